What follows belongs to an exercise in optimizing a design on an open flow for small area; a production flow would make more cautious choices.
Function was checked by simulation only, so behaviour that the tests miss may differ from the original.
The runs stand in the order in which they began. Some may have run side by side, so a run need not build on the results above it, and the first need not be the original design.
The series may have gaps, and a smaller design here may also do less where the tests do not look.
Power is estimated from default activity; no workload was simulated.

==> flow/design.v <==
module axi_s_to_fifos #(
    parameter integer FIFO_DEPTH = 32,
    parameter integer C_DATA_WIDTH = 32
)(
    input  logic                     clk,
    input  logic                     nrst,
    input  logic [31:0]  awaddr,
    input  logic [3:0]               awprot,
    input  logic                     awvalid,
    output logic                     awready,
    input  logic [C_DATA_WIDTH-1:0]  wdata,
    input  logic [C_DATA_WIDTH/8-1:0] wstrb,
    input  logic                     wvalid,
    output logic                     wready,
    output logic [1:0]               bresp,
    output logic                     bvalid,
    input  logic                     bready,
    input  logic [31:0]  araddr,
    input  logic [3:0]               arprot,
    input  logic                     arvalid,
    output logic                     arready,
    output logic [C_DATA_WIDTH-1:0]  rdata,
    output logic [1:0]               rresp,
    output logic                     rvalid,
    input  logic                     rready,
    input logic [C_DATA_WIDTH-1:0]  fifo_wdata,
    output logic                    fifo_full,
    output logic                    fifo_almost_full,
    input logic                     fifo_wena,
    output logic [C_DATA_WIDTH-1:0] fifo_rdata,
    output logic                    fifo_empty,
    output logic                    fifo_almost_empty,
    input logic                     fifo_rena
);
    localparam ADDR_STATUS  = 0;
    localparam ADDR_WRITE   = 1;
    localparam ADDR_READ    = 2;
    localparam BYTES        = C_DATA_WIDTH/8;
    localparam ADDR_LSB     = $clog2(BYTES); 
    logic [C_DATA_WIDTH-1:0]    reg_write   [0:FIFO_DEPTH-1];
    logic [C_DATA_WIDTH-1:0]    reg_read    [0:FIFO_DEPTH-1];
    logic [31:0]                araddr_reg;
    logic [31:0]                awaddr_reg;
    logic [C_DATA_WIDTH-1:0]    wdata_reg;
    logic full2;
    logic almost_full2;
    logic empty2;
    logic almost_empty2;
    logic full1;
    logic almost_full1;
    logic empty1;
    logic almost_empty1;
    logic wrote_axi;
    logic rd_pop;
    logic push_fifo1;
    logic pop_fifo1;
    logic push_fifo2;
    logic pop_fifo2;
    localparam int INDEX_W = $clog2(FIFO_DEPTH);
    logic [INDEX_W-1:0] write_index_axi, read_index_axi;
    logic [INDEX_W-1:0] write_index_fifo, read_index_fifo;
    logic [INDEX_W:0]   size_fifo1, size_fifo2;
    typedef enum logic {
        IDLE_READ,
        READ_DATA
    } state_read;
    state_read state_r;
    always_ff @(posedge clk or negedge nrst) begin
        if (!nrst) begin
            arready             <= 0;
            araddr_reg          <= 0;
            rdata               <= 0;
            rresp               <= 0;
            rvalid              <= 0;
            state_r             <= IDLE_READ;
            read_index_axi      <= 0;
            rd_pop              <= 0;
        end else begin
            case (state_r)
                IDLE_READ: begin
                    arready     <= 1;
                    if (arvalid && arready) begin
                        araddr_reg  <= araddr;
                        state_r     <= READ_DATA;
                        arready <= 0;
                    end
                end
                READ_DATA: begin
                    if (!rvalid) begin
                        rvalid  <= 1;
                        rresp   <= 0;
                        rd_pop  <= (araddr_reg[31:ADDR_LSB] == ADDR_READ) && !empty1;
                        if (araddr_reg[31:ADDR_LSB] == ADDR_STATUS) begin
                            rdata   <= {28'b0,
                                        full2,
                                        almost_full2,
                                        empty1,
                                        almost_empty1};
                        end else if (araddr_reg[31:ADDR_LSB] == ADDR_READ && !empty1) begin
                            rdata   <= reg_read[read_index_axi];
                        end else begin
                            rdata   <= 0;
                        end
                    end else if (rready) begin
                        if (rd_pop) begin
                            read_index_axi <= read_index_axi + 1;
                            if (read_index_axi == FIFO_DEPTH - 1) begin
                                read_index_axi <= 0;
                            end
                        end
                        rvalid  <= 0;
                        state_r <= IDLE_READ;
                    end
                end
                default: begin
                    state_r <= IDLE_READ;
                end
            endcase
        end
    end
    always_ff @(posedge clk or negedge nrst) begin
        if (!nrst) begin
            for (int i = 0; i < FIFO_DEPTH; i++) begin
                reg_read[i]     <= '0;
            end
            write_index_fifo    <= 0;
        end else begin
            if (fifo_wena && !full1) begin
                reg_read[write_index_fifo] <= fifo_wdata;
                write_index_fifo <= write_index_fifo + 1;
                if (write_index_fifo == FIFO_DEPTH - 1) begin
                    write_index_fifo <= 0;
                end
            end
        end
    end
    always_comb begin
        push_fifo1 = (fifo_wena && !full1);
        pop_fifo1 = rd_pop && (state_r == READ_DATA) && (rready && rvalid);
    end
    always_ff @(posedge clk or negedge nrst) begin
        if (!nrst) begin
            size_fifo1 <= FIFO_DEPTH;
        end else begin
            size_fifo1 <= size_fifo1 + pop_fifo1 - push_fifo1;
        end
    end
    typedef enum logic [1:0] {
        IDLE_WRITE,
        HAVE_AW,
        HAVE_W,
        RESP
    } state_write;
    state_write state_w;
    always_ff @(posedge clk or negedge nrst) begin
        if (!nrst) begin
            awready         <= 0;
            wready          <= 0;
            bvalid          <= 0;
            bresp           <= 0;
            awaddr_reg      <= 0;
            wdata_reg       <= 0;
            wrote_axi       <= 0;
            write_index_axi <= 0;
            state_w         <= IDLE_WRITE;
            for (int i = 0; i < FIFO_DEPTH; i++) begin
                reg_write[i] <= '0;
            end
        end else begin
            case (state_w)
                IDLE_WRITE: begin
                    awready <= 1;
                    wready  <= 1;
                    wrote_axi   <= 0;
                    if ((wvalid && wready) && (awvalid && awready)) begin
                        wdata_reg   <= wdata;
                        awaddr_reg  <= awaddr;
                        wready      <= 0;
                        awready     <= 0;
                        state_w     <= RESP;
                    end else if (awvalid && awready) begin
                        awaddr_reg  <= awaddr;
                        awready     <= 0;
                        state_w     <= HAVE_AW;
                    end else if (wvalid && wready) begin
                        wdata_reg   <= wdata;
                        wready      <= 0;
                        state_w     <= HAVE_W;
                    end
                end
                HAVE_AW: begin
                    wready  <= 1;
                    if (wvalid && wready) begin
                        wdata_reg   <= wdata;
                        wready      <= 0;
                        state_w     <= RESP;
                    end
                end
                HAVE_W: begin
                    awready <= 1;
                    if (awvalid && awready) begin
                        awaddr_reg  <= awaddr;
                        awready     <= 0;
                        state_w     <= RESP;
                    end
                end
                RESP: begin
                    if (awaddr_reg[31:ADDR_LSB] == ADDR_WRITE && !wrote_axi && !full2) begin
                        reg_write[write_index_axi] <= wdata_reg;
                        write_index_axi <= write_index_axi + 1;
                        if (write_index_axi == FIFO_DEPTH - 1) begin
                            write_index_axi <= 0;
                        end
                        wrote_axi <= 1;
                    end
                    bvalid  <= 1;
                    bresp   <= 0;
                    if (bready && bvalid) begin
                        bvalid  <= 0;
                        state_w <= IDLE_WRITE;
                    end
                end
                default: begin
                    state_w <= IDLE_WRITE;
                end
            endcase
        end
    end
    always_ff @(posedge clk or negedge nrst) begin
        if (!nrst) begin
            read_index_fifo <= 0;
        end else begin
            if (fifo_rena && !empty2) begin
                read_index_fifo <= read_index_fifo + 1;
                if (read_index_fifo == FIFO_DEPTH - 1) begin
                    read_index_fifo <= 0;
                end
            end
        end
    end
    always_comb begin
        pop_fifo2 = (fifo_rena && !empty2);
        push_fifo2 = (awaddr_reg[31:ADDR_LSB] == ADDR_WRITE && !wrote_axi && !full2) && (state_w == RESP);
    end
    always_ff @(posedge clk or negedge nrst) begin
        if (!nrst) begin
            size_fifo2 <= FIFO_DEPTH;
        end else begin
            size_fifo2 <= size_fifo2 + pop_fifo2 - push_fifo2;
        end
    end
    always_comb fifo_rdata = reg_write[read_index_fifo];
    always_comb begin
        empty2        = size_fifo2 == FIFO_DEPTH;
        almost_empty2 = size_fifo2 == (FIFO_DEPTH - 1);
        full2         = size_fifo2 == 0;
        almost_full2  = size_fifo2 == 1;
        empty1         = size_fifo1 == FIFO_DEPTH;
        almost_empty1  = size_fifo1 == (FIFO_DEPTH - 1);
        full1          = size_fifo1 == 0;
        almost_full1   = size_fifo1 == 1;
        fifo_full           = full1;
        fifo_almost_full    = almost_full1;
        fifo_empty          = empty2;
        fifo_almost_empty   = almost_empty2;
    end
endmodule
==> flow/run.sh <==
#!/bin/bash
# synth_recipe.tcl (not shown) runs the flow's synth.tcl, then flattens the netlist and writes it again
# the make line also repeats each setting of config.mk as NAME=value (left out here)
make -C /OpenROAD-flow-scripts/flow DESIGN_CONFIG=/design/flow/config.mk WORK_HOME=/design/flow/orfs CLKGATE_MAP_FILE= SYNTH_SCRIPT=/design/flow/synth_recipe.tcl finish
==> flow/config.mk <==
export PLATFORM = sky130hd
export DESIGN_NAME = axi_s_to_fifos
export DESIGN_NICKNAME = axi_s_to_fifos
export VERILOG_FILES = /design/flow/design.v
export SDC_FILE = /design/flow/constraint.sdc
export NUM_CORES = 4
export LEC_CHECK = 0
export CAP_MARGIN = 20
export CORE_MARGIN = 2
export CORE_UTILIZATION = 40
export SLEW_MARGIN = 20
==> flow/constraint.sdc <==
create_clock -name core_clock -period 8.0 [get_ports {clk}]
set_input_delay 1.6000 -clock core_clock [delete_from_list [all_inputs] [get_ports {clk}]]
set_output_delay 1.6000 -clock core_clock [all_outputs]
set_load 0.01 [all_outputs]
==> impl_metrics.tcl, run 1 <==
set metrics [dict create \
    required_ns 6.40 \
    fin_total_pwr_w 0.03350 \
    post-cts-setup-buffer-count 0 \
    syn2layout_area_growth_pct 14.56 \
    maxSlewHeadroom_pct 17.74 \
    yosys_warnings 3 \
    finClkSkew_ns 0.09632 \
    synth_flop_cell "dfrtp_1" \
    grt_use_met3_pct 5.491 \
    yosysSeqAreaShare_pct 56.35 \
    fin_nets 7468 \
    clockBufferDepth 3 \
    cts_hold_buf 0 \
    r2r_cells 8 \
    grt_usage_pct 29.11 \
    critical_path_arrival_ns 5.63 \
    place_congestion 0.8429 \
    die_w_um 499.8 \
    worst_slew_pin_slew_ns 1.228 \
    synth_top_cell_by_area "dfrtp_1" \
    gr-total-overflow 0 \
    cts_resized 0 \
    clkTransAtPathRegs_ns 0.06 \
    start_util_pct 40.09 \
    power.leakage_nw 52.41 \
    outcome "finished clean" \
    io_buffers 205 \
    period_share_pct 90.43 \
    antenna_left 0 \
    drt-initial-drc-count 7848 \
    cts_sinks 2214 \
    fin_tns_setup_ns 0 \
    met2_usage_pct 45.97 \
    chipHeight_um 499.8 \
    ys_top_cells_by_count "2212 x dfrtp_1, 2191 x mux2_2, 441 x clkbuf_1, 360 x a22oi_1, 215 x nand2_1" \
    min_from "rdata[28]" \
    grt_pass1_vias 68390 \
    dr.pass1.iters 6 \
    synthesis.area_um2 98320 \
    clk_latency_ns 0.94 \
    drive_above_1_share_pct 40.38 \
    std_cell_rows 182 \
    crit_type "reg2out" \
    max_stage_delay_ns 0.68 \
    r2r_end "reg_write[25][6]" \
    rsz0062_at_grt "no" \
    finalWorstSetupSlack_ns 0.7657 \
    min_path_type "reg2reg" \
    cp-end-kind "output pin" \
    async_flop_share_pct 100.0 \
    wl_um 371100 \
    ir_drop_mv 0.2315 \
    vias 67900 \
    finalCriticalPeriod_ns 7.234 \
    io_pins 226 \
    max-cap-violations 0 \
    grt_pass1_wl_um 521200 \
    synthCells 7259 \
    critPathLaunchType "flip-flop" \
    dp_hpwl_um 214700 \
    place_ws_ns 1.879 \
    htreeDepth 4 \
    wl_per_cell_um 34.71 \
    utilization_pct 45.93 \
    cts_tree "built" \
    core_um2 245300 \
    crit_slowest_cell "clkdlybuf4s50_1" \
    use_met1_pct 38.32 \
    antenna_found_initial 23 \
    synthTopCellsByArea "dfrtp_1 56%, mux2_2 25%, a22oi_1 2.7%" \
    hold_depth 2 \
    die-area_um2 249800 \
    numCtsBuffers 234 \
    synth_area_per_cell_um2 13.54 \
    cts-root-buf "clkbuf_16" \
    crit_fanout 34 \
    slew_violations 0 \
    drcViolationCount 0 \
    synth-edff-count 0 \
    r2r_slack_ns 3.24 \
    fmax_mhz 138.2 \
    critical_path.most_common_cell "buf_4" \
    globalRoute.busiestLayer "met2" \
    synth_top_cell_area_share_pct 56.30 \
    vias_per_cell 6.352 \
    final_hold_viol_count 0 \
    setup_violations 0 \
    ys_ff_latch 2214 \
    path_cells "inv_1 > ha_2 > buf_4 > nand2b_1 > nor2_2 > or2_2 > buf_4 > nor2_1 > a41oi_1 > clkdlybuf4s50_1" \
    yosys.cell_count.top_type "dfrtp_1" \
    grt_start_max_net_pins 169 \
    ys_types 74 \
    power_density_nw_per_um2 297.4 \
    hold_path_end "rdata[28]" \
]
## layout by cell type, fill, tap and decap left out, types with 18 or more instances in the layout
cell type,count
nor2_1,117
a222oi_1,65
nor3_1,56
nand2_4,21
a22o_1,86
clkinv_2,39
nor4_1,35
a221o_1,21
a31oi_1,21
a221oi_1,69
a21oi_1,91
dfrtp_1,2192
clkbuf_8,70
mux2i_1,212
clkbuf_16,234
o22ai_1,68
inv_1,43
buf_2,21
a2111oi_0,20
a32oi_1,34
a22oi_1,360
nand2_1,180
mux2_2,2191
buf_4,215
a32o_1,18
clkdlybuf4s50_1,183
o2111ai_1,27
o211ai_1,20
nand4_1,58
clkbuf_1,47
nand2b_1,22
o21ai_0,110
ha_1,43
nand3_1,39
## metal layers
layer | wire (um) | share of wire (%) | vias to the layer above
li1 | - | - | 27020
met1 | 149500 | 40 | 36590
met4 | 21090 | 5.7 | 8
met3 | 29790 | 8.0 | 920
met5 | 47 | 0.013 | -
met2 | 170600 | 46 | 3365
## how the worst max path moves through the flow
stage	from	to	slack (ns)	cells after the start
after global routing	read_index_fifo[0]	fifo_rdata[2]	0.61	10
after detailed placement	read_index_fifo[0]	fifo_rdata[2]	1.88	10
after CTS	read_index_fifo[0]	fifo_rdata[2]	0.91	10
after global placement	read_index_fifo[0]	fifo_rdata[2]	1.86	10
after floorplan	read_index_fifo[3]	fifo_rdata[31]	3.28	14
final	read_index_fifo[0]	fifo_rdata[2]	0.77	10
## power breakdown
part,total [W],internal (W),switching [W]
clock,0.0114,0.00657,0.00482
combinational,0.00645,0.00296,0.00348
sequential,0.0157,0.0135,0.00215
## cells by family (layout without fill, tap and decap cells)
logic type | count (synthesis) | after routing | share of synthesized area, %
compound gates | 1121 | 1121 | 8.624
xor+xnor | 10 | 10 | 0.08907
fa+ha+maj | 52 | 52 | 0.6770
buf+inv | 715 | 914 | 2.909
flops | 2214 | 2214 | 56.35
mux | 2417 | 2417 | 27.57
other cells | 1 | 13 | 0.003814
simple gates | 729 | 729 | 3.774
## final cells by class
type                       instances  area [um2]
antenna                            9       22.52
clock buffer                     351        6995
clock inverter                    79        1156
fill                           21650      132600
inverter                          46       172.7
multi-input combinational       4333       40890
sequential                      2214       55450
tap                             3220        4029
timing repair buffer             438        3929
## through the flow
step | cells | hold slack [ns] | cell area, um2
global placement | 10250 | 0.4558 | 104500
detailed placement | 10250 | 0.4699 | 104500
floorplan | 7262 | 0.4502 | 98330
finish | 10690 | 0.4834 | 112600
CTS | 10680 | 0.4835 | 112700
global route | 10690 | 0.5078 | 112600
## critical path, delay by kind of cell (launching register included)
family | cells | cell delay, ns
AOI/OAI and AO/OA | 1 | 0.67
adders and majority gates | 1 | 0.49
buffers and inverters | 4 | 1.90
DFF | 1 | 0.43
and+or+nand+nor | 4 | 1.19
==> run 2: changes to the inputs <==
==> flow/design.v (replaced) <==
module axi_s_to_fifos #(
    parameter integer FIFO_DEPTH = 32,
    parameter integer C_DATA_WIDTH = 32
)(
    input  logic                     clk,
    input  logic                     nrst,
    input  logic [31:0]  awaddr,
    input  logic [3:0]               awprot,
    input  logic                     awvalid,
    output logic                     awready,
    input  logic [C_DATA_WIDTH-1:0]  wdata,
    input  logic [C_DATA_WIDTH/8-1:0] wstrb,
    input  logic                     wvalid,
    output logic                     wready,
    output logic [1:0]               bresp,
    output logic                     bvalid,
    input  logic                     bready,
    input  logic [31:0]  araddr,
    input  logic [3:0]               arprot,
    input  logic                     arvalid,
    output logic                     arready,
    output logic [C_DATA_WIDTH-1:0]  rdata,
    output logic [1:0]               rresp,
    output logic                     rvalid,
    input  logic                     rready,
    input logic [C_DATA_WIDTH-1:0]  fifo_wdata,
    output logic                    fifo_full,
    output logic                    fifo_almost_full,
    input logic                     fifo_wena,
    output logic [C_DATA_WIDTH-1:0] fifo_rdata,
    output logic                    fifo_empty,
    output logic                    fifo_almost_empty,
    input logic                     fifo_rena
);
    localparam int IW = $clog2(FIFO_DEPTH);
    localparam int DW = C_DATA_WIDTH;
    logic [DW-1:0] mem_r [0:FIFO_DEPTH-1];
    logic [DW-1:0] mem_w [0:FIFO_DEPTH-1];
    logic [DW-1:0] wdata_reg;
    logic [IW-1:0] wp_r, rp_r;
    logic [IW:0]   cnt_r;
    logic [IW-1:0] wp_w, rp_w;
    logic [IW:0]   cnt_w;
    logic full_r, afull_r, empty_r, aempty_r;
    logic full_w, afull_w, empty_w, aempty_w;
    assign full_r   = cnt_r == FIFO_DEPTH;
    assign afull_r  = cnt_r == FIFO_DEPTH - 1;
    assign empty_r  = cnt_r == 0;
    assign aempty_r = cnt_r == 1;
    assign full_w   = cnt_w == FIFO_DEPTH;
    assign afull_w  = cnt_w == FIFO_DEPTH - 1;
    assign empty_w  = cnt_w == 0;
    assign aempty_w = cnt_w == 1;
    assign fifo_full         = full_r;
    assign fifo_almost_full  = afull_r;
    assign fifo_empty        = empty_w;
    assign fifo_almost_empty = aempty_w;
    assign bresp = 2'b00;
    assign rresp = 2'b00;
    logic rd_wait;           
    logic sel_st, sel_rd;    
    logic rd_pop;            
    logic [3:0] st;          
    wire ar_hs = arvalid && arready;
    wire r_hs  = rvalid && rready;
    wire pop_r = rd_pop && r_hs;
    wire push_r = fifo_wena && !full_r;
    always_ff @(posedge clk or negedge nrst) begin
        if (!nrst) begin
            arready <= 1'b0;
            rvalid  <= 1'b0;
            rd_wait <= 1'b0;
            rd_pop  <= 1'b0;
        end else begin
            if (rd_wait) begin
                rd_wait <= 1'b0;
                rvalid  <= 1'b1;
                rd_pop  <= sel_rd && !empty_r;
            end else if (rvalid) begin
                if (rready) rvalid <= 1'b0;
            end else if (ar_hs) begin
                arready <= 1'b0;
                rd_wait <= 1'b1;
            end else begin
                arready <= 1'b1;
            end
        end
    end
    always_ff @(posedge clk) begin
        if (ar_hs) begin
            sel_st <= araddr[31:2] == 30'd0;
            sel_rd <= araddr[31:2] == 30'd2;
        end
        if (rd_wait)
            st <= sel_st ? {full_w, afull_w, empty_r, aempty_r} : 4'b0;
    end
    logic in_resp;           
    logic pend;              
    wire aw_hs = awvalid && awready;
    wire w_hs  = wvalid && wready;
    wire aw_is_wr = awaddr[31:2] == 30'd1;
    wire push_w = in_resp && pend && !full_w;
    wire pop_w  = fifo_rena && !empty_w;
    always_ff @(posedge clk or negedge nrst) begin
        if (!nrst) begin
            awready <= 1'b0;
            wready  <= 1'b0;
            bvalid  <= 1'b0;
            in_resp <= 1'b0;
            pend    <= 1'b0;
        end else begin
            if (in_resp) begin
                if (push_w) pend <= 1'b0;
                bvalid <= 1'b1;
                if (bready && bvalid) begin
                    bvalid  <= 1'b0;
                    in_resp <= 1'b0;
                    pend    <= 1'b0;
                end
            end else if (!awready && !wready) begin
                awready <= 1'b1;
                wready  <= 1'b1;
            end else begin
                if (aw_hs) begin
                    awready <= 1'b0;
                    pend    <= aw_is_wr;
                end
                if (w_hs)
                    wready <= 1'b0;
                if ((aw_hs || !awready) && (w_hs || !wready))
                    in_resp <= 1'b1;
            end
        end
    end
    always_ff @(posedge clk) begin
        if (w_hs) wdata_reg <= wdata;
    end
    always_ff @(posedge clk or negedge nrst) begin
        if (!nrst) begin
            wp_r  <= '0;
            rp_r  <= '0;
            cnt_r <= '0;
            wp_w  <= '0;
            rp_w  <= '0;
            cnt_w <= '0;
        end else begin
            wp_r  <= wp_r + push_r;
            rp_r  <= rp_r + pop_r;
            cnt_r <= cnt_r + {{IW{pop_r & ~push_r}}, pop_r ^ push_r};
            wp_w  <= wp_w + push_w;
            rp_w  <= rp_w + pop_w;
            cnt_w <= cnt_w + {{IW{pop_w & ~push_w}}, pop_w ^ push_w};
        end
    end
    logic [DW-1:0] rd_r, rd_w;
    logic [FIFO_DEPTH-1:0] sel_r, sel_w;
    logic [FIFO_DEPTH*DW-1:0] flat_r, flat_w;
    always_comb begin
        for (int k = 0; k < FIFO_DEPTH; k++) begin
            sel_r[k] = rd_pop && (rp_r == k[IW-1:0]);
            sel_w[k] = (rp_w == k[IW-1:0]);
            flat_r[k*DW +: DW] = mem_r[k];
            flat_w[k*DW +: DW] = mem_w[k];
        end
    end
    axi_s_to_fifos_ohmux #(.N(FIFO_DEPTH), .W(DW)) u_mux_r (.sel(sel_r), .d(flat_r), .y(rd_r));
    axi_s_to_fifos_ohmux #(.N(FIFO_DEPTH), .W(DW)) u_mux_w (.sel(sel_w), .d(flat_w), .y(rd_w));
    genvar g;
    generate
        for (g = 0; g < FIFO_DEPTH; g++) begin : g_row
            always_ff @(posedge clk) begin
                if (push_r && wp_r == g) mem_r[g] <= fifo_wdata;
                if (push_w && wp_w == g) mem_w[g] <= wdata_reg;
            end
        end
    endgenerate
    assign rdata      = rd_r | {{(DW-4){1'b0}}, st};
    assign fifo_rdata = rd_w;
endmodule
module axi_s_to_fifos_ohmux #(
    parameter integer N = 32,
    parameter integer W = 32
)(
    input  logic [N-1:0]   sel,
    input  logic [N*W-1:0] d,
    output logic [W-1:0]   y
);
    genvar b, k;
    generate
        for (b = 0; b < W; b++) begin : g_bit
            logic [N-1:0] col;
            for (k = 0; k < N; k++) begin : g_col
                assign col[k] = d[k*W + b];
            end
            axi_s_to_fifos_ohmux32 u_bit (.sel(sel), .d(col), .y(y[b]));
        end
    endgenerate
endmodule
module axi_s_to_fifos_ohmux32 (
    input  logic [31:0] sel,
    input  logic [31:0] d,
    output logic        y
);
    logic [10:0] g;
    genvar k;
    generate
        for (k = 0; k < 10; k++) begin : g_aoi
            axi_s_to_fifos_aoi222 u_aoi (
                .a0(sel[3*k]),   .b0(d[3*k]),
                .a1(sel[3*k+1]), .b1(d[3*k+1]),
                .a2(sel[3*k+2]), .b2(d[3*k+2]),
                .y(g[k]));
        end
    endgenerate
    axi_s_to_fifos_aoi22 u_aoi_last (
        .a0(sel[30]), .b0(d[30]),
        .a1(sel[31]), .b1(d[31]),
        .y(g[10]));
    assign y = ~&g;
endmodule
module axi_s_to_fifos_aoi222 (
    input  logic a0, b0, a1, b1, a2, b2,
    output logic y
);
    assign y = ~((a0 & b0) | (a1 & b1) | (a2 & b2));
endmodule
module axi_s_to_fifos_aoi22 (
    input  logic a0, b0, a1, b1,
    output logic y
);
    assign y = ~((a0 & b0) | (a1 & b1));
endmodule
==> flow/flow/run.sh (new file) <==
#!/bin/bash
# Standard ORFS layout (standard.sh, synthesis unchanged) with:
#  - single-stage buf_1 port buffers instead of the default delay buffers
#  - clkbuf_8 leaf clusters of at most 18 sinks, and no dummy loads in CTS
set -euo pipefail
export BUFFER_PORTS_ARGS="-buffer_cell sky130_fd_sc_hd__buf_1"
export CTS_ARGS="-sink_clustering_enable -repair_clock_nets -dont_use_dummy_load -buf_list sky130_fd_sc_hd__clkbuf_8 -sink_clustering_size 18 -sink_clustering_max_diameter 40"
bash standard.sh > standard_run.log 2>&1
==> flow/standard.sh (new file) <==
#!/bin/bash
# synth_recipe.tcl (not shown) runs the flow's synth.tcl, then flattens the netlist and writes it again
# the make line also repeats each setting of config.mk as NAME=value (left out here)
make -C /OpenROAD-flow-scripts/flow DESIGN_CONFIG=/design/flow/config.mk WORK_HOME=/design/flow/orfs CLKGATE_MAP_FILE= SYNTH_SCRIPT=/design/flow/synth_recipe.tcl "${@:-finish}"
--- a/flow/config.mk
+++ b/flow/config.mk
@@ -8,4 +8,6 @@
 export CAP_MARGIN = 20
 export CORE_MARGIN = 2
-export CORE_UTILIZATION = 40
+export CORE_UTILIZATION = 80
 export SLEW_MARGIN = 20
+export SYNTH_HIERARCHICAL = 1
+export SYNTH_MINIMUM_KEEP_SIZE = 0
removed: flow/run.sh
==> run 2 against run 1 <==
Effect of this change: via count shrank 36%; register-to-register slack gained 0.87 ns; maximum frequency grew 25%; utilization is 42 points higher.
==> impl_metrics.tcl, run 2 <==
set metrics [dict create \
    clk_latency_ns 0.87 \
    worst_slew_pin_slew_ns 1.183 \
    finalCriticalPeriod_ns 5.804 \
    chipHeight_um 309.3 \
    drive_above_1_share_pct 14.06 \
    drt-initial-drc-count 10320 \
    period_share_pct 72.55 \
    post-cts-setup-buffer-count 0 \
    hold_depth 1 \
    maxSlewHeadroom_pct 21.16 \
    setup_violations 0 \
    io_buffers 205 \
    min_path_type "reg2reg" \
    cts_resized 0 \
    rsz0062_at_grt "no" \
    wl_per_cell_um 38.63 \
    gr-total-overflow 0 \
    die_w_um 309.3 \
    antenna_found_initial 14 \
    die-area_um2 95660 \
    max-cap-violations 0 \
    grt_pass1_vias 43200 \
    synth_flop_cell "edfxtp_1" \
    grt_usage_pct 42.74 \
    antenna_left 0 \
    place_congestion 0.9320 \
    clockBufferDepth 3 \
    fin_tns_setup_ns 0 \
    cts_tree "built" \
    r2r_cells 9 \
    power_density_nw_per_um2 275.0 \
    async_flop_share_pct 1.928 \
    grt_pass1_wl_um 282400 \
    mostFrequentLayoutCell "edfxtp_1" \
    r2r_end "cnt_r[5]" \
    std_cell_rows 111 \
    final_cell_mix "2086 x edfxtp_1, 640 x a222oi_1, 176 x buf_1" \
    synth-edff-count 2086 \
    outcome "finished clean" \
    yosys.cell_count.top_type "edfxtp_1" \
    grt_start_max_net_pins 42 \
    hold_path_end "pend" \
    fin_total_pwr_w 0.02232 \
    power.leakage_nw 24.84 \
    fin_nets 4152 \
    crit_fanout 32 \
    required_ns 6.40 \
    cts_sinks 2127 \
    final_hold_viol_count 0 \
    synth_top_cell_area_share_pct 84.01 \
    ys_top_cells_by_count "2086 x edfxtp_1, 640 x a222oi_1, 137 x nand4_1, 135 x nor2_1, 81 x nand3_1" \
    synthCells 3479 \
    io_pins 226 \
    critPathLaunchType "flip-flop" \
    min_from "pend" \
    crit_type "reg2out" \
    ir_drop_mv 0.2782 \
    slew_violations 0 \
    core_um2 92080 \
    cp-end-kind "output pin" \
    vias_per_cell 8.324 \
    r2r-start "cnt_r[1]" \
    drcViolationCount 0 \
    vias 43540 \
    cts_hold_buf 0 \
    clkTransAtPathRegs_ns 0.09 \
    synthTopCellsByArea "edfxtp_1 84%, a222oi_1 8.6%, dfrtp_1 1.4%" \
    yosys_warnings 9 \
    dp_hpwl_um 108800 \
    dr.pass1.iters 19 \
    cts-root-buf "clkbuf_8" \
    start_util_pct 80.98 \
    critical_path_arrival_ns 4.20 \
    synthesis.area_um2 74560 \
    r2r_slack_ns 4.11 \
    syn2layout_area_growth_pct 8.872 \
    ys_ff_latch 2127 \
    fmax_mhz 172.3 \
    htreeDepth 4 \
    finClkSkew_ns 0.07779 \
    ys_types 49 \
    synth_top_cell_by_area "edfxtp_1" \
    yosysSeqAreaShare_pct 85.39 \
    wl_um 202100 \
    numCtsBuffers 172 \
    synth_area_per_cell_um2 21.43 \
]
-- run 2: final cells by class --
class	count	area, um2
Antenna cell	4	10.01
Fill cell	3419	10900
Clock buffer	172	2367
Timing Repair Buffer	359	2128
Inverter	13	48.80
Tap cell	1243	1555
Sequential cell	2127	63670
Multi-Input combinational cell	1313	11400
-- run 2: worst max-delay path, stage by stage, from the launching register on --
cell and delay (ns):
dfrtp_1 0.63, nand2b_1 0.37, or3_1 0.30, nor2_2 0.04, buf_4 0.31, a222oi_1 0.66
nand4_1 0.40, or3_1 0.50, buf_1 0.16
-- run 2: logic make-up (layout without fill, tap and decap cells) --
kind of cell,Yosys count,in the layout,synth area share [%]
compound gates,735,735,9.953
flops,2127,2127,85.39
buf+inv,42,544,0.2316
simple gates,531,531,3.829
mux,2,2,0.02853
xor+xnor,24,24,0.2819
other cells,1,8,0.005029
fa+ha+maj,17,17,0.2853
-- run 2: worst max path at each step --
stage / from / endpoint / slack (ns) / depth (start not counted)
final: rp_r[0] / rdata[30] / 2.20 / 8
after global routing: rp_r[0] / rdata[0] / 2.05 / 9
after CTS: rp_r[1] / rdata[4] / 2.25 / 8
after detailed placement: rp_r[1] / rdata[4] / 3.16 / 8
after global placement: rp_r[2] / rdata[4] / 3.20 / 7
after floorplan: rp_r[0] / rdata[0] / 3.01 / 8
-- run 2: modules after synthesis, one instance, submodules excluded, a selection --
module                  copies in the design  cells  area (um2)
axi_s_to_fifos_aoi222                    640      1       10.01
axi_s_to_fifos_aoi22                      64      1       12.51
axi_s_to_fifos_ohmux32                    64      4       23.77
axi_s_to_fifos                             1   2519       65830
-- run 2: per-stage QoR --
step | setup slack [ns] | area (um2) | hold slack, ns | utilization, % | std cells
after floorplan | 3.012 | 74570 | 0.4641 | - | 3482
after global placement | 3.197 | 78440 | 0.4744 | 85.18 | 5034
after detailed placement | 3.159 | 78470 | 0.4950 | 85.22 | 5036
after CTS | 2.248 | 80840 | 0.5064 | 87.79 | 5208
after global routing | 2.054 | 81170 | 0.5370 | 88.16 | 5229
final | 2.196 | 81180 | 0.5003 | 88.16 | 5231
-- run 2: per-layer routing --
layer  wire length [um]  vias to the layer above  part of all wire, %  GRT usage [%]
met5                 86                        -                0.043              0
met4               7937                       14                  3.9          18.15
met3              42220                      689                   21          19.02
met2              89620                     4972                   44          61.12
met1              62230                    21070                   31          58.63
li1                   -                    16800                    -              -
-- run 2: power by group --
group | total (W) | switching [W] | internal [W]
clock network | 0.00500 | 0.00309 | 0.00192
registers | 0.0133 | 0.000397 | 0.0129
logic | 0.00403 | 0.00295 | 0.00108
total | 0.0223 | 0.00643 | 0.0159
==> run 3: changes to the inputs <==
--- a/flow/flow/run.sh
+++ b/flow/flow/run.sh
@@ -3,6 +3,8 @@
 #  - single-stage buf_1 port buffers instead of the default delay buffers
 #  - clkbuf_8 leaf clusters of at most 18 sinks, and no dummy loads in CTS
+#  - power recovery (downsizing) after global route
 set -euo pipefail
 export BUFFER_PORTS_ARGS="-buffer_cell sky130_fd_sc_hd__buf_1"
 export CTS_ARGS="-sink_clustering_enable -repair_clock_nets -dont_use_dummy_load -buf_list sky130_fd_sc_hd__clkbuf_8 -sink_clustering_size 18 -sink_clustering_max_diameter 40"
+export RECOVER_POWER=100
 bash standard.sh > standard_run.log 2>&1
==> run 3 against run 2 <==
Effect of this change: sequential power hardly changed; hold slack worse by 0.00062 ns; largest cell class unchanged; total power is 0.34% lower; highest routed layer unchanged; the layout now fails its checks (capacitance limit, slew limit); first-iteration DRC count is 3.2% lower; final cell count hardly changed; non-clock buffer count stayed put; synthesized area stayed put; worst setup slack worse by 1.3 ns; utilization is 0.88 points lower; sequential cell count stayed put.
==> impl_metrics.tcl, run 3 <==
set metrics [dict create \
    fillers 3598 \
    synth_flop_cell "edfxtp_1" \
    crit_type "reg2out" \
    grt_pass1_wl_um 282400 \
    place_area_um2 78470 \
    worst_slew_pin_slew_ns 3.297 \
    power_density_nw_per_um2 276.8 \
    drive_above_1_share_pct 9.990 \
    wl_met1_um 61880 \
    critical_path_arrival_ns 5.51 \
    crit_fanout 17 \
    core_um2 92080 \
    grt_pass1_vias 43200 \
    yosys.cell_count.top_type "edfxtp_1" \
    synth_top_cell_by_area "edfxtp_1" \
    place_congestion 0.9320 \
    clockBufferDepth 3 \
    vias 43650 \
    synthesis.area_um2 74560 \
    finClkSkew_ns 0.08423 \
    wl_um 202600 \
    dr_wl_met2_um 89470 \
    cp-end-kind "output pin" \
    cts-root-buf "clkbuf_8" \
    fmax_mhz 140.7 \
    antenna_left 0 \
    outcome "finished with violations" \
    rsz0062_at_grt "no" \
    setup_violations 0 \
    io_buffers 205 \
    cts_hold_buf 0 \
    synth_area_per_cell_um2 21.43 \
    wl_met3_um 42970 \
    post-cts-setup-buffer-count 0 \
    cts_sinks 2127 \
    std_cell_rows 111 \
    antenna_found_initial 14 \
    finalCriticalPeriod_ns 7.109 \
    final_hold_viol_count 0 \
    power.leakage_nw 24.28 \
    clkTransAtPathRegs_ns 0.07 \
    fin_tns_setup_ns 0 \
    start_util_pct 80.98 \
    die_w_um 309.3 \
    ir_drop_mv 0.2778 \
    wl_per_cell_um 38.73 \
    syn2layout_area_growth_pct 7.789 \
    yosys_warnings 9 \
    mostFrequentLayoutCell "edfxtp_1" \
    dp_hpwl_um 108800 \
    async_flop_share_pct 1.928 \
    min_path_type "reg2reg" \
    synthTopCellsByArea "edfxtp_1 84%, a222oi_1 8.6%, dfrtp_1 1.4%" \
    chipHeight_um 309.3 \
    grt_start_max_net_pins 42 \
    violations "capacitance limit, slew limit" \
    synthCells 3479 \
    synth-edff-count 2086 \
    grt_usage_pct 42.74 \
    highest_layer "met5" \
    ys_ff_latch 2127 \
    synth_top_cell_area_share_pct 84.01 \
    vias_per_cell 8.343 \
    drt-initial-drc-count 9987 \
    maxSlewHeadroom_pct -119.8 \
    final_cell_mix "2086 x edfxtp_1, 640 x a222oi_1, 172 x clkbuf_8" \
    ys_types 49 \
    clk_latency_ns 0.88 \
    htreeDepth 4 \
    dr.pass1.iters 10 \
    gr-total-overflow 0 \
    critPathLaunchType "flip-flop" \
    cts_tree "built" \
    slew_violations 2233 \
    io_pins 226 \
    fin_area_um2 80370 \
    fin_nets 4152 \
    drcViolationCount 0 \
    period_share_pct 88.86 \
    die-area_um2 95660 \
    cts_resized 0 \
    ys_top_cells_by_count "2086 x edfxtp_1, 640 x a222oi_1, 137 x nand4_1, 135 x nor2_1, 81 x nand3_1" \
    yosysSeqAreaShare_pct 85.39 \
    numCtsBuffers 172 \
    max-cap-violations 84 \
    required_ns 6.40 \
]
-- run 3: changes by cell type in the layout (fill, tap and decap cells not counted), moves of 4 or more --
| cell | before | now |
|---|---|---|
| a22oi_1 | 1 | 5 |
| a22oi_2 | 64 | 60 |
| buf_1 | 176 | 169 |
| buf_4 | 133 | 61 |
| buf_8 | 19 | 0 |
| clkbuf_1 | 0 | 128 |
| clkbuf_2 | 29 | 1 |
| nor2_1 | 23 | 49 |
| nor2_4 | 60 | 36 |
| nor3_1 | 7 | 13 |
| nor3_2 | 15 | 9 |
-- run 3: worst paths after layout --
kind	start	to	slack (ns)	depth (start not counted)
worst max-delay path	rd_pop	rdata[20]	0.89	9
worst min register to register	pend	pend	0.50	1
max in group asynchronous	nrst	rp_r[4]	4.92	2
worst min-delay path	pend	pend	0.50	1
min in group asynchronous	nrst	cnt_r[0]	1.62	2
worst max register to register	cnt_r[1]	mem_r[17][21]	3.01	7
-- run 3: routing by layer --
layer,track usage (%),vias up
met4,18.15,14
met1,58.63,21000
met2,61.12,5089
met5,0,-
met3,19.02,736
li1,-,16820
-- run 3: cell type report --
type	count	area (um2)	share of cell area (%)
clock buffers	172	2367	2.945
well taps	1243	1555	1.935
multi-input cells	1313	11140	13.86
repair buffers	359	1578	1.963
inverters	13	48.80	0.06071
diodes	5	12.51	0.01557
flip-flops and latches	2127	63670	79.22
-- run 3: per-module statistics from Yosys (local to each module, per instance), a selection --
module,area [um2],copies in the design,flops+latches,cells inside
axi_s_to_fifos,65830,1,2127,2519
axi_s_to_fifos_ohmux32,23.77,64,0,4
axi_s_to_fifos_aoi22,12.51,64,0,1
axi_s_to_fifos_aoi222,10.01,640,0,1
-- run 3: logic make-up after synthesis --
kind of cell	Yosys count	share of synthesized area (%)
flip-flops	2127	85.39
AO/OA/AOI/OAI	735	9.953
AND/OR/NAND/NOR	531	3.829
buffers and inverters	42	0.2316
XOR/XNOR	24	0.2819
adder cells (fa/ha/maj)	17	0.2853
multiplexers	2	0.02853
other	1	0.005029
-- run 3: report_power, final --
part / internal, W / switching [W]
combinational: 0.00101 / 0.00291
sequential: 0.0129 / 0.000389
clock: 0.00192 / 0.00309
total: 0.0159 / 0.00639
-- run 3: through the flow --
step	util, %	power (W)	hold WS (ns)	std cells	setup slack, ns
floorplan	-	0.01518	0.4641	3482	3.012
global placement	85.18	0.01707	0.4744	5034	3.197
detailed placement	85.22	0.01725	0.4950	5036	3.159
CTS	87.79	0.02200	0.5064	5208	2.248
global route	87.28	0.02267	0.5370	5229	1.028
finish	87.28	0.02225	0.4997	5232	0.8911
-- run 3: worst max-delay path: stages (launching register included) --
cell and delay (ns):
dfrtp_1 0.49, inv_1 0.17, nor2_1 0.22, nand3_1 0.23
nor2_1 1.51, clkbuf_1 1.12, a222oi_1 0.27, nand4_1 0.21
or3_1 0.25, buf_1 0.19
==> run 4: changes to the inputs <==
--- a/flow/design.v
+++ b/flow/design.v
@@ -154,14 +154,35 @@
     end
     logic [DW-1:0] rd_r, rd_w;
-    logic [FIFO_DEPTH-1:0] sel_r, sel_w;
+    logic [FIFO_DEPTH-1:0] sel_r, sel_w, we_r, we_w;
     logic [FIFO_DEPTH*DW-1:0] flat_r, flat_w;
+    logic [7:0] sel_r_lo, sel_w_lo, we_r_lo, we_w_lo;
+    logic [3:0] sel_r_hi, sel_w_hi, we_r_hi, we_w_hi;
     always_comb begin
+        for (int j = 0; j < 8; j++) begin
+            sel_r_lo[j] = rd_pop && (rp_r[2:0] == j[2:0]);
+            sel_w_lo[j] = (rp_w[2:0] == j[2:0]);
+            we_r_lo[j]  = push_r && (wp_r[2:0] == j[2:0]);
+            we_w_lo[j]  = push_w && (wp_w[2:0] == j[2:0]);
+        end
+        for (int i = 0; i < 4; i++) begin
+            sel_r_hi[i] = (rp_r[4:3] == i[1:0]);
+            sel_w_hi[i] = (rp_w[4:3] == i[1:0]);
+            we_r_hi[i]  = (wp_r[4:3] == i[1:0]);
+            we_w_hi[i]  = (wp_w[4:3] == i[1:0]);
+        end
         for (int k = 0; k < FIFO_DEPTH; k++) begin
-            sel_r[k] = rd_pop && (rp_r == k[IW-1:0]);
-            sel_w[k] = (rp_w == k[IW-1:0]);
             flat_r[k*DW +: DW] = mem_r[k];
             flat_w[k*DW +: DW] = mem_w[k];
         end
     end
+    genvar gd;
+    generate
+        for (gd = 0; gd < FIFO_DEPTH; gd++) begin : g_dec
+            axi_s_to_fifos_and2 u_sel_r (.a(sel_r_lo[gd % 8]), .b(sel_r_hi[gd / 8]), .y(sel_r[gd]));
+            axi_s_to_fifos_and2 u_sel_w (.a(sel_w_lo[gd % 8]), .b(sel_w_hi[gd / 8]), .y(sel_w[gd]));
+            axi_s_to_fifos_and2 u_we_r  (.a(we_r_lo[gd % 8]),  .b(we_r_hi[gd / 8]),  .y(we_r[gd]));
+            axi_s_to_fifos_and2 u_we_w  (.a(we_w_lo[gd % 8]),  .b(we_w_hi[gd / 8]),  .y(we_w[gd]));
+        end
+    endgenerate
     axi_s_to_fifos_ohmux #(.N(FIFO_DEPTH), .W(DW)) u_mux_r (.sel(sel_r), .d(flat_r), .y(rd_r));
     axi_s_to_fifos_ohmux #(.N(FIFO_DEPTH), .W(DW)) u_mux_w (.sel(sel_w), .d(flat_w), .y(rd_w));
@@ -170,6 +191,6 @@
         for (g = 0; g < FIFO_DEPTH; g++) begin : g_row
             always_ff @(posedge clk) begin
-                if (push_r && wp_r == g) mem_r[g] <= fifo_wdata;
-                if (push_w && wp_w == g) mem_w[g] <= wdata_reg;
+                if (we_r[g]) mem_r[g] <= fifo_wdata;
+                if (we_w[g]) mem_w[g] <= wdata_reg;
             end
         end
@@ -202,5 +223,5 @@
     output logic        y
 );
-    logic [10:0] g;
+    logic [9:0] g;
     genvar k;
     generate
@@ -213,9 +234,8 @@
         end
     endgenerate
-    axi_s_to_fifos_aoi22 u_aoi_last (
-        .a0(sel[30]), .b0(d[30]),
-        .a1(sel[31]), .b1(d[31]),
-        .y(g[10]));
-    assign y = ~&g;
+    logic [1:0] h;
+    axi_s_to_fifos_nand2 u_n30 (.a(sel[30]), .b(d[30]), .y(h[0]));
+    axi_s_to_fifos_nand2 u_n31 (.a(sel[31]), .b(d[31]), .y(h[1]));
+    assign y = ~&{g[9:0], h};
 endmodule
 module axi_s_to_fifos_aoi222 (
@@ -225,8 +245,14 @@
     assign y = ~((a0 & b0) | (a1 & b1) | (a2 & b2));
 endmodule
-module axi_s_to_fifos_aoi22 (
-    input  logic a0, b0, a1, b1,
+module axi_s_to_fifos_nand2 (
+    input  logic a, b,
     output logic y
 );
-    assign y = ~((a0 & b0) | (a1 & b1));
-endmodule
+    assign y = ~(a & b);
+endmodule
+module axi_s_to_fifos_and2 (
+    input  logic a, b,
+    output logic y
+);
+    assign y = a & b;
+endmodule
==> flow/flow/run.sh (replaced) <==
#!/bin/bash
# Standard ORFS layout (standard.sh, synthesis unchanged) with:
#  - single-stage buf_1 port buffers instead of the default delay buffers
#  - clkbuf_8 leaf clusters of at most 18 sinks, and no dummy loads in CTS
set -euo pipefail
export BUFFER_PORTS_ARGS="-buffer_cell sky130_fd_sc_hd__buf_1"
export CTS_ARGS="-sink_clustering_enable -repair_clock_nets -dont_use_dummy_load -buf_list sky130_fd_sc_hd__clkbuf_8 -sink_clustering_size 18 -sink_clustering_max_diameter 40"
bash standard.sh > standard_run.log 2>&1
--- a/flow/config.mk
+++ b/flow/config.mk
@@ -8,5 +8,5 @@
 export CAP_MARGIN = 20
 export CORE_MARGIN = 2
-export CORE_UTILIZATION = 80
+export CORE_UTILIZATION = 86
 export SLEW_MARGIN = 20
 export SYNTH_HIERARCHICAL = 1
==> run 4 against run 3 <==
Effect of this change: the run now fails in global routing (5_1_grt); synthesized area hardly changed; synthesized cell count is 1.4% higher.
==> impl_metrics.tcl, run 4 <==
set metrics [dict create \
    yosys.cell_count.top_type "edfxtp_1" \
    grt_start_max_net_pins 42 \
    dp.cells 4939 \
    cts_sinks 2127 \
    io_pins 226 \
    cts-root-buf "clkbuf_8" \
    die_w_um 298.4 \
    chipHeight_um 298.4 \
    async_flop_share_pct 1.928 \
    synthTopCellsByArea "edfxtp_1 84%, a222oi_1 8.6%, nand4_1 1.7%" \
    cts_hold_buf 0 \
    htreeDepth 4 \
    synthesis.area_um2 74560 \
    synth_top_cell_by_area "edfxtp_1" \
    outcome "stopped before the end" \
    numCtsBuffers 165 \
    synthCells 3527 \
    place_congestion 0.8869 \
    ys_types 51 \
    clockBufferDepth 3 \
    ys_top_cells_by_count "2086 x edfxtp_1, 640 x a222oi_1, 197 x nand4_1, 140 x nand2_1, 135 x and2_1" \
    error "[ERROR DPL-0033] detailed placement checks failed during check placement." \
    antenna_found_initial 11 \
    synth_flop_cell "edfxtp_1" \
    yosys_warnings 9 \
    std_cell_rows 107 \
    yosysSeqAreaShare_pct 85.39 \
    synth-edff-count 2086 \
    io_buffers 205 \
    post-cts-setup-buffer-count 0 \
    cts_resized 0 \
    synth_top_cell_area_share_pct 84.02 \
    synth_area_per_cell_um2 21.14 \
    start_util_pct 87.15 \
    ys_ff_latch 2127 \
    haltStage "global routing (5_1_grt)" \
    dp_hpwl_um 108200 \
]
-- run 4: cell count changes after synthesis, moves of 7 or more --
| cell | previous run | this run |
|---|---|---|
| nand4_1 | 137 | 197 |
| nand2_1 | 19 | 140 |
| inv_1 | 12 | 19 |
| nor2_1 | 135 | 23 |
| a22oi_2 | 64 | 0 |
| and2_1 | 3 | 135 |
| nand3_1 | 81 | 10 |
-- run 4: power groups by stage --
stage               registers [W]  logic (W)  clock network (W)
floorplan                  0.0134    0.00174                  0
global placement           0.0135    0.00300                  0
detailed placement         0.0136    0.00315                  0
CTS                        0.0134    0.00326            0.00502
-- run 4: logic make-up after synthesis --
family	after synthesis	synth area share (%)
simple gates	646	4.872
flops	2127	85.39
buf+inv	38	0.2215
other cells	1	0.005030
xor+xnor	26	0.3054
fa+ha+maj	16	0.2685
mux	2	0.02853
compound gates	671	8.906
-- run 4: worst min-delay path by stage --
stage / slack [ns] / end / depth (start not counted) / startpoint
CTS: 0.52 / cnt_w[5] / 1 / cnt_w[5]
detailed placement: 0.51 / cnt_w[5] / 1 / cnt_w[5]
floorplan: 0.47 / cnt_w[5] / 1 / cnt_w[5]
global placement: 0.49 / cnt_w[5] / 1 / cnt_w[5]
-- run 4: modules after synthesis, one instance, submodules excluded, excerpt --
module                  cell area, um2  cells  flops+latches
axi_s_to_fifos                   65270   2375           2127
axi_s_to_fifos_ohmux32           25.02      4              0
axi_s_to_fifos_and2              6.256      1              0
axi_s_to_fifos_aoi222            10.01      1              0
axi_s_to_fifos_nand2             3.754      1              0
-- run 4: stage by stage --
| step | setup WS (ns) | hold slack (ns) | cell area [um2] |
|---|---|---|---|
| after floorplan | 4.107 | 0.4686 | 74570 |
| after global placement | 3.660 | 0.4880 | 77340 |
| after detailed placement | 3.447 | 0.5106 | 77340 |
| after CTS | 2.355 | 0.5230 | 79610 |
==> run 5: changes to the inputs <==
--- a/flow/config.mk
+++ b/flow/config.mk
@@ -6,8 +6,8 @@
 export NUM_CORES = 4
 export LEC_CHECK = 0
-export CAP_MARGIN = 20
+export CAP_MARGIN = 5
 export CORE_MARGIN = 2
-export CORE_UTILIZATION = 86
-export SLEW_MARGIN = 20
+export CORE_UTILIZATION = 82
+export SLEW_MARGIN = 5
 export SYNTH_HIERARCHICAL = 1
 export SYNTH_MINIMUM_KEEP_SIZE = 0
==> run 5 against run 4 <==
Effect of this change: now clean on timing, DRC and antenna; synthesized area stayed put; synthesized cell count unchanged.
==> impl_metrics.tcl, run 5 <==
set metrics [dict create \
    outcome "finished clean" \
    synthesis.area_um2 74560 \
    grt_usage_pct 40.61 \
    synthTopCellsByArea "edfxtp_1 84%, a222oi_1 8.6%, nand4_1 1.7%" \
    critical_path_arrival_ns 3.89 \
    std_cell_rows 110 \
    dr.pass1.iters 10 \
    core_um2 90010 \
    critPathLaunchType "flip-flop" \
    vias 42680 \
    crit_fanout 32 \
    async_flop_share_pct 1.928 \
    dp_hpwl_um 101000 \
    r2r_cells 8 \
    post-cts-setup-buffer-count 0 \
    finClkSkew_ns 0.07069 \
    ir_drop_mv 0.2296 \
    fmax_mhz 182.0 \
    cts_resized 0 \
    cts-root-buf "clkbuf_8" \
    power_density_nw_per_um2 271.8 \
    grt_pass1_wl_um 269900 \
    die-area_um2 93350 \
    synthCells 3527 \
    io_pins 226 \
    yosys.cell_count.top_type "edfxtp_1" \
    yosys_warnings 9 \
    clk_latency_ns 0.89 \
    synth_area_per_cell_um2 21.14 \
    crit_type "reg2out" \
    power.leakage_nw 24.51 \
    fillers 3260 \
    ys_ff_latch 2127 \
    die_w_um 305.5 \
    wl_per_cell_um 36.61 \
    io_buffers 205 \
    clkTransAtPathRegs_ns 0.10 \
    finalCriticalPeriod_ns 5.494 \
    antenna_left 0 \
    place_congestion 0.8387 \
    wl_um 188400 \
    max-cap-violations 0 \
    hold_depth 1 \
    numCtsBuffers 177 \
    grt_pass1_vias 43290 \
    synth_flop_cell "edfxtp_1" \
    ys_types 51 \
    vias_per_cell 8.294 \
    drcViolationCount 0 \
    drive_above_1_share_pct 8.470 \
    gr-total-overflow 0 \
    fin_hold_ws_ns 0.4856 \
    fin_nets 4134 \
    start_util_pct 82.83 \
    mostFrequentLayoutCell "edfxtp_1" \
    cp-end-kind "output pin" \
    synth-edff-count 2086 \
    grt_start_max_net_pins 42 \
    yosysSeqAreaShare_pct 85.39 \
    chipHeight_um 305.5 \
    final_cell_mix "2086 x edfxtp_1, 640 x a222oi_1, 197 x nand4_1" \
    cts_tree "built" \
    synth_top_cell_by_area "edfxtp_1" \
    final_hold_viol_count 0 \
    slew_violations 0 \
    period_share_pct 68.68 \
    clockBufferDepth 3 \
    cts_hold_buf 0 \
    fin_tns_setup_ns 0 \
    synth_top_cell_area_share_pct 84.02 \
    maxSlewHeadroom_pct 13.67 \
    ys_top_cells_by_count "2086 x edfxtp_1, 640 x a222oi_1, 197 x nand4_1, 140 x nand2_1, 135 x and2_1" \
    worst_slew_pin_slew_ns 1.295 \
    htreeDepth 4 \
    syn2layout_area_growth_pct 7.059 \
    rsz0062_at_grt "no" \
    drt-initial-drc-count 10380 \
    min_path_type "reg2reg" \
    required_ns 6.40 \
    cts_sinks 2127 \
    antenna_found_initial 6 \
    setup_violations 0 \
]
## run 5: report_power, final
| part | switching (W) | internal, W | total (W) |
|---|---|---|---|
| registers | 0.000458 | 0.0129 | 0.0133 |
| logic | 0.00227 | 0.00101 | 0.00328 |
| clock network | 0.00310 | 0.00197 | 0.00507 |
## run 5: path summary, 6_finish.rpt
kind	endpoint	slack, ns	start
hold reg to reg	awready	0.49	wready
setup / recovery	rdata[2]	2.51	rp_r[2]
min in group asynchronous	cnt_r[2]	0.93	nrst
setup reg to reg	cnt_w[4]	4.71	cnt_w[2]
max in group asynchronous	wready	6.35	nrst
hold / removal	awready	0.49	wready
## run 5: logic make-up (layout without fill, tap and decap cells)
family | Yosys count | after routing | share of synthesized area, %
other | 1 | 7 | 0.005030
AND/OR/NAND/NOR | 646 | 646 | 4.872
multiplexers | 2 | 2 | 0.02853
AO/OA/AOI/OAI | 671 | 671 | 8.906
flip-flops | 2127 | 2127 | 85.39
adder cells (fa/ha/maj) | 16 | 16 | 0.2685
XOR/XNOR | 26 | 26 | 0.3054
buffers and inverters | 38 | 475 | 0.2215
## run 5: routing by layer
| layer | routed length [um] | track usage, % | part of all wire (%) | vias to the layer above |
|---|---|---|---|---|
| met2 | 86890 | 61.23 | 46 | 4822 |
| li1 | - | - | - | 16740 |
| met4 | 8521 | 17.87 | 4.5 | 6 |
| met3 | 34220 | 11.77 | 18 | 653 |
| met5 | 36 | 0 | 0.019 | - |
| met1 | 58710 | 57.23 | 31 | 20460 |
## run 5: final cells by class
class	instances	area, um2	share of cell area, %
sequential	2127	63670	79.76
multi-input combinational	1365	10820	13.55
clock buffer	177	2436	3.052
tap	1176	1471	1.843
timing repair buffer	279	1350	1.691
inverter	19	71.32	0.08935
antenna	3	7.507	0.009405
## run 5: through the flow
step	power (W)	cells	setup WS [ns]	utilization [%]	instance area, um2
2_1_floorplan	0.01510	3530	4.107	-	74570
3_3_place_gp	0.01653	4965	3.556	85.93	77340
3_5_place_dp	0.01671	4965	3.526	85.93	77340
4_1_cts	0.02156	5142	2.574	88.63	79780
5_1_grt	0.02217	5144	2.434	88.67	79810
6_report	0.02169	5146	2.506	88.68	79820
## run 5: critical path, stage by stage, from the launching register on
cell	delay [ns]
dfrtp_1	0.49
nand2b_1	0.18
nor2_1	0.07
and2_1	0.17
buf_4	0.30
a222oi_1	0.60
nand4_1	0.34
or3_1	0.46
or2_2	0.28
buf_1	0.13
## run 5: Yosys stat by module, one instance, submodules excluded, excerpt
module / times used / cell area [um2] / flops+latches / cells inside
axi_s_to_fifos_ohmux32: 64 / 25.02 / 0 / 4
axi_s_to_fifos_nand2: 128 / 3.754 / 0 / 1
axi_s_to_fifos_and2: 128 / 6.256 / 0 / 1
axi_s_to_fifos_aoi222: 640 / 10.01 / 0 / 1
axi_s_to_fifos: 1 / 65270 / 2127 / 2375
==> run 6: changes to the inputs <==
--- a/flow/config.mk
+++ b/flow/config.mk
@@ -6,8 +6,8 @@
 export NUM_CORES = 4
 export LEC_CHECK = 0
-export CAP_MARGIN = 5
+export CAP_MARGIN = 20
 export CORE_MARGIN = 2
-export CORE_UTILIZATION = 82
-export SLEW_MARGIN = 5
+export CORE_UTILIZATION = 80
+export SLEW_MARGIN = 20
 export SYNTH_HIERARCHICAL = 1
 export SYNTH_MINIMUM_KEEP_SIZE = 0
==> run 6 against run 5 <==
Effect of this change: still clean on timing, DRC and antenna; via count shrank 0.36%; clock skew is 0.0096 ns lower; maximum frequency shrank 1.3%; synthesized cell count unchanged; clock power decreased by 3%.
==> impl_metrics.tcl, run 6 <==
set metrics [dict create \
    outcome "finished clean" \
    required_ns 6.40 \
    async_flop_share_pct 1.928 \
    start_util_pct 80.97 \
    synthesis.area_um2 74560 \
    synth_area_per_cell_um2 21.14 \
    ys_types 51 \
    synth_flop_cell "edfxtp_1" \
    wl_um 189700 \
    io_buffers 205 \
    grt_pass1_vias 42620 \
    cp-end-kind "output pin" \
    place_ws_ns 3.470 \
    antenna_found_initial 5 \
    final_cell_mix "2086 x edfxtp_1, 640 x a222oi_1, 197 x nand4_1" \
    period_share_pct 69.57 \
    yosysSeqAreaShare_pct 85.39 \
    setup_violations 0 \
    finalWorstSetupSlack_ns 2.434 \
    power.leakage_nw 24.54 \
    numCtsBuffers 169 \
    std_cell_rows 111 \
    die_w_um 309.3 \
    die-area_um2 95650 \
    cts_hold_buf 0 \
    drcViolationCount 0 \
    clk_latency_ns 0.88 \
    critical_path_arrival_ns 3.97 \
    dp_hpwl_um 102200 \
    min_path_type "reg2reg" \
    fin_area_um2 79890 \
    yosys.cell_count.top_type "edfxtp_1" \
    slew_violations 0 \
    synth_top_cell_area_share_pct 84.02 \
    wl_per_cell_um 36.43 \
    core_um2 92080 \
    ys_top_cells_by_count "2086 x edfxtp_1, 640 x a222oi_1, 197 x nand4_1, 140 x nand2_1, 135 x and2_1" \
    vias_per_cell 8.166 \
    clkTransAtPathRegs_ns 0.07 \
    syn2layout_area_growth_pct 7.147 \
    cts_resized 0 \
    dr.pass1.iters 10 \
    critPathLaunchType "flip-flop" \
    synthTopCellsByArea "edfxtp_1 84%, a222oi_1 8.6%, nand4_1 1.7%" \
    finClkSkew_ns 0.06108 \
    drt-initial-drc-count 10640 \
    cts-root-buf "clkbuf_8" \
    fin_tns_setup_ns 0 \
    chipHeight_um 309.3 \
    post-cts-setup-buffer-count 0 \
    synthCells 3527 \
    ys_ff_latch 2127 \
    cts_tree "built" \
    crit_fanout 18 \
    grt_pass1_wl_um 269000 \
    io_pins 226 \
    max-cap-violations 0 \
    fmax_mhz 179.7 \
    clockBufferDepth 3 \
    antenna_left 0 \
    utilization_pct 86.76 \
    place_area_um2 77440 \
    worst_slew_pin_slew_ns 1.249 \
    power_density_nw_per_um2 270.1 \
    maxSlewHeadroom_pct 16.70 \
    rsz0062_at_grt "no" \
    htreeDepth 4 \
    drive_above_1_share_pct 8.783 \
    yosys_warnings 9 \
    ir_drop_mv 0.2582 \
    crit_type "reg2out" \
    cts_sinks 2127 \
    fillers 3681 \
    synth_top_cell_by_area "edfxtp_1" \
    place_congestion 0.8412 \
    grt_usage_pct 40.05 \
    synth-edff-count 2086 \
    grt_start_max_net_pins 42 \
    fin_nets 4129 \
    finalCriticalPeriod_ns 5.566 \
    mostFrequentLayoutCell "edfxtp_1" \
    vias 42530 \
    gr-total-overflow 0 \
    final_hold_viol_count 0 \
]
==> run 6: logic make-up (layout without fill, tap and decap cells) <==
kind of cell | after synthesis | count (layout) | synth area share, %
other | 1 | 7 | 0.005030
XOR/XNOR | 26 | 26 | 0.3054
AO/OA/AOI/OAI | 671 | 671 | 8.906
buffers and inverters | 38 | 470 | 0.2215
flip-flops | 2127 | 2127 | 85.39
AND/OR/NAND/NOR | 646 | 646 | 4.872
adder cells (fa/ha/maj) | 16 | 16 | 0.2685
multiplexers | 2 | 2 | 0.02853
==> run 6: per-module statistics from Yosys (local to each module, per instance), excerpt <==
module | cell area [um2] | flip-flops and latches | cells inside | copies in the design
axi_s_to_fifos_nand2 | 3.754 | 0 | 1 | 128
axi_s_to_fifos | 65270 | 2127 | 2375 | 1
axi_s_to_fifos_aoi222 | 10.01 | 0 | 1 | 640
axi_s_to_fifos_ohmux32 | 25.02 | 0 | 4 | 64
axi_s_to_fifos_and2 | 6.256 | 0 | 1 | 128
==> run 6: worst max-delay path, stage by stage, from the launching register on <==
cell	delay, ns
dfrtp_1	0.42
nor2b_1	0.43
and2_1	0.90
buf_4	0.52
a222oi_1	0.15
nand4_1	0.29
or3_1	0.19
buf_1	0.19
==> run 6: final cells by class <==
| type | instances | area [um2] | share of cell area, % |
|---|---|---|---|
| Sequential cell | 2127 | 63670 | 79.70 |
| Clock buffer | 169 | 2326 | 2.912 |
| Inverter | 19 | 71.32 | 0.08928 |
| Multi-Input combinational cell | 1365 | 10840 | 13.57 |
| Antenna cell | 3 | 7.507 | 0.009397 |
| Tap cell | 1243 | 1555 | 1.947 |
| Timing Repair Buffer | 282 | 1416 | 1.773 |
==> run 6: through the flow <==
step	hold slack [ns]	total power, W	cells
2_1_floorplan	0.4686	0.01510	3530
3_3_place_gp	0.4866	0.01656	5032
3_5_place_dp	0.5028	0.01675	5033
4_1_cts	0.5164	0.02144	5202
5_1_grt	0.5324	0.02207	5207
6_report	0.5174	0.02158	5208
==> run 6: final timing paths <==
check / startpoint / end / slack (ns) / cells past startpoint
setup reg to reg: cnt_w[2] / cnt_w[4] / 4.58 / 8
hold / removal: cnt_w[5] / cnt_w[5] / 0.52 / 1
min in group asynchronous: nrst / rp_r[3] / 0.91 / 1
hold reg to reg: cnt_w[5] / cnt_w[5] / 0.52 / 1
max in group asynchronous: nrst / wp_r[3] / 6.42 / 1
setup / recovery: rp_w[4] / fifo_rdata[4] / 2.43 / 7
==> run 6: routing by layer <==
metal  up-vias  wire [um]  track usage [%]
li1      16730          -                -
met2      4525      87360            59.59
met5         -         30           0.2022
met3       508      33990            11.99
met4         4       7540            17.50
met1     20760      60820            56.93
==> run 6: where the power goes <==
part | switching (W) | leakage [nW] | internal (W)
logic | 0.00231 | 4.04 | 0.00101
clock network | 0.00305 | 1.22 | 0.00188
registers | 0.000438 | 19.3 | 0.0129
==> run 7: changes to the inputs <==
==> flow/flow/run.sh (replaced) <==
#!/bin/bash
# Standard ORFS layout (standard.sh, synthesis unchanged) with:
#  - single-stage buf_1 port buffers instead of the default delay buffers
#  - clkbuf_8 leaf clusters of at most 20 sinks within 50 um, and no dummy loads in CTS
set -euo pipefail
export BUFFER_PORTS_ARGS="-buffer_cell sky130_fd_sc_hd__buf_1"
export CTS_ARGS="-sink_clustering_enable -repair_clock_nets -dont_use_dummy_load -buf_list sky130_fd_sc_hd__clkbuf_8 -sink_clustering_size 20 -sink_clustering_max_diameter 50"
bash standard.sh > standard_run.log 2>&1
==> run 7 against run 6 <==
Effect of this change: first-iteration DRC count down 2.7%; final area shrank 0.39%; clock power down 6.9%; total power fell by 1.6%; clock-buffer cell count is 27 lower; final cell count shrank 0.50%; register-to-register slack lost 0.04 ns; global-route usage is 0.19 points lower; critical endpoint unchanged; sequential cell count stayed put; die area did not move.
==> impl_metrics.tcl, run 7 <==
set metrics [dict create \
    fillers 3683 \
    worst_slew_pin_slew_ns 1.239 \
    required_ns 6.40 \
    synthTopCellsByArea "edfxtp_1 84%, a222oi_1 8.6%, nand4_1 1.7%" \
    crit_path_end "fifo_rdata[4]" \
    vias_per_cell 8.195 \
    crit_fanout 18 \
    r2r-start "cnt_w[2]" \
    crit_slowest_cell "dfrtp_1" \
    seqCellArea_um2 63670 \
    finalCriticalPeriod_ns 5.556 \
    wl_um 189400 \
    multiInputGateArea_um2 10840 \
    cts_hold_buf 0 \
    ys_types 51 \
    fin_nets 4105 \
    path_cells "and3b_1 > and2_1 > buf_4 > a222oi_1 > nand4_1 > or3_1 > buf_1" \
    drive_above_1_share_pct 8.228 \
    synthCells 3527 \
    clk_latency_ns 0.87 \
    grt_pass1_wl_um 268200 \
    std_cell_rows 111 \
    drt-initial-drc-count 10350 \
    period_share_pct 69.45 \
    synth_top_cell_by_area "edfxtp_1" \
    async_flop_share_pct 1.928 \
    syn2layout_area_growth_pct 6.730 \
    dr.pass1.iters 11 \
    clockBufferDepth 3 \
    fmax_mhz 180.0 \
    vias 42470 \
    yosys.cell_count.top_type "edfxtp_1" \
    cts-root-buf "clkbuf_8" \
    r2r_slack_ns 4.54 \
    synth-edff-count 2086 \
    fin_tns_setup_ns 0 \
    r2r_end "cnt_w[4]" \
    start_util_pct 80.97 \
    wl_per_cell_um 36.55 \
    drcViolationCount 0 \
    yosys_warnings 9 \
    cts_sinks 2127 \
    grt_start_max_net_pins 42 \
    die-area_um2 95650 \
    ys_top_cells_by_count "2086 x edfxtp_1, 640 x a222oi_1, 197 x nand4_1, 140 x nand2_1, 135 x and2_1" \
    htreeDepth 4 \
    gr-total-overflow 0 \
    rsz0062_at_grt "no" \
    final_cell_mix "2086 x edfxtp_1, 640 x a222oi_1, 197 x nand4_1" \
    r2r_cells 8 \
    maxSlewHeadroom_pct 17.43 \
    synth_area_per_cell_um2 21.14 \
    critPathLaunchType "flip-flop" \
    critical_path_arrival_ns 3.96 \
    dp_hpwl_um 102200 \
    io_pins 226 \
    place_congestion 0.8412 \
    chipHeight_um 309.3 \
    power.leakage_nw 24.37 \
    grt_usage_pct 39.86 \
    utilization_pct 86.42 \
    synth_top_cell_area_share_pct 84.02 \
    antenna_found_initial 6 \
    cp-startpoint "rp_w[2]" \
    slew_violations 0 \
    ys_ff_latch 2127 \
    antenna_left 0 \
    core_um2 92080 \
    mostFrequentLayoutCell "edfxtp_1" \
    yosysSeqAreaShare_pct 85.39 \
    die_w_um 309.3 \
    cts_resized 0 \
    synth_flop_cell "edfxtp_1" \
    clkTransAtPathRegs_ns 0.11 \
    final_hold_viol_count 0 \
    power_density_nw_per_um2 266.8 \
    min_path_type "reg2reg" \
    outcome "finished clean" \
    synthesis.area_um2 74560 \
    max-cap-violations 0 \
    ir_drop_mv 0.2797 \
    setup_violations 0 \
    max_stage_delay_ns 0.53 \
    cp-end-kind "output pin" \
    crit_type "reg2out" \
    cts_tree "built" \
    numCtsBuffers 142 \
    finClkSkew_ns 0.06179 \
    io_buffers 205 \
    post-cts-setup-buffer-count 0 \
    grt_pass1_vias 42330 \
]
run 7: layout make-up:
type	instances	share of cell area, %
clock buffer	142	2.456
inverter	19	0.08963
multi-input combinational	1365	13.62
tap	1243	1.954
antenna	1	0.003145
timing repair buffer	285	1.865
sequential	2127	80.01
run 7: metrics by stage:
stage / worst slack [ns] / area, um2 / power [W] / hold slack (ns) / cells
after floorplan: 4.107 / 74570 / 0.01510 / 0.4686 / 3530
after global placement: 3.554 / 77430 / 0.01656 / 0.4866 / 5032
after detailed placement: 3.470 / 77440 / 0.01675 / 0.5028 / 5033
after CTS: 2.530 / 79390 / 0.02109 / 0.5221 / 5175
after global routing: 2.352 / 79570 / 0.02170 / 0.5398 / 5182
final: 2.444 / 79570 / 0.02123 / 0.5217 / 5182
run 7: worst min path at each step:
| stage | from | endpoint | cells after the start |
|---|---|---|---|
| floorplan | cnt_w[5] | cnt_w[5] | 1 |
| global placement | cnt_w[5] | cnt_w[5] | 1 |
| detailed placement | cnt_w[5] | cnt_w[5] | 1 |
| CTS | cnt_w[5] | cnt_w[5] | 1 |
| global route | cnt_w[5] | cnt_w[5] | 1 |
| finish | cnt_w[5] | cnt_w[5] | 1 |
run 7: modules after synthesis, one instance, submodules excluded, a selection:
module | copies in the design | area [um2] | flip-flops and latches | cells
axi_s_to_fifos | 1 | 65270 | 2127 | 2375
axi_s_to_fifos_and2 | 128 | 6.256 | 0 | 1
axi_s_to_fifos_aoi222 | 640 | 10.01 | 0 | 1
axi_s_to_fifos_nand2 | 128 | 3.754 | 0 | 1
axi_s_to_fifos_ohmux32 | 64 | 25.02 | 0 | 4
run 7: cells by family after synthesis:
group	share of synthesized area, %
AOI/OAI and AO/OA	8.906
xor gates and xnor gates	0.3054
adders and majority gates	0.2685
buffers and inverters	0.2215
DFF	85.39
muxes	0.02853
other	0.005030
and+or+nand+nor	4.872
run 7: routing by layer:
| metal | GRT usage (%) | vias to the layer above | wire, um |
|---|---|---|---|
| li1 | - | 16680 | - |
| met1 | 56.75 | 20760 | 61260 |
| met2 | 59.44 | 4439 | 87000 |
| met3 | 11.60 | 579 | 33030 |
| met4 | 17.49 | 8 | 8052 |
| met5 | 0 | - | 45 |
run 7: power by group:
| part | leakage (nW) | internal (W) | switching [W] |
|---|---|---|---|
| combinational | 4.07 | 0.00102 | 0.00231 |
| clock | 1.02 | 0.00160 | 0.00299 |
| sequential | 19.3 | 0.0129 | 0.000439 |
| total | 24.4 | 0.0155 | 0.00574 |
run 7: critical path: cells and delay by family (launching register included):
| family | cells | cell delay [ns] |
|---|---|---|
| flip-flops | 1 | 0.53 |
| buffers and inverters | 2 | 0.57 |
| AO/OA/AOI/OAI | 1 | 0.41 |
| AND/OR/NAND/NOR | 4 | 1.53 |
==> run 8: changes to the inputs <==
--- a/flow/design.v
+++ b/flow/design.v
@@ -35,10 +35,8 @@
     localparam int IW = $clog2(FIFO_DEPTH);
     localparam int DW = C_DATA_WIDTH;
-    logic [DW-1:0] mem_r [0:FIFO_DEPTH-1];
-    logic [DW-1:0] mem_w [0:FIFO_DEPTH-1];
+    logic [FIFO_DEPTH-1:0][DW-1:0] mem_r;
+    logic [FIFO_DEPTH-1:0][DW-1:0] mem_w;
     logic [DW-1:0] wdata_reg;
-    logic [IW-1:0] wp_r, rp_r;
     logic [IW:0]   cnt_r;
-    logic [IW-1:0] wp_w, rp_w;
     logic [IW:0]   cnt_w;
     logic full_r, afull_r, empty_r, aempty_r;
@@ -138,40 +136,23 @@
     always_ff @(posedge clk or negedge nrst) begin
         if (!nrst) begin
-            wp_r  <= '0;
-            rp_r  <= '0;
             cnt_r <= '0;
-            wp_w  <= '0;
-            rp_w  <= '0;
             cnt_w <= '0;
         end else begin
-            wp_r  <= wp_r + push_r;
-            rp_r  <= rp_r + pop_r;
             cnt_r <= cnt_r + {{IW{pop_r & ~push_r}}, pop_r ^ push_r};
-            wp_w  <= wp_w + push_w;
-            rp_w  <= rp_w + pop_w;
             cnt_w <= cnt_w + {{IW{pop_w & ~push_w}}, pop_w ^ push_w};
         end
     end
     logic [DW-1:0] rd_r, rd_w;
-    logic [FIFO_DEPTH-1:0] sel_r, sel_w, we_r, we_w;
-    logic [FIFO_DEPTH*DW-1:0] flat_r, flat_w;
-    logic [7:0] sel_r_lo, sel_w_lo, we_r_lo, we_w_lo;
-    logic [3:0] sel_r_hi, sel_w_hi, we_r_hi, we_w_hi;
+    logic [FIFO_DEPTH-1:0] sel_r, sel_w;
+    logic [7:0] sel_r_lo, sel_w_lo;
+    logic [4:0] sel_r_hi, sel_w_hi;
     always_comb begin
         for (int j = 0; j < 8; j++) begin
-            sel_r_lo[j] = rd_pop && (rp_r[2:0] == j[2:0]);
-            sel_w_lo[j] = (rp_w[2:0] == j[2:0]);
-            we_r_lo[j]  = push_r && (wp_r[2:0] == j[2:0]);
-            we_w_lo[j]  = push_w && (wp_w[2:0] == j[2:0]);
-        end
-        for (int i = 0; i < 4; i++) begin
-            sel_r_hi[i] = (rp_r[4:3] == i[1:0]);
-            sel_w_hi[i] = (rp_w[4:3] == i[1:0]);
-            we_r_hi[i]  = (wp_r[4:3] == i[1:0]);
-            we_w_hi[i]  = (wp_w[4:3] == i[1:0]);
-        end
-        for (int k = 0; k < FIFO_DEPTH; k++) begin
-            flat_r[k*DW +: DW] = mem_r[k];
-            flat_w[k*DW +: DW] = mem_w[k];
+            sel_r_lo[j] = rd_pop && (cnt_r[2:0] == j[2:0]);
+            sel_w_lo[j] = (cnt_w[2:0] == j[2:0]);
+        end
+        for (int i = 0; i < 5; i++) begin
+            sel_r_hi[i] = (cnt_r[IW:3] == i[2:0]);
+            sel_w_hi[i] = (cnt_w[IW:3] == i[2:0]);
         end
     end
@@ -179,21 +160,14 @@
     generate
         for (gd = 0; gd < FIFO_DEPTH; gd++) begin : g_dec
-            axi_s_to_fifos_and2 u_sel_r (.a(sel_r_lo[gd % 8]), .b(sel_r_hi[gd / 8]), .y(sel_r[gd]));
-            axi_s_to_fifos_and2 u_sel_w (.a(sel_w_lo[gd % 8]), .b(sel_w_hi[gd / 8]), .y(sel_w[gd]));
-            axi_s_to_fifos_and2 u_we_r  (.a(we_r_lo[gd % 8]),  .b(we_r_hi[gd / 8]),  .y(we_r[gd]));
-            axi_s_to_fifos_and2 u_we_w  (.a(we_w_lo[gd % 8]),  .b(we_w_hi[gd / 8]),  .y(we_w[gd]));
+            axi_s_to_fifos_and2 u_sel_r (.a(sel_r_lo[(gd + 1) % 8]), .b(sel_r_hi[(gd + 1) / 8]), .y(sel_r[gd]));
+            axi_s_to_fifos_and2 u_sel_w (.a(sel_w_lo[(gd + 1) % 8]), .b(sel_w_hi[(gd + 1) / 8]), .y(sel_w[gd]));
         end
     endgenerate
-    axi_s_to_fifos_ohmux #(.N(FIFO_DEPTH), .W(DW)) u_mux_r (.sel(sel_r), .d(flat_r), .y(rd_r));
-    axi_s_to_fifos_ohmux #(.N(FIFO_DEPTH), .W(DW)) u_mux_w (.sel(sel_w), .d(flat_w), .y(rd_w));
-    genvar g;
-    generate
-        for (g = 0; g < FIFO_DEPTH; g++) begin : g_row
-            always_ff @(posedge clk) begin
-                if (we_r[g]) mem_r[g] <= fifo_wdata;
-                if (we_w[g]) mem_w[g] <= wdata_reg;
-            end
-        end
-    endgenerate
+    axi_s_to_fifos_ohmux #(.N(FIFO_DEPTH), .W(DW)) u_mux_r (.sel(sel_r), .d(mem_r), .y(rd_r));
+    axi_s_to_fifos_ohmux #(.N(FIFO_DEPTH), .W(DW)) u_mux_w (.sel(sel_w), .d(mem_w), .y(rd_w));
+    always_ff @(posedge clk) begin
+        if (push_r) mem_r <= {mem_r[FIFO_DEPTH-2:0], fifo_wdata};
+        if (push_w) mem_w <= {mem_w[FIFO_DEPTH-2:0], wdata_reg};
+    end
     assign rdata      = rd_r | {{(DW-4){1'b0}}, st};
     assign fifo_rdata = rd_w;
==> flow/flow/run.sh (replaced) <==
#!/bin/bash
# Standard ORFS layout (standard.sh, synthesis unchanged) with:
#  - single-stage buf_1 port buffers instead of the default delay buffers
#  - clkbuf_8 leaf clusters of at most 18 sinks, and no dummy loads in CTS
set -euo pipefail
export BUFFER_PORTS_ARGS="-buffer_cell sky130_fd_sc_hd__buf_1"
export CTS_ARGS="-sink_clustering_enable -repair_clock_nets -dont_use_dummy_load -buf_list sky130_fd_sc_hd__clkbuf_8 -sink_clustering_size 18 -sink_clustering_max_diameter 40"
bash standard.sh > standard_run.log 2>&1
==> run 8 against run 7 <==
Effect of this change: critical path depth is 1 higher; utilization increased by 0.79 points; total power is 1.8% lower; highest routed layer is now met4; global-route usage fell by 2.2 points.
==> impl_metrics.tcl, run 8 <==
set metrics [dict create \
    synthAdderAreaFrac_pct 0.2601 \
    crit_slowest_cell "and2_1" \
    maxSlewHeadroom_pct 19.87 \
    fin_area_um2 78740 \
    grt_pass1_vias 40490 \
    critical_path_arrival_ns 4.43 \
    cts_hold_buf 0 \
    worst_slew_pin_slew_ns 1.202 \
    synth_area_per_cell_um2 21.79 \
    clockBufferDepth 3 \
    cts-root-buf "clkbuf_8" \
    yosys.area_share.simple_pct 4.140 \
    antenna_left 0 \
    fmax_mhz 165.9 \
    drive_above_1_share_pct 7.702 \
    finClkSkew_ns 0.07071 \
    ys_ff_latch 2107 \
    synth_top_cell_area_share_pct 85.67 \
    std_cell_rows 110 \
    fin_nets 3995 \
    ys_top_cells_by_count "2086 x edfxtp_1, 640 x a222oi_1, 196 x nand4_1, 141 x nand2_1, 70 x and2_1" \
    utilization_pct 87.21 \
    seqCellArea_um2 63170 \
    grt_start_max_net_pins 238 \
    finalWorstSetupSlack_ns 1.971 \
    rsz0062_at_grt "no" \
    die_w_um 306.3 \
    wl_per_cell_um 35.36 \
    synthesis.area_um2 73110 \
    numCtsBuffers 178 \
    start_util_pct 80.98 \
    wl_um 177100 \
    yosys.cell_count.top_type "edfxtp_1" \
    critPathLaunchType "flip-flop" \
    cp-end-kind "output pin" \
    io_pins 226 \
    grt_usage_pct 37.61 \
    htreeDepth 4 \
    path_cells "nor3b_1 > and2_1 > buf_4 > a222oi_1 > nand4_1 > or3_1 > or2_2 > buf_1" \
    ir_drop_mv 0.2078 \
    dp_hpwl_um 93940 \
    drt-initial-drc-count 9883 \
    crit_fanout 17 \
    final_cell_mix "2086 x edfxtp_1, 640 x a222oi_1, 204 x buf_1" \
    cts_resized 0 \
    max_stage_delay_ns 1.03 \
    synthCells 3356 \
    synth_top_family_by_area "compound AO/OA/AOI/OAI gates" \
    yosysSeqAreaShare_pct 86.39 \
    async_flop_share_pct 0.9967 \
    post-cts-setup-buffer-count 0 \
    crit_type "reg2out" \
    synth_flop_cell "edfxtp_1" \
    antenna_found_initial 1 \
    power.leakage_nw 24.87 \
    required_ns 6.40 \
    r2r-start "cnt_w[1]" \
    finalCriticalPeriod_ns 6.029 \
    slew_violations 0 \
    synthTopCellsByArea "edfxtp_1 86%, a222oi_1 8.8%, nand4_1 1.7%" \
    clk_latency_ns 0.91 \
    fin_tns_setup_ns 0 \
    mostFrequentLayoutCell "edfxtp_1" \
    period_share_pct 75.37 \
    r2r_slack_ns 4.25 \
    cp-startpoint "cnt_r[5]" \
    cts_tree "built" \
    outcome "finished clean" \
    core_um2 90290 \
    setup_violations 0 \
    synth.mux.area_fraction_pct 0.01540 \
    min_from "wdata_reg[31]" \
    gr-total-overflow 0 \
    fillers 3484 \
    die-area_um2 93830 \
    io_buffers 205 \
    clkTransAtPathRegs_ns 0.10 \
    max-cap-violations 0 \
    place_area_um2 76160 \
    dr.pass1.iters 12 \
    fin_hold_ws_ns 0.3856 \
    synth_xor_area_share_pct 0.1198 \
    synth-compound-area-share_pct 8.959 \
    ys_types 41 \
    grt_pass1_wl_um 254100 \
    final_hold_viol_count 0 \
    power_density_nw_per_um2 264.8 \
    place_congestion 0.8625 \
    synth-edff-count 2086 \
    yosys_warnings 7 \
    vias 40810 \
    multiInputGateArea_um2 9922 \
    chipHeight_um 306.3 \
    place_ws_ns 3.086 \
    syn2layout_area_growth_pct 7.692 \
    drcViolationCount 0 \
    min_path_type "reg2reg" \
    synth_top_cell_by_area "edfxtp_1" \
    vias_per_cell 8.147 \
    cts_sinks 2107 \
]
==> run 8: changes by cell type after synthesis, sizes merged, moves of 8 or more <==
cell and change:
nand3 -10, xnor2 -8, clkbuf -13, and2 -65, nor3 -8, nor2b -8
xor2 -8, dfrtp -20
==> run 8: worst paths after layout <==
kind                                   end  depth (start not counted)
worst max-delay path              rdata[0]                          8
worst min-delay path             mem_w[31]                          0
worst max register to register  mem_w[163]                          5
worst min register to register   mem_w[31]                          0
max in group asynchronous         cnt_r[4]                          1
min in group asynchronous         cnt_w[5]                          1
==> run 8: per-stage QoR <==
step / power, W / std cells
6_report: 0.02085 / 5009
5_1_grt: 0.02137 / 5007
4_1_cts: 0.02079 / 5002
3_5_place_dp: 0.01585 / 4824
3_3_place_gp: 0.01569 / 4822
2_1_floorplan: 0.01477 / 3359
==> run 8: logic make-up after synthesis <==
group,after synthesis
fa+ha+maj,14
buf+inv,17
other cells,1
compound gates,661
mux,1
flops,2107
xor+xnor,10
simple gates,545
==> run 8: worst max-delay path: cells and delay by family (launching register included) <==
kind,cells,cell delay [ns]
AO/OA/AOI/OAI,1,0.18
buffers and inverters,2,0.69
AND/OR/NAND/NOR,5,2.18
flip-flops,1,0.48
==> run 8: layout make-up <==
type                            instances  area share [%]
Antenna cell                            3        0.009534
Clock buffer                          178           3.111
Inverter                               12         0.05721
Tap cell                             1176           1.869
Sequential cell                      2107           80.22
Multi-Input combinational cell       1235           12.60
Timing Repair Buffer                  298           2.129
==> run 8: power by group <==
| group | internal (W) | total (W) | switching (W) |
|---|---|---|---|
| registers | 0.0129 | 0.0133 | 0.000429 |
| clock network | 0.00198 | 0.00513 | 0.00314 |
| logic | 0.000774 | 0.00243 | 0.00165 |
| total | 0.0156 | 0.0209 | 0.00523 |
==> run 8: modules after synthesis (local to each module, per instance), a selection <==
module / flip-flops and latches / cells inside
axi_s_to_fifos: 2107 / 2268
axi_s_to_fifos_ohmux32: 0 / 4
axi_s_to_fifos_aoi222: 0 / 1
axi_s_to_fifos_and2: 0 / 1
axi_s_to_fifos_nand2: 0 / 1
==> run 8: metal layers <==
| layer | routed length, um | track usage [%] | vias up |
|---|---|---|---|
| met3 | 31790 | 12.85 | 657 |
| met2 | 80210 | 56.06 | 4089 |
| li1 | - | - | 16270 |
| met4 | 8190 | 15.23 | 0 |
| met5 | 0 | 0 | - |
| met1 | 56950 | 52.68 | 19790 |
==> run 9: changes to the inputs <==
--- a/flow/config.mk
+++ b/flow/config.mk
@@ -9,4 +9,5 @@
 export CORE_MARGIN = 2
 export CORE_UTILIZATION = 80
+export GPL_TIMING_DRIVEN = 0
 export SLEW_MARGIN = 20
 export SYNTH_HIERARCHICAL = 1
==> run 9 against run 8 <==
Effect of this change: global-route usage grew 1.7 points; non-clock buffer count up 8; via count increased by 2.5%; synthesized area stayed put; clock skew is 0.0013 ns lower; final cell count is essentially flat; critical path depth stayed put; maximum frequency is 7.2% higher; total power up 0.49%; hold slack improved by 0.011 ns; clock-buffer cell count shrank 6; final area rose by 2.0%; highest routed layer unchanged.
==> impl_metrics.tcl, run 9 <==
set metrics [dict create \
    cts_tree "built" \
    wl_per_cell_um 36.80 \
    die_w_um 306.3 \
    cts_sinks 2107 \
    final_hold_viol_count 0 \
    mostFrequentLayoutCell "edfxtp_1" \
    drive_above_1_share_pct 9.186 \
    critPathLaunchType "flip-flop" \
    vias_per_cell 8.350 \
    synth-edff-count 2086 \
    outcome "finished clean" \
    async_flop_share_pct 0.9967 \
    std_cell_rows 110 \
    start_util_pct 80.98 \
    worst_slew_pin_slew_ns 0.9243 \
    drt-initial-drc-count 10790 \
    period_share_pct 70.34 \
    final_cells 5011 \
    numCtsBuffers 172 \
    io_buffers 205 \
    die-area_um2 93830 \
    synthTopCellsByArea "edfxtp_1 86%, a222oi_1 8.8%, nand4_1 1.7%" \
    maxSlewHeadroom_pct 38.25 \
    cts_resized 0 \
    dp.cells 4836 \
    yosys.cell_count.top_type "edfxtp_1" \
    finClkSkew_ns 0.06946 \
    antenna_found_initial 2 \
    htreeDepth 4 \
    io_pins 226 \
    ys_types 41 \
    grt_usage_pct 39.33 \
    synthCells 3356 \
    r2r_slack_ns 4.13 \
    core_um2 90290 \
    critical_path_arrival_ns 4.03 \
    grt_pass1_vias 41950 \
    fin_hold_ws_ns 0.3969 \
    min_path_type "reg2reg" \
    multiInputGateArea_um2 10030 \
    post-cts-setup-buffer-count 0 \
    synth_area_per_cell_um2 21.79 \
    power_density_nw_per_um2 260.9 \
    crit_type "reg2out" \
    chipHeight_um 306.3 \
    place_congestion 0.8442 \
    grt_pass1_wl_um 265800 \
    final_cell_mix "2086 x edfxtp_1, 640 x a222oi_1, 204 x buf_1" \
    grt_start_max_net_pins 70 \
    max-cap-violations 0 \
    slew_violations 0 \
    cp-end-kind "output pin" \
    synth_top_cell_by_area "edfxtp_1" \
    clkTransAtPathRegs_ns 0.10 \
    dp_hpwl_um 101800 \
    synth_top_cell_area_share_pct 85.67 \
    synth_flop_cell "edfxtp_1" \
    clk_latency_ns 0.91 \
    setup_violations 0 \
    rsz0062_at_grt "no" \
    required_ns 6.40 \
    drcViolationCount 0 \
    power.leakage_nw 25.37 \
    cts-root-buf "clkbuf_8" \
    seqCellArea_um2 63170 \
    yosysSeqAreaShare_pct 86.39 \
    syn2layout_area_growth_pct 9.825 \
    fin_nets 3997 \
    synthesis.area_um2 73110 \
    ys_top_cells_by_count "2086 x edfxtp_1, 640 x a222oi_1, 196 x nand4_1, 141 x nand2_1, 70 x and2_1" \
    clockBufferDepth 3 \
    ys_ff_latch 2107 \
    dr.pass1.iters 11 \
    cts_hold_buf 0 \
    antenna_left 0 \
    fin_tns_setup_ns 0 \
    fmax_mhz 177.7 \
    vias 41840 \
    fillers 3187 \
    finalCriticalPeriod_ns 5.627 \
    gr-total-overflow 0 \
    wl_um 184400 \
    ir_drop_mv 0.2634 \
    yosys_warnings 7 \
    crit_fanout 17 \
]
## run 9: cell counts after synthesis
No cell type changed its count.
## run 9: cell type report
cell class	instances	area share, %
Antenna cell	3	0.009349
Buffer	5	0.04207
Clock buffer	172	2.948
Inverter	12	0.05610
Multi-Input combinational cell	1235	12.49
Sequential cell	2107	78.66
Tap cell	1176	1.832
Timing Repair Buffer	301	3.958
## run 9: power by group
group	internal, W	switching [W]	total [W]
combinational	0.000840	0.00171	0.00255
sequential	0.0129	0.000440	0.0133
clock	0.00192	0.00318	0.00510
## run 9: final timing paths
check | endpoint | start | cells past startpoint
worst max register to register | mem_w[695] | cnt_w[1] | 12
worst max-delay path | rdata[3] | cnt_r[5] | 8
worst min-delay path | mem_r[550] | mem_r[518] | 0
max in group asynchronous | cnt_r[1] | nrst | 1
worst min register to register | mem_r[550] | mem_r[518] | 0
min in group asynchronous | cnt_w[3] | nrst | 1
## run 9: cells by family (layout without fill, tap and decap cells)
family          after synthesis  after routing  share of synthesized area, %
simple gates                545            545                         4.140
mux                           1              1                       0.01540
flops                      2107           2107                         86.39
buf+inv                      17            490                        0.1078
compound gates              661            661                         8.959
fa+ha+maj                    14             14                        0.2601
xor+xnor                     10             10                        0.1198
other cells                   1              7                      0.005129
## run 9: Yosys stat by module (local to each module, per instance), a selection
module                  cells inside  flops+latches  cell area [um2]
axi_s_to_fifos_and2                1              0            6.256
axi_s_to_fifos_aoi222              1              0            10.01
axi_s_to_fifos_nand2               1              0            3.754
axi_s_to_fifos_ohmux32             4              0            25.02
axi_s_to_fifos                  2268           2107            64230
## run 9: layer usage
metal / track usage [%] / vias to the layer above / routed length (um)
met5: 0 / - / 0
met2: 59.53 / 4515 / 85990
met1: 54.28 / 20290 / 58570
met4: 18.75 / 0 / 9011
met3: 11.56 / 726 / 30850
li1: - / 16310 / -
## run 9: worst max-delay path, stage by stage, from the launching register on
cell and delay, ns:
dfrtp_1 0.48, nor3b_1 0.76, and2_2 0.77, buf_12 0.31, a222oi_1 0.09, nand4_1 0.09, or3_1 0.19, or2_2 0.14
buf_1 0.34
## run 9: per-stage QoR
stage               power (W)  worst slack [ns]  util (%)  instance area [um2]
floorplan             0.01477            -11.45         -                73150
global placement      0.01579            -14.76     83.51                75390
detailed placement    0.01595             3.396     86.30                77920
CTS                   0.02086             2.426     88.93                80290
global route          0.02142             2.303     88.93                80290
finish                0.02095             2.373     88.94                80300
==> run 10: changes to the inputs <==
==> flow/flow/run.sh (replaced) <==
#!/bin/bash
# Standard ORFS layout (standard.sh, synthesis unchanged) with:
#  - single-stage buf_1 port buffers instead of the default delay buffers
#  - clkbuf_8 leaf clusters of at most 18 sinks, no dummy loads in CTS, and
#    double-width clock wiring (non-default rule) on the whole clock tree
set -euo pipefail
export BUFFER_PORTS_ARGS="-buffer_cell sky130_fd_sc_hd__buf_1"
export CTS_ARGS="-sink_clustering_enable -repair_clock_nets -dont_use_dummy_load -apply_ndr full -buf_list sky130_fd_sc_hd__clkbuf_8 -sink_clustering_size 18 -sink_clustering_max_diameter 40"
bash standard.sh > standard_run.log 2>&1
--- a/flow/config.mk
+++ b/flow/config.mk
@@ -9,5 +9,4 @@
 export CORE_MARGIN = 2
 export CORE_UTILIZATION = 80
-export GPL_TIMING_DRIVEN = 0
 export SLEW_MARGIN = 20
 export SYNTH_HIERARCHICAL = 1
==> run 10 against run 9 <==
Effect of this change: clock-buffer cell count grew 6; clock skew grew 0.0013 ns; still clean on timing, DRC and antenna; critical path type unchanged; via count shrank 2.5%.
==> impl_metrics.tcl, run 10 <==
set metrics [dict create \
    outcome "finished clean" \
    crit_fanout 17 \
    core_um2 90290 \
    mostFrequentLayoutCell "edfxtp_1" \
    cts_hold_buf 0 \
    htreeDepth 4 \
    crit_path_end "rdata[0]" \
    finalCriticalPeriod_ns 6.029 \
    vias 40810 \
    pwr-share-clk_pct 24.6 \
    syn2layout_area_growth_pct 7.692 \
    start_util_pct 80.98 \
    clkTransAtPathRegs_ns 0.10 \
    synthCells 3356 \
    ys_ff_latch 2107 \
    grt_pass1_vias 40490 \
    ys_types 41 \
    place_congestion 0.8625 \
    fin_tns_setup_ns 0 \
    grt_start_max_net_pins 238 \
    internal-power_w 0.01563 \
    wl_um 177100 \
    crit_type "reg2out" \
    worst_slew_pin_slew_ns 1.202 \
    rsz0062_at_grt "no" \
    dr.pass1.iters 12 \
    finClkSkew_ns 0.07071 \
    synth_top_cell_area_share_pct 85.67 \
    final_hold_viol_count 0 \
    cp-end-kind "output pin" \
    period_share_pct 75.37 \
    cts_resized 0 \
    power.leakage_nw 24.87 \
    combPwrFrac_pct 11.6 \
    drt-initial-drc-count 9883 \
    r2r-start "cnt_w[1]" \
    io_buffers 205 \
    ir_drop_mv 0.2078 \
    die-area_um2 93830 \
    required_ns 6.40 \
    synth_flop_cell "edfxtp_1" \
    vias_per_cell 8.147 \
    fillers 3484 \
    antenna_left 0 \
    dp_hpwl_um 93940 \
    place_area_um2 76160 \
    grt_pass1_wl_um 254100 \
    swShare_pct 25.06 \
    antenna_found_initial 1 \
    maxSlewHeadroom_pct 19.87 \
    ys_top_cells_by_count "2086 x edfxtp_1, 640 x a222oi_1, 196 x nand4_1, 141 x nand2_1, 70 x and2_1" \
    r2r_slack_ns 4.25 \
    min_path_type "reg2reg" \
    synth_top_cell_by_area "edfxtp_1" \
    slew_violations 0 \
    fin_total_pwr_w 0.02085 \
    wl_per_cell_um 35.36 \
    drive_above_1_share_pct 7.702 \
    synth-edff-count 2086 \
    final_cell_mix "2086 x edfxtp_1, 640 x a222oi_1, 204 x buf_1" \
    cts_sinks 2107 \
    p_sw_w 0.005225 \
    fmax_mhz 165.9 \
    post-cts-setup-buffer-count 0 \
    power_density_nw_per_um2 264.8 \
    r2r_end "mem_w[163]" \
    critPathLaunchType "flip-flop" \
    synth_area_per_cell_um2 21.79 \
    critical_path_arrival_ns 4.43 \
    numCtsBuffers 178 \
    yosysSeqAreaShare_pct 86.39 \
    gr-total-overflow 0 \
    io_pins 226 \
    yosys.cell_count.top_type "edfxtp_1" \
    die_w_um 306.3 \
    cts-root-buf "clkbuf_8" \
    cp-startpoint "cnt_r[5]" \
    yosys_warnings 7 \
    max-cap-violations 0 \
    chipHeight_um 306.3 \
    pwr-share-seq_pct 63.8 \
    synthesis.area_um2 73110 \
    async_flop_share_pct 0.9967 \
    r2r_cells 5 \
    drcViolationCount 0 \
    setup_violations 0 \
    synthTopCellsByArea "edfxtp_1 86%, a222oi_1 8.8%, nand4_1 1.7%" \
    fin_area_um2 78740 \
    fin_nets 3995 \
    cts_tree "built" \
    std_cell_rows 110 \
    grt_usage_pct 37.61 \
    clockBufferDepth 3 \
    clk_latency_ns 0.91 \
]
==> run 10: per-module statistics from Yosys, one instance, submodules excluded, excerpt <==
module                  cell area, um2  cells
axi_s_to_fifos_and2              6.256      1
axi_s_to_fifos                   64230   2268
axi_s_to_fifos_ohmux32           25.02      4
axi_s_to_fifos_aoi222            10.01      1
axi_s_to_fifos_nand2             3.754      1
==> run 10: power by group through the flow <==
stage	combinational, W	clock, W	sequential (W)
finish	0.00243	0.00513	0.0133
global route	0.00251	0.00550	0.0134
CTS	0.00234	0.00516	0.0133
detailed placement	0.00234	0	0.0135
global placement	0.00224	0	0.0134
floorplan	0.00131	0	0.0135
==> run 10: kinds of logic after synthesis <==
family	Yosys count	share of synthesized area (%)
AO/OA/AOI/OAI	661	8.959
XOR/XNOR	10	0.1198
adder cells (fa/ha/maj)	14	0.2601
buffers and inverters	17	0.1078
flip-flops	2107	86.39
multiplexers	1	0.01540
other	1	0.005129
AND/OR/NAND/NOR	545	4.140
==> run 10: worst max-delay path: stages, from the launching register on <==
cell and delay (ns):
dfrtp_1 0.48, nor3b_1 0.66, and2_1 1.03, buf_4 0.52, a222oi_1 0.18, nand4_1 0.14, or3_1 0.20, or2_2 0.15
buf_1 0.17
==> run 10: per-layer routing <==
| layer | track usage (%) | up-vias | routed length (um) |
|---|---|---|---|
| li1 | - | 16270 | - |
| met3 | 12.85 | 657 | 31790 |
| met2 | 56.06 | 4089 | 80210 |
| met5 | 0 | - | 0 |
| met4 | 15.23 | 0 | 8190 |
| met1 | 52.68 | 19790 | 56950 |
==> run 10: worst min-delay path by stage <==
stage	startpoint	end	slack [ns]	cells after the start
after floorplan	wdata_reg[0]	mem_w[0]	0.40	0
after global placement	wdata_reg[10]	mem_w[10]	0.40	0
after detailed placement	wdata_reg[23]	mem_w[23]	0.40	0
after CTS	wdata_reg[31]	mem_w[31]	0.38	0
after global routing	wdata_reg[31]	mem_w[31]	0.39	0
final	wdata_reg[31]	mem_w[31]	0.39	0
==> run 10: final cells by class <==
class	instances	area (um2)	share of cell area, %
well taps	1176	1471	1.869
clock buffers	178	2450	3.111
diodes	3	7.507	0.009534
inverters	12	45.04	0.05721
flip-flops and latches	2107	63170	80.22
multi-input cells	1235	9922	12.60
repair buffers	298	1677	2.129
==> run 10: stage by stage <==
step | utilization [%] | setup WS, ns | std cells | hold WS (ns)
3_3_place_gp | 84.30 | 3.187 | 4822 | 0.4013
5_1_grt | 87.20 | 1.931 | 5007 | 0.3915
4_1_cts | 87.07 | 2.092 | 5002 | 0.3838
6_report | 87.21 | 1.971 | 5009 | 0.3856
2_1_floorplan | - | -11.45 | 3359 | 0.4003
3_5_place_dp | 84.35 | 3.086 | 4824 | 0.4045
==> run 11: changes to the inputs <==
==> flow/flow/run.sh (replaced) <==
#!/bin/bash
# Standard ORFS layout (standard.sh, synthesis unchanged) with:
#  - single-stage buf_1 port buffers instead of the default delay buffers
#  - clkbuf_8 leaf clusters of at most 18 sinks, and no dummy loads in CTS
set -euo pipefail
export BUFFER_PORTS_ARGS="-buffer_cell sky130_fd_sc_hd__buf_1"
export CTS_ARGS="-sink_clustering_enable -repair_clock_nets -dont_use_dummy_load -buf_list sky130_fd_sc_hd__clkbuf_8 -sink_clustering_size 18 -sink_clustering_max_diameter 40"
bash standard.sh > standard_run.log 2>&1
--- a/flow/config.mk
+++ b/flow/config.mk
@@ -8,5 +8,5 @@
 export CAP_MARGIN = 20
 export CORE_MARGIN = 2
-export CORE_UTILIZATION = 80
+export CORE_UTILIZATION = 83
 export SLEW_MARGIN = 20
 export SYNTH_HIERARCHICAL = 1
==> run 11 against run 10 <==
Effect of this change: utilization grew 2.9 points; synthesized cell count is the same; first-iteration DRC count grew 16%; critical path depth shrank 1; maximum frequency grew 1.4%; register-to-register slack gained 0.40 ns; hold slack gained 0.019 ns; total power is essentially flat; via count grew 3.1%; global-route usage grew 3.3 points; sequential power is essentially flat.
==> impl_metrics.tcl, run 11 <==
set metrics [dict create \
    outcome "finished clean" \
    die-area_um2 90480 \
    async_flop_share_pct 0.9967 \
    synth-edff-count 2086 \
    yosys_warnings 7 \
    antenna_left 0 \
    synthCells 3356 \
    fin_tns_setup_ns 0 \
    max-cap-violations 0 \
    final_cell_mix "2086 x edfxtp_1, 640 x a222oi_1, 205 x buf_1" \
    drive_above_1_share_pct 7.259 \
    seqCellArea_um2 63170 \
    rsz0062_at_grt "no" \
    grt_start_max_net_pins 245 \
    synth_top_cell_area_share_pct 85.67 \
    wl_per_cell_um 37.67 \
    ys_top_cells_by_count "2086 x edfxtp_1, 640 x a222oi_1, 196 x nand4_1, 141 x nand2_1, 70 x and2_1" \
    io_buffers 205 \
    cts_hold_buf 0 \
    synthesis.area_um2 73110 \
    post-cts-setup-buffer-count 0 \
    yosys.cell_count.top_type "edfxtp_1" \
    chipHeight_um 300.8 \
    die_w_um 300.8 \
    vias 42090 \
    critical_path_arrival_ns 4.35 \
    crit_type "reg2out" \
    power.leakage_nw 24.70 \
    slew_violations 0 \
    clk_latency_ns 0.92 \
    core_um2 87020 \
    wl_um 186900 \
    multiInputGateArea_um2 9933 \
    r2r_slack_ns 4.65 \
    fmax_mhz 168.2 \
    ys_ff_latch 2107 \
    final_cells 4961 \
    crit_fanout 23 \
    vias_per_cell 8.484 \
    grt_pass1_wl_um 263400 \
    dp.cells 4785 \
    period_share_pct 74.32 \
    synth_top_cell_by_area "edfxtp_1" \
    maxSlewHeadroom_pct 15.05 \
    ir_drop_mv 0.3259 \
    dr.pass1.iters 15 \
    finalCriticalPeriod_ns 5.946 \
    grt_pass1_vias 41710 \
    gr-total-overflow 0 \
    numCtsBuffers 169 \
    finalWorstSetupSlack_ns 2.054 \
    cts-root-buf "clkbuf_8" \
    mostFrequentLayoutCell "edfxtp_1" \
    fin_nets 3967 \
    setup_violations 0 \
    clockBufferDepth 3 \
    synth_flop_cell "edfxtp_1" \
    grt_usage_pct 40.90 \
    start_util_pct 84.02 \
    power_density_nw_per_um2 266.0 \
    fin_area_um2 78420 \
    htreeDepth 4 \
    drt-initial-drc-count 11440 \
    cts_tree "built" \
    required_ns 6.40 \
    cts_sinks 2107 \
    place_congestion 0.8514 \
    fillers 2871 \
    finClkSkew_ns 0.08044 \
    dp_hpwl_um 98870 \
    place_ws_ns 3.231 \
    fin_hold_ws_ns 0.4045 \
    critPathLaunchType "flip-flop" \
    cts_resized 0 \
    worst_slew_pin_slew_ns 1.274 \
    drcViolationCount 0 \
    std_cell_rows 108 \
    place_area_um2 76000 \
    ys_types 41 \
    yosysSeqAreaShare_pct 86.39 \
    io_pins 226 \
    final_hold_viol_count 0 \
    antenna_found_initial 4 \
    syn2layout_area_growth_pct 7.261 \
    cp-end-kind "output pin" \
    clkTransAtPathRegs_ns 0.10 \
    synth_area_per_cell_um2 21.79 \
    min_path_type "reg2reg" \
    synthTopCellsByArea "edfxtp_1 86%, a222oi_1 8.8%, nand4_1 1.7%" \
]
## run 11: modules after synthesis (local to each module, per instance), a selection
module	flops+latches	times used	cell area, um2
axi_s_to_fifos	2107	1	64230
axi_s_to_fifos_ohmux32	0	64	25.02
axi_s_to_fifos_aoi222	0	640	10.01
axi_s_to_fifos_and2	0	64	6.256
axi_s_to_fifos_nand2	0	128	3.754
## run 11: worst max-delay path, stage by stage (launching register included)
cell and delay, ns:
dfrtp_1 0.48, nor3b_1 0.75, and2_1 0.77, buf_4 0.60
a222oi_1 0.26, nand4_1 0.16, or3_1 0.14, buf_1 0.30
## run 11: path summary, 6_finish.rpt
check / cells past startpoint / startpoint / endpoint
max in group asynchronous: 2 / nrst / cnt_w[3]
min in group asynchronous: 1 / nrst / cnt_r[4]
max reg2reg: 7 / cnt_r[1] / mem_r[846]
min reg2reg: 0 / wdata_reg[6] / mem_w[6]
max: 7 / cnt_r[4] / rdata[16]
min: 0 / wdata_reg[6] / mem_w[6]
## run 11: cell families after synthesis
family                   synth area share, %
flip-flops                             86.39
AO/OA/AOI/OAI                          8.959
AND/OR/NAND/NOR                        4.140
buffers and inverters                 0.1078
adder cells (fa/ha/maj)               0.2601
XOR/XNOR                              0.1198
other                               0.005129
multiplexers                         0.01540
## run 11: layout make-up
class	instances	area share, %
inverters	12	0.05903
diodes	4	0.01276
multi-input cells	1235	12.67
repair buffers	279	1.908
flip-flops and latches	2107	80.55
well taps	1155	1.843
clock buffers	169	2.966
## run 11: per-layer routing
layer / global-route usage [%] / share of wire (%) / up-vias
met2: 61.19 / 46 / 4887
met4: 20.11 / 5.2 / 2
met5: 0 / 0.0091 / -
li1: - / - / 16210
met1: 57.37 / 30 / 20170
met3: 11.73 / 18 / 824
## run 11: where the power goes
part,internal [W],switching (W),leakage (nW)
clock network,0.00189,0.00320,1.22
logic,0.000767,0.00166,3.67
registers,0.0129,0.000467,19.8
## run 11: metrics by stage
step / util (%) / total power (W)
after global routing: 90.11 / 0.02130
after detailed placement: 87.33 / 0.01585
after CTS: 90.00 / 0.02072
after floorplan: - / 0.01477
after global placement: 87.31 / 0.01566
final: 90.12 / 0.02086
==> run 12: changes to the inputs <==
==> flow/flow/run.sh (replaced) <==
#!/bin/bash
# Standard ORFS layout (standard.sh, synthesis unchanged) with:
#  - single-stage buf_1 port buffers instead of the default delay buffers
#  - clkbuf_8 leaf clusters of at most 20 sinks within 50 um, and no dummy loads in CTS
set -euo pipefail
export BUFFER_PORTS_ARGS="-buffer_cell sky130_fd_sc_hd__buf_1"
export CTS_ARGS="-sink_clustering_enable -repair_clock_nets -dont_use_dummy_load -buf_list sky130_fd_sc_hd__clkbuf_8 -sink_clustering_size 20 -sink_clustering_max_diameter 50"
bash standard.sh > standard_run.log 2>&1
--- a/flow/config.mk
+++ b/flow/config.mk
@@ -8,5 +8,5 @@
 export CAP_MARGIN = 20
 export CORE_MARGIN = 2
-export CORE_UTILIZATION = 83
+export CORE_UTILIZATION = 80
 export SLEW_MARGIN = 20
 export SYNTH_HIERARCHICAL = 1
==> run 12 against run 11 <==
Effect of this change: still clean on timing, DRC and antenna; synthesized area did not move; sequential power is essentially flat; worst setup slack improved by 0.026 ns; non-clock buffer count rose by 19; sequential share of layout area increased by 0.15 points; clock-buffer cell count shrank 24; clock power decreased by 8.1%; sequential cell count is the same; utilization decreased by 3.4 points; synthesized cell count stayed put; largest cell class unchanged.
==> impl_metrics.tcl, run 12 <==
set metrics [dict create \
    post-cts-setup-buffer-count 0 \
    async_flop_share_pct 0.9967 \
    syn2layout_area_growth_pct 7.068 \
    path_depth 8 \
    cts_resized 0 \
    slew_violations 0 \
    std_cell_rows 110 \
    grt_usage_pct 37.40 \
    critical_path_arrival_ns 4.32 \
    fin_nets 3962 \
    yosysSeqAreaShare_pct 86.39 \
    cts-root-buf "clkbuf_8" \
    ys_types 41 \
    drive_above_1_share_pct 6.900 \
    r2r_cells 5 \
    grt_pass1_wl_um 252800 \
    grt_pass1_vias 40230 \
    ir_drop_mv 0.2211 \
    r2r-start "cnt_w[1]" \
    antenna_left 0 \
    min_path_type "reg2reg" \
    wl_per_cell_um 35.50 \
    start_util_pct 80.98 \
    drcViolationCount 0 \
    path_cells "nor3b_1 > and2_1 > buf_4 > a222oi_1 > nand4_1 > or3_1 > or2_2 > buf_1" \
    rsz0062_at_grt "no" \
    maxSlewHeadroom_pct 20.22 \
    synthesis.area_um2 73110 \
    fin_total_pwr_w 0.02040 \
    cts_hold_buf 0 \
    fin_area_um2 78280 \
    ys_ff_latch 2107 \
    synth-edff-count 2086 \
    die-area_um2 93830 \
    core_um2 90290 \
    required_ns 6.40 \
    dp_hpwl_um 93940 \
    clockBufferDepth 3 \
    synthCells 3356 \
    io_buffers 205 \
    clk_latency_ns 0.85 \
    final_cell_mix "2086 x edfxtp_1, 640 x a222oi_1, 204 x buf_1" \
    fmax_mhz 168.9 \
    crit_path_end "rdata[0]" \
    clkTransAtPathRegs_ns 0.11 \
    critPathLaunchType "flip-flop" \
    fillers 3556 \
    worst_slew_pin_slew_ns 1.197 \
    multiInputGateArea_um2 9922 \
    synth_top_cell_by_area "edfxtp_1" \
    finalCriticalPeriod_ns 5.920 \
    max_stage_delay_ns 1.03 \
    dr.pass1.iters 13 \
    final_hold_viol_count 0 \
    path_buf_inv 2 \
    cp-end-kind "output pin" \
    outcome "finished clean" \
    synth_flop_cell "edfxtp_1" \
    seqCellArea_um2 63170 \
    crit_type "reg2out" \
    cp-startpoint "cnt_r[5]" \
    yosys_warnings 7 \
    vias_per_cell 8.174 \
    ys_top_cells_by_count "2086 x edfxtp_1, 640 x a222oi_1, 196 x nand4_1, 141 x nand2_1, 70 x and2_1" \
    r2r_slack_ns 4.25 \
    finClkSkew_ns 0.08041 \
    finalWorstSetupSlack_ns 2.080 \
    yosys.cell_count.top_type "edfxtp_1" \
    place_area_um2 76160 \
    synth_top_cell_area_share_pct 85.67 \
    crit_slowest_cell "and2_1" \
    wl_um 176600 \
    synthTopCellsByArea "edfxtp_1 86%, a222oi_1 8.8%, nand4_1 1.7%" \
    place_ws_ns 3.086 \
    htreeDepth 4 \
    crit_fanout 17 \
    place_congestion 0.8625 \
    cts_tree "built" \
    critPathTopFamily "simple AND/OR/NAND/NOR gates" \
    drt-initial-drc-count 9815 \
    grt_start_max_net_pins 238 \
    vias 40670 \
    gr-total-overflow 0 \
    power.leakage_nw 24.63 \
    io_pins 226 \
    period_share_pct 74.00 \
    chipHeight_um 306.3 \
    numCtsBuffers 145 \
    setup_violations 0 \
    r2r_end "mem_w[560]" \
    max-cap-violations 0 \
    power_density_nw_per_um2 260.6 \
    die_w_um 306.3 \
    cts_sinks 2107 \
    mostFrequentLayoutCell "edfxtp_1" \
    antenna_found_initial 2 \
    synth_area_per_cell_um2 21.79 \
    fin_tns_setup_ns 0 \
]
==> run 12: cell counts after synthesis <==
No cell type changed its count.
==> run 12: logic make-up (layout without fill, tap and decap cells) <==
group | Yosys count | count (layout) | share of synthesized area (%)
DFF | 2107 | 2107 | 86.39
xor gates and xnor gates | 10 | 10 | 0.1198
other | 1 | 6 | 0.005129
adders and majority gates | 14 | 14 | 0.2601
and+or+nand+nor | 545 | 545 | 4.140
AOI/OAI and AO/OA | 661 | 661 | 8.959
buffers and inverters | 17 | 455 | 0.1078
muxes | 1 | 1 | 0.01540
==> run 12: layout make-up <==
type / count / share of cell area, %
clock buffers: 145 / 2.549
repair buffers: 298 / 2.142
inverters: 12 / 0.05754
multi-input cells: 1235 / 12.67
flip-flops and latches: 2107 / 80.69
diodes: 2 / 0.006393
well taps: 1176 / 1.880
==> run 12: stage by stage <==
step	cells	util (%)	hold slack, ns
after CTS	4969	86.56	0.4154
final	4975	86.70	0.4116
after detailed placement	4824	84.35	0.4045
after floorplan	3359	-	0.4003
after global routing	4975	86.70	0.4233
after global placement	4822	84.30	0.4013
==> run 12: worst register-to-register path, delay by kind of cell (launching register included) <==
| kind | cells | cell delay (ns) |
|---|---|---|
| AOI/OAI and AO/OA | 1 | 0.17 |
| buffers and inverters | 3 | 2.48 |
| DFF | 1 | 0.55 |
| and+or+nand+nor | 1 | 0.16 |
==> run 12: how the worst min path moves through the flow <==
| stage | start | endpoint | slack, ns | cells past startpoint |
|---|---|---|---|---|
| floorplan | wdata_reg[0] | mem_w[0] | 0.40 | 0 |
| CTS | wdata_reg[25] | mem_w[25] | 0.42 | 0 |
| detailed placement | wdata_reg[23] | mem_w[23] | 0.40 | 0 |
| global placement | wdata_reg[10] | mem_w[10] | 0.40 | 0 |
| finish | wdata_reg[25] | mem_w[25] | 0.41 | 0 |
| global route | wdata_reg[25] | mem_w[25] | 0.42 | 0 |
==> run 12: modules after synthesis (local to each module, per instance), excerpt <==
| module | flip-flops and latches | times used | cells |
|---|---|---|---|
| axi_s_to_fifos_nand2 | 0 | 128 | 1 |
| axi_s_to_fifos_ohmux32 | 0 | 64 | 4 |
| axi_s_to_fifos_and2 | 0 | 64 | 1 |
| axi_s_to_fifos_aoi222 | 0 | 640 | 1 |
| axi_s_to_fifos | 2107 | 1 | 2268 |
==> run 12: power breakdown <==
group / internal, W / switching (W)
combinational: 0.000773 / 0.00165
sequential: 0.0129 / 0.000429
clock: 0.00163 / 0.00305
total: 0.0153 / 0.00513
==> run 12: per-layer routing <==
layer / track usage [%] / vias to the layer above / part of all wire (%)
met5: 0.2584 / - / 0
met4: 14.90 / 0 / 4.1
met3: 12.33 / 592 / 18
met2: 55.87 / 4041 / 46
met1: 52.69 / 19830 / 32
li1: - / 16200 / -
==> run 13: changes to the inputs <==
--- a/flow/design.v
+++ b/flow/design.v
@@ -38,4 +38,5 @@
     logic [FIFO_DEPTH-1:0][DW-1:0] mem_w;
     logic [DW-1:0] wdata_reg;
+    localparam logic [FIFO_DEPTH-1:0] WPOS = 32'b0100_1001_0010_0100_1001_0010_0100_1001;
     logic [IW:0]   cnt_r;
     logic [IW:0]   cnt_w;
@@ -134,11 +135,30 @@
         if (w_hs) wdata_reg <= wdata;
     end
+    logic [IW-1:0] ph_w;      
+    logic          unpl_w;    
+    logic [IW:0]   placed_w;  
+    logic [IW-1:0] pf_w;      
+    logic          want_w;    
+    logic          byp_w;     
+    logic [FIFO_DEPTH-1:0] wr_w;  
+    assign placed_w = cnt_w - unpl_w;
+    assign pf_w     = ph_w + placed_w[IW-1:0];
+    assign want_w   = unpl_w | push_w;
+    assign byp_w    = unpl_w & (cnt_w == 1);
+    always_comb begin
+        for (int p = 0; p < FIFO_DEPTH; p++)
+            wr_w[p] = WPOS[p] && want_w && (pf_w == IW'(p - 1));
+    end
     always_ff @(posedge clk or negedge nrst) begin
         if (!nrst) begin
-            cnt_r <= '0;
-            cnt_w <= '0;
+            cnt_r  <= '0;
+            cnt_w  <= '0;
+            ph_w   <= '0;
+            unpl_w <= 1'b0;
         end else begin
-            cnt_r <= cnt_r + {{IW{pop_r & ~push_r}}, pop_r ^ push_r};
-            cnt_w <= cnt_w + {{IW{pop_w & ~push_w}}, pop_w ^ push_w};
+            cnt_r  <= cnt_r + {{IW{pop_r & ~push_r}}, pop_r ^ push_r};
+            cnt_w  <= cnt_w + {{IW{pop_w & ~push_w}}, pop_w ^ push_w};
+            ph_w   <= ph_w + 1'b1 + pop_w;
+            unpl_w <= want_w & ~|wr_w & ~(pop_w & byp_w);
         end
     end
@@ -150,9 +170,9 @@
         for (int j = 0; j < 8; j++) begin
             sel_r_lo[j] = rd_pop && (cnt_r[2:0] == j[2:0]);
-            sel_w_lo[j] = (cnt_w[2:0] == j[2:0]);
+            sel_w_lo[j] = !byp_w && (ph_w[2:0] == j[2:0]);
         end
         for (int i = 0; i < 5; i++) begin
             sel_r_hi[i] = (cnt_r[IW:3] == i[2:0]);
-            sel_w_hi[i] = (cnt_w[IW:3] == i[2:0]);
+            sel_w_hi[i] = ({1'b0, ph_w[IW-1:3]} == i[2:0]);
         end
     end
@@ -161,12 +181,13 @@
         for (gd = 0; gd < FIFO_DEPTH; gd++) begin : g_dec
             axi_s_to_fifos_and2 u_sel_r (.a(sel_r_lo[(gd + 1) % 8]), .b(sel_r_hi[(gd + 1) / 8]), .y(sel_r[gd]));
-            axi_s_to_fifos_and2 u_sel_w (.a(sel_w_lo[(gd + 1) % 8]), .b(sel_w_hi[(gd + 1) / 8]), .y(sel_w[gd]));
+            axi_s_to_fifos_and2 u_sel_w (.a(sel_w_lo[gd % 8]), .b(sel_w_hi[gd / 8]), .y(sel_w[gd]));
         end
     endgenerate
     axi_s_to_fifos_ohmux #(.N(FIFO_DEPTH), .W(DW)) u_mux_r (.sel(sel_r), .d(mem_r), .y(rd_r));
-    axi_s_to_fifos_ohmux #(.N(FIFO_DEPTH), .W(DW)) u_mux_w (.sel(sel_w), .d(mem_w), .y(rd_w));
+    axi_s_to_fifos_ohmux33 #(.W(DW)) u_mux_w (.sel(sel_w), .d(mem_w), .sel_x(byp_w), .x(wdata_reg), .y(rd_w));
     always_ff @(posedge clk) begin
         if (push_r) mem_r <= {mem_r[FIFO_DEPTH-2:0], fifo_wdata};
-        if (push_w) mem_w <= {mem_w[FIFO_DEPTH-2:0], wdata_reg};
+        for (int p = 0; p < FIFO_DEPTH; p++)
+            mem_w[p] <= wr_w[p] ? wdata_reg : mem_w[(p + FIFO_DEPTH - 1) % FIFO_DEPTH];
     end
     assign rdata      = rd_r | {{(DW-4){1'b0}}, st};
@@ -213,4 +234,49 @@
     assign y = ~&{g[9:0], h};
 endmodule
+module axi_s_to_fifos_ohmux33 #(
+    parameter integer W = 32
+)(
+    input  logic [31:0]   sel,
+    input  logic [32*W-1:0] d,
+    input  logic          sel_x,
+    input  logic [W-1:0]  x,
+    output logic [W-1:0]  y
+);
+    genvar b, k;
+    generate
+        for (b = 0; b < W; b++) begin : g_bit
+            logic [31:0] col;
+            for (k = 0; k < 32; k++) begin : g_col
+                assign col[k] = d[k*W + b];
+            end
+            axi_s_to_fifos_ohmux33b u_bit (.sel(sel), .d(col), .sel_x(sel_x), .x(x[b]), .y(y[b]));
+        end
+    endgenerate
+endmodule
+module axi_s_to_fifos_ohmux33b (
+    input  logic [31:0] sel,
+    input  logic [31:0] d,
+    input  logic        sel_x,
+    input  logic        x,
+    output logic        y
+);
+    logic [10:0] g;
+    genvar k;
+    generate
+        for (k = 0; k < 10; k++) begin : g_aoi
+            axi_s_to_fifos_aoi222 u_aoi (
+                .a0(sel[3*k]),   .b0(d[3*k]),
+                .a1(sel[3*k+1]), .b1(d[3*k+1]),
+                .a2(sel[3*k+2]), .b2(d[3*k+2]),
+                .y(g[k]));
+        end
+    endgenerate
+    axi_s_to_fifos_aoi222 u_aoi_last (
+        .a0(sel[30]), .b0(d[30]),
+        .a1(sel[31]), .b1(d[31]),
+        .a2(sel_x),   .b2(x),
+        .y(g[10]));
+    assign y = ~&g;
+endmodule
 module axi_s_to_fifos_aoi222 (
     input  logic a0, b0, a1, b1, a2, b2,
==> flow/flow/run.sh (replaced) <==
#!/bin/bash
# Standard ORFS layout (standard.sh, synthesis unchanged) with:
#  - single-stage buf_1 port buffers instead of the default delay buffers
#  - clkbuf_8 leaf clusters of at most 18 sinks, and no dummy loads in CTS
set -euo pipefail
export BUFFER_PORTS_ARGS="-buffer_cell sky130_fd_sc_hd__buf_1"
export CTS_ARGS="-sink_clustering_enable -repair_clock_nets -dont_use_dummy_load -buf_list sky130_fd_sc_hd__clkbuf_8 -sink_clustering_size 18 -sink_clustering_max_diameter 40"
bash standard.sh > standard_run.log 2>&1
==> run 13 against run 12 <==
Effect of this change: still clean on timing, DRC and antenna; final area decreased by 7.0%; worst setup slack worse by 1.1 ns; clock power is 6.8% higher; via count is 3.5% higher; non-clock buffer count decreased by 36; final cell count increased by 7.6%; routed wire length grew 3.2%; synthesized area is 7.0% lower; sequential cell count increased by 6; clock skew decreased by 0.0010 ns; critical path depth is 3 higher; sequential share of layout area is 7.8 points lower; critical path type unchanged; highest routed layer unchanged.
==> impl_metrics.tcl, run 13 <==
set metrics [dict create \
    fillers 3623 \
    synth_top_cell_by_area "edfxtp_1" \
    outcome "finished clean" \
    grt_pass1_vias 42100 \
    cts_hold_buf 0 \
    chipHeight_um 295.5 \
    die_w_um 295.5 \
    drcViolationCount 0 \
    max-cap-violations 0 \
    dp_hpwl_um 95820 \
    place_congestion 0.9269 \
    io_buffers 205 \
    synth_top_cell_area_share_pct 46.91 \
    fmax_mhz 142.7 \
    vias_per_cell 7.865 \
    synthesis.area_um2 67980 \
    period_share_pct 87.60 \
    r2r_cells 12 \
    clockBufferDepth 3 \
    ys_top_cells_by_count "1062 x edfxtp_1, 1024 x dfxtp_1, 672 x a222oi_1, 350 x mux2_2, 164 x nand4_1" \
    mostFrequentLayoutCell "edfxtp_1" \
    wl_um 182200 \
    synth_flop_cell "edfxtp_1" \
    finalCriticalPeriod_ns 7.008 \
    grt_usage_pct 41.18 \
    fin_nets 4387 \
    async_flop_share_pct 1.278 \
    synthCells 3853 \
    grt_pass1_wl_um 261500 \
    power_density_nw_per_um2 275.4 \
    r2r_slack_ns 3.94 \
    final_cells 5351 \
    wl_per_cell_um 34.05 \
    crit_fanout 27 \
    multiInputGateArea_um2 14590 \
    hold_depth 0 \
    vias 42080 \
    post-cts-setup-buffer-count 0 \
    core_um2 83950 \
    htreeDepth 4 \
    start_util_pct 80.97 \
    ys_types 52 \
    antenna_left 0 \
    crit_path_end "fifo_rdata[6]" \
    drt-initial-drc-count 9333 \
    rsz0062_at_grt "no" \
    power.leakage_nw 25.95 \
    synth-edff-count 1062 \
    io_pins 226 \
    cts_sinks 2113 \
    finClkSkew_ns 0.07938 \
    die-area_um2 87320 \
    antenna_found_initial 3 \
    cp-startpoint "cnt_w[2]" \
    clkTransAtPathRegs_ns 0.11 \
    cts-root-buf "clkbuf_8" \
    setup_violations 0 \
    slew_violations 0 \
    yosysSeqAreaShare_pct 78.06 \
    min_path_type "reg2reg" \
    critPathLaunchType "flip-flop" \
    drive_above_1_share_pct 15.53 \
    yosys.cell_count.top_type "edfxtp_1" \
    yosys_warnings 7 \
    ir_drop_mv 0.2575 \
    cts_resized 0 \
    gr-total-overflow 0 \
    required_ns 6.40 \
    synth_area_per_cell_um2 17.64 \
    worst_slew_pin_slew_ns 1.318 \
    dp.cells 5175 \
    r2r-start "ph_w[0]" \
    cts_tree "built" \
    ys_ff_latch 2113 \
    numCtsBuffers 167 \
    seqCellArea_um2 53070 \
    std_cell_rows 106 \
    clk_latency_ns 0.92 \
    grt_start_max_net_pins 215 \
    final_hold_viol_count 0 \
    maxSlewHeadroom_pct 12.13 \
    utilization_pct 86.75 \
    crit_type "reg2out" \
    dr.pass1.iters 14 \
    cp-end-kind "output pin" \
    synthTopCellsByArea "edfxtp_1 47%, dfxtp_1 30%, a222oi_1 9.9%" \
    critical_path_arrival_ns 5.41 \
    final_cell_mix "1062 x edfxtp_1, 1024 x dfxtp_1, 672 x a222oi_1" \
    r2r_end "mem_w[865]" \
    syn2layout_area_growth_pct 7.132 \
]
## run 13: layout make-up
cell class,count,area share [%]
Antenna cell,6,0.02062
Inverter,38,0.2010
Multi-Input combinational cell,1631,20.03
Tap cell,1134,1.948
Sequential cell,2113,72.87
Timing Repair Buffer,262,1.778
Clock buffer,167,3.156
## run 13: stage by stage
stage	hold WS, ns	setup slack [ns]	TNS, ns	power [W]	instance area, um2
6_report	0.2963	0.9922	0	0.02006	72830
5_1_grt	0.2974	1.017	0	0.02054	72820
4_1_cts	0.2980	1.139	0	0.01991	72710
3_5_place_dp	0.3347	2.124	0	0.01514	70420
3_3_place_gp	0.3328	2.180	0	0.01494	70420
2_1_floorplan	0.3298	-9.490	-9717.67	0.01428	67990
## run 13: cells by family (layout without fill, tap and decap cells)
| family | after synthesis | after routing | synth area share, % |
|---|---|---|---|
| DFF | 2113 | 2113 | 78.06 |
| other | 1 | 10 | 0.005517 |
| muxes | 355 | 355 | 5.877 |
| buffers and inverters | 112 | 467 | 0.7123 |
| AOI/OAI and AO/OA | 708 | 708 | 10.24 |
| xor gates and xnor gates | 18 | 18 | 0.2632 |
| adders and majority gates | 25 | 25 | 0.4933 |
| and+or+nand+nor | 521 | 521 | 4.344 |
## run 13: layer usage
layer  track usage (%)  share of wire, %  vias up
met5                 0                 0        -
met4             27.21               6.7        0
met3             10.80                14      843
met2             64.49                46     3851
met1             51.29                33    20400
li1                  -                 -    16990
## run 13: worst min path at each step
| stage | startpoint | endpoint | slack [ns] |
|---|---|---|---|
| 4_1_cts | mem_w[119] | mem_w[151] | 0.30 |
| 5_1_grt | mem_w[119] | mem_w[151] | 0.30 |
| 3_3_place_gp | mem_w[969] | mem_w[1001] | 0.33 |
| 2_1_floorplan | mem_w[968] | mem_w[1000] | 0.33 |
| 6_report | mem_w[119] | mem_w[151] | 0.30 |
| 3_5_place_dp | mem_w[289] | mem_w[321] | 0.33 |
## run 13: worst max-delay path, stage by stage (launching register included)
cell and delay [ns]:
dfrtp_1 0.43, or4_4 0.56, nor2_1 0.18, and2_2 0.47
buf_4 0.61, nor4_1 0.21, and2_1 0.41, buf_4 0.42
a222oi_1 0.48, nand3_1 0.16, or3_1 0.40, buf_1 0.16
## run 13: power by group
| group | leakage (nW) | total, W | internal [W] | switching [W] |
|---|---|---|---|---|
| clock network | 1.20 | 0.00500 | 0.00187 | 0.00313 |
| logic | 5.82 | 0.00240 | 0.000618 | 0.00178 |
| registers | 18.9 | 0.0127 | 0.0122 | 0.000505 |
## run 13: Yosys stat by module (local to each module, per instance), a selection
module	copies in the design	flip-flops and latches	area (um2)	cells inside
axi_s_to_fifos_ohmux32	32	0	25.02	4
axi_s_to_fifos	1	2113	59050	2797
axi_s_to_fifos_nand2	64	0	3.754	1
axi_s_to_fifos_aoi222	672	0	10.01	1
axi_s_to_fifos_ohmux33b	32	0	23.77	4
axi_s_to_fifos_and2	64	0	6.256	1
==> run 14: changes to the inputs <==
==> flow/flow/run.sh (replaced) <==
#!/bin/bash
# Standard ORFS layout (standard.sh, synthesis unchanged) with:
#  - single-stage buf_1 port buffers instead of the default delay buffers
#  - clkbuf_8 leaf clusters of at most 15 sinks, and no dummy loads in CTS
set -euo pipefail
export BUFFER_PORTS_ARGS="-buffer_cell sky130_fd_sc_hd__buf_1"
export CTS_ARGS="-sink_clustering_enable -repair_clock_nets -dont_use_dummy_load -buf_list sky130_fd_sc_hd__clkbuf_8 -sink_clustering_size 15 -sink_clustering_max_diameter 40"
bash standard.sh > standard_run.log 2>&1
==> run 14 against run 13 <==
Effect of this change: via count increased by 0.72%; non-clock buffer count increased by 1; largest power group unchanged; register-to-register slack improved by 0.03 ns.
==> impl_metrics.tcl, run 14 <==
set metrics [dict create \
    synthesis.area_um2 67980 \
    yosys_warnings 7 \
    clkTransAtPathRegs_ns 0.09 \
    gr-total-overflow 0 \
    clk_latency_ns 0.92 \
    synth_top_cell_by_area "edfxtp_1" \
    fin_area_um2 73020 \
    post-cts-setup-buffer-count 0 \
    grt_pass1_vias 42450 \
    fillers 3589 \
    period_share_pct 88.09 \
    ys_ff_latch 2113 \
    yosys.cell_count.top_type "edfxtp_1" \
    cts_tree "built" \
    cp-end-kind "output pin" \
    numCtsBuffers 180 \
    setup_violations 0 \
    wl_um 183000 \
    async_flop_share_pct 1.278 \
    cts_resized 0 \
    fmax_mhz 141.9 \
    required_ns 6.40 \
    die_w_um 295.5 \
    pwr-share-seq_pct 62.5 \
    synthTopCellsByArea "edfxtp_1 47%, dfxtp_1 30%, a222oi_1 9.9%" \
    yosysSeqAreaShare_pct 78.06 \
    p_sw_w 0.005487 \
    drcViolationCount 0 \
    critical_path_arrival_ns 5.45 \
    critical_path.most_common_cell "buf_4" \
    final_cells 5363 \
    antenna_left 0 \
    swShare_pct 27.07 \
    finalWorstSetupSlack_ns 0.9527 \
    finalCriticalPeriod_ns 7.047 \
    power.leakage_nw 26.05 \
    wl_per_cell_um 34.13 \
    dp.cells 5175 \
    std_cell_rows 106 \
    grt_start_max_net_pins 215 \
    clockBufferDepth 3 \
    die-area_um2 87320 \
    rsz0062_at_grt "no" \
    cts_sinks 2113 \
    maxSlewHeadroom_pct 12.42 \
    crit_type "reg2out" \
    power_density_nw_per_um2 277.6 \
    crit_slowest_cell "buf_4" \
    drive_above_1_share_pct 15.81 \
    internal-power_w 0.01478 \
    drt-initial-drc-count 9439 \
    vias 42390 \
    max_stage_delay_ns 0.61 \
    ys_top_cells_by_count "1062 x edfxtp_1, 1024 x dfxtp_1, 672 x a222oi_1, 350 x mux2_2, 164 x nand4_1" \
    final_hold_viol_count 0 \
    outcome "finished clean" \
    dr.pass1.iters 13 \
    start_util_pct 80.97 \
    crit_fanout 27 \
    synth_area_per_cell_um2 17.64 \
    final_cell_mix "1062 x edfxtp_1, 1024 x dfxtp_1, 672 x a222oi_1" \
    grt_usage_pct 41.35 \
    htreeDepth 4 \
    pwr-share-clk_pct 25.7 \
    cts_hold_buf 0 \
    grt_pass1_wl_um 262600 \
    synth-edff-count 1062 \
    place_ws_ns 2.124 \
    io_pins 226 \
    syn2layout_area_growth_pct 7.410 \
    cts-root-buf "clkbuf_8" \
    path_cells "or4_4 > nor2_1 > and2_2 > buf_4 > nor4_1 > and2_1 > buf_4 > a222oi_1 > nand3_1 > or3_1 > buf_1" \
    dp_hpwl_um 95820 \
    synthCells 3853 \
    chipHeight_um 295.5 \
    critPathLaunchType "flip-flop" \
    max-cap-violations 0 \
    ys_types 52 \
    core_um2 83950 \
    antenna_found_initial 3 \
    slew_violations 0 \
    vias_per_cell 7.903 \
    fin_nets 4401 \
    synth_top_cell_area_share_pct 46.91 \
    mostFrequentLayoutCell "edfxtp_1" \
    synth_flop_cell "edfxtp_1" \
    ir_drop_mv 0.2570 \
    utilization_pct 86.97 \
    io_buffers 205 \
    place_congestion 0.9269 \
    min_path_type "reg2reg" \
    finClkSkew_ns 0.08549 \
    combPwrFrac_pct 11.8 \
    place_area_um2 70420 \
    worst_slew_pin_slew_ns 1.314 \
]
run 14: per-stage QoR:
| step | hold WS (ns) | setup TNS [ns] | power (W) |
|---|---|---|---|
| floorplan | 0.3298 | -9717.67 | 0.01428 |
| global placement | 0.3328 | 0 | 0.01494 |
| detailed placement | 0.3347 | 0 | 0.01514 |
| CTS | 0.3211 | 0 | 0.02011 |
| global route | 0.3199 | 0 | 0.02076 |
| finish | 0.3223 | 0 | 0.02027 |
run 14: path summary, 6_finish.rpt:
kind	start	end	slack, ns	depth (start not counted)
setup / recovery	cnt_w[2]	fifo_rdata[6]	0.95	11
setup reg to reg	ph_w[0]	mem_w[865]	3.97	12
hold / removal	mem_w[960]	mem_w[992]	0.32	0
hold reg to reg	mem_w[960]	mem_w[992]	0.32	0
min in group asynchronous	nrst	unpl_w	0.73	2
max in group asynchronous	nrst	rd_wait	6.95	2
run 14: final cells by class:
cell class                      count  area (um2)  area share (%)
Sequential cell                  2113       53070           72.68
Antenna cell                        4       10.01         0.01371
Inverter                           38       146.4          0.2005
Tap cell                         1134        1419           1.943
Multi-Input combinational cell   1631       14590           19.98
Timing Repair Buffer              263        1311           1.796
Clock buffer                      180        2477           3.393
run 14: per-module statistics from Yosys (local to each module, per instance), excerpt:
module	copies in the design	cell area, um2	cells inside
axi_s_to_fifos	1	59050	2797
axi_s_to_fifos_ohmux32	32	25.02	4
axi_s_to_fifos_ohmux33b	32	23.77	4
axi_s_to_fifos_aoi222	672	10.01	1
axi_s_to_fifos_and2	64	6.256	1
axi_s_to_fifos_nand2	64	3.754	1
run 14: routing by layer:
| layer | vias up | share of wire, % | GRT usage, % |
|---|---|---|---|
| met2 | 4135 | 47 | 65.17 |
| met5 | - | 0 | 0 |
| met4 | 0 | 6.5 | 25.58 |
| li1 | 17000 | - | - |
| met1 | 20370 | 33 | 51.90 |
| met3 | 873 | 14 | 10.82 |
run 14: cells by family (layout without fill, tap and decap cells):
| family | after synthesis | after routing | share of synthesized area [%] |
|---|---|---|---|
| muxes | 355 | 355 | 5.877 |
| other | 1 | 8 | 0.005517 |
| DFF | 2113 | 2113 | 78.06 |
| xor gates and xnor gates | 18 | 18 | 0.2632 |
| adders and majority gates | 25 | 25 | 0.4933 |
| AOI/OAI and AO/OA | 708 | 708 | 10.24 |
| and+or+nand+nor | 521 | 521 | 4.344 |
| buffers and inverters | 112 | 481 | 0.7123 |
run 14: critical path: cells and delay by family, from the launching register on:
family | cells | cell delay (ns)
AOI/OAI and AO/OA | 1 | 0.55
buffers and inverters | 3 | 1.19
DFF | 1 | 0.43
and+or+nand+nor | 7 | 2.38
run 14: power by group through the flow:
stage / Sequential, W / Combinational (W) / Clock (W)
after floorplan: 0.0129 / 0.00139 / 0
after global placement: 0.0128 / 0.00215 / 0
after detailed placement: 0.0129 / 0.00228 / 0
after CTS: 0.0126 / 0.00228 / 0.00519
after global routing: 0.0127 / 0.00248 / 0.00556
final: 0.0127 / 0.00240 / 0.00520
==> run 15: changes to the inputs <==
--- a/flow/design.v
+++ b/flow/design.v
@@ -38,5 +38,5 @@
     logic [FIFO_DEPTH-1:0][DW-1:0] mem_w;
     logic [DW-1:0] wdata_reg;
-    localparam logic [FIFO_DEPTH-1:0] WPOS = 32'b0100_1001_0010_0100_1001_0010_0100_1001;
+    localparam logic [FIFO_DEPTH-1:0] WPOS = 32'h1111_1111;
     logic [IW:0]   cnt_r;
     logic [IW:0]   cnt_w;
@@ -140,9 +140,12 @@
     logic [IW-1:0] pf_w;      
     logic          want_w;    
+    logic          early_w;   
+    logic          pre_w;     
     logic          byp_w;     
     logic [FIFO_DEPTH-1:0] wr_w;  
     assign placed_w = cnt_w - unpl_w;
     assign pf_w     = ph_w + placed_w[IW-1:0];
-    assign want_w   = unpl_w | push_w;
+    assign early_w  = in_resp & pend & full_w & pop_w & ~(bready & bvalid);
+    assign want_w   = unpl_w | push_w | early_w;
     assign byp_w    = unpl_w & (cnt_w == 1);
     always_comb begin
@@ -156,9 +159,11 @@
             ph_w   <= '0;
             unpl_w <= 1'b0;
+            pre_w  <= 1'b0;
         end else begin
             cnt_r  <= cnt_r + {{IW{pop_r & ~push_r}}, pop_r ^ push_r};
             cnt_w  <= cnt_w + {{IW{pop_w & ~push_w}}, pop_w ^ push_w};
             ph_w   <= ph_w + 1'b1 + pop_w;
-            unpl_w <= want_w & ~|wr_w & ~(pop_w & byp_w);
+            unpl_w <= (unpl_w | push_w) & ~|wr_w & ~(pop_w & byp_w) & ~pre_w;
+            pre_w  <= early_w & |wr_w;
         end
     end
==> flow/flow/run.sh (replaced) <==
#!/bin/bash
# Standard ORFS layout (standard.sh, synthesis unchanged) with:
#  - single-stage buf_1 port buffers instead of the default delay buffers
#  - clkbuf_8 leaf clusters of at most 18 sinks, and no dummy loads in CTS
set -euo pipefail
export BUFFER_PORTS_ARGS="-buffer_cell sky130_fd_sc_hd__buf_1"
export CTS_ARGS="-sink_clustering_enable -repair_clock_nets -dont_use_dummy_load -buf_list sky130_fd_sc_hd__clkbuf_8 -sink_clustering_size 18 -sink_clustering_max_diameter 40"
bash standard.sh > standard_run.log 2>&1
==> run 15 against run 14 <==
Effect of this change: worst setup slack better by 0.37 ns; die area decreased by 1.6%; combinational power is 7% higher; routed wire length shrank 2.8%; utilization is 0.78 points lower; sequential share of layout area grew 1.3 points; register-to-register slack lost 0.44 ns; final cell count is 3.4% lower; critical endpoint is now fifo_rdata[30]; clock skew fell by 0.025 ns; synthesized cell count shrank 4.2%; first-iteration DRC count is 12% lower; total power rose by 8.7%.
==> impl_metrics.tcl, run 15 <==
set metrics [dict create \
    cts-root-buf "clkbuf_8" \
    highest_layer "met5" \
    syn2layout_area_growth_pct 7.309 \
    ys_ff_latch 2114 \
    synthTopCellsByArea "edfxtp_1 48%, dfxtp_1 31%, a222oi_1 10%" \
    dr.pass1.iters 19 \
    crit_fanout 17 \
    htreeDepth 4 \
    clockBufferDepth 3 \
    drive_above_1_share_pct 13.70 \
    gr-total-overflow 0 \
    maxSlewHeadroom_pct 14.74 \
    async_flop_share_pct 1.325 \
    io_buffers 205 \
    vias 40820 \
    path_cells "or4_2 > nor3b_1 > nand2_1 > nand2_1 > nor3_1 > and2_1 > buf_4 > a222oi_1 > nand4_1 > or3_1 > buf_1" \
    wl_met3_um 24580 \
    synth_top_cell_by_area "edfxtp_1" \
    outcome "finished clean" \
    dr_wl_met2_um 83480 \
    rsz0062_at_grt "no" \
    drcViolationCount 0 \
    synthesis.area_um2 66900 \
    clkTransAtPathRegs_ns 0.10 \
    grt_pass1_wl_um 255600 \
    grt_start_max_net_pins 232 \
    fin_area_um2 71790 \
    utilization_pct 86.19 \
    critical_path_arrival_ns 5.08 \
    min_path_type "reg2reg" \
    drt-initial-drc-count 8334 \
    fmax_mhz 149.7 \
    worst_slew_pin_slew_ns 1.279 \
    grt_pass1_vias 41090 \
    std_cell_rows 106 \
    numCtsBuffers 170 \
    power_density_nw_per_um2 306.8 \
    crit_slowest_cell "or4_2" \
    synth-edff-count 1062 \
    critPathTopFamily "simple AND/OR/NAND/NOR gates" \
    critPathLaunchType "flip-flop" \
    antenna_found_initial 5 \
    synth_area_per_cell_um2 18.12 \
    required_ns 6.40 \
    ir_drop_mv 0.2644 \
    ys_types 51 \
    vias_per_cell 7.883 \
    min_from "mem_w[542]" \
    cts_hold_buf 0 \
    clk_latency_ns 0.87 \
    yosys_warnings 7 \
    ys_top_cells_by_count "1062 x edfxtp_1, 1024 x dfxtp_1, 672 x a222oi_1, 197 x mux2_2, 165 x nand4_1" \
    power.leakage_nw 25.43 \
    place_congestion 0.8755 \
    die-area_um2 85950 \
    path_buf_inv 2 \
    r2r-start "ph_w[0]" \
    io_pins 226 \
    antenna_left 0 \
    fin_hold_ws_ns 0.2993 \
    finClkSkew_ns 0.06011 \
    synth_top_cell_area_share_pct 47.67 \
    crit_type "reg2out" \
    mostFrequentLayoutCell "edfxtp_1" \
    wl_per_cell_um 34.35 \
    fin_nets 4267 \
    cp-end-kind "output pin" \
    period_share_pct 83.50 \
    finalCriticalPeriod_ns 6.680 \
    yosysSeqAreaShare_pct 79.36 \
    max_stage_delay_ns 0.69 \
    start_util_pct 80.32 \
    slew_violations 0 \
    cts_tree "built" \
    synthCells 3692 \
    wl_met1_um 58170 \
    grt_usage_pct 40.67 \
    setup_violations 0 \
    synth_flop_cell "edfxtp_1" \
    cts_resized 0 \
    cts_sinks 2114 \
    critical_path.most_common_cell "nand2_1" \
    max-cap-violations 0 \
    yosys.cell_count.top_type "edfxtp_1" \
    final_cell_mix "1062 x edfxtp_1, 1024 x dfxtp_1, 672 x a222oi_1" \
    place_area_um2 69390 \
    core_um2 83290 \
    dp_hpwl_um 94780 \
    chipHeight_um 293.2 \
    final_hold_viol_count 0 \
    post-cts-setup-buffer-count 0 \
    die_w_um 293.2 \
    cp-startpoint "cnt_w[2]" \
    wl_um 177900 \
]
## run 15: changes by cell type after synthesis, sizes merged, moves of 3 or more
cell,previous run,this run
xor2,5,11
nand2b,5,8
a21o,8,4
nor2,30,23
inv,38,31
clkbuf,36,5
buf,38,31
nor3,18,14
a31oi,3,0
nand2,84,75
mux2,353,257
nor2b,5,1
## run 15: cell type report
type	count	area, um2
Sequential cell	2114	53090
Multi-Input combinational cell	1514	13570
Fill cell	3639	11500
Clock buffer	170	2340
Tap cell	1080	1351
Timing Repair Buffer	265	1304
Inverter	31	120.1
Antenna cell	5	12.51
## run 15: Yosys stat by module, one instance, submodules excluded, a selection
module	times used	cells inside
axi_s_to_fifos_and2	64	1
axi_s_to_fifos_aoi222	672	1
axi_s_to_fifos_ohmux33b	32	4
axi_s_to_fifos_ohmux32	32	4
axi_s_to_fifos	1	2636
axi_s_to_fifos_nand2	64	1
## run 15: logic make-up (layout without fill, tap and decap cells)
group                      count (synthesis)  after routing  synth area share [%]
AOI/OAI and AO/OA                        705            705                 10.36
xor gates and xnor gates                  22             22                0.2880
adders and majority gates                 22             22                0.4339
buffers and inverters                     67            466                0.5723
DFF                                     2114           2114                 79.36
muxes                                    259            259                 4.693
other                                      1              9              0.005605
and+or+nand+nor                          502            502                 4.285
## run 15: path summary, 6_finish.rpt
| path | cells after the start | end | slack, ns |
|---|---|---|---|
| worst max-delay path | 11 | fifo_rdata[30] | 1.32 |
| worst min-delay path | 0 | mem_w[574] | 0.30 |
| worst max register to register | 9 | mem_w[387] | 3.53 |
| worst min register to register | 0 | mem_w[574] | 0.30 |
| max in group asynchronous | 1 | ph_w[1] | 6.68 |
| min in group asynchronous | 1 | ph_w[4] | 0.80 |
## run 15: worst reg2reg max path: stages, from the launching register on
cell and delay (ns):
dfrtp_1 0.44, inv_1 0.17, ha_1 0.31, inv_1 0.04, ha_1 0.21, fa_1 0.47
xor2_1 0.19, nor4_1 0.89, nand3_4 0.97, mux2_2 0.64
## run 15: metrics by stage
stage / worst slack, ns / setup TNS (ns) / std cells / total power, W
global route: 1.228 / 0 / 5177 / 0.02260
finish: 1.320 / 0 / 5179 / 0.02203
detailed placement: 2.373 / 0 / 5002 / 0.01705
global placement: 2.433 / 0 / 5002 / 0.01677
floorplan: -9.489 / -9717.05 / 3695 / 0.01590
CTS: 1.404 / 0 / 5172 / 0.02188
## run 15: routing by layer
layer	vias up	track usage, %
met1	19850	51.71
met3	786	9.932
li1	16520	-
met4	2	23.94
met2	3668	64.62
met5	-	0
## run 15: report_power, final
group / total, W / internal [W] / switching [W]
logic: 0.00256 / 0.000816 / 0.00175
clock network: 0.00502 / 0.00190 / 0.00313
registers: 0.0144 / 0.0133 / 0.00112
==> run 16: changes to the inputs <==
--- a/flow/design.v
+++ b/flow/design.v
@@ -191,8 +191,24 @@
     axi_s_to_fifos_ohmux #(.N(FIFO_DEPTH), .W(DW)) u_mux_r (.sel(sel_r), .d(mem_r), .y(rd_r));
     axi_s_to_fifos_ohmux33 #(.W(DW)) u_mux_w (.sel(sel_w), .d(mem_w), .sel_x(byp_w), .x(wdata_reg), .y(rd_w));
+    logic [FIFO_DEPTH-1:0][DW-1:0] mem_w_nx;
+    genvar gp;
+    generate
+        for (gp = 0; gp < FIFO_DEPTH; gp++) begin : g_ring
+            if (WPOS[gp]) begin : g_wpt
+                wire keep = ~wr_w[gp];
+                for (genvar b = 0; b < DW; b++) begin : g_b
+                    axi_s_to_fifos_ao22 u_sel (
+                        .a1(wr_w[gp]), .a2(wdata_reg[b]),
+                        .b1(keep),     .b2(mem_w[(gp + FIFO_DEPTH - 1) % FIFO_DEPTH][b]),
+                        .y(mem_w_nx[gp][b]));
+                end
+            end else begin : g_pass
+                assign mem_w_nx[gp] = mem_w[(gp + FIFO_DEPTH - 1) % FIFO_DEPTH];
+            end
+        end
+    endgenerate
     always_ff @(posedge clk) begin
         if (push_r) mem_r <= {mem_r[FIFO_DEPTH-2:0], fifo_wdata};
-        for (int p = 0; p < FIFO_DEPTH; p++)
-            mem_w[p] <= wr_w[p] ? wdata_reg : mem_w[(p + FIFO_DEPTH - 1) % FIFO_DEPTH];
+        mem_w <= mem_w_nx;
     end
     assign rdata      = rd_r | {{(DW-4){1'b0}}, st};
@@ -290,4 +306,10 @@
     assign y = ~((a0 & b0) | (a1 & b1) | (a2 & b2));
 endmodule
+module axi_s_to_fifos_ao22 (
+    input  logic a1, a2, b1, b2,
+    output logic y
+);
+    assign y = (a1 & a2) | (b1 & b2);
+endmodule
 module axi_s_to_fifos_nand2 (
     input  logic a, b,
==> run 16 against run 15 <==
Effect of this change: routed wire length up 6.1%; via count up 5.0%; final cell count up 0.17%; critical endpoint is now fifo_rdata[27].
==> impl_metrics.tcl, run 16 <==
set metrics [dict create \
    outcome "finished clean" \
    drive_above_1_share_pct 6.999 \
    setup_violations 0 \
    mostFrequentLayoutCell "edfxtp_1" \
    std_cell_rows 105 \
    ys_ff_latch 2114 \
    clockBufferDepth 3 \
    dr.pass1.iters 14 \
    gr-total-overflow 0 \
    syn2layout_area_growth_pct 7.738 \
    wl_per_cell_um 36.37 \
    grt_pass1_wl_um 271100 \
    vias 42880 \
    ir_drop_mv 0.3166 \
    cts_resized 0 \
    utilization_pct 86.78 \
    finClkSkew_ns 0.1049 \
    rsz0062_at_grt "no" \
    period_share_pct 85.36 \
    synth_area_per_cell_um2 17.91 \
    final_hold_viol_count 0 \
    fillers 3474 \
    synth_top_cell_area_share_pct 48.37 \
    antenna_left 0 \
    antenna_found_initial 4 \
    power_density_nw_per_um2 349.8 \
    required_ns 6.40 \
    wl_um 188700 \
    numCtsBuffers 166 \
    fin_nets 4288 \
    critPathLaunchType "flip-flop" \
    worst_slew_pin_slew_ns 1.311 \
    htreeDepth 4 \
    grt_usage_pct 43.64 \
    ys_top_cells_by_count "1062 x edfxtp_1, 1024 x dfxtp_1, 672 x a222oi_1, 256 x a22o_1, 167 x nand4_1" \
    grt_pass1_vias 43230 \
    synth-edff-count 1062 \
    cts_sinks 2114 \
    post-cts-setup-buffer-count 0 \
    yosysSeqAreaShare_pct 80.53 \
    max-cap-violations 0 \
    drcViolationCount 0 \
    async_flop_share_pct 1.325 \
    critical_path_arrival_ns 5.23 \
    crit_fanout 36 \
    die-area_um2 84720 \
    clkTransAtPathRegs_ns 0.10 \
    chipHeight_um 291.1 \
    power.leakage_nw 24.93 \
    yosys.cell_count.top_type "edfxtp_1" \
    cts-root-buf "clkbuf_8" \
    core_um2 81850 \
    start_util_pct 80.55 \
    maxSlewHeadroom_pct 12.58 \
    drt-initial-drc-count 9457 \
    fmax_mhz 146.4 \
    place_congestion 0.8890 \
    seqCellArea_um2 53090 \
    ys_types 50 \
    cts_hold_buf 0 \
    synthTopCellsByArea "edfxtp_1 48%, dfxtp_1 31%, a222oi_1 10%" \
    finalCriticalPeriod_ns 6.829 \
    min_path_type "reg2reg" \
    yosys_warnings 7 \
    synth_flop_cell "edfxtp_1" \
    synthCells 3680 \
    vias_per_cell 8.266 \
    die_w_um 291.1 \
    crit_type "reg2out" \
    cts_tree "built" \
    synth_top_cell_by_area "edfxtp_1" \
    io_pins 226 \
    io_buffers 205 \
    dp_hpwl_um 100800 \
    fin_total_pwr_w 0.02484 \
    slew_violations 0 \
    clk_latency_ns 0.88 \
    grt_start_max_net_pins 232 \
    cp-end-kind "output pin" \
    multiInputGateArea_um2 12770 \
    synthesis.area_um2 65930 \
    final_cell_mix "1062 x edfxtp_1, 1024 x dfxtp_1, 672 x a222oi_1" \
]
run 16: cell types whose count changed after synthesis, moves of 4 or more:
cell,change
or3_1,+5
buf_6,-6
nand2_1,+4
mux2_4,-60
buf_2,-15
a22o_1,+255
mux2_2,-197
nand3_1,-5
run 16: routing by layer:
layer / track usage, % / share of wire, % / wire (um)
met3: 12.35 / 16 / 30120
met5: 0 / 0.018 / 34
met2: 66.74 / 45 / 84920
met1: 55.39 / 31 / 58910
met4: 28.76 / 7.8 / 14730
run 16: cells by family (layout without fill, tap and decap cells):
| kind of cell | after synthesis | count (layout) | share of synthesized area (%) |
|---|---|---|---|
| other | 1 | 7 | 0.005688 |
| buffers and inverters | 40 | 472 | 0.2619 |
| muxes | 1 | 1 | 0.01518 |
| xor gates and xnor gates | 20 | 20 | 0.2866 |
| adders and majority gates | 22 | 22 | 0.4403 |
| and+or+nand+nor | 514 | 514 | 4.443 |
| AOI/OAI and AO/OA | 968 | 968 | 14.02 |
| DFF | 2114 | 2114 | 80.53 |
run 16: cell type report:
cell class	instances	share of cell area, %
clock buffers	166	3.217
diodes	3	0.01057
well taps	1070	1.885
inverters	29	0.1585
multi-input cells	1529	17.97
flip-flops and latches	2114	74.75
repair buffers	277	2.008
run 16: where the power goes:
part | internal, W | switching [W]
registers | 0.0141 | 0.00164
logic | 0.00142 | 0.00274
clock network | 0.00186 | 0.00313
total | 0.0173 | 0.00751
run 16: modules after synthesis (local to each module, per instance), a selection:
| module | area (um2) | copies in the design | flip-flops and latches | cells |
|---|---|---|---|---|
| axi_s_to_fifos_and2 | 6.256 | 64 | 0 | 1 |
| axi_s_to_fifos_nand2 | 3.754 | 64 | 0 | 1 |
| axi_s_to_fifos | 54760 | 1 | 2114 | 2368 |
| axi_s_to_fifos_aoi222 | 10.01 | 672 | 0 | 1 |
| axi_s_to_fifos_ao22 | 8.758 | 256 | 0 | 1 |
| axi_s_to_fifos_ohmux33b | 23.77 | 32 | 0 | 4 |
| axi_s_to_fifos_ohmux32 | 25.02 | 32 | 0 | 4 |
run 16: worst paths after layout:
| kind | cells after the start | startpoint | slack (ns) | endpoint |
|---|---|---|---|---|
| worst max-delay path | 11 | cnt_w[2] | 1.17 | fifo_rdata[27] |
| worst min-delay path | 0 | mem_w[163] | 0.29 | mem_w[195] |
| worst max register to register | 10 | ph_w[0] | 4.05 | mem_w[139] |
| worst min register to register | 0 | mem_w[163] | 0.29 | mem_w[195] |
| max in group asynchronous | 1 | nrst | 6.64 | ph_w[0] |
| min in group asynchronous | 1 | nrst | 0.81 | wready |
run 16: stage by stage:
step | setup TNS, ns | cell area (um2) | hold WS [ns] | worst slack (ns) | instances
final | 0 | 71030 | 0.2943 | 1.171 | 5188
after global routing | 0 | 71020 | 0.2947 | 1.142 | 5186
after CTS | 0 | 70980 | 0.2928 | 1.421 | 5184
after detailed placement | 0 | 68700 | 0.3353 | 2.271 | 5018
after global placement | 0 | 68620 | 0.3326 | 2.474 | 5015
after floorplan | -9717.67 | 65940 | 0.3298 | -9.490 | 3683
run 16: critical path, cell delays in order, from the launching register on:
cell and delay [ns]:
dfrtp_1 0.50, nor3_2 0.39, nand3_1 0.20, inv_1 0.12
buf_4 0.63, nor3_1 0.19, and2_1 0.62, buf_4 0.48
a222oi_1 0.45, nand4_1 0.14, or3_1 0.50, buf_1 0.19
==> run 17: changes to the inputs <==
--- a/flow/design.v
+++ b/flow/design.v
@@ -208,6 +208,20 @@
         end
     endgenerate
+    logic [FIFO_DEPTH-1:0][DW-1:0] mem_r_nx;
+    logic [FIFO_DEPTH-1:0][DW-1:0] mem_r_in;
+    wire  hold_r = ~push_r;
+    assign mem_r_in = {mem_r[FIFO_DEPTH-2:0], fifo_wdata};
+    generate
+        for (gp = 0; gp < FIFO_DEPTH; gp++) begin : g_shift
+            for (genvar b = 0; b < DW; b++) begin : g_b
+                axi_s_to_fifos_ao22 u_sel (
+                    .a1(push_r), .a2(mem_r_in[gp][b]),
+                    .b1(hold_r), .b2(mem_r[gp][b]),
+                    .y(mem_r_nx[gp][b]));
+            end
+        end
+    endgenerate
     always_ff @(posedge clk) begin
-        if (push_r) mem_r <= {mem_r[FIFO_DEPTH-2:0], fifo_wdata};
+        mem_r <= mem_r_nx;
         mem_w <= mem_w_nx;
     end
==> run 17 against run 16 <==
Effect of this change: still clean; final cell count grew 19%; hold slack worse by 0.035 ns; critical path depth decreased by 2; sequential share of layout area shrank 13 points; critical path type unchanged; largest cell class unchanged.
==> impl_metrics.tcl, run 17 <==
set metrics [dict create \
    ys_ff_latch 2114 \
    wl_met1_um 67140 \
    grt_start_max_net_pins 260 \
    synthCells 4700 \
    worst_slew_pin_slew_ns 1.357 \
    synth_top_cell_area_share_pct 63.45 \
    max_stage_delay_ns 0.73 \
    synth-compound-area-share_pct 28.19 \
    wl_per_cell_um 32.04 \
    yosysSeqAreaShare_pct 66.30 \
    dp_hpwl_um 98370 \
    synth_top_family_by_area "compound AO/OA/AOI/OAI gates" \
    clkTransAtPathRegs_ns 0.09 \
    cts_tree "built" \
    clockBufferDepth 3 \
    syn2layout_area_growth_pct 7.861 \
    start_util_pct 80.48 \
    synth_area_per_cell_um2 13.75 \
    cts_resized 0 \
    critPathLaunchType "flip-flop" \
    ir_drop_mv 0.3220 \
    yosys.cell_count.top_type "dfxtp_1" \
    synthTopCellsByArea "dfxtp_1 63%, a22o_1 17%, a222oi_1 10%" \
    path_cells "or4_4 > nor3_4 > or2b_2 > nor3_1 > and2_2 > a222oi_1 > nand4_1 > or3_1 > buf_1" \
    period_share_pct 87.69 \
    ys_types 52 \
    ys_top_cells_by_count "2048 x dfxtp_1, 1280 x a22o_1, 672 x a222oi_1, 164 x nand4_1, 81 x nand2_1" \
    io_buffers 205 \
    vias_per_cell 8.195 \
    rsz0062_at_grt "no" \
    fillers 3880 \
    place_area_um2 67320 \
    finClkSkew_ns 0.1179 \
    synthesis.area_um2 64620 \
    yosys_warnings 7 \
    vias 50680 \
    io_pins 226 \
    power_density_nw_per_um2 382.8 \
    numCtsBuffers 167 \
    drive_above_1_share_pct 6.287 \
    crit_type "reg2out" \
    post-cts-setup-buffer-count 0 \
    synth-edff-count 38 \
    finalCriticalPeriod_ns 7.015 \
    slew_violations 0 \
    drt-initial-drc-count 10350 \
    grt_pass1_vias 48940 \
    gr-total-overflow 0 \
    core_um2 80290 \
    fin_total_pwr_w 0.02668 \
    drcViolationCount 0 \
    maxSlewHeadroom_pct 9.502 \
    dr_wl_met2_um 86670 \
    max-cap-violations 0 \
    die_w_um 288.2 \
    async_flop_share_pct 1.325 \
    synth_top_cell_by_area "dfxtp_1" \
    grt_pass1_wl_um 291300 \
    synth.mux.area_fraction_pct 0.03098 \
    clk_latency_ns 0.92 \
    fin_tns_setup_ns 0 \
    setup_violations 0 \
    crit_fanout 32 \
    critical_path_arrival_ns 5.42 \
    synth_flop_cell "dfxtp_1" \
    power.leakage_nw 26.65 \
    chipHeight_um 288.2 \
    crit_slowest_cell "a222oi_1" \
    wl_um 198200 \
    wl_met3_um 27450 \
    outcome "finished clean" \
    final_cell_mix "2048 x dfxtp_1, 1280 x a22o_1, 672 x a222oi_1" \
    place_congestion 0.8438 \
    mostFrequentLayoutCell "dfxtp_1" \
    htreeDepth 4 \
    min_path_type "reg2reg" \
    antenna_found_initial 3 \
    antenna_left 0 \
    cts_hold_buf 0 \
    synth_xor_area_share_pct 0.2711 \
    cp-end-kind "output pin" \
    grt_usage_pct 45.92 \
    cts_sinks 2114 \
    required_ns 6.40 \
    dr.pass1.iters 12 \
    fmax_mhz 142.5 \
    synthAdderAreaFrac_pct 0.4492 \
    final_hold_viol_count 0 \
    fin_area_um2 69700 \
    yosys.area_share.simple_pct 4.498 \
    std_cell_rows 104 \
    fin_nets 5295 \
    cts-root-buf "clkbuf_8" \
    highest_layer "met4" \
    die-area_um2 83060 \
]
## run 17: cell count changes after synthesis, moves of 5 or more
cell and change:
or3_1 -5, a22o_1 +1024, edfxtp_1 -1024, nand3_1 +7, dfxtp_1 +1024, nor3_1 +7
## run 17: metrics by stage
step                      worst slack, ns  hold WS [ns]  util, %  cells
final                              0.9848        0.2597    86.81   6185
after global routing               0.9048        0.2715    86.80   6183
after CTS                           1.341        0.2653    86.71   6179
after detailed placement            2.416        0.3352    83.85   6012
after global placement              2.541        0.3318    83.85   6012
after floorplan                    -14.85        0.3298        -   4703
## run 17: path summary, 6_finish.rpt
kind | from | to | slack, ns | cells past startpoint
hold / removal | mem_w[646] | mem_w[678] | 0.26 | 0
max in group asynchronous | nrst | ph_w[2] | 6.72 | 1
setup reg to reg | ph_w[0] | mem_w[924] | 3.48 | 11
hold reg to reg | mem_w[646] | mem_w[678] | 0.26 | 0
setup / recovery | cnt_w[2] | fifo_rdata[1] | 0.98 | 9
min in group asynchronous | nrst | in_resp | 0.75 | 1
## run 17: logic make-up (layout without fill, tap and decap cells)
kind of cell	Yosys count	after routing
mux	2	2
simple gates	511	511
compound gates	1992	1992
flops	2114	2114
fa+ha+maj	22	22
buf+inv	38	457
other cells	1	7
xor+xnor	20	20
## run 17: layer usage
layer,vias to the layer above,track usage (%)
met5,-,0
met4,0,33.69
met3,1304,11.26
met2,4273,69.57
met1,24160,57.72
li1,20940,-
## run 17: layout make-up
class	count	area (um2)	area share, %
diodes	3	7.507	0.01077
repair buffers	262	1299	1.863
inverters	28	112.6	0.1616
multi-input cells	2551	21810	31.30
well taps	1060	1326	1.903
clock buffers	167	2298	3.298
flip-flops and latches	2114	42840	61.47
## run 17: per-module statistics from Yosys, one instance, submodules excluded, a selection
module | flip-flops and latches | cells | area [um2]
axi_s_to_fifos | 2114 | 2364 | 44480
axi_s_to_fifos_aoi222 | 0 | 1 | 10.01
axi_s_to_fifos_ohmux32 | 0 | 4 | 25.02
axi_s_to_fifos_nand2 | 0 | 1 | 3.754
axi_s_to_fifos_ao22 | 0 | 1 | 8.758
axi_s_to_fifos_and2 | 0 | 1 | 6.256
axi_s_to_fifos_ohmux33b | 0 | 4 | 23.77
## run 17: critical path: cells and delay by family, from the launching register on
family | cells | cell delay [ns]
compound gates | 1 | 0.73
flops | 1 | 0.50
simple gates | 7 | 3.10
buf+inv | 1 | 0.17
## run 17: report_power, final
part	switching (W)	internal, W	total [W]
Sequential	0.00259	0.0142	0.0168
Combinational	0.00292	0.00193	0.00485
Clock	0.00318	0.00187	0.00504
==> run 18: changes to the inputs <==
--- a/flow/design.v
+++ b/flow/design.v
@@ -36,4 +36,6 @@
     localparam int DW = C_DATA_WIDTH;
     logic [FIFO_DEPTH-1:0][DW-1:0] mem_r;
+    logic [DW-1:0] hold_r;
+    localparam logic [FIFO_DEPTH-1:0] RPOS = 32'h5555_5555;
     logic [FIFO_DEPTH-1:0][DW-1:0] mem_w;
     logic [DW-1:0] wdata_reg;
@@ -144,4 +146,24 @@
     logic          byp_w;     
     logic [FIFO_DEPTH-1:0] wr_w;  
+    logic [IW-1:0] ph_r;      
+    logic          nh_r;      
+    logic [IW:0]   placed_r;  
+    logic [IW-1:0] pf_r;      
+    logic          at_r;      
+    logic          byp_r;     
+    logic [DW-1:0] src_r;     
+    logic [FIFO_DEPTH-1:0] wr_r;  
+    assign placed_r = cnt_r - nh_r;
+    assign pf_r     = ph_r + placed_r[IW-1:0];
+    assign at_r     = pf_r[0];
+    assign byp_r    = nh_r & (cnt_r == 1);
+    assign src_r    = nh_r ? hold_r : fifo_wdata;
+    always_comb begin
+        for (int p = 0; p < FIFO_DEPTH; p++)
+            wr_r[p] = RPOS[p] && (nh_r | push_r) && (pf_r == IW'(p - 1));
+    end
+    always_ff @(posedge clk) begin
+        if (push_r && (nh_r || !at_r)) hold_r <= fifo_wdata;
+    end
     assign placed_w = cnt_w - unpl_w;
     assign pf_w     = ph_w + placed_w[IW-1:0];
@@ -159,4 +181,6 @@
             ph_w   <= '0;
             unpl_w <= 1'b0;
+            ph_r   <= '0;
+            nh_r   <= 1'b0;
             pre_w  <= 1'b0;
         end else begin
@@ -164,4 +188,6 @@
             cnt_w  <= cnt_w + {{IW{pop_w & ~push_w}}, pop_w ^ push_w};
             ph_w   <= ph_w + 1'b1 + pop_w;
+            ph_r   <= ph_r + 1'b1 + pop_r;
+            nh_r   <= push_r & (nh_r | ~at_r);
             unpl_w <= (unpl_w | push_w) & ~|wr_w & ~(pop_w & byp_w) & ~pre_w;
             pre_w  <= early_w & |wr_w;
@@ -174,9 +200,9 @@
     always_comb begin
         for (int j = 0; j < 8; j++) begin
-            sel_r_lo[j] = rd_pop && (cnt_r[2:0] == j[2:0]);
+            sel_r_lo[j] = rd_pop && !byp_r && (ph_r[2:0] == j[2:0]);
             sel_w_lo[j] = !byp_w && (ph_w[2:0] == j[2:0]);
         end
         for (int i = 0; i < 5; i++) begin
-            sel_r_hi[i] = (cnt_r[IW:3] == i[2:0]);
+            sel_r_hi[i] = ({1'b0, ph_r[IW-1:3]} == i[2:0]);
             sel_w_hi[i] = ({1'b0, ph_w[IW-1:3]} == i[2:0]);
         end
@@ -185,9 +211,9 @@
     generate
         for (gd = 0; gd < FIFO_DEPTH; gd++) begin : g_dec
-            axi_s_to_fifos_and2 u_sel_r (.a(sel_r_lo[(gd + 1) % 8]), .b(sel_r_hi[(gd + 1) / 8]), .y(sel_r[gd]));
+            axi_s_to_fifos_and2 u_sel_r (.a(sel_r_lo[gd % 8]), .b(sel_r_hi[gd / 8]), .y(sel_r[gd]));
             axi_s_to_fifos_and2 u_sel_w (.a(sel_w_lo[gd % 8]), .b(sel_w_hi[gd / 8]), .y(sel_w[gd]));
         end
     endgenerate
-    axi_s_to_fifos_ohmux #(.N(FIFO_DEPTH), .W(DW)) u_mux_r (.sel(sel_r), .d(mem_r), .y(rd_r));
+    axi_s_to_fifos_ohmux33 #(.W(DW)) u_mux_r (.sel(sel_r), .d(mem_r), .sel_x(rd_pop & byp_r), .x(hold_r), .y(rd_r));
     axi_s_to_fifos_ohmux33 #(.W(DW)) u_mux_w (.sel(sel_w), .d(mem_w), .sel_x(byp_w), .x(wdata_reg), .y(rd_w));
     logic [FIFO_DEPTH-1:0][DW-1:0] mem_w_nx;
@@ -209,14 +235,16 @@
     endgenerate
     logic [FIFO_DEPTH-1:0][DW-1:0] mem_r_nx;
-    logic [FIFO_DEPTH-1:0][DW-1:0] mem_r_in;
-    wire  hold_r = ~push_r;
-    assign mem_r_in = {mem_r[FIFO_DEPTH-2:0], fifo_wdata};
     generate
-        for (gp = 0; gp < FIFO_DEPTH; gp++) begin : g_shift
-            for (genvar b = 0; b < DW; b++) begin : g_b
-                axi_s_to_fifos_ao22 u_sel (
-                    .a1(push_r), .a2(mem_r_in[gp][b]),
-                    .b1(hold_r), .b2(mem_r[gp][b]),
-                    .y(mem_r_nx[gp][b]));
+        for (gp = 0; gp < FIFO_DEPTH; gp++) begin : g_ring_r
+            if (RPOS[gp]) begin : g_wpt
+                wire keep = ~wr_r[gp];
+                for (genvar b = 0; b < DW; b++) begin : g_b
+                    axi_s_to_fifos_ao22 u_sel (
+                        .a1(wr_r[gp]), .a2(src_r[b]),
+                        .b1(keep),     .b2(mem_r[(gp + FIFO_DEPTH - 1) % FIFO_DEPTH][b]),
+                        .y(mem_r_nx[gp][b]));
+                end
+            end else begin : g_pass
+                assign mem_r_nx[gp] = mem_r[(gp + FIFO_DEPTH - 1) % FIFO_DEPTH];
             end
         end
==> run 18 against run 17 <==
Effect of this change: clock power about the same; routed wire length up 6.5%; clock skew down 0.0092 ns; critical path depth up 1; total power up 18%; critical endpoint unchanged; synthesized area down 3.2%; global-route usage up 4.8 points; final area down 2.7%; via count down 4.0%; non-clock buffer count up 12; sequential share of layout area up 3.3 points; highest routed layer is now met5; utilization up 0.74 points.
==> impl_metrics.tcl, run 18 <==
set metrics [dict create \
    slew_violations 0 \
    wl_um 211100 \
    yosys_warnings 7 \
    final_cell_mix "2048 x dfxtp_1, 768 x a22o_1, 704 x a222oi_1" \
    antenna_found_initial 10 \
    std_cell_rows 102 \
    critPathLaunchType "flip-flop" \
    hold_path_end "mem_w[511]" \
    wl_per_cell_um 36.23 \
    synth_flop_cell "dfxtp_1" \
    synth_top_cell_by_area "dfxtp_1" \
    yosysSeqAreaShare_pct 70.29 \
    dr.pass1.iters 13 \
    drt-initial-drc-count 11130 \
    drcViolationCount 0 \
    fin_area_um2 67820 \
    syn2layout_area_growth_pct 8.458 \
    synth_top_cell_area_share_pct 65.56 \
    place_area_um2 65380 \
    start_util_pct 80.72 \
    crit_type "reg2out" \
    grt_pass1_vias 48970 \
    r2r_cells 11 \
    ys_top_cells_by_count "2048 x dfxtp_1, 768 x a22o_1, 704 x a222oi_1, 137 x nand4_1, 75 x nand3_1" \
    final_hold_viol_count 0 \
    outcome "finished clean" \
    synth-edff-count 70 \
    ys_types 70 \
    numCtsBuffers 167 \
    synthesis.area_um2 62530 \
    r2r_slack_ns 3.59 \
    cts_hold_buf 0 \
    finClkSkew_ns 0.1087 \
    gr-total-overflow 0 \
    grt_pass1_wl_um 304700 \
    synthCells 4352 \
    core_um2 77470 \
    vias_per_cell 8.347 \
    min_from "mem_w[479]" \
    die-area_um2 80420 \
    fin_nets 4960 \
    cp-end-kind "output pin" \
    drive_above_1_share_pct 8.689 \
    maxSlewHeadroom_pct 7.812 \
    vias 48650 \
    cts-root-buf "clkbuf_8" \
    cts_sinks 2152 \
    setup_violations 0 \
    clockBufferDepth 3 \
    fin_tns_setup_ns 0 \
    htreeDepth 4 \
    clk_latency_ns 0.88 \
    worst_slew_pin_slew_ns 1.383 \
    finalCriticalPeriod_ns 6.923 \
    fin_total_pwr_w 0.03148 \
    synthTopCellsByArea "dfxtp_1 66%, a222oi_1 11%, a22o_1 11%" \
    fmax_mhz 144.4 \
    grt_usage_pct 50.76 \
    yosys.cell_count.top_type "dfxtp_1" \
    chipHeight_um 283.6 \
    post-cts-setup-buffer-count 0 \
    period_share_pct 86.54 \
    fillers 3640 \
    cts_tree "built" \
    min_path_type "reg2reg" \
    critical_path_arrival_ns 5.32 \
    grt_start_max_net_pins 41 \
    antenna_left 0 \
    mostFrequentLayoutCell "dfxtp_1" \
    ys_ff_latch 2152 \
    power_density_nw_per_um2 464.1 \
    power.leakage_nw 26.29 \
    r2r_end "mem_r[157]" \
    die_w_um 283.6 \
    max-cap-violations 0 \
    cts_resized 0 \
    dp_hpwl_um 109600 \
    place_congestion 0.8948 \
    required_ns 6.40 \
    synth_area_per_cell_um2 14.37 \
    async_flop_share_pct 1.580 \
    hold_depth 0 \
    clkTransAtPathRegs_ns 0.10 \
    crit_fanout 32 \
    rsz0062_at_grt "no" \
    r2r-start "nh_r" \
    io_buffers 205 \
    io_pins 226 \
    ir_drop_mv 0.6107 \
]
run 18: changes by cell type in the layout (fill, tap and decap cells not counted), sizes merged, moves of 19 or more:
| cell | previous run | this run |
|---|---|---|
| nand2 | 81 | 34 |
| nand3 | 44 | 75 |
| nand4 | 164 | 137 |
| a222oi | 672 | 704 |
| mux2 | 0 | 32 |
| edfxtp | 38 | 70 |
| nor2 | 19 | 38 |
| inv | 28 | 49 |
| a22o | 1280 | 768 |
run 18: final cells by class:
class	count	area, um2	area share, %
multi-input cells	2134	18630	27.47
clock buffers	167	2298	3.389
diodes	12	30.03	0.04428
flip-flops and latches	2152	43950	64.81
inverters	49	183.9	0.2712
well taps	1040	1301	1.919
repair buffers	274	1426	2.103
run 18: power by group:
part	switching, W	internal [W]	leakage [nW]	total [W]
Sequential	0.00259	0.0151	17.9	0.0177
Clock	0.00320	0.00187	1.20	0.00506
Combinational	0.00574	0.00294	7.22	0.00869
Total	0.0115	0.0200	26.3	0.0315
run 18: logic make-up after synthesis:
family                     synth area share (%)
DFF                                       70.29
AOI/OAI and AO/OA                         22.75
and+or+nand+nor                           4.696
buffers and inverters                    0.4902
muxes                                    0.6243
adders and majority gates                0.6963
xor gates and xnor gates                 0.4482
other                                  0.005997
run 18: worst max path at each step:
stage	startpoint	to	cells past startpoint
after floorplan	cnt_r[1]	rdata[0]	10
final	cnt_w[2]	fifo_rdata[1]	10
after CTS	cnt_w[2]	fifo_rdata[1]	10
after global placement	cnt_w[2]	fifo_rdata[11]	11
after detailed placement	cnt_w[2]	fifo_rdata[1]	10
after global routing	cnt_w[2]	fifo_rdata[1]	10
run 18: critical path, cell delays in order (launching register included):
cell,delay (ns)
dfrtp_1,0.51
nor3_4,0.35
nand3_1,0.23
inv_2,0.46
buf_4,0.56
nor4_1,0.20
and2_2,0.66
a222oi_1,0.65
nand4_1,0.19
or3_1,0.49
buf_1,0.17
run 18: per-module statistics from Yosys, one instance, submodules excluded, a selection:
module	flip-flops and latches	times used
axi_s_to_fifos	2152	1
axi_s_to_fifos_ohmux33b	0	64
axi_s_to_fifos_aoi222	0	704
axi_s_to_fifos_ao22	0	768
axi_s_to_fifos_and2	0	64
run 18: layer usage:
metal	wire length, um	vias up	share of wire, %	GRT usage (%)
li1	-	19090	-	-
met1	66820	22830	32	60.26
met2	90080	5110	43	75.52
met3	33900	1609	16	17.41
met4	20210	6	9.6	40.54
met5	106	-	0.050	0.7738
run 18: metrics by stage:
| step | setup WS (ns) | hold WS, ns | cells | util [%] |
|---|---|---|---|---|
| finish | 1.077 | 0.2774 | 5828 | 87.55 |
| global route | 1.146 | 0.2886 | 5819 | 87.52 |
| CTS | 1.379 | 0.2757 | 5812 | 87.36 |
| detailed placement | 2.292 | 0.3348 | 5645 | 84.39 |
| global placement | 2.415 | 0.3300 | 5641 | 84.25 |
| floorplan | 3.371 | 0.3298 | 4355 | - |

==> what the ideal ports hide <==
The flow's constraints put no driver on any port. The routed layouts listed below were extracted and timed again, unchanged, in two steps. Step 1: set_driving_cell puts a clkbuf_16 on clk and a buf_2 on each other input, an assumption about the parent block. Step 2 also shifts input and output timing later by t, the mid clock arrival at the registers, as if the neighbouring blocks saw the same clock. a / b / c = ideal ports / drivers / drivers and shift; a / b = the first two.
run | t, ns | slack for setup (ns) | worst register clock-pin slew, ns | worst data-port slew with drivers (ns)
run 1 | 0.988 | 0.766 / 0.667 / 1.655 | 0.07 / 0.07 | 0.21
run 2 | 0.912 | 2.196 / 2.121 / 3.034 | 0.11 / 0.11 | 0.15
run 3 | 0.917 | 0.891 / 0.813 / 1.731 | 0.10 / 0.10 | 0.16
run 5 | 0.921 | 2.506 / 2.435 / 3.356 | 0.11 / 0.11 | 0.14
run 6 | 0.923 | 2.434 / 2.363 / 3.286 | 0.10 / 0.10 | 0.16
run 7 | 0.916 | 2.444 / 2.373 / 3.289 | 0.12 / 0.12 | 0.16
run 8 | 0.948 | 1.971 / 1.899 / 2.846 | 0.11 / 0.11 | 0.06
run 9 | 0.948 | 2.373 / 2.298 / 3.246 | 0.11 / 0.11 | 0.10
run 10 | 0.948 | 1.971 / 1.899 / 2.846 | 0.11 / 0.11 | 0.06
run 11 | 0.948 | 2.054 / 1.982 / 2.930 | 0.12 / 0.12 | 0.07
run 12 | 0.890 | 2.080 / 2.008 / 2.898 | 0.12 / 0.12 | 0.06
run 13 | 0.944 | 0.992 / 0.922 / 1.866 | 0.11 / 0.11 | 0.10
run 14 | 0.951 | 0.953 / 0.882 / 1.833 | 0.10 / 0.10 | 0.11
run 15 | 0.909 | 1.320 / 1.251 / 2.161 | 0.11 / 0.11 | 0.16
run 16 | 0.899 | 1.171 / 1.100 / 2.000 | 0.11 / 0.11 | 0.13
run 17 | 0.921 | 0.985 / 0.915 / 1.836 | 0.11 / 0.11 | 0.05
run 18 | 0.898 | 1.077 / 1.002 / 1.900 | 0.11 / 0.11 | 0.14
